Background: an optimization exercise with open tools, aiming at small area, a short achievable clock period and few clock cycles. Do not read the settings as production practice. At most, simulation tests tie the RTL to the original design; equivalence was not proved. Runs are listed by start time; runs that overlapped did not see each other's results, and the first one shown may already differ from the original design. Some runs may be left out. An edit can pass the tests and still lose a function that they never use. No functional check of the RTL was part of runs 3 to 7, 9, 10, 12, 13, 15, 18 and 21.

--- flow/design.v ---
module Single_Reduction(sum,page_rank,out_deg,clk,reset,start,new_sum,done);
input [31:0] sum;
input [31:0] page_rank;
input [31:0] out_deg;
input clk;
input reset;
input start;
output reg [31:0] new_sum;
output reg [0:0] done;
localparam S_IDLE = 2'd0, S_ALIGN = 2'd1, S_ITER = 2'd2;
reg [1:0] state;
reg [31:0] rem;      
reg [31:0] dvs;      
reg [31:0] quo;      
reg [3:0] cnt;       
function [4:0] msb32;
	input [31:0] x;
	integer i;
	begin
		msb32 = 5'd0;
		for (i = 0; i < 32; i = i + 1)
			if (x[i]) msb32 = i;
	end
endfunction
wire [4:0] msb_r = msb32(rem);
wire [4:0] msb_d = msb32(dvs);
wire [4:0] shift = (msb_r > msb_d) ? (msb_r - msb_d) : 5'd0;
wire [31:0] dvs_aligned = dvs << {shift[4:1], 1'b0};
wire [34:0] r35 = {3'b000, rem};
wire [34:0] d1 = r35 - {3'b000, dvs};
wire [34:0] d2 = r35 - {2'b00, dvs, 1'b0};
wire [34:0] d3 = r35 - {2'b00, dvs, 1'b0} - {3'b000, dvs};
wire ge1 = ~d1[34];
wire ge2 = ~d2[34];
wire ge3 = ~d3[34];
wire [1:0] digit = ge3 ? 2'd3 : ge2 ? 2'd2 : ge1 ? 2'd1 : 2'd0;
wire [31:0] rem_next = ge3 ? d3[31:0] : ge2 ? d2[31:0] : ge1 ? d1[31:0] : rem;
wire [31:0] quo_next = {quo[29:0], digit};
always @(posedge clk, negedge reset)
begin
	if (!reset)
	begin
		state <= S_IDLE;
		done <= 1'b0;
	end
	else
	begin
		done <= 1'b0;
		case (state)
		S_IDLE: if (start) state <= S_ALIGN;
		S_ALIGN: state <= S_ITER;
		S_ITER: if (cnt == 4'd0)
		begin
			state <= S_IDLE;
			done <= 1'b1;
		end
		default: state <= S_IDLE;
		endcase
	end
end
always @(posedge clk)
begin
	case (state)
	S_IDLE:
	begin
		rem <= page_rank;
		dvs <= out_deg;
		new_sum <= sum;
	end
	S_ALIGN:
	begin
		dvs <= dvs_aligned;
		quo <= 32'd0;
		cnt <= shift[4:1];
	end
	default:
	begin
		rem <= rem_next;
		dvs <= {2'b00, dvs[31:2]};
		quo <= quo_next;
		cnt <= cnt - 4'd1;
		if (cnt == 4'd0)
			new_sum <= new_sum + quo_next;
	end
	endcase
end
endmodule
--- flow/run.sh ---
#!/bin/bash
# synth_recipe.tcl (not shown) runs the flow's synth.tcl, then flattens the netlist and writes it again
# the make line also repeats each setting of config.mk as NAME=value (left out here)
make -C /OpenROAD-flow-scripts/flow DESIGN_CONFIG=/design/flow/config.mk WORK_HOME=/design/flow/orfs CLKGATE_MAP_FILE= SYNTH_SCRIPT=/design/flow/synth_recipe.tcl finish
--- flow/config.mk ---
export PLATFORM = sky130hd
export DESIGN_NAME = Single_Reduction
export DESIGN_NICKNAME = Single_Reduction
export VERILOG_FILES = /design/flow/design.v
export SDC_FILE = /design/flow/constraint.sdc
export NUM_CORES = 4
export LEC_CHECK = 0
export CAP_MARGIN = 20
export CORE_MARGIN = 2
export CORE_UTILIZATION = 40
export SLEW_MARGIN = 20
--- flow/constraint.sdc ---
create_clock -name core_clock -period 15.0 [get_ports {clk}]
set_input_delay 3.0000 -clock core_clock [delete_from_list [all_inputs] [get_ports {clk}]]
set_output_delay 3.0000 -clock core_clock [all_outputs]
set_load 0.01 [all_outputs]
==> results of run 1 <==
-- cell usage in the layout (no fill, tap or decap), drive strengths merged, types with 28 or more instances in the layout --
master / count
a21o: 48
a21oi: 184
a31oi: 28
and2: 40
clkdlybuf4s50: 131
dfxtp: 32
edfxtp: 98
ha: 133
inv: 73
nand2: 159
nor2: 144
nor3: 36
o211ai: 31
o21a: 29
o21ai: 115
xnor2: 61
xor2: 51
-- through the flow --
stage | instance area, um2 | std cells
finish | 16200 | 2261
CTS | 16200 | 2261
global route | 16200 | 2261
detailed placement | 15600 | 2229
floorplan | 13900 | 1694
global placement | 15600 | 2229
-- flip-flops by register name, indices dropped and copies added, names as in the netlist --
| name | count |
|---|---|
| done | 1 |
| cnt | 4 |
| dvs | 32 |
| rem | 32 |
| quo | 30 |
| state | 2 |
| new_sum | 32 |
-- cell type report --
cell class,instances,area (um2)
tap,455,569
clock inverter,12,103
fill,3416,18100
inverter,68,258
timing repair buffer,150,1450
clock buffer,20,489
multi-input combinational,1423,9700
sequential,133,3660
-- metal layers --
metal	GRT usage	part of all wire
met2	0.383	0.42
met5	0	0
met4	0.0894	0.024
met1	0.390	0.49
met3	0.0363	0.065
-- worst paths after layout --
| path | from | endpoint | depth (start not counted) |
|---|---|---|---|
| max in group asynchronous | reset | state[0] | 1 |
| max reg2reg | rem[1] | new_sum[28] | 37 |
| max | rem[1] | new_sum[28] | 37 |
| min in group asynchronous | reset | done | 1 |
| min reg2reg | dvs[2] | dvs[0] | 2 |
| min | dvs[2] | dvs[0] | 2 |
-- critical path: cells and delay by family, from the launching register on --
kind,cells,cell delay (ps)
flip-flops,1,410
XOR/XNOR,2,280
adder cells (fa/ha/maj),6,1950
AO/OA/AOI/OAI,20,4340
buffers and inverters,2,170
AND/OR/NAND/NOR,7,1110
-- cells by family (layout without fill, tap and decap cells) --
family / after synthesis / in the layout / synth area share
AO/OA/AOI/OAI: 639 / 639 / 0.305
XOR/XNOR: 112 / 112 / 0.0706
adder cells (fa/ha/maj): 138 / 138 / 0.127
buffers and inverters: 138 / 250 / 0.0405
flip-flops: 133 / 133 / 0.263
multiplexers: 28 / 28 / 0.0234
AND/OR/NAND/NOR: 506 / 506 / 0.170
-- cells in the mapped netlist (29+ instances only) --
| master | number | area [um2] |
|---|---|---|
| xor2_1 | 51 | 447 |
| nor2_1 | 144 | 541 |
| o21a_1 | 29 | 218 |
| a21o_1 | 48 | 360 |
| clkbuf_1 | 51 | 191 |
| nor3_1 | 35 | 175 |
| and2_1 | 40 | 250 |
| dfxtp_1 | 32 | 641 |
| xnor2_1 | 61 | 534 |
| inv_1 | 65 | 244 |
| nand2_1 | 159 | 597 |
| a21oi_1 | 183 | 916 |
| o21ai_0 | 103 | 515 |
| ha_1 | 133 | 1660 |
| edfxtp_1 | 98 | 2940 |
==> notes.md, run 1 <==
Status = complete, no violations
Predominant post-synthesis flop cell = edfxtp_1
Synth cell types = 90
Core area = 0.0344 mm2
Initial antenna violation count = 0
Via/cell ratio = 6.10
Final #Nets = 2030
Max Cap Viol = 0
Pins Over Slew Limit = 0
Hold WS = 540 ps
Port Buffers = 131
Post-Syn Instances = 1694
Most frequent cell on the critical path = ha_1
First-pass GRT wire length = 73.6 mm
Post-CTS setup buffers = 0
Number of diodes = 0
Clock sinks = 133
Initial core utilization = 0.404
Post-synth ARST share = 0.0226
HPWL after DPL = 35.9 mm
Post-synthesis instance area = 0.0139 mm2
Layout area overhead = 16.9%
Fin. Hold Viols = 0
# rows = 68
Clock-pin slew on the worst setup and hold paths = 70 ps
HP Class = flop to flop
Die Y = 190 um
Seq cells post-synth = 133
Initial DRC count = 1461
Vias in the first global route = 13100
WL final = 47.3 mm
Final Util = 0.472
Latest clock arrival within the worst-skew pair = 460 ps
CTS Buf Count = 17
RSZ-0062 raised after global routing = false
# IOs = 132
Setup Skew = 21.3 ps
Crit start category = flop
Worst-Margin Slew = 911 ps
Slowest cell delay on critical path = 480 ps
Sequential share of the synthesized area = 0.263
Synth warnings = 1
Min Tclk post-route = 8540 ps
Cts hold-fix bufs = 0
Syn avg cell area = 8.20 um2
Gr ovfl total = 0
Max Clock Freq = 0.117 GHz
Max_slew headroom = 0.393
Share of layout cells above drive strength 1 = 0.0576
Final worst slack = 6460 ps
Gpl congestion = 0.951
Post-synth EDFFs = 98
Final period util = 0.569
Worst path arrival time = 8720 ps
Reg2Reg Setup Slack = 6460 ps
Mapped Nets = 1931
Die extent in x = 190 um
Final Setup Violations = 0
Worst slack at placement = 6600 ps
Routed wire per std cell = 20.9 um
DR vias = 13800
CP max-delay cell = a2111oi_2
Setup CP Type = flop to flop
DRC errors left = 0
CP required = 15180 ps
CTS HTree Levels = 4
TNS Setup = 0 ps
First-pass DRT Iterations = 6
Largest net degree at the start of global routing = 70
Bufs on Longest Clock Path = 2
CTS Root Cell = clkbuf_16
Gr usage total = 0.261
Worst Path Max Fanout = 7
TritonCTS clock tree = built
Setup crit end kind = flop
Post-CTS sizing = 0
DRT antenna net count = 0
Die ar. = 0.0362 mm2
Testbench counts, summed over its fixed seeds: cycles 12,771.
Power of run 1 is left out: the tool's default activity adds up to more than one toggle a clock period on the data nets, which glitch-free logic cannot reach.
==> run 2: changes to the inputs <==
--- a/flow/config.mk
+++ b/flow/config.mk
@@ -5,6 +5,7 @@
 export SDC_FILE = /design/flow/constraint.sdc
 export NUM_CORES = 4
 export LEC_CHECK = 0
+export ABC_CLOCK_PERIOD_IN_PS = 3000
 export CAP_MARGIN = 20
 export CORE_MARGIN = 2
 export CORE_UTILIZATION = 40
==> run 2 against run 1 <==
  * Via count stayed put
  * Hold slack stayed put
  * Register-to-register slack hardly changed
  * Non-clock buffer count stayed put
  * First-iteration DRC count stayed put
  * Critical endpoint unchanged
  * Routed wire length stayed put
  * Die area stayed put
  * Clock skew stayed put
  * Critical path depth stayed put
  * Sequential share of layout area stayed put
  * Worst setup slack stayed put
==> notes.md, run 2 <==
Placed Area = 0.0156 mm2 (unchanged)
Number of diodes = 0 (unchanged)
Area of the multi-input gates = 0.00970 mm2 (unchanged)
Vias in the first global route = 13100 (unchanged)
Post-synth ARST share = 0.0226 (unchanged)
DR vias = 13800 (unchanged)
Most frequent cell on the critical path = ha_1 (unchanged)
Area contributors post-synth = edfxtp_1 (21%), ha_1 (12%), a21oi_1 (6.6%) (unchanged)
Bufs on Longest Clock Path = 2 (unchanged)
Post-synth top area cell = edfxtp_1 (unchanged)
Commonest cells in the synthesized netlist = a21oi_1 (183), nand2_1 (159), nor2_1 (144) (unchanged)
Clock sinks = 133 (unchanged)
DRC errors left = 0 (unchanged)
Worst path arrival time = 8720 ps (about the same)
Post-CTS setup buffers = 0 (unchanged)
Port Buffers = 131 (unchanged)
Post-synthesis instance area = 0.0139 mm2 (unchanged)
Final Setup Violations = 0 (unchanged)
Core area = 0.0344 mm2 (unchanged)
Fin. Hold Viols = 0 (unchanged)
Gr usage total = 0.261 (unchanged)
Worst setup startpoint = rem[1] (unchanged)
HPWL after DPL = 35.9 mm (unchanged)
First-pass GRT wire length = 73.6 mm (unchanged)
Synth Area in XOR/XNOR = 0.0706 (unchanged)
Initial DRC count = 1461 (unchanged)
Share of layout cells above drive strength 1 = 0.0576 (unchanged)
DRT antenna net count = 0 (unchanged)
Routed wire per std cell = 20.9 um (unchanged)
Mux cell area share after synthesis = 0.0234 (unchanged)
Worst Path Max Fanout = 7 (unchanged)
Post-synth EDFFs = 98 (unchanged)
RSZ-0062 raised after global routing = false (unchanged)
Post-Syn Instances = 1694 (unchanged)
Most frequent cell after synthesis = a21oi_1 (unchanged)
Post-route cell area = 0.0162 mm2 (unchanged)
Min Tclk post-route = 8540 ps (unchanged)
Worst R2R Path Depth = 37 (unchanged)
WP buf/inv = 2 (unchanged)
Die extent in x = 190 um (unchanged)
Most frequent cells in the layout = a21oi_1 (182), nand2_1 (159), nor2_1 (143), ha_1 (133), clkdlybuf4s50_1 (131) (unchanged)
Status = complete, no violations (unchanged)
Final #Nets = 2030 (unchanged)
Die ar. = 0.0362 mm2 (unchanged)
Setup Skew = 21.3 ps (unchanged)
CP delay by family, top = compound AO/OA/AOI/OAI gates (unchanged)
Largest regs = dvs (32), new_sum (32), rem (32) (unchanged)
CP required = 15180 ps (about the same)
Main combinational cell family by area after synthesis = compound AO/OA/AOI/OAI gates (unchanged)
TritonCTS clock tree = built (unchanged)
Die Y = 190 um (unchanged)
Initial core utilization = 0.404 (unchanged)
Seq cells post-synth = 133 (unchanged)
Slowest cell delay on critical path = 480 ps (about the same)
Synth Area in Simple Gates = 0.170 (unchanged)
Largest net degree at the start of global routing = 70 (unchanged)
Post-CTS sizing = 0 (unchanged)
# rows = 68 (unchanged)
CP max-delay cell = a2111oi_2 (unchanged)
Setup CP Type = flop to flop (unchanged)
Reg2reg start = rem[1] (unchanged)
Layout area overhead = 16.9% (unchanged)
Critical Path Stages = 37 (unchanged)
Cts hold-fix bufs = 0 (unchanged)
Setup crit end kind = flop (unchanged)
Initial antenna violation count = 0 (unchanged)
Commonest non-fill, non-tap cell in the layout = a21oi_1 (unchanged)
Latest clock arrival within the worst-skew pair = 460 ps (about the same)
Top-area cell type share of the netlist area = 0.212 (unchanged)
First-pass DRT Iterations = 6 (unchanged)
Syn avg cell area = 8.20 um2 (unchanged)
Final period util = 0.569 (unchanged)
HP Class = flop to flop (unchanged)
Reg area = 0.00366 mm2 (unchanged)
CTS HTree Levels = 4 (unchanged)
Mapped Nets = 1931 (unchanged)
Clock-pin slew on the worst setup and hold paths = 70 ps (about the same)
Pins Over Slew Limit = 0 (unchanged)
Synth Area in Adders = 0.127 (unchanged)
CTS Root Cell = clkbuf_16 (unchanged)
Reg2Reg Setup Slack = 6460 ps (about the same)
Total of fill cells in the finished design = 3416 (unchanged)
Synth warnings = 1 (unchanged)
Synth cell types = 90 (unchanged)
Max_slew headroom = 0.393 (unchanged)
Gpl congestion = 0.951 (unchanged)
Via/cell ratio = 6.10 (unchanged)
WL final = 47.3 mm (unchanged)
CTS Buf Count = 17 (unchanged)
Max Cap Viol = 0 (unchanged)
TNS Setup = 0 ps (unchanged)
Worst-Margin Slew = 911 ps (unchanged)
# IOs = 132 (unchanged)
Gr ovfl total = 0 (unchanged)
Sequential share of the synthesized area = 0.263 (unchanged)
Max Clock Freq = 0.117 GHz (unchanged)
Worst setup path endpoint = new_sum[28] (unchanged)
Synth Area in Compound Gates = 0.305 (unchanged)
Crit start category = flop (unchanged)
Predominant post-synthesis flop cell = edfxtp_1 (unchanged)
R2R Path End = new_sum[28] (unchanged)
## run 2: cell counts in the layout (fill, tap and decap cells not counted)
Identical to the previous run, type by type.
## run 2: cells by family after synthesis
| group | Yosys count |
|---|---|
| AOI/OAI and AO/OA | 639 |
| and+or+nand+nor | 506 |
| buffers and inverters | 138 |
| adders and majority gates | 138 |
| DFF | 133 |
| xor gates and xnor gates | 112 |
| muxes | 28 |
## run 2: layout make-up
class / instances / area share
multi-input combinational: 1423 / 0.598
sequential: 133 / 0.225
timing repair buffer: 150 / 0.0896
tap: 455 / 0.0351
clock buffer: 20 / 0.0301
inverter: 68 / 0.0159
clock inverter: 12 / 0.00632
## run 2: worst min-delay path: cells and delay by family (launching register included)
| kind | cells | cell delay, ps |
|---|---|---|
| simple gates | 1 | 70 |
| flops | 1 | 350 |
| compound gates | 1 | 70 |
## run 2: through the flow
step / hold slack (ps) / worst slack, ps / utilization / cells
after global placement: 524 / 6840 / 0.455 / 2229
after floorplan: 489 / 7140 / - / 1694
after global routing: 575 / 5840 / 0.472 / 2261
after CTS: 547 / 6570 / 0.472 / 2261
after detailed placement: 535 / 6600 / 0.455 / 2229
final: 540 / 6460 / 0.472 / 2261
## run 2: per-layer routing
metal / vias to the layer above / GRT usage / share of wire
li1: 6596 / - / -
met1: 6540 / 0.390 / 0.49
met3: 78 / 0.0363 / 0.065
met5: - / 0 / 0
met2: 570 / 0.383 / 0.42
met4: 0 / 0.0894 / 0.024
## run 2: how the worst min path moves through the flow
stage | startpoint | end | cells past startpoint
final | dvs[2] | dvs[0] | 2
after global routing | quo[9] | quo[11] | 1
after CTS | dvs[2] | dvs[0] | 2
after detailed placement | dvs[2] | dvs[0] | 2
after global placement | dvs[2] | dvs[0] | 2
after floorplan | dvs[2] | dvs[0] | 2
Power of run 2 is left out for the same reason.
==> run 3: changes to the inputs <==
--- a/flow/design.v
+++ b/flow/design.v
@@ -26,16 +26,34 @@
 wire [4:0] msb_d = msb32(dvs);
 wire [4:0] shift = (msb_r > msb_d) ? (msb_r - msb_d) : 5'd0;
 wire [31:0] dvs_aligned = dvs << {shift[4:1], 1'b0};
-wire [34:0] r35 = {3'b000, rem};
-wire [34:0] d1 = r35 - {3'b000, dvs};
-wire [34:0] d2 = r35 - {2'b00, dvs, 1'b0};
-wire [34:0] d3 = r35 - {2'b00, dvs, 1'b0} - {3'b000, dvs};
+wire [33:0] b1 = {2'b00, dvs};
+wire [33:0] b2 = {1'b0, dvs, 1'b0};
+wire [34:0] d1 = {3'b000, rem} - {1'b0, b1};
+wire [34:0] d2 = {3'b000, rem} - {1'b0, b2};
+wire [34:0] ca = {3'b000, rem};
+wire [34:0] cb = ~{1'b0, b1};
+wire [34:0] cc = ~{1'b0, b2};
+wire [34:0] cs_s = ca ^ cb ^ cc;
+wire [34:0] cs_c = (ca & cb) | (ca & cc) | (cb & cc);
+wire [35:0] d3w = {cs_s, 1'b1} + {cs_c[33:0], 1'b1, 1'b1};
+wire [34:0] d3 = d3w[35:1];
 wire ge1 = ~d1[34];
 wire ge2 = ~d2[34];
 wire ge3 = ~d3[34];
 wire [1:0] digit = ge3 ? 2'd3 : ge2 ? 2'd2 : ge1 ? 2'd1 : 2'd0;
 wire [31:0] rem_next = ge3 ? d3[31:0] : ge2 ? d2[31:0] : ge1 ? d1[31:0] : rem;
 wire [31:0] quo_next = {quo[29:0], digit};
+wire [29:0] hi = new_sum[31:2] + quo[29:0];
+wire [2:0] low = {1'b0, new_sum[1:0]} + {1'b0, digit};
+reg [29:0] ones;     
+integer k;
+always @(*)
+begin
+	ones[0] = 1'b1;
+	for (k = 1; k < 30; k = k + 1)
+		ones[k] = ones[k-1] & hi[k-1];
+end
+wire [31:0] sum_last = {hi ^ (ones & {30{low[2]}}), low[1:0]};
 always @(posedge clk, negedge reset)
 begin
 	if (!reset)
@@ -80,7 +98,7 @@
 		quo <= quo_next;
 		cnt <= cnt - 4'd1;
 		if (cnt == 4'd0)
-			new_sum <= new_sum + quo_next;
+			new_sum <= sum_last;
 	end
 	endcase
 end
--- a/flow/config.mk
+++ b/flow/config.mk
@@ -5,7 +5,6 @@
 export SDC_FILE = /design/flow/constraint.sdc
 export NUM_CORES = 4
 export LEC_CHECK = 0
-export ABC_CLOCK_PERIOD_IN_PS = 3000
 export CAP_MARGIN = 20
 export CORE_MARGIN = 2
 export CORE_UTILIZATION = 40
==> run 3 against run 2 <==
  * Still clean
  * Critical path depth shrank 9
  * Clock skew fell by 7.6 ps
  * Design area increased by 7.8%
  * Sequential cell count did not move
  * First-iteration DRC count fell by 27%
  * Core utilization fell by 0.43 points
  * Worst setup slack better by 850 ps
  * Clock-buffer cell count fell by 1
  * Fmax increased by 11%
  * Final cell count grew 7.9%
  * Via count up 5.2%
  * Sequential share of layout area shrank 1.6 points
  * Critical endpoint is now new_sum[31]
  * Largest cell class unchanged
==> notes.md, run 3 <==
Post-synth top area cell = edfxtp_1 (unchanged)
Met3 Use GR = 0.0264 (was 0.0363)
Final Setup Violations = 0 (unchanged)
Commonest non-fill, non-tap cell in the layout = nand2_1 (was a21oi_1)
Worst-Margin Slew = 1010 ps (was 911 ps)
Gr usage total = 0.253 (was 0.261)
# IOs = 132 (unchanged)
Share of layout cells above drive strength 1 = 0.0483 (was 0.0576)
Gr ovfl total = 0 (unchanged)
Area contributors post-synth = edfxtp_1 (20%), ha_1 (11%), a21oi_1 (5.1%) (was edfxtp_1 (21%), ha_1 (12%), a21oi_1 (6.6%))
TritonCTS clock tree = built (unchanged)
Sequential share of the synthesized area = 0.243 (was 0.263)
CP required = 15160 ps (was 15180 ps)
Bufs on Longest Clock Path = 2 (unchanged)
Seq cells post-synth = 133 (unchanged)
Worst setup startpoint = dvs[1] (was rem[1])
Via/cell ratio = 5.94 (was 6.10)
Status = complete, no violations (unchanged)
Most frequent cell after synthesis = nand2_1 (was a21oi_1)
Min-delay src = dvs[25] (was dvs[2])
RSZ-0062 raised after global routing = false (unchanged)
Area of the multi-input gates = 0.0109 mm2 (was 0.00970 mm2)
Die extent in x = 198 um (was 190 um)
Initial antenna violation count = 1 (was 0)
Predominant post-synthesis flop cell = edfxtp_1 (unchanged)
Post-synth ARST share = 0.0226 (unchanged)
Post-CTS sizing = 0 (unchanged)
Max_slew headroom = 0.322 (was 0.393)
Worst Path Max Fanout = 29 (was 7)
CTS Root Cell = clkbuf_16 (unchanged)
Setup Skew = 13.7 ps (was 21.3 ps)
Commonest cells in the synthesized netlist = nand2_1 (167), nor2_1 (156), a21oi_1 (155) (was a21oi_1 (183), nand2_1 (159), nor2_1 (144))
Cts hold-fix bufs = 0 (unchanged)
Max Cap Viol = 0 (unchanged)
CTS HTree Levels = 4 (unchanged)
Die ar. = 0.0393 mm2 (was 0.0362 mm2)
HPWL after DPL = 37.7 mm (was 35.9 mm)
Post-synthesis instance area = 0.0151 mm2 (was 0.0139 mm2)
First-pass GRT wire length = 77.1 mm (was 73.6 mm)
Die Y = 198 um (was 190 um)
Port Buffers = 131 (unchanged)
Min Tclk post-route = 7690 ps (was 8540 ps)
Synth cell types = 91 (was 90)
CP max-delay cell = fa_1 (was a2111oi_2)
# rows = 71 (was 68)
Pins Over Slew Limit = 0 (unchanged)
WP buf/inv = 5 (was 2)
Initial core utilization = 0.403 (was 0.404)
Mapped Nets = 2084 (was 1931)
Top Usage Layer GRT = met2 (was met1)
Largest net degree at the start of global routing = 75 (was 70)
First-pass DRT Iterations = 6 (unchanged)
WL final = 49.4 mm (was 47.3 mm)
Total of fill cells in the finished design = 3692 (was 3416)
Fin. Hold Viols = 0 (unchanged)
Layout area overhead = 16.0% (was 16.9%)
Core area = 0.0374 mm2 (was 0.0344 mm2)
Final period util = 0.513 (was 0.569)
Initial DRC count = 1061 (was 1461)
Clock sinks = 133 (unchanged)
DRC errors left = 0 (unchanged)
GR Util met1 = 0.334 (was 0.390)
Setup CP Type = flop to flop (unchanged)
Post-synth EDFFs = 98 (unchanged)
Slowest cell delay on critical path = 550 ps (was 480 ps)
Clock-pin slew on the worst setup and hold paths = 70 ps (about the same)
Latest clock arrival within the worst-skew pair = 450 ps (was 460 ps)
Syn avg cell area = 8.31 um2 (was 8.20 um2)
Post-CTS setup buffers = 0 (unchanged)
Reg area = 0.00366 mm2 (about the same)
DRT antenna net count = 0 (unchanged)
TNS Setup = 0 ps (unchanged)
Setup crit end kind = flop (unchanged)
Met2 Use GR = 0.422 (was 0.383)
Gpl congestion = 0.913 (was 0.951)
HP Class = flop to flop (unchanged)
Final #Nets = 2181 (was 2030)
Post-Syn Instances = 1816 (was 1694)
Synth warnings = 1 (unchanged)
CP delay by family, top = compound AO/OA/AOI/OAI gates (unchanged)
CTS Buf Count = 17 (unchanged)
Crit start category = flop (unchanged)
Top-area cell type share of the netlist area = 0.195 (was 0.212)
Reg2reg start = dvs[1] (was rem[1])
Most frequent cells in the layout = nand2_1 (167), a21oi_1 (155), nor2_1 (154), ha_1 (132), clkdlybuf4s50_1 (131) (was a21oi_1 (182), nand2_1 (159), nor2_1 (143), ha_1 (133), clkdlybuf4s50_1 (131))
Largest regs = dvs (32), new_sum (32), rem (32) (unchanged)
Most frequent cell on the critical path = buf_4 (was ha_1)
Vias in the first global route = 14200 (was 13100)
DR vias = 14500 (was 13800)
Routed wire per std cell = 20.3 um (was 20.9 um)
Max Clock Freq = 0.130 GHz (was 0.117 GHz)
Worst path arrival time = 7860 ps (was 8720 ps)
-- run 3: metrics by stage --
step / area, um2 / worst slack, ps / std cells / hold slack [ps] / util
after floorplan: 15100 / 8940 / 1816 / 448 / -
after global placement: 16900 / 7470 / 2405 / 474 / 0.453
after detailed placement: 16900 / 7300 / 2405 / 489 / 0.453
after CTS: 17500 / 7290 / 2437 / 493 / 0.468
after global routing: 17500 / 6680 / 2437 / 516 / 0.468
final: 17500 / 7310 / 2439 / 496 / 0.468
-- run 3: cells by family after synthesis --
kind of cell,Yosys count,synth area share
AOI/OAI and AO/OA,602,0.265
and+or+nand+nor,583,0.189
adders and majority gates,169,0.159
buffers and inverters,155,0.0389
DFF,133,0.243
xor gates and xnor gates,119,0.0691
muxes,55,0.0372
-- run 3: worst paths after layout --
kind / endpoint / slack (ps) / cells after the start
worst max-delay path: new_sum[31] / 7310 / 28
worst min-delay path: dvs[23] / 500 / 2
worst max register to register: new_sum[31] / 7310 / 28
worst min register to register: dvs[23] / 500 / 2
max in group asynchronous: state[1] / 12060 / 1
min in group asynchronous: done / 2750 / 1
-- run 3: layout make-up --
| type | instances | area share |
|---|---|---|
| clock buffers | 19 | 0.0247 |
| inverters | 85 | 0.0184 |
| multi-input cells | 1528 | 0.622 |
| clock inverters | 13 | 0.00715 |
| diodes | 2 | 0.000286 |
| flip-flops and latches | 133 | 0.209 |
| repair buffers | 148 | 0.0822 |
| well taps | 511 | 0.0365 |
-- run 3: layer usage --
metal | routed length [um] | vias to the layer above | share of wire
met4 | 1790 | 0 | 0.036
met1 | 21800 | 6888 | 0.44
met3 | 2880 | 96 | 0.058
met2 | 22900 | 532 | 0.46
met5 | 0 | - | 0
li1 | - | 6978 | -
-- run 3: worst reg2reg max path: cells and delay by family (launching register included) --
kind	cells	cell delay [ps]
AO/OA/AOI/OAI	9	2420
XOR/XNOR	1	160
adder cells (fa/ha/maj)	3	1040
buffers and inverters	5	1240
flip-flops	1	480
AND/OR/NAND/NOR	10	2030
Power of run 3 is left out for the same reason.
==> run 4: changes to the inputs <==
--- a/flow/config.mk
+++ b/flow/config.mk
@@ -5,6 +5,7 @@
 export SDC_FILE = /design/flow/constraint.sdc
 export NUM_CORES = 4
 export LEC_CHECK = 0
+export ABC_AREA = 1
 export CAP_MARGIN = 20
 export CORE_MARGIN = 2
 export CORE_UTILIZATION = 40
==> run 4 against run 3 <==
  * Synthesized cell count up 14%
  * Final cell count is 8.9% higher
  * Design area decreased by 1.8%
  * Global-route usage is 0.41 points lower
  * Fmax grew 10%
  * Sequential cell count is the same
  * Synthesized area decreased by 2.3%
  * Worst setup slack gained 720 ps
  * Via count rose by 0.57%
  * Hold slack improved by 57 ps
  * Non-clock buffer count shrank 4
  * Die area shrank 2.3%
  * Highest routed layer unchanged
==> notes.md, run 4 <==
Setup crit end kind = flop (unchanged)
Synth warnings = 1 (unchanged)
Total of fill cells in the finished design = 3684 (was 3692)
Die ar. = 0.0384 mm2 (was 0.0393 mm2)
DRC errors left = 0 (unchanged)
Commonest non-fill, non-tap cell in the layout = nand2_1 (unchanged)
CTS Buf Count = 17 (unchanged)
Layout area overhead = 16.6% (was 16.0%)
Placed Area = 0.0165 mm2 (was 0.0169 mm2)
Largest regs = dvs (32), new_sum (32), rem (32) (unchanged)
Post-synth ARST share = 0.0226 (unchanged)
Initial DRC count = 981 (was 1061)
Die extent in x = 196 um (was 198 um)
Pins Over Slew Limit = 0 (unchanged)
Core area = 0.0364 mm2 (was 0.0374 mm2)
Max Cap Viol = 0 (unchanged)
Final worst slack = 8030 ps (was 7310 ps)
Max_slew headroom = 0.327 (was 0.322)
Crit start category = flop (unchanged)
# IOs = 132 (unchanged)
Worst path arrival time = 7160 ps (was 7860 ps)
# rows = 70 (was 71)
Mapped Nets = 2336 (was 2084)
Post-synthesis instance area = 0.0147 mm2 (was 0.0151 mm2)
Hold WS = 553 ps (was 496 ps)
Gpl congestion = 0.939 (was 0.913)
Largest net degree at the start of global routing = 86 (was 75)
First-pass DRT Iterations = 6 (unchanged)
Min Tclk post-route = 6970 ps (was 7690 ps)
First-pass GRT wire length = 75.2 mm (was 77.1 mm)
Max Clock Freq = 0.143 GHz (was 0.130 GHz)
DR vias = 14600 (was 14500)
Routed wire per std cell = 17.8 um (was 20.3 um)
CP required = 15190 ps (was 15160 ps)
Number of diodes = 0 (was 2)
Via/cell ratio = 5.49 (was 5.94)
Syn avg cell area = 7.12 um2 (was 8.31 um2)
R2R Path End = new_sum[31] (unchanged)
Clock sinks = 133 (unchanged)
WL final = 47.2 mm (was 49.4 mm)
Setup CP Type = flop to flop (unchanged)
CTS HTree Levels = 4 (unchanged)
Clock-pin slew on the worst setup and hold paths = 70 ps (about the same)
Synth cell types = 64 (was 91)
Final Setup Violations = 0 (unchanged)
Fin. Hold Viols = 0 (unchanged)
Sequential share of the synthesized area = 0.248 (was 0.243)
Commonest cells in the synthesized netlist = nand2_1 (475), inv_1 (261), a21oi_1 (189) (was nand2_1 (167), nor2_1 (156), a21oi_1 (155))
TNS Setup = 0 ps (unchanged)
Worst Path Max Fanout = 32 (was 29)
Latest clock arrival within the worst-skew pair = 440 ps (was 450 ps)
Most frequent cells in the layout = nand2_1 (475), inv_1 (260), a21oi_1 (189), nor2_1 (168), o21ai_0 (147) (was nand2_1 (167), a21oi_1 (155), nor2_1 (154), ha_1 (132), clkdlybuf4s50_1 (131))
Top-area cell type share of the netlist area = 0.200 (was 0.195)
Predominant post-synthesis flop cell = edfxtp_1 (unchanged)
TritonCTS clock tree = built (unchanged)
Post-CTS sizing = 0 (unchanged)
Vias in the first global route = 14300 (was 14200)
Worst setup startpoint = dvs[27] (was dvs[1])
Final period util = 0.465 (was 0.513)
Worst-Margin Slew = 1010 ps (about the same)
Reg2reg start = dvs[27] (was dvs[1])
Seq cells post-synth = 133 (unchanged)
DRT antenna net count = 0 (unchanged)
Die Y = 196 um (was 198 um)
Most frequent cell after synthesis = nand2_1 (unchanged)
Final #Nets = 2442 (was 2181)
Reg2Reg Setup Slack = 8030 ps (was 7310 ps)
CTS Root Cell = clkbuf_16 (unchanged)
CP max-delay cell = nor4b_1 (was fa_1)
Hold endpoint = dvs[28] (was dvs[23])
Min-delay src = dvs[30] (was dvs[25])
Gr usage total = 0.249 (was 0.253)
Worst slack at placement = 8020 ps (was 7300 ps)
Post-CTS setup buffers = 0 (unchanged)
Initial antenna violation count = 0 (was 1)
Setup Skew = 17.2 ps (was 13.7 ps)
HPWL after DPL = 37.6 mm (was 37.7 mm)
Area contributors post-synth = edfxtp_1 (20%), nand2_1 (12%), ha_1 (11%) (was edfxtp_1 (20%), ha_1 (11%), a21oi_1 (5.1%))
Post-synth EDFFs = 98 (unchanged)
Post-Syn Instances = 2068 (was 1816)
Post-route cell area = 0.0172 mm2 (was 0.0175 mm2)
Gr ovfl total = 0 (unchanged)
Cts hold-fix bufs = 0 (unchanged)
Bufs on Longest Clock Path = 2 (unchanged)
Min-Delay Path Depth = 2 (unchanged)
RSZ-0062 raised after global routing = false (unchanged)
Initial core utilization = 0.404 (was 0.403)
Status = complete, no violations (unchanged)
Share of layout cells above drive strength 1 = 0.0352 (was 0.0483)
Port Buffers = 131 (unchanged)
Worst R2R Path Depth = 30 (was 28)
Slowest cell delay on critical path = 720 ps (was 550 ps)
HP Class = flop to flop (unchanged)
Post-synth top area cell = edfxtp_1 (unchanged)
[run 4: cell count changes after synthesis, moves of 34 or more]
cell and delta:
nand3_1 +62, a21o_1 -52, inv_1 +177, mux2i_1 -45, and2_1 -42, a21oi_1 +34
nand2_1 +308
[run 4: cell families after synthesis]
kind of cell | after synthesis | share of synthesized area
AOI/OAI and AO/OA | 520 | 0.204
DFF | 133 | 0.248
muxes | 1 | 0.000679
buffers and inverters | 320 | 0.0820
xor gates and xnor gates | 105 | 0.0624
adders and majority gates | 169 | 0.162
and+or+nand+nor | 820 | 0.240
[run 4: how the worst max path moves through the flow]
stage	end	depth (start not counted)
after CTS	new_sum[31]	30
after global routing	new_sum[31]	30
final	new_sum[31]	30
after floorplan	new_sum[31]	36
after global placement	new_sum[31]	30
after detailed placement	new_sum[31]	30
[run 4: worst max-delay path: cells and delay by family (launching register included)]
kind,cells,cell delay (ps)
DFF,1,430
buffers and inverters,3,730
adders and majority gates,4,1250
and+or+nand+nor,23,4260
[run 4: layout make-up]
type                    instances  area, um2  area share
multi-input cells            1615       9910       0.577
flip-flops and latches        133       3660       0.213
repair buffers                144       1430      0.0832
inverters                     263        988      0.0575
well taps                     468        586      0.0341
clock buffers                  21        460      0.0268
clock inverters                11        151     0.00881
[run 4: through the flow]
stage,instances,util
finish,2655,0.471
global route,2655,0.471
CTS,2654,0.471
detailed placement,2622,0.454
global placement,2622,0.454
floorplan,2068,-
[run 4: metal layers]
layer | vias to the layer above | share of wire | global-route usage
met5 | - | 0 | 0
met4 | 0 | 0.029 | 0.0853
met3 | 70 | 0.048 | 0.0280
met2 | 406 | 0.47 | 0.427
met1 | 6825 | 0.45 | 0.327
li1 | 7275 | - | -
Power of run 4 is left out for the same reason.
==> run 5: changes to the inputs <==
==> flow/design.v (replaced) <==
module msb_pos(x, pos);
input [31:0] x;
output reg [4:0] pos;
integer i;
always @(*)
begin
	pos = 5'd0;
	for (i = 0; i < 32; i = i + 1)
		if (x[i]) pos = i;
end
endmodule
module div_align(rem, dvs, dvs_aligned, digits);
input [31:0] rem, dvs;
output [31:0] dvs_aligned;
output [3:0] digits;         
wire [4:0] msb_r, msb_d;
msb_pos pr(rem, msb_r);
msb_pos pd(dvs, msb_d);
wire [4:0] shift = (msb_r > msb_d) ? (msb_r - msb_d) : 5'd0;
assign dvs_aligned = dvs << {shift[4:1], 1'b0};
assign digits = shift[4:1];
endmodule
module div_step(rem, dvs, digit, rem_next);
input [31:0] rem, dvs;
output [1:0] digit;
output [31:0] rem_next;
wire [33:0] b1 = {2'b00, dvs};
wire [33:0] b2 = {1'b0, dvs, 1'b0};
wire [34:0] d1 = {3'b000, rem} - {1'b0, b1};
wire [34:0] d2 = {3'b000, rem} - {1'b0, b2};
wire [34:0] ca = {3'b000, rem};
wire [34:0] cb = ~{1'b0, b1};
wire [34:0] cc = ~{1'b0, b2};
wire [34:0] cs_s = ca ^ cb ^ cc;
wire [34:0] cs_c = (ca & cb) | (ca & cc) | (cb & cc);
wire [35:0] d3w = {cs_s, 1'b1} + {cs_c[33:0], 1'b1, 1'b1};
wire [34:0] d3 = d3w[35:1];
wire ge1 = ~d1[34];
wire ge2 = ~d2[34];
wire ge3 = ~d3[34];
assign digit = ge3 ? 2'd3 : ge2 ? 2'd2 : ge1 ? 2'd1 : 2'd0;
assign rem_next = ge3 ? d3[31:0] : ge2 ? d2[31:0] : ge1 ? d1[31:0] : rem;
endmodule
module acc_digit(acc, pos, digit, acc_next);
input [31:0] acc;
input [3:0] pos;
input [1:0] digit;
output [31:0] acc_next;
wire [15:0] at = 16'd1 << pos;      
reg [15:0] above;                   
reg [15:0] run;                     
integer k;
always @(*)
begin
	above[0] = 1'b0;
	for (k = 1; k < 16; k = k + 1)
		above[k] = above[k-1] | at[k-1];
	run[0] = 1'b1;
	for (k = 1; k < 16; k = k + 1)
		run[k] = run[k-1] & (~above[k-1] | (acc[2*k-1] & acc[2*k-2]));
end
wire [1:0] pair = acc[2*pos +: 2];
wire [2:0] pair_sum = {1'b0, pair} + {1'b0, digit};
genvar g;
generate
	for (g = 0; g < 16; g = g + 1)
	begin : grp
		wire c = pair_sum[2] & run[g];
		assign acc_next[2*g+1:2*g] = at[g] ? pair_sum[1:0]
			: above[g] ? {acc[2*g+1] ^ (c & acc[2*g]), acc[2*g] ^ c}
			: acc[2*g+1:2*g];
	end
endgenerate
endmodule
module Single_Reduction(sum,page_rank,out_deg,clk,reset,start,new_sum,done);
input [31:0] sum;
input [31:0] page_rank;
input [31:0] out_deg;
input clk;
input reset;
input start;
output reg [31:0] new_sum;
output reg [0:0] done;
localparam S_IDLE = 2'd0, S_ALIGN = 2'd1, S_ITER = 2'd2;
reg [1:0] state;
reg [31:0] rem;      
reg [31:0] dvs;      
reg [3:0] cnt;       
wire [31:0] dvs_aligned;
wire [3:0] digits;
wire [1:0] digit;
wire [31:0] rem_next;
wire [31:0] acc_next;
div_align al(rem, dvs, dvs_aligned, digits);
div_step st(rem, dvs, digit, rem_next);
acc_digit ac(new_sum, cnt, digit, acc_next);
always @(posedge clk, negedge reset)
begin
	if (!reset)
	begin
		state <= S_IDLE;
		done <= 1'b0;
	end
	else
	begin
		done <= 1'b0;
		case (state)
		S_IDLE: if (start) state <= S_ALIGN;
		S_ALIGN: state <= S_ITER;
		S_ITER: if (cnt == 4'd0)
		begin
			state <= S_IDLE;
			done <= 1'b1;
		end
		default: state <= S_IDLE;
		endcase
	end
end
always @(posedge clk)
begin
	case (state)
	S_IDLE:
	begin
		rem <= page_rank;
		dvs <= out_deg;
		new_sum <= sum;
	end
	S_ALIGN:
	begin
		dvs <= dvs_aligned;
		cnt <= digits;
	end
	default:
	begin
		rem <= rem_next;
		dvs <= {2'b00, dvs[31:2]};
		new_sum <= acc_next;
		cnt <= cnt - 4'd1;
	end
	endcase
end
endmodule
==> run 5 against run 4 <==
  * Non-clock buffer count fell by 1
  * First-iteration DRC count rose by 38%
  * Sequential cell count fell by 30
  * Design area fell by 9.7%
  * Final cell count fell by 4.0%
  * Synthesized cell count fell by 3.0%
  * Global-route usage rose by 3.4 points
  * Critical path depth fell by 8
==> notes.md, run 5 <==
Vias in the first global route = 13800 (was 14300)
Post-synth EDFFs = 68 (was 98)
CTS Root Cell = clkbuf_16 (unchanged)
CP delay by family, top = simple AND/OR/NAND/NOR gates (unchanged)
Initial DRC count = 1349 (was 981)
Number of diodes = 0 (unchanged)
Synth cell types = 58 (was 64)
Status = complete, no violations (unchanged)
Final Setup Violations = 0 (unchanged)
Final period util = 0.398 (was 0.465)
HP Class = flop to flop (unchanged)
Initial core utilization = 0.404 (about the same)
Crit start category = flop (unchanged)
Sequential share of the synthesized area = 0.205 (was 0.248)
Setup Skew = 16.2 ps (was 17.2 ps)
Worst-Margin Slew = 1090 ps (was 1010 ps)
Latest clock arrival within the worst-skew pair = 400 ps (was 440 ps)
Synth warnings = 3 (was 1)
Max Clock Freq = 0.168 GHz (was 0.143 GHz)
Clock-pin slew on the worst setup and hold paths = 90 ps (was 70 ps)
Port Buffers = 131 (unchanged)
Syn avg cell area = 6.72 um2 (was 7.12 um2)
Bufs on Longest Clock Path = 2 (unchanged)
Largest net degree at the start of global routing = 67 (was 86)
Clock sinks = 103 (was 133)
DRC errors left = 0 (unchanged)
Via/cell ratio = 5.62 (was 5.49)
Critical-path cell list = inv_1 -> fa_1 -> ha_1 -> inv_1 -> nor3_1 -> inv_1 -> nor2_1 -> inv_1 -> nor4_1 -> nand3_1 -> nand3_1 -> inv_1 -> buf_4 -> o21ai_1 -> ha_1 -> inv_1 -> fa_1 -> nor2_1 -> and2_1 -> ha_1 -> o21ai_0 -> o21ai_0
CTS Buf Count = 9 (was 17)
Fin. Hold Viols = 0 (unchanged)
Core area = 0.0334 mm2 (was 0.0364 mm2)
TNS Setup = 0 ps (unchanged)
DRT antenna net count = 0 (unchanged)
Routed wire per std cell = 19.6 um (was 17.8 um)
R2R Path End = new_sum[14] (was new_sum[31])
Post-synth top area cell = edfxtp_1 (unchanged)
# IOs = 132 (unchanged)
RSZ-0062 raised after global routing = false (unchanged)
# rows = 67 (was 70)
Final #Nets = 2351 (was 2442)
Top-area cell type share of the netlist area = 0.152 (was 0.200)
WP buf/inv = 7 (was 3)
Die Y = 188 um (was 196 um)
Post-Syn Instances = 2006 (was 2068)
Worst path arrival time = 6080 ps (was 7160 ps)
Die extent in x = 188 um (was 196 um)
Cts hold-fix bufs = 0 (unchanged)
Commonest non-fill, non-tap cell in the layout = nand2_1 (unchanged)
Gr usage total = 0.283 (was 0.249)
Reg2reg start = dvs[31] (was dvs[27])
TritonCTS clock tree = built (unchanged)
DR vias = 14300 (was 14600)
WL final = 50.0 mm (was 47.2 mm)
Share of layout cells above drive strength 1 = 0.0352 (about the same)
Min-delay src = state[0] (was dvs[30])
Gr ovfl total = 0 (unchanged)
CTS HTree Levels = 3 (was 4)
HPWL after DPL = 39.7 mm (was 37.6 mm)
Most frequent cell on the critical path = inv_1
Min Tclk post-route = 5970 ps (was 6970 ps)
Commonest cells in the synthesized netlist = nand2_1 (486), inv_1 (218), o21ai_0 (211) (was nand2_1 (475), inv_1 (261), a21oi_1 (189))
Post-synth ARST share = 0.0291 (was 0.0226)
Largest regs = dvs (32), new_sum (32), rem (32) (unchanged)
Setup crit end kind = flop (unchanged)
Seq cells post-synth = 103 (was 133)
Setup CP Type = flop to flop (unchanged)
Reg2Reg Setup Slack = 9030 ps (was 8030 ps)
Worst Path Max Fanout = 42 (was 32)
Post-synthesis instance area = 0.0135 mm2 (was 0.0147 mm2)
Initial antenna violation count = 0 (unchanged)
Max_slew headroom = 0.266 (was 0.327)
Max Cap Viol = 0 (unchanged)
Predominant post-synthesis flop cell = edfxtp_1 (unchanged)
Gpl congestion = 0.934 (was 0.939)
First-pass GRT wire length = 78.1 mm (was 75.2 mm)
First-pass DRT Iterations = 5 (was 6)
Die ar. = 0.0352 mm2 (was 0.0384 mm2)
Mapped Nets = 2262 (was 2336)
Slowest cell delay on critical path = 830 ps (was 720 ps)
Min-Delay Path Depth = 1 (was 2)
Worst R2R Path Depth = 22 (was 30)
CP max-delay cell = nor4_1 (was nor4b_1)
Layout area overhead = 15.1% (was 16.6%)
Hold endpoint = done (was dvs[28])
Most frequent cell after synthesis = nand2_1 (unchanged)
Area contributors post-synth = edfxtp_1 (15%), nand2_1 (14%), ha_1 (11%) (was edfxtp_1 (20%), nand2_1 (12%), ha_1 (11%))
Post-CTS sizing = 0 (unchanged)
CP required = 15120 ps (was 15190 ps)
Most frequent cells in the layout = nand2_1 (486), inv_1 (218), o21ai_0 (211), nor2_1 (165), a21oi_1 (163) (was nand2_1 (475), inv_1 (260), a21oi_1 (189), nor2_1 (168), o21ai_0 (147))
Worst setup startpoint = dvs[31] (was dvs[27])
Post-CTS setup buffers = 0 (unchanged)
Pins Over Slew Limit = 0 (unchanged)
run 5: cell count changes in the layout (fill, tap and decap cells not counted), sizes merged, moves of 15 or more:
cell    previous run  this run
edfxtp            98        68
inv              262       233
a21oi            190       165
nand2            476       491
nand3             97        70
o21ai            172       226
xnor2             48        27
run 5: worst max path at each step:
stage / to / slack, ps / depth (start not counted)
after global routing: new_sum[15] / 8790 / 23
after CTS: new_sum[14] / 9240 / 22
final: new_sum[14] / 9030 / 22
after floorplan: rem[10] / 10290 / 19
after global placement: new_sum[14] / 9310 / 22
after detailed placement: new_sum[15] / 9280 / 27
run 5: per-layer routing:
layer	vias up	global-route usage	share of wire
met5	-	0	0
met4	0	0.0912	0.030
met3	79	0.0322	0.056
met2	515	0.467	0.46
met1	6696	0.386	0.45
li1	7030	-	-
run 5: metrics by stage:
stage	cells	instance area [um2]	setup WS, ps	hold WS [ps]	utilization
2_1_floorplan	2006	13500	10290	432	-
3_3_place_gp	2532	15200	9310	517	0.456
3_5_place_dp	2532	15200	9280	520	0.456
4_1_cts	2548	15500	9240	535	0.465
5_1_grt	2548	15500	8790	571	0.465
6_report	2548	15500	9030	531	0.465
run 5: area by class of cell:
type | instances | area [um2]
fill | 3474 | 17900
multi-input combinational | 1606 | 9610
sequential | 103 | 2760
timing repair buffer | 143 | 1400
inverter | 232 | 872
tap | 448 | 561
clock buffer | 9 | 225
clock inverter | 7 | 81.3
run 5: cell families (layout without fill, tap and decap cells):
kind of cell             count (synthesis)  after routing  synth area share
AO/OA/AOI/OAI                          551            551             0.237
flip-flops                             103            103             0.205
AND/OR/NAND/NOR                        813            813             0.253
multiplexers                             2              2           0.00149
buffers and inverters                  297            391            0.0840
adder cells (fa/ha/maj)                157            157             0.166
XOR/XNOR                                83             83            0.0540
Power of run 5 is left out for the same reason.
==> run 6: changes to the inputs <==
--- a/flow/config.mk
+++ b/flow/config.mk
@@ -10,3 +10,4 @@
 export CORE_MARGIN = 2
 export CORE_UTILIZATION = 40
 export SLEW_MARGIN = 20
+export SYNTH_HIERARCHICAL = 1
==> run 6 against run 5 <==
  * Still clean on timing, DRC and antenna
  * Highest routed layer unchanged
  * Clock skew grew 2.8 ps
  * First-iteration DRC count grew 21%
  * Largest cell class unchanged
  * Hold slack gained 16 ps
  * Sequential cell count is the same
==> notes.md, run 6 <==
Initial DRC count = 1632 (was 1349)
Commonest non-fill, non-tap cell in the layout = nand2_1 (unchanged)
Die ar. = 0.0441 mm2 (was 0.0352 mm2)
Post-Syn Instances = 2938 (was 2006)
Vias in the first global route = 18700 (was 13800)
Gr usage total = 0.315 (was 0.283)
Reg2reg start = dvs[5] (was dvs[31])
DR vias = 19300 (was 14300)
Fin. Hold Viols = 0 (unchanged)
Max Cap Viol = 0 (unchanged)
Commonest cells in the synthesized netlist = nand2_1 (1157), inv_1 (413), nand3_1 (321) (was nand2_1 (486), inv_1 (218), o21ai_0 (211))
First-pass GRT wire length = 107 mm (was 78.1 mm)
Pins Over Slew Limit = 0 (unchanged)
Mapped Nets = 3189 (was 2262)
Largest net degree at the start of global routing = 98 (was 67)
Post-CTS setup buffers = 0 (unchanged)
Clock sinks = 103 (unchanged)
Worst setup path endpoint = new_sum[20] (was new_sum[14])
Max_slew headroom = 0.291 (was 0.266)
Setup CP Type = flop to flop (unchanged)
R2R Path End = new_sum[20] (was new_sum[14])
Setup crit end kind = flop (unchanged)
TNS Setup = 0 ps (unchanged)
Top-area cell type share of the netlist area = 0.256 (was 0.152)
Synth cell types = 62 (was 58)
Slowest cell delay on critical path = 560 ps (was 830 ps)
Worst-Margin Slew = 1060 ps (was 1090 ps)
Worst setup startpoint = dvs[5] (was dvs[31])
Gpl congestion = 0.987 (was 0.934)
Number of diodes = 0 (unchanged)
Setup Skew = 18.9 ps (was 16.2 ps)
Crit start category = flop (unchanged)
Final #Nets = 3260 (was 2351)
Max Clock Freq = 0.170 GHz (was 0.168 GHz)
Layout area overhead = 10.7% (was 15.1%)
Initial core utilization = 0.405 (was 0.404)
Clock-pin slew on the worst setup and hold paths = 90 ps (about the same)
CP required = 15160 ps (was 15120 ps)
Sequential share of the synthesized area = 0.162 (was 0.205)
Share of layout cells above drive strength 1 = 0.0362 (was 0.0352)
Min Tclk post-route = 5870 ps (was 5970 ps)
Worst R2R Path Depth = 25 (was 22)
HPWL after DPL = 57.0 mm (was 39.7 mm)
Final Setup Violations = 0 (unchanged)
Routed wire per std cell = 19.5 um (was 19.6 um)
Post-synth top area cell = nand2_1 (was edfxtp_1)
Die Y = 210 um (was 188 um)
Most frequent cell on the critical path = nand2_1 (was inv_1)
WL final = 69.2 mm (was 50.0 mm)
Syn avg cell area = 5.78 um2 (was 6.72 um2)
Gr ovfl total = 0 (unchanged)
# rows = 75 (was 67)
Most frequent cell after synthesis = nand2_1 (unchanged)
CTS Root Cell = clkbuf_16 (unchanged)
Status = complete, no violations (unchanged)
CTS Buf Count = 9 (unchanged)
Post-synthesis instance area = 0.0170 mm2 (was 0.0135 mm2)
Worst path arrival time = 6030 ps (was 6080 ps)
Port Buffers = 131 (unchanged)
CTS HTree Levels = 3 (unchanged)
Reg2Reg Setup Slack = 9130 ps (was 9030 ps)
DRT antenna net count = 0 (unchanged)
HP Class = flop to flop (unchanged)
Bufs on Longest Clock Path = 2 (unchanged)
Initial antenna violation count = 0 (unchanged)
Post-synth ARST share = 0.0291 (unchanged)
Predominant post-synthesis flop cell = edfxtp_1 (unchanged)
Via/cell ratio = 5.43 (was 5.62)
DRC errors left = 0 (unchanged)
Area contributors post-synth = nand2_1 (26%), edfxtp_1 (12%), nand3_1 (9.5%) (was edfxtp_1 (15%), nand2_1 (14%), ha_1 (11%))
Worst Path Max Fanout = 39 (was 42)
Synth warnings = 9 (was 3)
Post-synth EDFFs = 68 (unchanged)
First-pass DRT Iterations = 5 (unchanged)
TritonCTS clock tree = built (unchanged)
Final period util = 0.391 (was 0.398)
Latest clock arrival within the worst-skew pair = 400 ps (about the same)
CP max-delay cell = fa_1 (was nor4_1)
Most frequent cells in the layout = nand2_1 (1156), inv_1 (412), nand3_1 (321), nor2_1 (212), clkdlybuf4s50_1 (131) (was nand2_1 (486), inv_1 (218), o21ai_0 (211), nor2_1 (165), a21oi_1 (163))
Cts hold-fix bufs = 0 (unchanged)
Largest regs = dvs (32), new_sum (32), rem (32) (unchanged)
# IOs = 132 (unchanged)
Seq cells post-synth = 103 (unchanged)
Die extent in x = 210 um (was 188 um)
Core area = 0.0419 mm2 (was 0.0334 mm2)
Post-CTS sizing = 0 (unchanged)
RSZ-0062 raised after global routing = false (unchanged)
run 6: cell types whose count changed after synthesis, moves of 41 or more:
cell / delta
nand2_1: +671
nand3_1: +251
inv_1: +195
o21ai_0: -146
a21oi_1: -56
nor2_1: +47
clkbuf_1: -43
nand4_1: +41
run 6: layer usage:
metal  vias to the layer above  wire [um]  global-route usage
li1                       9487          -                   -
met1                      9114      30700               0.416
met2                       599      33100               0.543
met3                        81       3240              0.0204
met4                         0       2200               0.116
met5                         -          0                   0
run 6: worst max-delay path, delay by kind of cell (launching register included):
family / cells / cell delay, ps
adders and majority gates: 5 / 1760
DFF: 1 / 520
and+or+nand+nor: 12 / 1560
AOI/OAI and AO/OA: 3 / 350
buffers and inverters: 5 / 1340
run 6: logic make-up after synthesis:
family                   after synthesis  share of synthesized area
AO/OA/AOI/OAI                        260                     0.0876
buffers and inverters                521                      0.131
XOR/XNOR                              65                     0.0335
adder cells (fa/ha/maj)              152                      0.128
AND/OR/NAND/NOR                     1837                      0.458
flip-flops                           103                      0.162
run 6: worst min path at each step:
stage,from,to,slack [ps],cells past startpoint
after global routing,dvs[31],dvs[29],580,2
final,dvs[31],dvs[29],550,2
after floorplan,dvs[6],dvs[4],480,2
after detailed placement,dvs[31],dvs[29],530,2
after global placement,dvs[31],dvs[29],530,2
after CTS,dvs[31],dvs[29],540,2
run 6: final cells by class:
type / count / area [um2]
clock buffers: 9 / 225
clock inverters: 7 / 60.1
fillers: 4651 / 23100
inverters: 440 / 1690
multi-input cells: 2314 / 12000
flip-flops and latches: 103 / 2760
well taps: 539 / 674
repair buffers: 141 / 1390
run 6: modules after synthesis, one instance, submodules excluded:
module	copies in the design	cells inside	cell area (um2)
div_align	1	367	1770
div_step	1	1596	8400
msb_pos	2	100	408
acc_digit	1	302	1670
Single_Reduction	1	473	4310
run 6: metrics by stage:
step | utilization | cell area [um2] | setup slack (ps) | std cells | hold WS (ps)
after floorplan | - | 17000 | 10930 | 2938 | 477
after global placement | 0.441 | 18500 | 9310 | 3537 | 530
after detailed placement | 0.441 | 18500 | 9240 | 3537 | 530
final | 0.448 | 18800 | 9130 | 3553 | 547
after global routing | 0.448 | 18800 | 8780 | 3553 | 575
after CTS | 0.448 | 18800 | 9180 | 3553 | 543
Power of run 6 is left out for the same reason.
==> run 7: changes to the inputs <==
==> flow/flow/run.sh (new file) <==
#!/bin/bash
# Layout flow: the standard flow (standard.sh), with the standard synthesis unchanged, and two
# changes to the layout steps:
#  - the port buffers are sky130_fd_sc_hd__buf_2 (the default pick is a slow delay buffer);
#  - repair_timing works to a setup slack margin, so that it sizes and buffers the critical
#    paths although the 15 ns clock leaves them slack. The SDC and clock period are unchanged.
# Each step's full output goes to a log of its own here; ORFS keeps per-stage logs under orfs/logs.
set -uo pipefail
MARGIN=10
bash standard.sh synth > synth.log 2>&1 || exit 1
bash standard.sh BUFFER_PORTS_ARGS="-buffer_cell sky130_fd_sc_hd__buf_2" SETUP_SLACK_MARGIN=$MARGIN finish > layout.log 2>&1 || exit 1
==> flow/standard.sh (new file) <==
#!/bin/bash
# synth_recipe.tcl (not shown) runs the flow's synth.tcl, then flattens the netlist and writes it again
# the make line also repeats each setting of config.mk as NAME=value (left out here)
make -C /OpenROAD-flow-scripts/flow DESIGN_CONFIG=/design/flow/config.mk WORK_HOME=/design/flow/orfs CLKGATE_MAP_FILE= SYNTH_SCRIPT=/design/flow/synth_recipe.tcl "${@:-finish}"
--- a/flow/config.mk
+++ b/flow/config.mk
@@ -10,4 +10,3 @@
 export CORE_MARGIN = 2
 export CORE_UTILIZATION = 40
 export SLEW_MARGIN = 20
-export SYNTH_HIERARCHICAL = 1
removed: flow/run.sh
==> run 7 against run 6 <==
  * Non-clock buffer count rose by 70
  * Register-to-register slack improved by 1100 ps
  * Clock-buffer cell count rose by 1
  * Global-route usage fell by 3.4 points
  * Largest cell class unchanged
  * Fmax rose by 22%
==> notes.md, run 7 <==
Final cell count without fillers = 2622 (was 3553)
HPWL after DPL = 39.2 mm (was 57.0 mm)
Bufs on Longest Clock Path = 2 (unchanged)
Status = complete, no violations (unchanged)
Reg2Reg Setup Slack = 10210 ps (was 9130 ps)
Number of diodes = 0 (unchanged)
Top-area cell type share of the netlist area = 0.152 (was 0.256)
Worst Path Max Fanout = 22 (was 39)
DRT antenna net count = 0 (unchanged)
Min Tclk post-route = 4790 ps (was 5870 ps)
Gpl congestion = 0.993 (was 0.987)
Max_slew headroom = 0.465 (was 0.291)
# rows = 67 (was 75)
Clock-pin slew on the worst setup and hold paths = 80 ps (was 90 ps)
Min-Delay Path Depth = 1 (was 2)
R2R Path End = new_sum[31] (was new_sum[20])
CTS Buf Count = 9 (unchanged)
TritonCTS clock tree = built (unchanged)
Largest net degree at the start of global routing = 78 (was 98)
Port Buffers = 131 (unchanged)
CTS HTree Levels = 3 (unchanged)
GR Util met1 = 0.378 (was 0.416)
Final #Nets = 2425 (was 3260)
Die Y = 188 um (was 210 um)
Layout area overhead = 19.0% (was 10.7%)
Largest regs = dvs (32), new_sum (32), rem (32) (unchanged)
Post-synth top area cell = edfxtp_1 (was nand2_1)
Final Setup Violations = 0 (unchanged)
Min-delay src = state[0] (was dvs[31])
Via/cell ratio = 5.68 (was 5.43)
# IOs = 132 (unchanged)
Hold endpoint = done (was dvs[29])
Gr ovfl total = 0 (unchanged)
Setup CP Type = flop to flop (unchanged)
Worst-Margin Slew = 802 ps (was 1060 ps)
Max Clock Freq = 0.209 GHz (was 0.170 GHz)
Seq cells post-synth = 103 (unchanged)
CP required = 15110 ps (was 15160 ps)
Setup crit end kind = flop (unchanged)
Crit start category = flop (unchanged)
Syn avg cell area = 6.72 um2 (was 5.78 um2)
DRC errors left = 0 (unchanged)
Die extent in x = 188 um (was 210 um)
Routed wire per std cell = 19.9 um (was 19.5 um)
Sequential share of the synthesized area = 0.205 (was 0.162)
Post-synth ARST share = 0.0291 (unchanged)
Latest clock arrival within the worst-skew pair = 390 ps (was 400 ps)
Commonest non-fill, non-tap cell in the layout = nand2_1 (unchanged)
First-pass GRT wire length = 77.4 mm (was 107 mm)
Met2 Use GR = 0.459 (was 0.543)
Inst Count DP = 2533 (was 3537)
Predominant post-synthesis flop cell = edfxtp_1 (unchanged)
Commonest cells in the synthesized netlist = nand2_1 (486), inv_1 (218), o21ai_0 (211) (was nand2_1 (1157), inv_1 (413), nand3_1 (321))
Synth warnings = 3 (was 9)
Initial antenna violation count = 0 (unchanged)
Most frequent cells in the layout = nand2_1 (480), inv_1 (183), o21ai_0 (168), a21oi_1 (161), nor2_1 (158) (was nand2_1 (1156), inv_1 (412), nand3_1 (321), nor2_1 (212), clkdlybuf4s50_1 (131))
Share of layout cells above drive strength 1 = 0.183 (was 0.0362)
Gr usage total = 0.281 (was 0.315)
Fin. Hold Viols = 0 (unchanged)
Final period util = 0.320 (was 0.391)
CTS Root Cell = clkbuf_16 (unchanged)
Worst R2R Path Depth = 22 (was 25)
Most frequent cell after synthesis = nand2_1 (unchanged)
Area contributors post-synth = edfxtp_1 (15%), nand2_1 (14%), ha_1 (11%) (was nand2_1 (26%), edfxtp_1 (12%), nand3_1 (9.5%))
DR vias = 14900 (was 19300)
Post-synthesis instance area = 0.0135 mm2 (was 0.0170 mm2)
Die ar. = 0.0352 mm2 (was 0.0441 mm2)
Vias in the first global route = 13700 (was 18700)
TNS Setup = 0 ps (unchanged)
First-pass DRT Iterations = 6 (was 5)
RSZ-0062 raised after global routing = true (was false)
Setup Skew = 15.8 ps (was 18.9 ps)
HP Class = flop to flop (unchanged)
WL final = 52.2 mm (was 69.2 mm)
Post-synth EDFFs = 68 (unchanged)
Reg2reg start = dvs[13] (was dvs[5])
Post-Syn Instances = 2006 (was 2938)
Clock sinks = 103 (unchanged)
Met3 Use GR = 0.0369 (was 0.0204)
Initial core utilization = 0.404 (was 0.405)
Top Usage Layer GRT = met2 (unchanged)
Synth cell types = 58 (was 62)
Core area = 0.0334 mm2 (was 0.0419 mm2)
Max Cap Viol = 0 (unchanged)
Pins Over Slew Limit = 0 (unchanged)
Mapped Nets = 2262 (was 3189)
Worst path arrival time = 4900 ps (was 6030 ps)
Initial DRC count = 1392 (was 1632)
## run 7: cell types whose count changed after synthesis, sizes merged, moves of 21 or more
cell    previous run  this run
nand2           1174       491
nand3            327        70
inv              438       229
o21ai             87       226
buf               70        11
a21oi            113       165
nor2             222       178
clkbuf            11        54
nand4             60        17
o211ai             4        36
a31oi              6        27
## run 7: final cells by class
type                    instances  area [um2]
fillers                      3509       17300
repair buffers                211        1410
inverters                     232         933
flip-flops and latches        103        2790
repair inverters                6        42.5
well taps                     448         561
multi-input cells            1606       10000
clock buffers                  10         229
clock inverters                 6        70.1
## run 7: metrics by stage
step	hold WS (ps)	instance area, um2	util	setup slack, ps
after floorplan	432	13500	-	10290
after global placement	535	14600	0.436	9440
after detailed placement	522	14600	0.436	9490
after CTS	535	15000	0.450	9990
after global routing	558	16000	0.480	9920
final	533	16000	0.480	10210
## run 7: worst max-delay path: stages (launching register included)
cell,delay [ps]
dfxtp_2,400
clkinvlp_4,230
buf_4,240
ha_1,330
a21oi_1,210
nor2_1,60
nor2_1,130
o21ai_0,140
a221oi_1,500
nand2_2,180
a21oi_4,240
inv_6,120
o21ai_1,190
ha_1,170
inv_1,50
fa_2,390
buf_4,210
a211oi_2,200
ha_1,180
xnor2_1,120
nand2_1,60
o21ai_0,60
o21ai_0,90
## run 7: routing by layer
layer  part of all wire  up-vias
li1                   -     7198
met1               0.44     6951
met2               0.46      616
met3              0.069      123
met4              0.038        0
met5                  0        -
## run 7: worst max path at each step
stage                       start           to  slack, ps  depth (start not counted)
after floorplan            rem[1]      rem[10]      10290                         19
after global placement     dvs[1]      dvs[29]       9440                         46
after detailed placement  dvs[13]  new_sum[15]       9490                         22
after CTS                  rem[2]      dvs[31]       9990                         32
after global routing       rem[2]      dvs[22]       9920                         42
final                     dvs[13]  new_sum[31]      10210                         22
## run 7: kinds of logic (layout without fill, tap and decap cells)
family,Yosys count,count (layout),synth area share
buf+inv,297,465,0.0840
mux,2,2,0.00149
compound gates,551,551,0.237
flops,103,103,0.205
fa+ha+maj,157,157,0.166
xor+xnor,83,83,0.0540
simple gates,813,813,0.253
## run 7: what timing repair did
item	CTS	global route
hold buffers	0	0
setup buffers	9	53
gates resized for setup	43	156
endpoints found under the setup margin	56	66
cloned	3	8
pin swaps	1	16
Power of run 7 is left out for the same reason.
==> run 8: changes to the inputs <==
--- a/flow/design.v
+++ b/flow/design.v
@@ -20,9 +20,10 @@
 assign dvs_aligned = dvs << {shift[4:1], 1'b0};
 assign digits = shift[4:1];
 endmodule
-module div_step(rem, dvs, digit, rem_next);
+module div_step(rem, dvs, ge, rem_next);
 input [31:0] rem, dvs;
-output [1:0] digit;
+output [2:0] ge;                     
+wire [1:0] digit;
 output [31:0] rem_next;
 wire [33:0] b1 = {2'b00, dvs};
 wire [33:0] b2 = {1'b0, dvs, 1'b0};
@@ -39,12 +40,13 @@
 wire ge2 = ~d2[34];
 wire ge3 = ~d3[34];
 assign digit = ge3 ? 2'd3 : ge2 ? 2'd2 : ge1 ? 2'd1 : 2'd0;
+assign ge = {ge3, ge2, ge1};
 assign rem_next = ge3 ? d3[31:0] : ge2 ? d2[31:0] : ge1 ? d1[31:0] : rem;
 endmodule
-module acc_digit(acc, pos, digit, acc_next);
+module acc_digit(acc, pos, ge1, ge2, ge3, acc_next);
 input [31:0] acc;
 input [3:0] pos;
-input [1:0] digit;
+input ge1, ge2, ge3;
 output [31:0] acc_next;
 wire [15:0] at = 16'd1 << pos;      
 reg [15:0] above;                   
@@ -60,15 +62,18 @@
 		run[k] = run[k-1] & (~above[k-1] | (acc[2*k-1] & acc[2*k-2]));
 end
 wire [1:0] pair = acc[2*pos +: 2];
-wire [2:0] pair_sum = {1'b0, pair} + {1'b0, digit};
+wire cout = (ge1 & pair[1] & pair[0]) | (ge2 & pair[1]) | (ge3 & (pair[1] | pair[0]));
+wire odd = ge1 & ~ge2 | ge3;
+wire lo = pair[0] ? ~odd : odd;
+wire hi_flip = ge2 ? ~(odd & pair[0]) : (odd & pair[0]);
+wire hi = pair[1] ? ~hi_flip : hi_flip;
 genvar g;
 generate
 	for (g = 0; g < 16; g = g + 1)
 	begin : grp
-		wire c = pair_sum[2] & run[g];
-		assign acc_next[2*g+1:2*g] = at[g] ? pair_sum[1:0]
-			: above[g] ? {acc[2*g+1] ^ (c & acc[2*g]), acc[2*g] ^ c}
-			: acc[2*g+1:2*g];
+		wire c = cout & run[g] & above[g];
+		assign acc_next[2*g]   = at[g] ? lo : (c ? ~acc[2*g] : acc[2*g]);
+		assign acc_next[2*g+1] = at[g] ? hi : ((c & acc[2*g]) ? ~acc[2*g+1] : acc[2*g+1]);
 	end
 endgenerate
 endmodule
@@ -88,12 +93,12 @@
 reg [3:0] cnt;       
 wire [31:0] dvs_aligned;
 wire [3:0] digits;
-wire [1:0] digit;
+wire [2:0] ge;
 wire [31:0] rem_next;
 wire [31:0] acc_next;
 div_align al(rem, dvs, dvs_aligned, digits);
-div_step st(rem, dvs, digit, rem_next);
-acc_digit ac(new_sum, cnt, digit, acc_next);
+div_step st(rem, dvs, ge, rem_next);
+acc_digit ac(new_sum, cnt, ge[0], ge[1], ge[2], acc_next);
 always @(posedge clk, negedge reset)
 begin
 	if (!reset)
--- a/flow/flow/run.sh
+++ b/flow/flow/run.sh
@@ -6,6 +6,6 @@
 #    paths although the 15 ns clock leaves them slack. The SDC and clock period are unchanged.
 # Each step's full output goes to a log of its own here; ORFS keeps per-stage logs under orfs/logs.
 set -uo pipefail
-MARGIN=10
+MARGIN=11
 bash standard.sh synth > synth.log 2>&1 || exit 1
 bash standard.sh BUFFER_PORTS_ARGS="-buffer_cell sky130_fd_sc_hd__buf_2" SETUP_SLACK_MARGIN=$MARGIN finish > layout.log 2>&1 || exit 1
==> run 8 against run 7 <==
  * Clock skew rose by 1.6 ps
  * Still clean on timing, DRC and antenna
  * Non-clock buffer count up 96
  * Worst setup slack better by 420 ps
  * Design area grew 7.5%
  * Highest routed layer unchanged
  * Critical endpoint is now dvs[19]
  * Largest cell class unchanged
  * Core utilization grew 5.1 points
==> notes.md, run 8 <==
Initial core utilization = 0.404 (about the same)
Met3 Use GR = 0.0600 (was 0.0369)
Final Setup Violations = 0 (unchanged)
DR vias = 15500 (was 14900)
Gpl congestion = 0.947 (was 0.993)
Post-synth ARST share = 0.0291 (unchanged)
CTS HTree Levels = 3 (unchanged)
Top Usage Layer GRT = met2 (unchanged)
HPWL after DPL = 37.0 mm (was 39.2 mm)
Worst slack at placement = 9500 ps (was 9490 ps)
Most frequent cell on the critical path = nand3_1
Placed Area = 0.0142 mm2 (was 0.0146 mm2)
CP required = 15320 ps (was 15110 ps)
Die ar. = 0.0343 mm2 (was 0.0352 mm2)
Commonest non-fill, non-tap cell in the layout = nand2_1 (unchanged)
Commonest cells in the synthesized netlist = nand2_1 (498), inv_1 (233), a21oi_1 (197) (was nand2_1 (486), inv_1 (218), o21ai_0 (211))
Worst Path Max Fanout = 6 (was 22)
CTS Buf Count = 9 (unchanged)
Min-Delay Path Depth = 1 (unchanged)
Synth warnings = 3 (unchanged)
RSZ-0062 raised after global routing = true (unchanged)
Max Cap Viol = 0 (unchanged)
Max Clock Freq = 0.229 GHz (was 0.209 GHz)
Synth cell types = 57 (was 58)
Latest clock arrival within the worst-skew pair = 400 ps (was 390 ps)
Met2 Use GR = 0.489 (was 0.459)
Gr usage total = 0.305 (was 0.281)
GR Util met1 = 0.399 (was 0.378)
Pins Over Slew Limit = 0 (unchanged)
Share of layout cells above drive strength 1 = 0.263 (was 0.183)
DRC errors left = 0 (unchanged)
Routed wire per std cell = 20.0 um (was 19.9 um)
Most frequent cell after synthesis = nand2_1 (unchanged)
Top-area cell type share of the netlist area = 0.156 (was 0.152)
R2R Path End = dvs[19] (was new_sum[31])
Bufs on Longest Clock Path = 2 (unchanged)
Largest net degree at the start of global routing = 66 (was 78)
Post-Syn Instances = 1991 (was 2006)
TritonCTS clock tree = built (unchanged)
Clock-pin slew on the worst setup and hold paths = 80 ps (about the same)
Initial antenna violation count = 0 (unchanged)
Port Buffers = 131 (unchanged)
Setup Skew = 17.4 ps (was 15.8 ps)
First-pass GRT wire length = 80.5 mm (was 77.4 mm)
Clock sinks = 103 (unchanged)
Status = complete, no violations (unchanged)
Die Y = 185 um (was 188 um)
Seq cells post-synth = 103 (unchanged)
Post-synth top area cell = edfxtp_1 (unchanged)
Inst Count DP = 2514 (was 2533)
Worst path arrival time = 4700 ps (was 4900 ps)
Post-route cell area = 0.0172 mm2 (was 0.0160 mm2)
Worst R2R Path Depth = 31 (was 22)
Max_slew headroom = 0.260 (was 0.465)
Final worst slack = 10620 ps (was 10210 ps)
Initial DRC count = 1505 (was 1392)
# IOs = 132 (unchanged)
Number of diodes = 0 (unchanged)
Core area = 0.0325 mm2 (was 0.0334 mm2)
Hold endpoint = done (unchanged)
Most frequent cells in the layout = nand2_1 (468), inv_1 (192), a21oi_1 (176), nor2_1 (149), buf_4 (140) (was nand2_1 (480), inv_1 (183), o21ai_0 (168), a21oi_1 (161), nor2_1 (158))
Final period util = 0.292 (was 0.320)
Via/cell ratio = 5.72 (was 5.68)
CTS Root Cell = clkbuf_16 (unchanged)
Setup crit end kind = flop (unchanged)
Min Tclk post-route = 4380 ps (was 4790 ps)
WL final = 54.1 mm (was 52.2 mm)
Fin. Hold Viols = 0 (unchanged)
Syn avg cell area = 6.59 um2 (was 6.72 um2)
Final cell count without fillers = 2704 (was 2622)
Gr ovfl total = 0 (unchanged)
Post-synthesis instance area = 0.0131 mm2 (was 0.0135 mm2)
Predominant post-synthesis flop cell = edfxtp_1 (unchanged)
TNS Setup = 0 ps (unchanged)
Die extent in x = 185 um (was 188 um)
Post-synth EDFFs = 68 (unchanged)
First-pass DRT Iterations = 6 (unchanged)
CP max-delay cell = o311ai_1 (was a221oi_1)
Reg2Reg Setup Slack = 10620 ps (was 10210 ps)
Setup CP Type = flop to flop (unchanged)
Area contributors post-synth = edfxtp_1 (16%), nand2_1 (14%), ha_1 (10%) (was edfxtp_1 (15%), nand2_1 (14%), ha_1 (11%))
Final #Nets = 2497 (was 2425)
Mapped Nets = 2231 (was 2262)
Crit start category = flop (unchanged)
Min-delay src = state[0] (unchanged)
DRT antenna net count = 0 (unchanged)
Worst-Margin Slew = 1110 ps (was 802 ps)
Vias in the first global route = 14400 (was 13700)
Slowest cell delay on critical path = 400 ps (was 500 ps)
Sequential share of the synthesized area = 0.210 (was 0.205)
# rows = 66 (was 67)
Reg2reg start = dvs[4] (was dvs[13])
Layout area overhead = 31.4% (was 19.0%)
Largest regs = dvs (32), new_sum (32), rem (32) (unchanged)
HP Class = flop to flop (unchanged)
-- run 8: layer usage --
layer  share of wire  wire length (um)
met3           0.086              4640
met2            0.44             23900
met5               0                 0
met1            0.42             22800
met4           0.050              2700
-- run 8: cell families after synthesis --
| group | Yosys count | share of synthesized area |
|---|---|---|
| xor gates and xnor gates | 60 | 0.0401 |
| AOI/OAI and AO/OA | 564 | 0.248 |
| muxes | 2 | 0.00153 |
| buffers and inverters | 302 | 0.0878 |
| and+or+nand+nor | 819 | 0.258 |
| DFF | 103 | 0.210 |
| adders and majority gates | 141 | 0.155 |
-- run 8: worst max-delay path: cells and delay by family (launching register included) --
family | cells | cell delay [ps]
compound gates | 9 | 1500
flops | 1 | 370
buf+inv | 7 | 850
simple gates | 14 | 1330
fa+ha+maj | 1 | 260
-- run 8: cell type report --
| class | instances | area (um2) |
|---|---|---|
| Fill cell | 3132 | 15200 |
| Multi-Input combinational cell | 1588 | 10200 |
| Sequential cell | 103 | 2810 |
| Timing Repair Buffer | 307 | 2380 |
| Inverter | 242 | 1000 |
| Tap cell | 442 | 553 |
| Clock buffer | 10 | 229 |
| Clock inverter | 6 | 52.6 |
| Timing Repair inverter | 6 | 42.5 |
-- run 8: stage by stage --
| step | hold WS, ps | util |
|---|---|---|
| 2_1_floorplan | 432 | - |
| 3_3_place_gp | 524 | 0.437 |
| 3_5_place_dp | 526 | 0.437 |
| 4_1_cts | 537 | 0.491 |
| 5_1_grt | 567 | 0.531 |
| 6_report | 540 | 0.531 |
-- run 8: how the worst max path moves through the flow --
stage                     slack (ps)      end  depth (start not counted)  startpoint
after floorplan                10990   cnt[3]                         43      dvs[1]
after global placement          9580  dvs[24]                         42      dvs[3]
after detailed placement        9500  dvs[24]                         42      dvs[3]
after CTS                      10830  dvs[30]                         27      rem[7]
after global routing           10270  dvs[19]                         48      dvs[1]
final                          10620  dvs[19]                         31      dvs[4]
-- run 8: repair_timing --
| item | in CTS | in global routing |
|---|---|---|
| endpoints found under the setup margin | 173 | 150 |
| setup buffers | 86 | 72 |
| resized for setup | 219 | 189 |
| pin swaps | 36 | 82 |
| hold buffers | 0 | 0 |
| gates cloned | 14 | 2 |
Testbench counts for the RTL of run 8, summed over its fixed seeds: cycles 12,771.
Power of run 8 is left out for the same reason.
==> run 9: changes to the inputs <==
==> flow/design.v (replaced) <==
module msb_pos(x, pos);
input [31:0] x;
output reg [4:0] pos;
integer i;
always @(*)
begin
	pos = 5'd0;
	for (i = 0; i < 32; i = i + 1)
		if (x[i]) pos = i;
end
endmodule
module div_align(rem, dvs, dvs_aligned, digits);
input [31:0] rem, dvs;
output [31:0] dvs_aligned;
output [3:0] digits;         
wire [4:0] msb_r, msb_d;
msb_pos pr(rem, msb_r);
msb_pos pd(dvs, msb_d);
wire [4:0] shift = (msb_r > msb_d) ? (msb_r - msb_d) : 5'd0;
assign dvs_aligned = dvs << {shift[4:1], 1'b0};
assign digits = shift[4:1];
endmodule
module div_step(rem, dx, qhi, qlo, rem_next, dx_next);
input [32:0] rem;
input [31:0] dx;
output qhi, qlo;
output [32:0] rem_next;
output [31:0] dx_next;
wire sub1 = ~rem[32];
wire [35:0] r1w = {{2{rem[32]}}, rem, 1'b1} + {{2{sub1}}, dx, sub1, sub1};
wire [34:0] r1 = r1w[35:1];
assign qhi = ~r1[34];
wire sub2 = ~r1[34];
wire [31:0] b2x = dx ^ {32{sub1 ^ sub2}};
wire [35:0] r2w = {r1, 1'b1} + {{3{sub2}}, b2x, sub2};
wire [34:0] r2 = r2w[35:1];
assign qlo = ~r2[34];
assign rem_next = r2[32:0];
wire [31:0] dvs = dx ^ {32{sub1}};
assign dx_next = {2'b00, dvs[31:2]} ^ {32{qlo}};
endmodule
module acc_digit(acc, pos, qhi, qlo, acc_next);
input [31:0] acc;
input [3:0] pos;
input qhi, qlo;
output [31:0] acc_next;
wire [15:0] at = 16'd1 << pos;      
reg [15:0] above;                   
reg [15:0] run;                     
integer k;
always @(*)
begin
	above[0] = 1'b0;
	for (k = 1; k < 16; k = k + 1)
		above[k] = above[k-1] | at[k-1];
	run[0] = 1'b1;
	for (k = 1; k < 16; k = k + 1)
		run[k] = run[k-1] & (~above[k-1] | (acc[2*k-1] & acc[2*k-2]));
end
wire [1:0] pair = acc[2*pos +: 2];
wire c_hi = qhi & pair[1];                        
wire c_lo = pair[1] & pair[0] | qhi & (pair[1] | pair[0]);    
wire cout = qlo ? c_lo : c_hi;
wire lo = qlo ? ~pair[0] : pair[0];
wire h0 = pair[1] ^ qhi;                          
wire h1 = pair[1] ^ qhi ^ pair[0];                
wire hi = qlo ? h1 : h0;
genvar g;
generate
	for (g = 0; g < 16; g = g + 1)
	begin : grp
		wire c = cout & run[g] & above[g];
		assign acc_next[2*g]   = at[g] ? lo : (c ? ~acc[2*g] : acc[2*g]);
		assign acc_next[2*g+1] = at[g] ? hi : ((c & acc[2*g]) ? ~acc[2*g+1] : acc[2*g+1]);
	end
endgenerate
endmodule
module Single_Reduction(sum,page_rank,out_deg,clk,reset,start,new_sum,done);
input [31:0] sum;
input [31:0] page_rank;
input [31:0] out_deg;
input clk;
input reset;
input start;
output reg [31:0] new_sum;
output reg [0:0] done;
localparam S_IDLE = 2'd0, S_ALIGN = 2'd1, S_ITER = 2'd2;
reg [1:0] state;
reg [32:0] rem;      
reg [31:0] dx;       
reg [3:0] cnt;       
wire [31:0] dvs_aligned;
wire [3:0] digits;
wire qhi, qlo;
wire [32:0] rem_next;
wire [31:0] acc_next;
wire [31:0] dx_next;
div_align al(rem[31:0], dx, dvs_aligned, digits);
div_step st(rem, dx, qhi, qlo, rem_next, dx_next);
acc_digit ac(new_sum, cnt, qhi, qlo, acc_next);
always @(posedge clk, negedge reset)
begin
	if (!reset)
	begin
		state <= S_IDLE;
		done <= 1'b0;
	end
	else
	begin
		done <= 1'b0;
		case (state)
		S_IDLE: if (start) state <= S_ALIGN;
		S_ALIGN: state <= S_ITER;
		S_ITER: if (cnt == 4'd0)
		begin
			state <= S_IDLE;
			done <= 1'b1;
		end
		default: state <= S_IDLE;
		endcase
	end
end
always @(posedge clk)
begin
	case (state)
	S_IDLE:
	begin
		rem <= {1'b0, page_rank};
		dx <= out_deg;
		new_sum <= sum;
	end
	S_ALIGN:
	begin
		dx <= ~dvs_aligned;
		cnt <= digits;
	end
	default:
	begin
		rem <= rem_next;
		dx <= dx_next;
		new_sum <= acc_next;
		cnt <= cnt - 4'd1;
	end
	endcase
end
endmodule
--- a/flow/flow/run.sh
+++ b/flow/flow/run.sh
@@ -6,6 +6,6 @@
 #    paths although the 15 ns clock leaves them slack. The SDC and clock period are unchanged.
 # Each step's full output goes to a log of its own here; ORFS keeps per-stage logs under orfs/logs.
 set -uo pipefail
-MARGIN=11
+MARGIN=10
 bash standard.sh synth > synth.log 2>&1 || exit 1
 bash standard.sh BUFFER_PORTS_ARGS="-buffer_cell sky130_fd_sc_hd__buf_2" SETUP_SLACK_MARGIN=$MARGIN finish > layout.log 2>&1 || exit 1
==> run 9 against run 8 <==
  * Final cell count shrank 9.4%
  * Hold slack gained 57 ps
  * Critical path type unchanged
  * First-iteration DRC count shrank 16%
  * Sequential share of layout area grew 1.6 points
  * Largest cell class unchanged
  * Via count shrank 13%
  * Synthesized area shrank 8.3%
  * Core utilization shrank 0.42 points
  * Still clean on timing, DRC and antenna
==> notes.md, run 9 <==
Largest net degree at the start of global routing = 63 (was 66)
Area contributors post-synth = edfxtp_1 (17%), nand2_1 (15%), ha_1 (8.3%) (was edfxtp_1 (16%), nand2_1 (14%), ha_1 (10%))
Reg2reg start = rem[32] (was dvs[4])
TNS Setup = 0 ps (unchanged)
Worst R2R Path Depth = 29 (was 31)
DRT antenna net count = 0 (unchanged)
Min Tclk post-route = 5050 ps (was 4380 ps)
Initial DRC count = 1269 (was 1505)
# IOs = 132 (unchanged)
RSZ-0062 raised after global routing = true (unchanged)
Initial antenna violation count = 1 (was 0)
Post-synthesis instance area = 0.0120 mm2 (was 0.0131 mm2)
Setup CP Type = flop to flop (unchanged)
R2R Path End = new_sum[3] (was dvs[19])
CTS Root Cell = clkbuf_16 (unchanged)
Core area = 0.0296 mm2 (was 0.0325 mm2)
Fin. Hold Viols = 0 (unchanged)
Top-area cell type share of the netlist area = 0.172 (was 0.156)
Most frequent cell on the critical path = o21ai_4 (was nand3_1)
Status = complete, no violations (unchanged)
Clock-pin slew on the worst setup and hold paths = 90 ps (was 80 ps)
Final Util = 0.527 (was 0.531)
Largest register by flop count = rem
Worst Path Max Fanout = 7 (was 6)
Initial core utilization = 0.406 (was 0.404)
Bufs on Longest Clock Path = 2 (unchanged)
Worst-Margin Slew = 778 ps (was 1110 ps)
# rows = 63 (was 66)
Final period util = 0.337 (was 0.292)
HP Class = flop to flop (unchanged)
Latest clock arrival within the worst-skew pair = 380 ps (was 400 ps)
Seq cells post-synth = 104 (was 103)
Max Clock Freq = 0.198 GHz (was 0.229 GHz)
First-pass GRT wire length = 68.4 mm (was 80.5 mm)
DRC errors left = 0 (unchanged)
Post-synth top area cell = edfxtp_1 (unchanged)
WL final = 45.9 mm (was 54.1 mm)
Max reg flops = 33
Synth warnings = 3 (unchanged)
Post-synth EDFFs = 69 (was 68)
Setup crit end kind = flop (unchanged)
Final #Nets = 2235 (was 2497)
Gr ovfl total = 0 (unchanged)
Commonest non-fill, non-tap cell in the layout = nand2_1 (unchanged)
Reg area = 0.00280 mm2 (was 0.00281 mm2)
Die ar. = 0.0315 mm2 (was 0.0343 mm2)
Layout area overhead = 29.9% (was 31.4%)
Post-synth ARST share = 0.0288 (was 0.0291)
Share of layout cells above drive strength 1 = 0.270 (was 0.263)
Crit start category = flop (unchanged)
CP required = 15140 ps (was 15320 ps)
Most frequent cell after synthesis = nand2_1 (unchanged)
Setup Skew = 11.3 ps (was 17.4 ps)
Sequential share of the synthesized area = 0.232 (was 0.210)
CTS HTree Levels = 3 (unchanged)
WP buf/inv = 6 (was 7)
Max_slew headroom = 0.477 (was 0.260)
Predominant post-synthesis flop cell = edfxtp_1 (unchanged)
CTS Buf Count = 9 (unchanged)
Gr usage total = 0.282 (was 0.305)
First-pass DRT Iterations = 5 (was 6)
Slowest cell delay on critical path = 440 ps (was 400 ps)
Clock sinks = 104 (was 103)
Min-delay src = state[0] (unchanged)
Min-Delay Path Depth = 1 (unchanged)
Die Y = 177 um (was 185 um)
Max Cap Viol = 0 (unchanged)
Worst path arrival time = 5190 ps (was 4700 ps)
Via/cell ratio = 5.50 (was 5.72)
Routed wire per std cell = 18.7 um (was 20.0 um)
Syn avg cell area = 6.56 um2 (was 6.59 um2)
Area of the multi-input gates = 0.00916 mm2 (was 0.0102 mm2)
Post-Syn Instances = 1833 (was 1991)
Final Setup Violations = 0 (unchanged)
Pins Over Slew Limit = 0 (unchanged)
Hold endpoint = done (unchanged)
CP delay by family, top = compound AO/OA/AOI/OAI gates (unchanged)
Reg2Reg Setup Slack = 9950 ps (was 10620 ps)
Total of fill cells in the finished design = 2930 (was 3132)
Mapped Nets = 2015 (was 2231)
TritonCTS clock tree = built (unchanged)
Largest regs = rem (33), dx (32), new_sum (32) (was dvs (32), new_sum (32), rem (32))
Cts hold-fix bufs = 0 (unchanged)
CP max-delay cell = edfxtp_1 (was o311ai_1)
Gpl congestion = 0.941 (was 0.947)
Vias in the first global route = 12700 (was 14400)
Synth cell types = 64 (was 57)
DR vias = 13500 (was 15500)
Port Buffers = 131 (unchanged)
HPWL after DPL = 32.4 mm (was 37.0 mm)
Die extent in x = 177 um (was 185 um)
Most frequent cells in the layout = nand2_1 (454), inv_1 (235), buf_2 (131), buf_4 (115), nor2_1 (112) (was nand2_1 (468), inv_1 (192), a21oi_1 (176), nor2_1 (149), buf_4 (140))
Commonest cells in the synthesized netlist = nand2_1 (483), inv_1 (245), o21ai_0 (152) (was nand2_1 (498), inv_1 (233), a21oi_1 (197))
run 9: per-stage QoR:
stage                     instances  worst slack (ps)  hold WS (ps)  area, um2
after floorplan                1833             10330           432      12000
after detailed placement       2300              8310           566      13000
after global routing           2448              9840           607      15600
after CTS                      2385              9970           590      14300
after global placement         2300              8400           555      13000
final                          2449              9950           597      15600
run 9: how the worst max path moves through the flow:
stage                     startpoint          end  cells after the start
after floorplan              rem[32]      rem[25]                     35
after global routing         rem[32]  new_sum[29]                     30
after global placement       rem[32]  new_sum[10]                     24
after CTS                     rem[1]  new_sum[27]                     28
final                        rem[32]   new_sum[3]                     29
after detailed placement     rem[32]  new_sum[12]                     24
run 9: cells by family (layout without fill, tap and decap cells):
kind of cell	count (synthesis)	after routing	share of synthesized area
compound gates	429	429	0.217
xor+xnor	122	122	0.0889
fa+ha+maj	83	83	0.0883
buf+inv	323	541	0.105
flops	104	104	0.232
mux	2	2	0.00167
other cells	0	1	0
simple gates	770	777	0.267
run 9: area by class of cell:
cell class | count | area share
clock buffers | 9 | 0.0144
well taps | 390 | 0.0313
clock inverters | 7 | 0.00505
inverters | 260 | 0.0653
diodes | 1 | 0.000160
repair inverters | 4 | 0.00152
flip-flops and latches | 104 | 0.179
repair buffers | 261 | 0.116
multi-input cells | 1413 | 0.587
run 9: routing by layer:
metal | GRT usage | wire [um] | vias to the layer above
li1 | - | - | 6562
met1 | 0.367 | 19400 | 6286
met2 | 0.466 | 21300 | 522
met3 | 0.0328 | 3060 | 109
met4 | 0.129 | 2080 | 0
met5 | 0 | 0 | -
run 9: timing repair:
action / CTS / global route
pin swaps: 41 / 86
gates resized for setup: 105 / 212
buffers inserted: 59 / 60
gates cloned: 10 / 3
hold endpoints to repair: 0 / 0
setup endpoints to repair: 122 / 107
Power of run 9 is left out for the same reason.
==> run 10: changes to the inputs <==
--- a/flow/flow/run.sh
+++ b/flow/flow/run.sh
@@ -6,6 +6,6 @@
 #    paths although the 15 ns clock leaves them slack. The SDC and clock period are unchanged.
 # Each step's full output goes to a log of its own here; ORFS keeps per-stage logs under orfs/logs.
 set -uo pipefail
-MARGIN=10
+MARGIN=9.5
 bash standard.sh synth > synth.log 2>&1 || exit 1
 bash standard.sh BUFFER_PORTS_ARGS="-buffer_cell sky130_fd_sc_hd__buf_2" SETUP_SLACK_MARGIN=$MARGIN finish > layout.log 2>&1 || exit 1
==> run 10 against run 9 <==
  * Die area is the same
  * Sequential cell count is the same
  * Routed wire length down 5.8%
  * Via count fell by 4.3%
  * Critical path type unchanged
  * Global-route usage fell by 1.2 points
  * Sequential share of layout area increased by 1.9 points
==> notes.md, run 10 <==
RSZ-0062 raised after global routing = false (was true)
Post-synthesis instance area = 0.0120 mm2 (unchanged)
Post-synth EDFFs = 69 (unchanged)
Synth cell types = 64 (unchanged)
Worst-Margin Slew = 846 ps (was 778 ps)
CTS Buf Count = 9 (unchanged)
GR Util met1 = 0.359 (was 0.367)
Final period util = 0.361 (was 0.337)
Post-synth ARST share = 0.0288 (unchanged)
Largest regs = rem (33), dx (32), new_sum (32) (unchanged)
Predominant post-synthesis flop cell = edfxtp_1 (unchanged)
Reg2reg start = rem[32] (unchanged)
Seq cells post-synth = 104 (unchanged)
Worst Path Max Fanout = 9 (was 7)
Clock sinks = 104 (unchanged)
Final worst slack = 9580 ps (was 9950 ps)
CP max-delay cell = edfxtp_1 (unchanged)
Cts hold-fix bufs = 0 (unchanged)
Port Buffers = 131 (unchanged)
Met3 Use GR = 0.0306 (was 0.0328)
Pins Over Slew Limit = 0 (unchanged)
Top Usage Layer GRT = met2 (unchanged)
Core area = 0.0296 mm2 (unchanged)
HPWL after DPL = 32.4 mm (unchanged)
Latest clock arrival within the worst-skew pair = 380 ps (about the same)
HP Class = flop to flop (unchanged)
DR vias = 12900 (was 13500)
# IOs = 132 (unchanged)
Most frequent cells in the layout = nand2_1 (479), inv_1 (241), o21ai_0 (143), buf_2 (131), nor2_1 (124) (was nand2_1 (454), inv_1 (235), buf_2 (131), buf_4 (115), nor2_1 (112))
Die Y = 177 um (unchanged)
Initial core utilization = 0.406 (unchanged)
Mapped Nets = 2015 (unchanged)
R2R Path End = new_sum[17] (was new_sum[3])
Gr usage total = 0.270 (was 0.282)
WL final = 43.2 mm (was 45.9 mm)
Setup Skew = 14.3 ps (was 11.3 ps)
Crit start category = flop (unchanged)
Setup crit end kind = flop (unchanged)
Clock-pin slew on the worst setup and hold paths = 90 ps (about the same)
Max_slew headroom = 0.436 (was 0.477)
Post-route cell area = 0.0141 mm2 (was 0.0156 mm2)
# rows = 63 (unchanged)
Area contributors post-synth = edfxtp_1 (17%), nand2_1 (15%), ha_1 (8.3%) (unchanged)
Min-Delay Path Depth = 1 (unchanged)
Hold endpoint = done (unchanged)
Min Tclk post-route = 5420 ps (was 5050 ps)
Initial antenna violation count = 1 (unchanged)
Vias in the first global route = 12100 (was 12700)
Initial DRC count = 1183 (was 1269)
CTS Root Cell = clkbuf_16 (unchanged)
Worst R2R Path Depth = 30 (was 29)
TNS Setup = 0 ps (unchanged)
TritonCTS clock tree = built (unchanged)
Via/cell ratio = 5.44 (was 5.50)
Worst slack at placement = 8310 ps (unchanged)
Max Cap Viol = 0 (unchanged)
Setup CP Type = flop to flop (unchanged)
CTS HTree Levels = 3 (unchanged)
Synth warnings = 3 (unchanged)
Reg2Reg Setup Slack = 9580 ps (was 9950 ps)
First-pass DRT Iterations = 7 (was 5)
Reg area = 0.00279 mm2 (was 0.00280 mm2)
Fin. Hold Viols = 0 (unchanged)
Worst path arrival time = 5560 ps (was 5190 ps)
Total of fill cells in the finished design = 3119 (was 2930)
Sequential share of the synthesized area = 0.232 (unchanged)
Commonest cells in the synthesized netlist = nand2_1 (483), inv_1 (245), o21ai_0 (152) (unchanged)
Slowest cell delay on critical path = 450 ps (was 440 ps)
Gpl congestion = 0.941 (unchanged)
First-pass GRT wire length = 65.6 mm (was 68.4 mm)
Largest net degree at the start of global routing = 63 (unchanged)
Layout area overhead = 17.2% (was 29.9%)
CP required = 15140 ps (about the same)
Most frequent cell after synthesis = nand2_1 (unchanged)
Die extent in x = 177 um (unchanged)
Final #Nets = 2158 (was 2235)
DRT antenna net count = 0 (unchanged)
Max Clock Freq = 0.185 GHz (was 0.198 GHz)
Syn avg cell area = 6.56 um2 (unchanged)
Commonest non-fill, non-tap cell in the layout = nand2_1 (unchanged)
Post-Syn Instances = 1833 (unchanged)
DRC errors left = 0 (unchanged)
Top-area cell type share of the netlist area = 0.172 (unchanged)
Die ar. = 0.0315 mm2 (unchanged)
Share of layout cells above drive strength 1 = 0.165 (was 0.270)
Area of the multi-input gates = 0.00836 mm2 (was 0.00916 mm2)
Bufs on Longest Clock Path = 2 (unchanged)
Max reg flops = 33 (unchanged)
Hold WS = 598 ps (was 597 ps)
Status = complete, no violations (unchanged)
Gr ovfl total = 0 (unchanged)
Routed wire per std cell = 18.2 um (was 18.7 um)
Placed Area = 0.0130 mm2 (unchanged)
Largest register by flop count = rem (unchanged)
Met2 Use GR = 0.446 (was 0.466)
Final Setup Violations = 0 (unchanged)
Min-delay src = state[0] (unchanged)
Post-synth top area cell = edfxtp_1 (unchanged)
## run 10: logic make-up (layout without fill, tap and decap cells)
kind of cell	Yosys count	after routing	synth area share
compound gates	429	429	0.217
xor+xnor	122	122	0.0889
fa+ha+maj	83	83	0.0883
buf+inv	323	464	0.105
flops	104	104	0.232
mux	2	2	0.00167
other cells	0	1	0
simple gates	770	777	0.267
## run 10: timing repair
item                                    4_1_cts  5_1_grt
setup buffers                                18       27
endpoints found under the setup margin      106      103
gates resized for setup                      26       63
pin swaps                                     5       15
cloned                                        5        5
## run 10: worst max-delay path by stage
stage / from / endpoint / slack (ps) / cells after the start
floorplan: rem[32] / rem[25] / 10330 / 35
global placement: rem[32] / new_sum[10] / 8400 / 24
detailed placement: rem[32] / new_sum[12] / 8310 / 24
CTS: rem[32] / new_sum[7] / 9420 / 30
global route: rem[32] / rem[25] / 9430 / 36
finish: rem[32] / new_sum[17] / 9580 / 30
## run 10: worst max-delay path, delay by kind of cell, from the launching register on
kind	cells	cell delay, ps
adders and majority gates	2	600
DFF	1	450
buffers and inverters	7	1030
AOI/OAI and AO/OA	10	1720
xor gates and xnor gates	1	170
and+or+nand+nor	10	1200
## run 10: final cells by class
class                      instances  area share
antenna                            1    0.000178
tap                              390      0.0346
clock buffer                       9      0.0160
timing repair inverter             2    0.000888
inverter                         260      0.0713
clock inverter                     7     0.00559
multi-input combinational       1413       0.593
timing repair buffer             186      0.0802
sequential                       104       0.198
## run 10: per-stage QoR
stage | util | std cells
after global routing | 0.475 | 2371
after global placement | 0.437 | 2300
final | 0.475 | 2372
after detailed placement | 0.437 | 2300
after floorplan | - | 1833
after CTS | 0.459 | 2339
## run 10: layer usage
layer	wire [um]	share of wire
met5	0	0
met4	1670	0.039
met2	19900	0.46
met1	19000	0.44
met3	2570	0.059
Power of run 10 is left out for the same reason.
==> run 11: changes to the inputs <==
==> flow/design.v: back to that of run 8 <==
--- a/flow/flow/run.sh
+++ b/flow/flow/run.sh
@@ -6,6 +6,6 @@
 #    paths although the 15 ns clock leaves them slack. The SDC and clock period are unchanged.
 # Each step's full output goes to a log of its own here; ORFS keeps per-stage logs under orfs/logs.
 set -uo pipefail
-MARGIN=9.5
+MARGIN=10
 bash standard.sh synth > synth.log 2>&1 || exit 1
 bash standard.sh BUFFER_PORTS_ARGS="-buffer_cell sky130_fd_sc_hd__buf_2" SETUP_SLACK_MARGIN=$MARGIN finish > layout.log 2>&1 || exit 1
==> run 11 against run 10 <==
  * Still clean
  * Final cell count increased by 8.2%
  * Routed wire length increased by 12%
  * Sequential cell count decreased by 1
  * Design area increased by 6.2%
  * Die area increased by 8.9%
  * Non-clock buffer count decreased by 14
  * Critical path depth decreased by 10
  * Fmax increased by 15%
  * Worst setup slack improved by 720 ps
  * Clock-buffer cell count increased by 1
  * Global-route usage increased by 0.55 points
  * Core utilization decreased by 1.4 points
==> notes.md, run 11 <==
Status = complete, no violations (unchanged)
Gr usage total = 0.275 (was 0.270)
Worst Path Max Fanout = 26 (was 9)
Initial antenna violation count = 0 (was 1)
WL final = 48.2 mm (was 43.2 mm)
Final #Nets = 2360 (was 2158)
Commonest non-fill, non-tap cell in the layout = nand2_1 (unchanged)
Syn avg cell area = 6.59 um2 (was 6.56 um2)
Die Y = 185 um (was 177 um)
Largest net degree at the start of global routing = 73 (was 63)
# IOs = 132 (unchanged)
Post-synthesis instance area = 0.0131 mm2 (was 0.0120 mm2)
Crit start category = flop (unchanged)
Final Setup Violations = 0 (unchanged)
Min-delay src = state[0] (unchanged)
Number of diodes = 0 (was 1)
Clock sinks = 103 (was 104)
TNS Setup = 0 ps (unchanged)
Commonest cells in the synthesized netlist = nand2_1 (498), inv_1 (233), a21oi_1 (197) (was nand2_1 (483), inv_1 (245), o21ai_0 (152))
Top-area cell type share of the netlist area = 0.156 (was 0.172)
Die ar. = 0.0343 mm2 (was 0.0315 mm2)
Gr ovfl total = 0 (unchanged)
Port Buffers = 131 (unchanged)
Pins Over Slew Limit = 0 (unchanged)
Most frequent cell on the critical path = nand2_1
CP max-delay cell = o21ai_1 (was edfxtp_1)
CTS Buf Count = 9 (unchanged)
Max Cap Viol = 0 (unchanged)
CP required = 15110 ps (was 15140 ps)
RSZ-0062 raised after global routing = true (was false)
Reg2Reg Setup Slack = 10300 ps (was 9580 ps)
Critical-path cell list = inv_1 -> fa_1 -> ha_1 -> nand3_1 -> nand2_1 -> nand2_1 -> nand2_1 -> nand2_1 -> nand2_1 -> a21oi_2 -> o21ai_1 -> a21oi_2 -> buf_4 -> inv_1 -> buf_4 -> a21oi_4 -> inv_1 -> nand3b_1 -> a21oi_1 -> o21a_1
Hold endpoint = done (unchanged)
R2R Path End = new_sum[7] (was new_sum[17])
Latest clock arrival within the worst-skew pair = 390 ps (was 380 ps)
Final period util = 0.313 (was 0.361)
Post-synth top area cell = edfxtp_1 (unchanged)
Clock-pin slew on the worst setup and hold paths = 80 ps (was 90 ps)
Min-Delay Path Depth = 1 (unchanged)
Mapped Nets = 2231 (was 2015)
Initial core utilization = 0.404 (was 0.406)
Share of layout cells above drive strength 1 = 0.130 (was 0.165)
First-pass DRT Iterations = 6 (was 7)
Setup Skew = 10.1 ps (was 14.3 ps)
DRT antenna net count = 0 (unchanged)
Layout area overhead = 14.1% (was 17.2%)
Die extent in x = 185 um (was 177 um)
Routed wire per std cell = 18.8 um (was 18.2 um)
Predominant post-synthesis flop cell = edfxtp_1 (unchanged)
Largest regs = dvs (32), new_sum (32), rem (32) (was rem (33), dx (32), new_sum (32))
Post-synth EDFFs = 68 (was 69)
CTS Root Cell = clkbuf_16 (unchanged)
Worst path arrival time = 4810 ps (was 5560 ps)
Area contributors post-synth = edfxtp_1 (16%), nand2_1 (14%), ha_1 (10%) (was edfxtp_1 (17%), nand2_1 (15%), ha_1 (8.3%))
Max_slew headroom = 0.465 (was 0.436)
Synth cell types = 57 (was 64)
DRC errors left = 0 (unchanged)
Initial DRC count = 1323 (was 1183)
Seq cells post-synth = 103 (was 104)
HP Class = flop to flop (unchanged)
Critical Path Stages = 20 (was 30)
Via/cell ratio = 5.64 (was 5.44)
Post-synth ARST share = 0.0291 (was 0.0288)
Most frequent cells in the layout = nand2_1 (495), inv_1 (221), a21oi_1 (195), o21ai_0 (167), nor2_1 (158) (was nand2_1 (479), inv_1 (241), o21ai_0 (143), buf_2 (131), nor2_1 (124))
Setup crit end kind = flop (unchanged)
Core area = 0.0325 mm2 (was 0.0296 mm2)
Bufs on Longest Clock Path = 2 (unchanged)
Vias in the first global route = 13500 (was 12100)
Gpl congestion = 0.953 (was 0.941)
Reg2reg start = dvs[2] (was rem[32])
HPWL after DPL = 36.9 mm (was 32.4 mm)
Worst R2R Path Depth = 20 (was 30)
DR vias = 14500 (was 12900)
Worst slack at placement = 9880 ps (was 8310 ps)
Setup CP Type = flop to flop (unchanged)
Max Clock Freq = 0.213 GHz (was 0.185 GHz)
Cts hold-fix bufs = 0 (unchanged)
Synth warnings = 3 (unchanged)
Fin. Hold Viols = 0 (unchanged)
WP buf/inv = 5 (was 7)
CP delay by family, top = compound AO/OA/AOI/OAI gates (unchanged)
First-pass GRT wire length = 73.6 mm (was 65.6 mm)
CTS HTree Levels = 3 (unchanged)
Sequential share of the synthesized area = 0.210 (was 0.232)
# rows = 66 (was 63)
Min Tclk post-route = 4700 ps (was 5420 ps)
Worst setup startpoint = dvs[2] (was rem[32])
Slowest cell delay on critical path = 560 ps (was 450 ps)
Post-Syn Instances = 1991 (was 1833)
Worst-Margin Slew = 803 ps (was 846 ps)
TritonCTS clock tree = built (unchanged)
Most frequent cell after synthesis = nand2_1 (unchanged)
Final worst slack = 10300 ps (was 9580 ps)
run 11: cell types whose count changed in the layout (fill, tap and decap cells not counted), sizes merged, moves of 7 or more:
cell     before  now
xor2         88   34
o2111ai      18    0
ha           80  106
a22oi         9   26
a21oi       120  201
buf         185  169
nand2       496  505
o21ai       178  208
nor2        148  176
fa            3   35
inv         258  238
and2          6   13
xnor2        34   26
run 11: per-layer routing:
layer | track usage | share of wire | up-vias
li1 | - | - | 7039
met1 | 0.380 | 0.44 | 6713
met2 | 0.448 | 0.45 | 650
met3 | 0.0324 | 0.079 | 84
met4 | 0.0889 | 0.028 | 0
met5 | 0 | 0 | -
run 11: what timing repair did:
item,in CTS,in global routing
setup endpoints to repair,16,104
gates resized for setup,6,67
pin swaps,0,7
cloned,2,7
setup buffers,2,24
run 11: layout make-up:
type	count	area [um2]
fillers	3407	17500
multi-input cells	1586	9330
flip-flops and latches	103	2770
repair buffers	172	1060
inverters	242	941
well taps	442	553
clock buffers	10	229
repair inverters	6	45.0
clock inverters	6	42.5
run 11: metrics by stage:
stage | hold slack (ps) | utilization | cells | area (um2)
floorplan | 432 | - | 1991 | 13100
global placement | 517 | 0.438 | 2516 | 14200
detailed placement | 519 | 0.438 | 2516 | 14200
CTS | 534 | 0.447 | 2536 | 14500
global route | 577 | 0.461 | 2567 | 15000
finish | 530 | 0.461 | 2567 | 15000
run 11: worst max path at each step:
stage | endpoint | slack, ps
4_1_cts | new_sum[3] | 10010
2_1_floorplan | rem[10] | 10240
3_5_place_dp | dvs[25] | 9880
6_report | new_sum[7] | 10300
3_3_place_gp | dvs[25] | 9770
5_1_grt | dvs[23] | 9950
run 11: cell families (layout without fill, tap and decap cells):
logic type | Yosys count | count (layout) | share of synthesized area
and+or+nand+nor | 819 | 819 | 0.258
muxes | 2 | 2 | 0.00153
AOI/OAI and AO/OA | 564 | 564 | 0.248
xor gates and xnor gates | 60 | 60 | 0.0401
buffers and inverters | 302 | 436 | 0.0878
DFF | 103 | 103 | 0.210
adders and majority gates | 141 | 141 | 0.155
Testbench counts for the RTL of run 11, summed over its fixed seeds: cycles 12,771.
Power of run 11 is left out for the same reason.
==> run 12: changes to the inputs <==
==> flow/design.v (replaced) <==
module msb_pos(x, pos);
input [31:0] x;
output reg [4:0] pos;
integer i;
always @(*)
begin
	pos = 5'd0;
	for (i = 0; i < 32; i = i + 1)
		if (x[i]) pos = i;
end
endmodule
module div_align(rem, dvs, dvs_aligned, bits);
input [31:0] rem, dvs;
output [31:0] dvs_aligned;
output [4:0] bits;           
wire [4:0] msb_r, msb_d;
msb_pos pr(rem, msb_r);
msb_pos pd(dvs, msb_d);
wire [4:0] shift = (msb_r > msb_d) ? (msb_r - msb_d) : 5'd0;
assign dvs_aligned = dvs << shift;
assign bits = shift;
endmodule
module div_step(rem, dvs, q, rem_next);
input [31:0] rem, dvs;
output q;
output [31:0] rem_next;
wire [32:0] d = {1'b0, rem} - {1'b0, dvs};
assign q = ~d[32];
assign rem_next = q ? d[31:0] : rem;
endmodule
module acc_bit(acc, pos, q, acc_next);
input [31:0] acc;
input [4:0] pos;
input q;
output [31:0] acc_next;
wire [31:0] at = 32'd1 << pos;
reg [31:0] run;              
reg [31:0] from;             
integer k;
always @(*)
begin
	from[0] = at[0];
	for (k = 1; k < 32; k = k + 1)
		from[k] = from[k-1] | at[k];
	run[0] = 1'b1;
	for (k = 1; k < 32; k = k + 1)
		run[k] = run[k-1] & (~from[k-1] | acc[k-1]);
end
assign acc_next = acc ^ ({32{q}} & from & run);
endmodule
module Single_Reduction(sum,page_rank,out_deg,clk,reset,start,new_sum,done);
input [31:0] sum;
input [31:0] page_rank;
input [31:0] out_deg;
input clk;
input reset;
input start;
output reg [31:0] new_sum;
output reg [0:0] done;
localparam S_IDLE = 2'd0, S_ALIGN = 2'd1, S_ITER = 2'd2;
reg [1:0] state;
reg [31:0] rem;      
reg [31:0] dvs;      
reg [4:0] cnt;       
wire [31:0] dvs_aligned;
wire [4:0] bits;
wire q;
wire [31:0] rem_next;
wire [31:0] acc_next;
div_align al(rem, dvs, dvs_aligned, bits);
div_step st(rem, dvs, q, rem_next);
acc_bit ac(new_sum, cnt, q, acc_next);
always @(posedge clk, negedge reset)
begin
	if (!reset)
	begin
		state <= S_IDLE;
		done <= 1'b0;
	end
	else
	begin
		done <= 1'b0;
		case (state)
		S_IDLE: if (start) state <= S_ALIGN;
		S_ALIGN: state <= S_ITER;
		S_ITER: if (cnt == 5'd0)
		begin
			state <= S_IDLE;
			done <= 1'b1;
		end
		default: state <= S_IDLE;
		endcase
	end
end
always @(posedge clk)
begin
	case (state)
	S_IDLE:
	begin
		rem <= page_rank;
		dvs <= out_deg;
		new_sum <= sum;
	end
	S_ALIGN:
	begin
		dvs <= dvs_aligned;
		cnt <= bits;
	end
	default:
	begin
		rem <= rem_next;
		dvs <= {1'b0, dvs[31:1]};
		new_sum <= acc_next;
		cnt <= cnt - 5'd1;
	end
	endcase
end
endmodule
--- a/flow/flow/run.sh
+++ b/flow/flow/run.sh
@@ -6,6 +6,6 @@
 #    paths although the 15 ns clock leaves them slack. The SDC and clock period are unchanged.
 # Each step's full output goes to a log of its own here; ORFS keeps per-stage logs under orfs/logs.
 set -uo pipefail
-MARGIN=10
+MARGIN=10.8
 bash standard.sh synth > synth.log 2>&1 || exit 1
 bash standard.sh BUFFER_PORTS_ARGS="-buffer_cell sky130_fd_sc_hd__buf_2" SETUP_SLACK_MARGIN=$MARGIN finish > layout.log 2>&1 || exit 1
==> run 12 against run 11 <==
  * Clock-buffer cell count unchanged
  * Design area decreased by 19%
  * Still clean on timing, DRC and antenna
  * Die area decreased by 30%
  * Largest cell class unchanged
==> notes.md, run 12 <==
Predominant post-synthesis flop cell = edfxtp_1 (unchanged)
Worst path arrival time = 5010 ps (was 4810 ps)
Die ar. = 0.0240 mm2 (was 0.0343 mm2)
Core area = 0.0225 mm2 (was 0.0325 mm2)
WP buf/inv = 5 (unchanged)
Bufs on Longest Clock Path = 2 (unchanged)
Clock sinks = 104 (was 103)
Setup crit end kind = flop (unchanged)
Min Tclk post-route = 4700 ps (about the same)
HP Class = flop to flop (unchanged)
Layout area overhead = 33.0% (was 14.1%)
Share of layout cells above drive strength 1 = 0.303 (was 0.130)
Number of diodes = 0 (unchanged)
Largest net degree at the start of global routing = 93 (was 73)
Worst-Margin Slew = 1000 ps (was 803 ps)
Met3 Use GR = 0.0412 (was 0.0324)
First-pass GRT wire length = 49.3 mm (was 73.6 mm)
CP delay by family, top = compound AO/OA/AOI/OAI gates (unchanged)
Syn avg cell area = 6.88 um2 (was 6.59 um2)
CTS Buf Count = 9 (unchanged)
Post-synth ARST share = 0.0288 (was 0.0291)
CTS HTree Levels = 3 (unchanged)
Via/cell ratio = 5.56 (was 5.64)
First-pass DRT Iterations = 7 (was 6)
Port Buffers = 131 (unchanged)
CP max-delay cell = edfxtp_1 (was o21ai_1)
Initial antenna violation count = 0 (unchanged)
Setup Skew = 9.31 ps (was 10.1 ps)
Synth cell types = 53 (was 57)
Most frequent cell after synthesis = nand2_1 (unchanged)
Status = complete, no violations (unchanged)
GR Util met1 = 0.338 (was 0.380)
Latest clock arrival within the worst-skew pair = 370 ps (was 390 ps)
CP required = 15300 ps (was 15110 ps)
Most frequent cells in the layout = nand2_1 (287), inv_1 (142), buf_2 (131), o21ai_0 (96), edfxtp_1 (69) (was nand2_1 (495), inv_1 (221), a21oi_1 (195), o21ai_0 (167), nor2_1 (158))
Pins Over Slew Limit = 0 (unchanged)
Gpl congestion = 0.971 (was 0.953)
Final Util = 0.539 (was 0.461)
Top-area cell type share of the netlist area = 0.227 (was 0.156)
Top Usage Layer GRT = met2 (unchanged)
RSZ-0062 raised after global routing = true (unchanged)
Max_slew headroom = 0.332 (was 0.465)
Mapped Nets = 1470 (was 2231)
Cts hold-fix bufs = 0 (unchanged)
Synth warnings = 3 (unchanged)
Gr ovfl total = 0 (unchanged)
DR vias = 10100 (was 14500)
Largest regs = dvs (32), new_sum (32), rem (32) (unchanged)
Initial DRC count = 992 (was 1323)
WL final = 32.3 mm (was 48.2 mm)
Max Cap Viol = 0 (unchanged)
TritonCTS clock tree = built (unchanged)
Die extent in x = 155 um (was 185 um)
Setup CP Type = flop to flop (unchanged)
Area contributors post-synth = edfxtp_1 (23%), nand2_1 (13%), o21ai_0 (10%) (was edfxtp_1 (16%), nand2_1 (14%), ha_1 (10%))
Final Setup Violations = 0 (unchanged)
Seq cells post-synth = 104 (was 103)
Slowest cell delay on critical path = 410 ps (was 560 ps)
TNS Setup = 0 ps (unchanged)
Post-synth EDFFs = 69 (was 68)
Post-route cell area = 0.0121 mm2 (was 0.0150 mm2)
Crit start category = flop (unchanged)
Max Clock Freq = 0.213 GHz (about the same)
Die Y = 155 um (was 185 um)
HPWL after DPL = 22.1 mm (was 36.9 mm)
Sequential share of the synthesized area = 0.305 (was 0.210)
Fin. Hold Viols = 0 (unchanged)
Final #Nets = 1661 (was 2360)
Routed wire per std cell = 17.9 um (was 18.8 um)
Hold WS = 521 ps (was 530 ps)
Placed Area = 0.0100 mm2 (was 0.0142 mm2)
Initial core utilization = 0.406 (was 0.404)
DRT antenna net count = 0 (unchanged)
Post-Syn Instances = 1327 (was 1991)
DRC errors left = 0 (unchanged)
Worst Path Max Fanout = 8 (was 26)
Commonest non-fill, non-tap cell in the layout = nand2_1 (unchanged)
# IOs = 132 (unchanged)
Post-synth top area cell = edfxtp_1 (unchanged)
Commonest cells in the synthesized netlist = nand2_1 (317), o21ai_0 (188), inv_1 (163) (was nand2_1 (498), inv_1 (233), a21oi_1 (197))
Final period util = 0.314 (was 0.313)
Vias in the first global route = 9311 (was 13500)
Clock-pin slew on the worst setup and hold paths = 80 ps (about the same)
Post-synthesis instance area = 0.00913 mm2 (was 0.0131 mm2)
Gr usage total = 0.257 (was 0.275)
CTS Root Cell = clkbuf_16 (unchanged)
Met2 Use GR = 0.421 (was 0.448)
# rows = 55 (was 66)
==> run 12: changes by cell type in the layout (fill, tap and decap cells not counted), moves of 14 or more <==
cell      before  now
ha_1         106   40
inv_1        221  142
o21a_1        16    1
o21ai_2        7   54
o21ai_0      167   96
o21ai_1       34   53
nor2_1       158   68
nand2_2        7   30
a21oi_1      195   58
fa_1          35    1
nand3_1       71   44
o211ai_1      22    8
nand2_1      495  287
buf_4         34   66
==> run 12: path summary, 6_finish.rpt <==
check / start / end / slack [ps] / cells after the start
hold / removal: dvs[3] / dvs[2] / 520 / 2
setup reg to reg: rem[2] / dvs[18] / 10300 / 33
hold reg to reg: dvs[3] / dvs[2] / 520 / 2
max in group asynchronous: reset / state[0] / 12450 / 1
setup / recovery: rem[2] / dvs[18] / 10300 / 33
min in group asynchronous: reset / state[1] / 2420 / 1
==> run 12: worst register-to-register path: cells and delay by family, from the launching register on <==
| family | cells | cell delay (ps) |
|---|---|---|
| adders and majority gates | 1 | 190 |
| AOI/OAI and AO/OA | 19 | 2450 |
| and+or+nand+nor | 8 | 920 |
| DFF | 1 | 410 |
| buffers and inverters | 5 | 690 |
==> run 12: metal layers <==
layer	up-vias	routed length [um]
li1	4896	-
met1	4584	13700
met2	463	14800
met3	114	2450
met4	0	1330
met5	-	0
==> run 12: kinds of logic (layout without fill, tap and decap cells) <==
kind of cell | after synthesis | after routing | synth area share
AOI/OAI and AO/OA | 355 | 355 | 0.218
and+or+nand+nor | 534 | 535 | 0.258
adders and majority gates | 44 | 44 | 0.0620
xor gates and xnor gates | 59 | 59 | 0.0566
DFF | 104 | 104 | 0.305
muxes | 4 | 4 | 0.00439
buffers and inverters | 227 | 422 | 0.0957
==> run 12: what timing repair did <==
action                     CTS  global route
cloned                      16             2
setup endpoints to repair   78            85
pin swaps                   40            59
buffers inserted            50            26
gates resized for setup    220           114
==> run 12: per-stage QoR <==
stage | worst slack [ps] | instances
after floorplan | 10880 | 1327
after global routing | 9900 | 1808
after detailed placement | 9450 | 1698
final | 10300 | 1808
after global placement | 9490 | 1698
after CTS | 10530 | 1780
==> run 12: cell type report <==
type / instances / area, um2
fill: 2120 / 10400
multi-input combinational: 997 / 6120
sequential: 104 / 2800
timing repair buffer: 226 / 1720
inverter: 172 / 727
tap: 285 / 357
clock buffer: 10 / 250
timing repair inverter: 8 / 86.3
clock inverter: 6 / 72.6
Power of run 12 is left out for the same reason.
==> run 13: changes to the inputs <==
==> flow/design.v (replaced) <==
module msb_pos(x, pos);
input [31:0] x;
output [4:0] pos;
reg [31:0] t;                
integer i, s;
always @(*)
begin
	t = x;
	for (s = 1; s < 32; s = s * 2)
		for (i = 0; i < 32; i = i + 1)
			if (i + s < 32) t[i] = t[i] | x[i+s] | t[i+s];
end
wire [31:0] first = t & ~{1'b0, t[31:1]};    
genvar b;
generate
	for (b = 0; b < 5; b = b + 1)
	begin : enc
		wire [31:0] m;
		genvar k;
		for (k = 0; k < 32; k = k + 1)
		begin : sel
			assign m[k] = ((k >> b) & 1) ? first[k] : 1'b0;
		end
		assign pos[b] = |m;
	end
endgenerate
endmodule
module div_align(rem, dvs, dvs_aligned, digits);
input [31:0] rem, dvs;
output [31:0] dvs_aligned;
output [3:0] digits;         
wire [4:0] msb_r, msb_d;
msb_pos pr(rem, msb_r);
msb_pos pd(dvs, msb_d);
wire [4:0] shift = (msb_r > msb_d) ? (msb_r - msb_d) : 5'd0;
wire [31:0] sh2 = shift[1] ? {dvs[29:0], 2'b00} : dvs;
wire [31:0] sh4 = shift[2] ? {sh2[27:0], 4'h0} : sh2;
wire [31:0] sh8 = shift[3] ? {sh4[23:0], 8'h00} : sh4;
assign dvs_aligned = shift[4] ? {sh8[15:0], 16'h0000} : sh8;
assign digits = shift[4:1];
endmodule
module div_step(rem, dvs, ge, rem_next);
input [31:0] rem, dvs;
output [2:0] ge;                     
wire [1:0] digit;
output [31:0] rem_next;
wire [33:0] b1 = {2'b00, dvs};
wire [33:0] b2 = {1'b0, dvs, 1'b0};
wire [34:0] d1 = {3'b000, rem} - {1'b0, b1};
wire [34:0] d2 = {3'b000, rem} - {1'b0, b2};
wire [34:0] ca = {3'b000, rem};
wire [34:0] cb = ~{1'b0, b1};
wire [34:0] cc = ~{1'b0, b2};
wire [34:0] cs_s = ca ^ cb ^ cc;
wire [34:0] cs_c = (ca & cb) | (ca & cc) | (cb & cc);
wire [35:0] d3w = {cs_s, 1'b1} + {cs_c[33:0], 1'b1, 1'b1};
wire [34:0] d3 = d3w[35:1];
wire ge1 = ~d1[34];
wire ge2 = ~d2[34];
wire ge3 = ~d3[34];
assign digit = ge3 ? 2'd3 : ge2 ? 2'd2 : ge1 ? 2'd1 : 2'd0;
assign ge = {ge3, ge2, ge1};
assign rem_next = ge3 ? d3[31:0] : ge2 ? d2[31:0] : ge1 ? d1[31:0] : rem;
endmodule
module acc_digit(acc, pos, ge1, ge2, ge3, acc_next);
input [31:0] acc;
input [3:0] pos;
input ge1, ge2, ge3;
output [31:0] acc_next;
wire [15:0] at = 16'd1 << pos;      
reg [15:0] above;                   
reg [15:0] run;                     
integer k;
always @(*)
begin
	above[0] = 1'b0;
	for (k = 1; k < 16; k = k + 1)
		above[k] = above[k-1] | at[k-1];
	run[0] = 1'b1;
	for (k = 1; k < 16; k = k + 1)
		run[k] = run[k-1] & (~above[k-1] | (acc[2*k-1] & acc[2*k-2]));
end
wire [1:0] pair = acc[2*pos +: 2];
wire cout = (ge1 & pair[1] & pair[0]) | (ge2 & pair[1]) | (ge3 & (pair[1] | pair[0]));
wire odd = ge1 & ~ge2 | ge3;
wire lo = pair[0] ? ~odd : odd;
wire hi_flip = ge2 ? ~(odd & pair[0]) : (odd & pair[0]);
wire hi = pair[1] ? ~hi_flip : hi_flip;
genvar g;
generate
	for (g = 0; g < 16; g = g + 1)
	begin : grp
		wire c = cout & run[g] & above[g];
		assign acc_next[2*g]   = at[g] ? lo : (c ? ~acc[2*g] : acc[2*g]);
		assign acc_next[2*g+1] = at[g] ? hi : ((c & acc[2*g]) ? ~acc[2*g+1] : acc[2*g+1]);
	end
endgenerate
endmodule
module Single_Reduction(sum,page_rank,out_deg,clk,reset,start,new_sum,done);
input [31:0] sum;
input [31:0] page_rank;
input [31:0] out_deg;
input clk;
input reset;
input start;
output reg [31:0] new_sum;
output reg [0:0] done;
localparam S_IDLE = 2'd0, S_ALIGN = 2'd1, S_ITER = 2'd2;
reg [1:0] state;
reg [31:0] rem;      
reg [31:0] dvs;      
reg [3:0] cnt;       
wire [31:0] dvs_aligned;
wire [3:0] digits;
wire [2:0] ge;
wire [31:0] rem_next;
wire [31:0] acc_next;
div_align al(rem, dvs, dvs_aligned, digits);
div_step st(rem, dvs, ge, rem_next);
acc_digit ac(new_sum, cnt, ge[0], ge[1], ge[2], acc_next);
always @(posedge clk, negedge reset)
begin
	if (!reset)
	begin
		state <= S_IDLE;
		done <= 1'b0;
	end
	else
	begin
		done <= 1'b0;
		case (state)
		S_IDLE: if (start) state <= S_ALIGN;
		S_ALIGN: state <= S_ITER;
		S_ITER: if (cnt == 4'd0)
		begin
			state <= S_IDLE;
			done <= 1'b1;
		end
		default: state <= S_IDLE;
		endcase
	end
end
always @(posedge clk)
begin
	case (state)
	S_IDLE:
	begin
		rem <= page_rank;
		dvs <= out_deg;
		new_sum <= sum;
	end
	S_ALIGN:
	begin
		dvs <= dvs_aligned;
		cnt <= digits;
	end
	default:
	begin
		rem <= rem_next;
		dvs <= {2'b00, dvs[31:2]};
		new_sum <= acc_next;
		cnt <= cnt - 4'd1;
	end
	endcase
end
endmodule
--- a/flow/flow/run.sh
+++ b/flow/flow/run.sh
@@ -6,6 +6,6 @@
 #    paths although the 15 ns clock leaves them slack. The SDC and clock period are unchanged.
 # Each step's full output goes to a log of its own here; ORFS keeps per-stage logs under orfs/logs.
 set -uo pipefail
-MARGIN=10.8
+MARGIN=10
 bash standard.sh synth > synth.log 2>&1 || exit 1
 bash standard.sh BUFFER_PORTS_ARGS="-buffer_cell sky130_fd_sc_hd__buf_2" SETUP_SLACK_MARGIN=$MARGIN finish > layout.log 2>&1 || exit 1
==> run 13 against run 12 <==
  * Still clean on timing, DRC and antenna
  * Global-route usage up 4.8 points
  * First-iteration DRC count up 70%
  * Design area up 37%
  * Clock skew up 8.2 ps
  * Core utilization down 8.3 points
  * Register-to-register slack worse by 70 ps
  * Non-clock buffer count down 46
  * Critical path depth down 4
  * Critical endpoint is now dvs[16]
  * Highest routed layer unchanged
==> notes.md, run 13 <==
Status = complete, no violations (unchanged)
Fin. Hold Viols = 0 (unchanged)
Gr ovfl total = 0 (unchanged)
Synth cell types = 60 (was 53)
Die Y = 196 um (was 155 um)
Pins Over Slew Limit = 0 (unchanged)
WL met2 = 26.1 mm (was 14.8 mm)
First-pass DRT Iterations = 6 (was 7)
CP required = 15340 ps (was 15300 ps)
HPWL after DPL = 46.3 mm (was 22.1 mm)
Final Setup Violations = 0 (unchanged)
Routed wire per std cell = 20.0 um (was 17.9 um)
Die ar. = 0.0382 mm2 (was 0.0240 mm2)
Crit start category = flop (unchanged)
R2R Path End = dvs[16] (was dvs[18])
Worst Path Max Fanout = 18 (was 8)
Final Util = 0.456 (was 0.539)
Commonest cells in the synthesized netlist = nand2_1 (620), nor2_1 (260), inv_1 (254) (was nand2_1 (317), o21ai_0 (188), inv_1 (163))
Number of diodes = 0 (unchanged)
Predominant post-synthesis flop cell = edfxtp_1 (unchanged)
Met3 routed WL = 4.53 mm (was 2.45 mm)
Sequential share of the synthesized area = 0.191 (was 0.305)
Clock-pin slew on the worst setup and hold paths = 90 ps (was 80 ps)
Min-Delay Path Depth = 1 (was 2)
WL met1 = 26.0 mm (was 13.7 mm)
Hold endpoint = done (was dvs[2])
WL final = 58.7 mm (was 32.3 mm)
Share of layout cells above drive strength 1 = 0.121 (was 0.303)
Top-area cell type share of the netlist area = 0.159 (was 0.227)
Setup crit end kind = flop (unchanged)
Vias in the first global route = 16000 (was 9311)
Area contributors post-synth = nand2_1 (16%), edfxtp_1 (15%), ha_1 (9.0%) (was edfxtp_1 (23%), nand2_1 (13%), o21ai_0 (10%))
# rows = 70 (was 55)
Synth warnings = 3 (unchanged)
Largest regs = dvs (32), new_sum (32), rem (32) (unchanged)
CP max-delay cell = edfxtp_1 (unchanged)
RSZ-0062 raised after global routing = true (unchanged)
CTS Buf Count = 9 (unchanged)
CTS HTree Levels = 3 (unchanged)
TNS Setup = 0 ps (unchanged)
Max Clock Freq = 0.209 GHz (was 0.213 GHz)
Reg2Reg Setup Slack = 10230 ps (was 10300 ps)
Post-synth ARST share = 0.0291 (was 0.0288)
Post-synthesis instance area = 0.0147 mm2 (was 0.00913 mm2)
Post-route cell area = 0.0166 mm2 (was 0.0121 mm2)
Most frequent cell on the critical path = inv_1
Placed Area = 0.0158 mm2 (was 0.0100 mm2)
Most frequent cell after synthesis = nand2_1 (unchanged)
Gpl congestion = 1.01 (was 0.971)
Initial DRC count = 1686 (was 992)
Max Cap Viol = 0 (unchanged)
Post-synth top area cell = nand2_1 (was edfxtp_1)
Latest clock arrival within the worst-skew pair = 400 ps (was 370 ps)
TritonCTS clock tree = built (unchanged)
Initial antenna violation count = 0 (unchanged)
DR vias = 16800 (was 10100)
Worst path arrival time = 5110 ps (was 5010 ps)
Worst-Margin Slew = 875 ps (was 1000 ps)
Slowest cell delay on critical path = 490 ps (was 410 ps)
Max_slew headroom = 0.412 (was 0.332)
Setup Skew = 17.5 ps (was 9.31 ps)
Syn avg cell area = 6.30 um2 (was 6.88 um2)
Mapped Nets = 2569 (was 1470)
HP Class = flop to flop (unchanged)
CTS Root Cell = clkbuf_16 (unchanged)
Min-delay src = state[0] (was dvs[3])
Min Tclk post-route = 4770 ps (was 4700 ps)
Commonest non-fill, non-tap cell in the layout = nand2_1 (unchanged)
Via/cell ratio = 5.72 (was 5.56)
Die extent in x = 196 um (was 155 um)
Final #Nets = 2710 (was 1661)
DRC errors left = 0 (unchanged)
Final period util = 0.318 (was 0.314)
Gr usage total = 0.305 (was 0.257)
Reg2reg start = rem[30] (was rem[2])
Cts hold-fix bufs = 0 (unchanged)
Post-synth EDFFs = 72 (was 69)
Layout area overhead = 12.9% (was 33.0%)
Worst R2R Path Depth = 29 (was 33)
Clock sinks = 103 (was 104)
Seq cells post-synth = 103 (was 104)
First-pass GRT wire length = 90.0 mm (was 49.3 mm)
Uppermost layer routed = met4 (unchanged)
Setup CP Type = flop to flop (unchanged)
Initial core utilization = 0.404 (was 0.406)
Most frequent cells in the layout = nand2_1 (618), nor2_1 (253), inv_1 (247), a21oi_1 (200), o21ai_0 (163) (was nand2_1 (287), inv_1 (142), buf_2 (131), o21ai_0 (96), edfxtp_1 (69))
Bufs on Longest Clock Path = 2 (unchanged)
# IOs = 132 (unchanged)
Post-Syn Instances = 2329 (was 1327)
Core area = 0.0363 mm2 (was 0.0225 mm2)
DRT antenna net count = 0 (unchanged)
Largest net degree at the start of global routing = 53 (was 93)
Port Buffers = 131 (unchanged)
## run 13: cell types whose count changed in the layout (fill, tap and decap cells not counted), sizes merged, moves of 10 or more
cell / previous run / this run
nand2: 324 / 636
nor2: 103 / 281
a21oi: 61 / 204
nand3: 49 / 167
inv: 168 / 262
ha: 42 / 106
buf: 220 / 180
o21ai: 213 / 176
fa: 2 / 35
nor3: 17 / 40
o211ai: 8 / 19
a22oi: 29 / 19
nand4: 24 / 34
## run 13: how the worst max path moves through the flow
stage | startpoint | end | slack [ps] | depth (start not counted)
floorplan | dvs[17] | rem[10] | 10600 | 14
global placement | rem[31] | dvs[29] | 9490 | 27
detailed placement | rem[30] | dvs[29] | 9360 | 27
CTS | rem[30] | dvs[16] | 10020 | 29
global route | dvs[31] | dvs[30] | 9970 | 35
finish | rem[30] | dvs[16] | 10230 | 29
## run 13: final cells by class
type	count	area, um2
Inverter	269	1040
Clock buffer	9	225
Tap cell	468	586
Timing Repair inverter	2	15.0
Sequential cell	103	2800
Fill cell	3948	19800
Multi-Input combinational cell	1905	10800
Clock inverter	7	86.3
Timing Repair Buffer	180	1050
## run 13: cell families (layout without fill, tap and decap cells)
family,Yosys count,in the layout,synth area share
compound gates,502,502,0.196
simple gates,1192,1197,0.350
buf+inv,326,467,0.0869
fa+ha+maj,141,141,0.138
xor+xnor,65,65,0.0388
flops,103,103,0.191
## run 13: timing repair
item	4_1_cts	5_1_grt
gates cloned	6	1
setup endpoints to repair	69	70
pin swaps	4	9
gates resized for setup	15	37
buffers inserted	8	27
## run 13: metal layers
metal / global-route usage / vias up
met5: 0 / -
met4: 0.128 / 0
met3: 0.0389 / 122
met2: 0.485 / 717
met1: 0.417 / 7844
li1: - / 8137
## run 13: critical path, delay by kind of cell (launching register included)
family                   cells  cell delay (ps)
AND/OR/NAND/NOR             16             1930
AO/OA/AOI/OAI                4              700
flip-flops                   1              490
adder cells (fa/ha/maj)      2              540
XOR/XNOR                     1              280
buffers and inverters        6              760
## run 13: metrics by stage
step / worst slack (ps) / std cells / hold WS [ps]
final: 10230 / 2943 / 534
after global routing: 9970 / 2943 / 554
after CTS: 10020 / 2915 / 532
after detailed placement: 9360 / 2885 / 517
after global placement: 9490 / 2885 / 519
after floorplan: 10600 / 2329 / 432
Power of run 13 is left out for the same reason.
==> run 14: changes to the inputs <==
--- a/flow/design.v
+++ b/flow/design.v
@@ -1,29 +1,13 @@
 module msb_pos(x, pos);
 input [31:0] x;
-output [4:0] pos;
-reg [31:0] t;                
-integer i, s;
+output reg [4:0] pos;
+integer i;
 always @(*)
 begin
-	t = x;
-	for (s = 1; s < 32; s = s * 2)
-		for (i = 0; i < 32; i = i + 1)
-			if (i + s < 32) t[i] = t[i] | x[i+s] | t[i+s];
+	pos = 5'd0;
+	for (i = 0; i < 32; i = i + 1)
+		if (x[i]) pos = i;
 end
-wire [31:0] first = t & ~{1'b0, t[31:1]};    
-genvar b;
-generate
-	for (b = 0; b < 5; b = b + 1)
-	begin : enc
-		wire [31:0] m;
-		genvar k;
-		for (k = 0; k < 32; k = k + 1)
-		begin : sel
-			assign m[k] = ((k >> b) & 1) ? first[k] : 1'b0;
-		end
-		assign pos[b] = |m;
-	end
-endgenerate
 endmodule
 module div_align(rem, dvs, dvs_aligned, digits);
 input [31:0] rem, dvs;
@@ -33,10 +17,7 @@
 msb_pos pr(rem, msb_r);
 msb_pos pd(dvs, msb_d);
 wire [4:0] shift = (msb_r > msb_d) ? (msb_r - msb_d) : 5'd0;
-wire [31:0] sh2 = shift[1] ? {dvs[29:0], 2'b00} : dvs;
-wire [31:0] sh4 = shift[2] ? {sh2[27:0], 4'h0} : sh2;
-wire [31:0] sh8 = shift[3] ? {sh4[23:0], 8'h00} : sh4;
-assign dvs_aligned = shift[4] ? {sh8[15:0], 16'h0000} : sh8;
+assign dvs_aligned = dvs << {shift[4:1], 1'b0};
 assign digits = shift[4:1];
 endmodule
 module div_step(rem, dvs, ge, rem_next);
--- a/flow/config.mk
+++ b/flow/config.mk
@@ -8,5 +8,5 @@
 export ABC_AREA = 1
 export CAP_MARGIN = 20
 export CORE_MARGIN = 2
-export CORE_UTILIZATION = 40
+export CORE_UTILIZATION = 65
 export SLEW_MARGIN = 20
==> run 14 against run 13 <==
  * Clock skew down 2.4 ps
  * Final cell count shrank 19%
  * Synthesized cell count decreased by 15%
  * Critical endpoint is now rem[19]
  * Largest cell class unchanged
==> notes.md, run 14 <==
Min-Delay Path Depth = 1 (unchanged)
Fin. Hold Viols = 0 (unchanged)
Clock-pin slew on the worst setup and hold paths = 80 ps (was 90 ps)
Final Setup Violations = 0 (unchanged)
Gr usage total = 0.406 (was 0.305)
Predominant post-synthesis flop cell = edfxtp_1 (unchanged)
Synth cell types = 57 (was 60)
Largest regs = dvs (32), new_sum (32), rem (32) (unchanged)
First-pass GRT wire length = 70.1 mm (was 90.0 mm)
Setup Skew = 15.1 ps (was 17.5 ps)
CTS HTree Levels = 3 (unchanged)
Synth Area in Compound Gates = 0.248 (was 0.196)
Gr ovfl total = 0 (unchanged)
Final worst slack = 10240 ps (was 10230 ps)
CTS Buf Count = 9 (unchanged)
Critical-path cell list = inv_2 -> buf_4 -> fa_1 -> ha_1 -> a21oi_1 -> nand2_1 -> nand2_1 -> nand2_1 -> nand2_1 -> nand2_1 -> a21oi_2 -> o21ai_2 -> a21oi_4 -> buf_4 -> inv_1 -> buf_4 -> nor2_1 -> inv_1 -> o21ai_0 -> a21oi_1
WL final = 45.2 mm (was 58.7 mm)
Post-synth EDFFs = 68 (was 72)
Most frequent cells in the layout = nand2_1 (495), inv_1 (222), a21oi_1 (195), o21ai_0 (161), nor2_1 (158) (was nand2_1 (618), nor2_1 (253), inv_1 (247), a21oi_1 (200), o21ai_0 (163))
Layout area overhead = 12.0% (was 12.9%)
CP max-delay cell = fa_1 (was edfxtp_1)
Commonest cells in the synthesized netlist = nand2_1 (498), inv_1 (233), a21oi_1 (197) (was nand2_1 (620), nor2_1 (260), inv_1 (254))
Die ar. = 0.0213 mm2 (was 0.0382 mm2)
Min-delay src = state[0] (unchanged)
Initial antenna violation count = 0 (unchanged)
Mux cell area share after synthesis = 0.00153 (was 0)
Status = complete, no violations (unchanged)
Worst-Margin Slew = 1040 ps (was 875 ps)
RSZ-0062 raised after global routing = true (unchanged)
Pins Over Slew Limit = 0 (unchanged)
Max Cap Viol = 0 (unchanged)
Gpl congestion = 1.00 (was 1.01)
Routed wire per std cell = 19.0 um (was 20.0 um)
Port Buffers = 131 (unchanged)
Latest clock arrival within the worst-skew pair = 370 ps (was 400 ps)
Post-synthesis instance area = 0.0131 mm2 (was 0.0147 mm2)
Final Util = 0.747 (was 0.456)
Synth Area in Adders = 0.155 (was 0.138)
Initial core utilization = 0.667 (was 0.404)
Max_slew headroom = 0.308 (was 0.412)
Setup crit end kind = flop (unchanged)
DRC errors left = 0 (unchanged)
Hold WS = 514 ps (was 534 ps)
Max Clock Freq = 0.210 GHz (was 0.209 GHz)
Worst slack at placement = 9820 ps (was 9360 ps)
Core area = 0.0197 mm2 (was 0.0363 mm2)
Die Y = 146 um (was 196 um)
Sequential share of the synthesized area = 0.210 (was 0.191)
DR vias = 15000 (was 16800)
Final #Nets = 2351 (was 2710)
TNS Setup = 0 ps (unchanged)
Bufs on Longest Clock Path = 2 (unchanged)
Main combinational cell family by area after synthesis = simple AND/OR/NAND/NOR gates (unchanged)
Worst path arrival time = 4880 ps (was 5110 ps)
Post-synth ARST share = 0.0291 (unchanged)
Worst Path Max Fanout = 29 (was 18)
Crit start category = flop (unchanged)
Setup CP Type = flop to flop (unchanged)
Mapped Nets = 2231 (was 2569)
# rows = 51 (was 70)
Commonest non-fill, non-tap cell in the layout = nand2_1 (unchanged)
Area contributors post-synth = edfxtp_1 (16%), nand2_1 (14%), ha_1 (10%) (was nand2_1 (16%), edfxtp_1 (15%), ha_1 (9.0%))
Post-synth top area cell = edfxtp_1 (was nand2_1)
First-pass DRT Iterations = 6 (unchanged)
Total of fill cells in the finished design = 1638 (was 3948)
Number of diodes = 0 (unchanged)
CTS Root Cell = clkbuf_16 (unchanged)
Vias in the first global route = 13700 (was 16000)
Reg2reg start = dvs[3] (was rem[30])
R2R Path End = rem[19] (was dvs[16])
Worst R2R Path Depth = 20 (was 29)
Reg2Reg Setup Slack = 10240 ps (was 10230 ps)
Most frequent cell after synthesis = nand2_1 (unchanged)
Syn avg cell area = 6.59 um2 (was 6.30 um2)
# IOs = 132 (unchanged)
Most frequent cell on the critical path = nand2_1 (was inv_1)
Slowest cell delay on critical path = 440 ps (was 490 ps)
Share of layout cells above drive strength 1 = 0.125 (was 0.121)
Top-area cell type share of the netlist area = 0.156 (was 0.159)
Via/cell ratio = 6.31 (was 5.72)
CP required = 15120 ps (was 15340 ps)
Post-Syn Instances = 1991 (was 2329)
Synth Area in XOR/XNOR = 0.0401 (was 0.0388)
Hold endpoint = done (unchanged)
Seq cells post-synth = 103 (unchanged)
Min Tclk post-route = 4760 ps (was 4770 ps)
Initial DRC count = 1754 (was 1686)
TritonCTS clock tree = built (unchanged)
Largest net degree at the start of global routing = 62 (was 53)
Synth warnings = 3 (unchanged)
Die extent in x = 146 um (was 196 um)
DRT antenna net count = 0 (unchanged)
Worst setup startpoint = dvs[3] (was rem[30])
HP Class = flop to flop (unchanged)
Final period util = 0.317 (was 0.318)
HPWL after DPL = 34.1 mm (was 46.3 mm)
Synth Area in Simple Gates = 0.258 (was 0.350)
Clock sinks = 103 (unchanged)
==> run 14: cell types whose count changed in the layout (fill, tap and decap cells not counted), sizes merged, moves of 23 or more <==
cell   before  now
o21ai     176  208
nand4      34   10
nor2      281  176
nand3     167   71
inv       262  239
nand2     636  505
==> run 14: cell families (layout without fill, tap and decap cells) <==
group,after synthesis,after routing
xor gates and xnor gates,60,60
and+or+nand+nor,819,819
muxes,2,2
AOI/OAI and AO/OA,564,564
DFF,103,103
adders and majority gates,141,141
buffers and inverters,302,427
==> run 14: through the flow <==
step                std cells  instance area [um2]
detailed placement       2337                14000
CTS                      2354                14300
global route             2381                14700
floorplan                1991                13100
global placement         2337                14000
finish                   2381                14700
==> run 14: critical path: cells and delay by family, from the launching register on <==
family / cells / cell delay (ps)
fa+ha+maj: 2 / 790
simple gates: 6 / 740
flops: 1 / 410
buf+inv: 6 / 1190
compound gates: 6 / 1350
==> run 14: area by class of cell <==
type | instances | area (um2) | share of cell area
repair inverters | 6 | 45.0 | 0.00307
clock buffers | 11 | 264 | 0.0180
repair buffers | 163 | 968 | 0.0659
clock inverters | 5 | 50.0 | 0.00341
inverters | 242 | 935 | 0.0636
well taps | 265 | 332 | 0.0226
flip-flops and latches | 103 | 2760 | 0.188
multi-input cells | 1586 | 9330 | 0.635
==> run 14: timing repair <==
action / CTS / global route
hold buffers: 0 / 0
cloned: 1 / 7
pin swaps: 0 / 8
gates resized for setup: 6 / 71
buffers inserted: 0 / 20
setup endpoints to repair: 79 / 111
==> run 14: worst max path at each step <==
stage                 end  slack [ps]  cells past startpoint
2_1_floorplan     rem[10]       10240                     16
3_3_place_gp      dvs[28]        9950                     43
3_5_place_dp   new_sum[3]        9820                     20
4_1_cts           dvs[21]       10010                     48
5_1_grt           dvs[28]        9940                     43
6_report          rem[19]       10240                     20
==> run 14: per-layer routing <==
| layer | GRT usage | up-vias | routed length (um) | part of all wire |
|---|---|---|---|---|
| met1 | 0.539 | 6714 | 17800 | 0.39 |
| met4 | 0.163 | 0 | 2210 | 0.049 |
| met2 | 0.641 | 1058 | 19400 | 0.43 |
| li1 | - | 7023 | - | - |
| met5 | 0 | - | 0 | 0 |
| met3 | 0.0978 | 218 | 5770 | 0.13 |
Testbench counts for the RTL of run 14, summed over its fixed seeds: cycles 12,771.
Power of run 14 is left out for the same reason.
==> run 15: changes to the inputs <==
--- a/flow/design.v
+++ b/flow/design.v
@@ -1,21 +1,40 @@
 module msb_pos(x, pos);
 input [31:0] x;
-output reg [4:0] pos;
-integer i;
-always @(*)
-begin
-	pos = 5'd0;
-	for (i = 0; i < 32; i = i + 1)
-		if (x[i]) pos = i;
-end
+output [4:0] pos;
+wire [15:0] v1; wire [15:0] p1;
+wire [7:0] v2;  wire [15:0] p2;
+wire [3:0] v3;  wire [11:0] p3;
+wire [1:0] v4;  wire [7:0] p4;
+genvar i;
+generate
+	for (i = 0; i < 16; i = i + 1)
+	begin : l1
+		assign v1[i] = x[2*i+1] | x[2*i];
+		assign p1[i] = x[2*i+1];
+	end
+	for (i = 0; i < 8; i = i + 1)
+	begin : l2
+		assign v2[i] = v1[2*i+1] | v1[2*i];
+		assign p2[2*i+1:2*i] = v1[2*i+1] ? {1'b1, p1[2*i+1]} : {1'b0, p1[2*i]};
+	end
+	for (i = 0; i < 4; i = i + 1)
+	begin : l3
+		assign v3[i] = v2[2*i+1] | v2[2*i];
+		assign p3[3*i+2:3*i] = v2[2*i+1] ? {1'b1, p2[4*i+3:4*i+2]} : {1'b0, p2[4*i+1:4*i]};
+	end
+	for (i = 0; i < 2; i = i + 1)
+	begin : l4
+		assign v4[i] = v3[2*i+1] | v3[2*i];
+		assign p4[4*i+3:4*i] = v3[2*i+1] ? {1'b1, p3[6*i+5:6*i+3]} : {1'b0, p3[6*i+2:6*i]};
+	end
+endgenerate
+assign pos = v4[1] ? {1'b1, p4[7:4]} : {1'b0, p4[3:0]};
 endmodule
-module div_align(rem, dvs, dvs_aligned, digits);
-input [31:0] rem, dvs;
+module div_align(msb_r, msb_d, dvs, dvs_aligned, digits);
+input [4:0] msb_r, msb_d;
+input [31:0] dvs;
 output [31:0] dvs_aligned;
 output [3:0] digits;         
-wire [4:0] msb_r, msb_d;
-msb_pos pr(rem, msb_r);
-msb_pos pd(dvs, msb_d);
 wire [4:0] shift = (msb_r > msb_d) ? (msb_r - msb_d) : 5'd0;
 assign dvs_aligned = dvs << {shift[4:1], 1'b0};
 assign digits = shift[4:1];
@@ -91,12 +110,16 @@
 reg [31:0] rem;      
 reg [31:0] dvs;      
 reg [3:0] cnt;       
+reg [4:0] msb_r, msb_d;    
 wire [31:0] dvs_aligned;
 wire [3:0] digits;
 wire [2:0] ge;
 wire [31:0] rem_next;
 wire [31:0] acc_next;
-div_align al(rem, dvs, dvs_aligned, digits);
+wire [4:0] msb_pr, msb_od;
+msb_pos mp(page_rank, msb_pr);
+msb_pos md(out_deg, msb_od);
+div_align al(msb_r, msb_d, dvs, dvs_aligned, digits);
 div_step st(rem, dvs, ge, rem_next);
 acc_digit ac(new_sum, cnt, ge[0], ge[1], ge[2], acc_next);
 always @(posedge clk, negedge reset)
@@ -129,6 +152,8 @@
 		rem <= page_rank;
 		dvs <= out_deg;
 		new_sum <= sum;
+		msb_r <= msb_pr;
+		msb_d <= msb_od;
 	end
 	S_ALIGN:
 	begin
--- a/flow/config.mk
+++ b/flow/config.mk
@@ -8,5 +8,5 @@
 export ABC_AREA = 1
 export CAP_MARGIN = 20
 export CORE_MARGIN = 2
-export CORE_UTILIZATION = 65
+export CORE_UTILIZATION = 40
 export SLEW_MARGIN = 20
==> run 15 against run 14 <==
  * Via count up 2.5%
  * Global-route usage down 12 points
  * Synthesized area up 7.5%
  * Fmax up 4.6%
  * Core utilization down 29 points
  * Die area up 72%
  * Sequential share of layout area up 0.52 points
  * Routed wire length up 15%
  * Critical path depth down 4
  * Clock-buffer cell count up 10
  * Synthesized cell count up 9.2%
  * Sequential cell count up 10
  * Critical path type unchanged
  * Largest cell class unchanged
==> notes.md, run 15 <==
Max Cap Viol = 0 (unchanged)
DRT antenna net count = 0 (unchanged)
Status = complete, no violations (unchanged)
Setup CP Type = flop to flop (unchanged)
Most frequent cell after synthesis = nand2_1 (unchanged)
First-pass DRT Iterations = 6 (unchanged)
Reg2Reg Setup Slack = 10450 ps (was 10240 ps)
Clock sinks = 113 (was 103)
Latest clock arrival within the worst-skew pair = 440 ps (was 370 ps)
Bufs on Longest Clock Path = 2 (unchanged)
Initial antenna violation count = 1 (was 0)
Core area = 0.0346 mm2 (was 0.0197 mm2)
Post-CTS sizing = 0 (was 6)
Synth warnings = 2 (was 3)
Syn avg cell area = 6.49 um2 (was 6.59 um2)
Min-delay src = dvs[19] (was state[0])
DR vias = 15400 (was 15000)
WL final = 52.0 mm (was 45.2 mm)
CTS Buf Count = 17 (was 9)
Post-synthesis instance area = 0.0141 mm2 (was 0.0131 mm2)
Reg area = 0.00306 mm2 (was 0.00276 mm2)
DRC errors left = 0 (unchanged)
Synth cell types = 51 (was 57)
RSZ-0062 raised after global routing = false (was true)
Pins Over Slew Limit = 0 (unchanged)
CTS Root Cell = clkbuf_16 (unchanged)
Predominant post-synthesis flop cell = edfxtp_1 (unchanged)
Largest regs = dvs (32), new_sum (32), rem (32) (unchanged)
Max_slew headroom = 0.370 (was 0.308)
CTS HTree Levels = 4 (was 3)
Top-area cell type share of the netlist area = 0.166 (was 0.156)
Post-synth top area cell = edfxtp_1 (unchanged)
Gpl congestion = 0.942 (was 1.00)
Port Buffers = 131 (unchanged)
Worst setup startpoint = dvs[11] (was dvs[3])
Vias in the first global route = 14700 (was 13700)
Largest net degree at the start of global routing = 78 (was 62)
Worst-Margin Slew = 944 ps (was 1040 ps)
Sequential share of the synthesized area = 0.217 (was 0.210)
Worst R2R Path Depth = 16 (was 20)
First-pass GRT wire length = 80.3 mm (was 70.1 mm)
Die ar. = 0.0368 mm2 (was 0.0213 mm2)
Area of the multi-input gates = 0.00980 mm2 (was 0.00933 mm2)
Setup crit end kind = flop (unchanged)
Routed wire per std cell = 19.0 um (about the same)
Min-Delay Path Depth = 2 (was 1)
Most frequent cells in the layout = nand2_1 (565), inv_1 (260), a21oi_1 (226), nor2_1 (189), o21ai_0 (174) (was nand2_1 (495), inv_1 (222), a21oi_1 (195), o21ai_0 (161), nor2_1 (158))
Post-synth ARST share = 0.0265 (was 0.0291)
Worst path arrival time = 4850 ps (was 4880 ps)
Post-CTS setup buffers = 0 (unchanged)
Cts hold-fix bufs = 0 (unchanged)
HP Class = flop to flop (unchanged)
Fin. Hold Viols = 0 (unchanged)
# rows = 68 (was 51)
Die extent in x = 192 um (was 146 um)
Final period util = 0.303 (was 0.317)
Final Setup Violations = 0 (unchanged)
Post-synth EDFFs = 78 (was 68)
Post-route cell area = 0.0158 mm2 (was 0.0147 mm2)
Initial core utilization = 0.407 (was 0.667)
Commonest non-fill, non-tap cell in the layout = nand2_1 (unchanged)
HPWL after DPL = 41.6 mm (was 34.1 mm)
Gr ovfl total = 0 (unchanged)
Seq cells post-synth = 113 (was 103)
Worst Path Max Fanout = 21 (was 29)
TritonCTS clock tree = built (unchanged)
Total of fill cells in the finished design = 3674 (was 1638)
R2R Path End = new_sum[7] (was rem[19])
Die Y = 192 um (was 146 um)
Gr usage total = 0.283 (was 0.406)
Mapped Nets = 2413 (was 2231)
TNS Setup = 0 ps (unchanged)
Commonest cells in the synthesized netlist = nand2_1 (565), inv_1 (261), a21oi_1 (227) (was nand2_1 (498), inv_1 (233), a21oi_1 (197))
Share of layout cells above drive strength 1 = 0.0897 (was 0.125)
Layout area overhead = 12.2% (was 12.0%)
Setup Skew = 14.7 ps (was 15.1 ps)
Via/cell ratio = 5.62 (was 6.31)
CP required = 15300 ps (was 15120 ps)
# IOs = 132 (unchanged)
Final #Nets = 2511 (was 2351)
Final worst slack = 10450 ps (was 10240 ps)
Placed Area = 0.0152 mm2 (was 0.0140 mm2)
Area contributors post-synth = edfxtp_1 (17%), nand2_1 (15%), ha_1 (9.3%) (was edfxtp_1 (16%), nand2_1 (14%), ha_1 (10%))
Max Clock Freq = 0.220 GHz (was 0.210 GHz)
Worst slack at placement = 10310 ps (was 9820 ps)
Post-Syn Instances = 2174 (was 1991)
Initial DRC count = 1403 (was 1754)
Clock-pin slew on the worst setup and hold paths = 50 ps (was 80 ps)
Reg2reg start = dvs[11] (was dvs[3])
Min Tclk post-route = 4550 ps (was 4760 ps)
Hold endpoint = dvs[17] (was done)
Crit start category = flop (unchanged)
[run 15: routing by layer]
metal | share of wire | track usage | vias up | wire length (um)
li1 | - | - | 7556 | -
met1 | 0.44 | 0.376 | 7146 | 23000
met2 | 0.45 | 0.463 | 597 | 23500
met3 | 0.067 | 0.0389 | 94 | 3470
met4 | 0.038 | 0.114 | 0 | 2000
met5 | 0 | 0 | - | 0
[run 15: cell families after synthesis]
logic type,share of synthesized area
flops,0.217
compound gates,0.219
buf+inv,0.0900
simple gates,0.292
fa+ha+maj,0.143
xor+xnor,0.0385
mux,0.000710
[run 15: worst max-delay path by stage]
stage | to | slack [ps]
detailed placement | msb_r[0] | 10310
finish | new_sum[7] | 10450
global placement | msb_r[1] | 10390
CTS | new_sum[31] | 10510
global route | new_sum[7] | 10110
floorplan | rem[10] | 10910
[run 15: final cells by class]
type                       count  area share
clock inverter                11      0.0117
clock buffer                  21      0.0285
timing repair buffer         142      0.0479
tap                          455      0.0360
sequential                   113       0.193
antenna                        1    0.000158
inverter                     267      0.0633
multi-input combinational   1731       0.619
[run 15: metrics by stage]
stage,util,hold WS (ps),instances
6_report,0.457,507,2741
3_5_place_dp,0.439,496,2708
2_1_floorplan,-,442,2174
5_1_grt,0.457,526,2740
3_3_place_gp,0.438,494,2707
4_1_cts,0.457,508,2740
[run 15: worst max-delay path, cell delays in order (launching register included)]
cell and delay (ps):
dfxtp_1 310, inv_1 260, fa_1 480, ha_1 380, a21oi_1 220, o21ai_0 130
a21oi_1 170, nand3_2 170, nand2_1 100, nand2_1 60, inv_1 680, nand2_1 120
ha_1 250, xor2_1 170, nor2_2 640, o21ai_0 170, nand2_1 90
Power of run 15 is left out for the same reason.
==> run 16: changes to the inputs <==
--- a/flow/design.v
+++ b/flow/design.v
@@ -1,40 +1,21 @@
 module msb_pos(x, pos);
 input [31:0] x;
-output [4:0] pos;
-wire [15:0] v1; wire [15:0] p1;
-wire [7:0] v2;  wire [15:0] p2;
-wire [3:0] v3;  wire [11:0] p3;
-wire [1:0] v4;  wire [7:0] p4;
-genvar i;
-generate
-	for (i = 0; i < 16; i = i + 1)
-	begin : l1
-		assign v1[i] = x[2*i+1] | x[2*i];
-		assign p1[i] = x[2*i+1];
-	end
-	for (i = 0; i < 8; i = i + 1)
-	begin : l2
-		assign v2[i] = v1[2*i+1] | v1[2*i];
-		assign p2[2*i+1:2*i] = v1[2*i+1] ? {1'b1, p1[2*i+1]} : {1'b0, p1[2*i]};
-	end
-	for (i = 0; i < 4; i = i + 1)
-	begin : l3
-		assign v3[i] = v2[2*i+1] | v2[2*i];
-		assign p3[3*i+2:3*i] = v2[2*i+1] ? {1'b1, p2[4*i+3:4*i+2]} : {1'b0, p2[4*i+1:4*i]};
-	end
-	for (i = 0; i < 2; i = i + 1)
-	begin : l4
-		assign v4[i] = v3[2*i+1] | v3[2*i];
-		assign p4[4*i+3:4*i] = v3[2*i+1] ? {1'b1, p3[6*i+5:6*i+3]} : {1'b0, p3[6*i+2:6*i]};
-	end
-endgenerate
-assign pos = v4[1] ? {1'b1, p4[7:4]} : {1'b0, p4[3:0]};
+output reg [4:0] pos;
+integer i;
+always @(*)
+begin
+	pos = 5'd0;
+	for (i = 0; i < 32; i = i + 1)
+		if (x[i]) pos = i;
+end
 endmodule
-module div_align(msb_r, msb_d, dvs, dvs_aligned, digits);
-input [4:0] msb_r, msb_d;
-input [31:0] dvs;
+module div_align(rem, dvs, dvs_aligned, digits);
+input [31:0] rem, dvs;
 output [31:0] dvs_aligned;
 output [3:0] digits;         
+wire [4:0] msb_r, msb_d;
+msb_pos pr(rem, msb_r);
+msb_pos pd(dvs, msb_d);
 wire [4:0] shift = (msb_r > msb_d) ? (msb_r - msb_d) : 5'd0;
 assign dvs_aligned = dvs << {shift[4:1], 1'b0};
 assign digits = shift[4:1];
@@ -110,16 +91,12 @@
 reg [31:0] rem;      
 reg [31:0] dvs;      
 reg [3:0] cnt;       
-reg [4:0] msb_r, msb_d;    
 wire [31:0] dvs_aligned;
 wire [3:0] digits;
 wire [2:0] ge;
 wire [31:0] rem_next;
 wire [31:0] acc_next;
-wire [4:0] msb_pr, msb_od;
-msb_pos mp(page_rank, msb_pr);
-msb_pos md(out_deg, msb_od);
-div_align al(msb_r, msb_d, dvs, dvs_aligned, digits);
+div_align al(rem, dvs, dvs_aligned, digits);
 div_step st(rem, dvs, ge, rem_next);
 acc_digit ac(new_sum, cnt, ge[0], ge[1], ge[2], acc_next);
 always @(posedge clk, negedge reset)
@@ -152,8 +129,6 @@
 		rem <= page_rank;
 		dvs <= out_deg;
 		new_sum <= sum;
-		msb_r <= msb_pr;
-		msb_d <= msb_od;
 	end
 	S_ALIGN:
 	begin
--- a/flow/flow/run.sh
+++ b/flow/flow/run.sh
@@ -6,6 +6,6 @@
 #    paths although the 15 ns clock leaves them slack. The SDC and clock period are unchanged.
 # Each step's full output goes to a log of its own here; ORFS keeps per-stage logs under orfs/logs.
 set -uo pipefail
-MARGIN=10
+MARGIN=10.4
 bash standard.sh synth > synth.log 2>&1 || exit 1
 bash standard.sh BUFFER_PORTS_ARGS="-buffer_cell sky130_fd_sc_hd__buf_2" SETUP_SLACK_MARGIN=$MARGIN finish > layout.log 2>&1 || exit 1
==> run 16 against run 15 <==
  * Clock skew fell by 1.2 ps
  * Worst setup slack gained 56 ps
  * First-iteration DRC count rose by 6.1%
  * Largest cell class unchanged
  * Die area is 6.8% lower
  * Synthesized cell count fell by 8.4%
  * Design area fell by 2.4%
  * Highest routed layer unchanged
==> notes.md, run 16 <==
Post-synthesis instance area = 0.0131 mm2 (was 0.0141 mm2)
Commonest non-fill, non-tap cell in the layout = nand2_1 (unchanged)
Sequential share of the synthesized area = 0.210 (was 0.217)
Post-Syn Instances = 1991 (was 2174)
HP Class = flop to flop (unchanged)
Bufs on Longest Clock Path = 2 (unchanged)
Number of diodes = 0 (was 1)
Worst R2R Path Depth = 29 (was 16)
CP required = 15320 ps (was 15300 ps)
TritonCTS clock tree = built (unchanged)
Slowest cell delay on critical path = 480 ps (was 680 ps)
Worst-Margin Slew = 764 ps (was 944 ps)
Cts hold-fix bufs = 0 (unchanged)
Mapped Nets = 2231 (was 2413)
Final period util = 0.300 (was 0.303)
Min-delay src = state[0] (was dvs[19])
Initial antenna violation count = 0 (was 1)
Vias in the first global route = 13400 (was 14700)
Initial core utilization = 0.404 (was 0.407)
WL final = 49.1 mm (was 52.0 mm)
Max Cap Viol = 0 (unchanged)
Largest regs = dvs (32), new_sum (32), rem (32) (unchanged)
Total of fill cells in the finished design = 3361 (was 3674)
Top-area cell type share of the netlist area = 0.156 (was 0.166)
Pins Over Slew Limit = 0 (unchanged)
Port Buffers = 131 (unchanged)
Die Y = 185 um (was 192 um)
Min-Delay Path Depth = 1 (was 2)
Area contributors post-synth = edfxtp_1 (16%), nand2_1 (14%), ha_1 (10%) (was edfxtp_1 (17%), nand2_1 (15%), ha_1 (9.3%))
Core area = 0.0325 mm2 (was 0.0346 mm2)
DRT antenna net count = 0 (unchanged)
# rows = 66 (was 68)
Layout area overhead = 17.8% (was 12.2%)
R2R Path End = dvs[30] (was new_sum[7])
CTS HTree Levels = 3 (was 4)
Hold WS = 525 ps (was 507 ps)
Gr ovfl total = 0 (unchanged)
Post-synth EDFFs = 68 (was 78)
CTS Buf Count = 9 (was 17)
CTS Root Cell = clkbuf_16 (unchanged)
Gr usage total = 0.278 (was 0.283)
First-pass DRT Iterations = 6 (unchanged)
DRC errors left = 0 (unchanged)
Fin. Hold Viols = 0 (unchanged)
Predominant post-synthesis flop cell = edfxtp_1 (unchanged)
Crit start category = flop (unchanged)
TNS Setup = 0 ps (unchanged)
Final Setup Violations = 0 (unchanged)
Largest net degree at the start of global routing = 71 (was 78)
Post-synth ARST share = 0.0291 (was 0.0265)
Worst path arrival time = 4810 ps (was 4850 ps)
Most frequent cell after synthesis = nand2_1 (unchanged)
Reg2reg start = rem[2] (was dvs[11])
Share of layout cells above drive strength 1 = 0.164 (was 0.0897)
Routed wire per std cell = 19.0 um (about the same)
Final #Nets = 2383 (was 2511)
Clock sinks = 103 (was 113)
Status = complete, no violations (unchanged)
Setup Skew = 13.6 ps (was 14.7 ps)
Hold endpoint = done (was dvs[17])
Latest clock arrival within the worst-skew pair = 380 ps (was 440 ps)
Synth warnings = 3 (was 2)
Synth cell types = 57 (was 51)
Gpl congestion = 0.939 (was 0.942)
CP max-delay cell = edfxtp_1 (was inv_1)
Post-synth top area cell = edfxtp_1 (unchanged)
Reg2Reg Setup Slack = 10510 ps (was 10450 ps)
Setup CP Type = flop to flop (unchanged)
Most frequent cells in the layout = nand2_1 (490), inv_1 (211), a21oi_1 (194), nor2_1 (155), o21ai_0 (138) (was nand2_1 (565), inv_1 (260), a21oi_1 (226), nor2_1 (189), o21ai_0 (174))
Max Clock Freq = 0.223 GHz (was 0.220 GHz)
Most frequent cell on the critical path = nand3_1 (was nand2_1)
HPWL after DPL = 36.8 mm (was 41.6 mm)
DR vias = 14700 (was 15400)
First-pass GRT wire length = 74.4 mm (was 80.3 mm)
Die ar. = 0.0343 mm2 (was 0.0368 mm2)
RSZ-0062 raised after global routing = true (was false)
Worst Path Max Fanout = 4 (was 21)
Clock-pin slew on the worst setup and hold paths = 90 ps (was 50 ps)
Syn avg cell area = 6.59 um2 (was 6.49 um2)
Max_slew headroom = 0.491 (was 0.370)
Commonest cells in the synthesized netlist = nand2_1 (498), inv_1 (233), a21oi_1 (197) (was nand2_1 (565), inv_1 (261), a21oi_1 (227))
Setup crit end kind = flop (unchanged)
Seq cells post-synth = 103 (was 113)
Die extent in x = 185 um (was 192 um)
Initial DRC count = 1488 (was 1403)
Via/cell ratio = 5.68 (was 5.62)
Min Tclk post-route = 4490 ps (was 4550 ps)
# IOs = 132 (unchanged)
-- run 16: worst max-delay path by stage --
| stage | cells past startpoint | start | slack (ps) | to |
|---|---|---|---|---|
| after global placement | 42 | dvs[1] | 9800 | dvs[25] |
| after global routing | 47 | rem[2] | 10150 | dvs[20] |
| final | 29 | rem[2] | 10510 | dvs[30] |
| after detailed placement | 46 | dvs[3] | 9870 | dvs[28] |
| after floorplan | 16 | dvs[1] | 10860 | rem[10] |
| after CTS | 45 | dvs[4] | 10380 | dvs[28] |
-- run 16: cell families after synthesis --
kind of cell	after synthesis	share of synthesized area
and+or+nand+nor	819	0.258
AOI/OAI and AO/OA	564	0.248
buffers and inverters	302	0.0878
adders and majority gates	141	0.155
DFF	103	0.210
xor gates and xnor gates	60	0.0401
muxes	2	0.00153
-- run 16: final cells by class --
type	instances	area, um2	area share
multi-input combinational	1587	9510	0.615
sequential	103	2780	0.180
timing repair buffer	195	1300	0.0841
inverter	242	973	0.0630
tap	442	553	0.0358
clock buffer	10	229	0.0148
clock inverter	6	75.1	0.00486
timing repair inverter	5	37.5	0.00243
-- run 16: per-stage QoR --
step,setup WS (ps),util,cells,area [um2]
6_report,10510,0.476,2590,15400
3_5_place_dp,9870,0.438,2516,14200
5_1_grt,10150,0.476,2590,15400
4_1_cts,10380,0.452,2542,14700
3_3_place_gp,9800,0.438,2516,14200
2_1_floorplan,10860,-,1991,13100
-- run 16: per-layer routing --
metal / GRT usage / vias to the layer above / wire length, um
met5: 0 / - / 0
met4: 0.0756 / 0 / 1100
met3: 0.0385 / 87 / 3770
met2: 0.449 / 667 / 22400
met1: 0.388 / 6862 / 21800
li1: - / 7094 / -
-- run 16: what timing repair did --
item / in CTS / in global routing
buffers inserted: 6 / 41
gates resized for setup: 38 / 136
cloned: 4 / 7
endpoints found under the setup margin: 84 / 93
pin swaps: 1 / 26
-- run 16: critical path, delay by kind of cell, from the launching register on --
| family | cells | cell delay [ps] |
|---|---|---|
| compound gates | 7 | 1240 |
| fa+ha+maj | 1 | 330 |
| buf+inv | 5 | 610 |
| flops | 1 | 480 |
| simple gates | 16 | 1740 |
Testbench counts for the RTL of run 16, summed over its fixed seeds: cycles 12,771.
Power of run 16 is left out for the same reason.
==> run 17: changes to the inputs <==
--- a/flow/flow/run.sh
+++ b/flow/flow/run.sh
@@ -6,6 +6,6 @@
 #    paths although the 15 ns clock leaves them slack. The SDC and clock period are unchanged.
 # Each step's full output goes to a log of its own here; ORFS keeps per-stage logs under orfs/logs.
 set -uo pipefail
-MARGIN=10.4
+MARGIN=10
 bash standard.sh synth > synth.log 2>&1 || exit 1
 bash standard.sh BUFFER_PORTS_ARGS="-buffer_cell sky130_fd_sc_hd__buf_2" SETUP_SLACK_MARGIN=$MARGIN finish > layout.log 2>&1 || exit 1
--- a/flow/config.mk
+++ b/flow/config.mk
@@ -5,7 +5,6 @@
 export SDC_FILE = /design/flow/constraint.sdc
 export NUM_CORES = 4
 export LEC_CHECK = 0
-export ABC_AREA = 1
 export CAP_MARGIN = 20
 export CORE_MARGIN = 2
 export CORE_UTILIZATION = 40
==> run 17 against run 16 <==
  * Fmax fell by 5.5%
  * Via count fell by 2.7%
  * Sequential cell count did not move
  * Non-clock buffer count fell by 27
  * Critical path type unchanged
  * Highest routed layer unchanged
==> notes.md, run 17 <==
Status = complete, no violations (unchanged)
Clock sinks = 103 (unchanged)
Port Buffers = 131 (unchanged)
CP delay by family, top = compound AO/OA/AOI/OAI gates (was simple AND/OR/NAND/NOR gates)
First-pass GRT wire length = 76.4 mm (was 74.4 mm)
Gr usage total = 0.274 (was 0.278)
Post-synthesis instance area = 0.0134 mm2 (was 0.0131 mm2)
Commonest cells in the synthesized netlist = a21oi_1 (197), nand2_1 (174), nor2_1 (154) (was nand2_1 (498), inv_1 (233), a21oi_1 (197))
Syn avg cell area = 7.71 um2 (was 6.59 um2)
Largest regs = dvs (32), new_sum (32), rem (32) (unchanged)
TNS Setup = 0 ps (unchanged)
Core area = 0.0328 mm2 (was 0.0325 mm2)
Final cell count without fillers = 2278 (was 2590)
Worst path arrival time = 5000 ps (was 4810 ps)
WL final = 49.7 mm (was 49.1 mm)
Final period util = 0.317 (was 0.300)
Gpl congestion = 0.957 (was 0.939)
Clock-pin slew on the worst setup and hold paths = 90 ps (about the same)
Mapped Nets = 1976 (was 2231)
Slowest cell delay on critical path = 520 ps (was 480 ps)
Setup crit end kind = flop (unchanged)
Bufs on Longest Clock Path = 2 (unchanged)
Die ar. = 0.0349 mm2 (was 0.0343 mm2)
Crit start category = flop (unchanged)
Max Cap Viol = 0 (unchanged)
HPWL after DPL = 36.8 mm (about the same)
Routed wire per std cell = 21.8 um (was 19.0 um)
Final Setup Violations = 0 (unchanged)
Area contributors post-synth = edfxtp_1 (15%), ha_1 (9.9%), a21oi_1 (7.4%) (was edfxtp_1 (16%), nand2_1 (14%), ha_1 (10%))
TritonCTS clock tree = built (unchanged)
Initial antenna violation count = 0 (unchanged)
Worst-Margin Slew = 955 ps (was 764 ps)
Setup Skew = 13.9 ps (was 13.6 ps)
Worst Path Max Fanout = 12 (was 4)
Layout area overhead = 13.8% (was 17.8%)
Post-Syn Instances = 1736 (was 1991)
Post-synth top area cell = edfxtp_1 (unchanged)
Sequential share of the synthesized area = 0.206 (was 0.210)
DRC errors left = 0 (unchanged)
Synth warnings = 3 (unchanged)
Synth cell types = 81 (was 57)
Max Clock Freq = 0.210 GHz (was 0.223 GHz)
Share of layout cells above drive strength 1 = 0.151 (was 0.164)
WP buf/inv = 3 (was 5)
CTS Buf Count = 9 (unchanged)
CTS Root Cell = clkbuf_16 (unchanged)
DRT antenna net count = 0 (unchanged)
Initial core utilization = 0.408 (was 0.404)
HP Class = flop to flop (unchanged)
Die extent in x = 187 um (was 185 um)
CP required = 15250 ps (was 15320 ps)
Final #Nets = 2070 (was 2383)
Vias in the first global route = 13400 (about the same)
Critical-path cell list = inv_2 -> a21oi_1 -> o21ai_0 -> a21o_1 -> a21oi_1 -> o21ai_0 -> a21oi_1 -> o21ai_0 -> a21oi_1 -> a221oi_1 -> ha_1 -> inv_1 -> fa_1 -> xnor2_1 -> buf_4 -> and2_2 -> a22oi_1 -> o22ai_1 -> mux2_4 -> a211oi_2 -> o21ai_0
CTS HTree Levels = 3 (unchanged)
Setup CP Type = flop to flop (unchanged)
Most frequent cells in the layout = a21oi_1 (191), nand2_1 (173), nor2_1 (148), buf_2 (132), o21ai_0 (110) (was nand2_1 (490), inv_1 (211), a21oi_1 (194), nor2_1 (155), o21ai_0 (138))
Post-synth EDFFs = 68 (unchanged)
DR vias = 14300 (was 14700)
Post-route cell area = 0.0152 mm2 (was 0.0154 mm2)
RSZ-0062 raised after global routing = true (unchanged)
Largest net degree at the start of global routing = 73 (was 71)
Gr ovfl total = 0 (unchanged)
Most frequent cell after synthesis = a21oi_1 (was nand2_1)
# IOs = 132 (unchanged)
Initial DRC count = 1678 (was 1488)
Placed Area = 0.0144 mm2 (was 0.0142 mm2)
# rows = 66 (unchanged)
Inst Count DP = 2236 (was 2516)
Latest clock arrival within the worst-skew pair = 390 ps (was 380 ps)
CP max-delay cell = fa_1 (was edfxtp_1)
Predominant post-synthesis flop cell = edfxtp_1 (unchanged)
Via/cell ratio = 6.28 (was 5.68)
Pins Over Slew Limit = 0 (unchanged)
First-pass DRT Iterations = 7 (was 6)
Seq cells post-synth = 103 (unchanged)
Top-area cell type share of the netlist area = 0.153 (was 0.156)
Max_slew headroom = 0.363 (was 0.491)
Commonest non-fill, non-tap cell in the layout = a21oi_1 (was nand2_1)
Min Tclk post-route = 4760 ps (was 4490 ps)
Die Y = 187 um (was 185 um)
Fin. Hold Viols = 0 (unchanged)
Post-synth ARST share = 0.0291 (unchanged)
## run 17: what timing repair did
item                       in CTS  in global routing
pin swaps                       4                  7
cloned                          2                  2
gates resized for setup        25                 57
setup endpoints to repair      65                121
setup buffers                   8                 13
hold buffers                    0                  0
## run 17: per-layer routing
layer / routed length (um) / GRT usage / up-vias
li1: - / - / 6739
met1: 21700 / 0.380 / 6758
met2: 22700 / 0.441 / 702
met3: 3650 / 0.0321 / 118
met4: 1710 / 0.0968 / 0
met5: 0 / 0 / -
## run 17: area by class of cell
class	count	area [um2]
Multi-Input combinational cell	1471	10300
Fill cell	3271	17600
Inverter	77	300
Timing Repair Buffer	168	993
Antenna cell	1	2.50
Tap cell	442	553
Clock inverter	7	86.3
Clock buffer	9	225
Sequential cell	103	2770
## run 17: stage by stage
step                      setup slack [ps]  utilization  hold slack [ps]
after floorplan                      10500            -              479
after global placement                9270        0.439              525
after detailed placement              9150        0.439              537
after CTS                            10020        0.453              567
after global routing                  9950        0.465              587
final                                10240        0.465              552
## run 17: worst reg2reg max path: stages, from the launching register on
cell      delay (ps)
dfxtp_1          380
inv_2            160
a21oi_1           80
o21ai_0          150
a21o_1           160
a21oi_1           70
o21ai_0          210
a21oi_1          110
o21ai_0          290
a21oi_1          130
a221oi_1         290
ha_1             240
inv_1             70
fa_1             520
xnor2_1          170
buf_4            200
and2_2           310
a22oi_1          210
o22ai_1          190
mux2_4           350
a211oi_2         250
o21ai_0          100
## run 17: worst paths after layout
kind / from / to / slack (ps) / depth (start not counted)
worst max-delay path: dvs[2] / dvs[28] / 10240 / 21
worst min-delay path: dvs[5] / dvs[3] / 550 / 2
worst min register to register: dvs[5] / dvs[3] / 550 / 2
max in group asynchronous: reset / state[1] / 12510 / 1
worst max register to register: dvs[2] / dvs[28] / 10240 / 21
min in group asynchronous: reset / state[0] / 2380 / 1
## run 17: logic make-up (layout without fill, tap and decap cells)
logic type	Yosys count	after routing	synth area share
AO/OA/AOI/OAI	666	667	0.319
flip-flops	103	103	0.206
buffers and inverters	164	261	0.0486
AND/OR/NAND/NOR	545	546	0.186
multiplexers	40	40	0.0394
XOR/XNOR	77	77	0.0504
other	0	1	0
adder cells (fa/ha/maj)	141	141	0.151
Power of run 17 is left out for the same reason.
==> run 18: changes to the inputs <==
--- a/flow/design.v
+++ b/flow/design.v
@@ -1,13 +1,20 @@
 module msb_pos(x, pos);
 input [31:0] x;
-output reg [4:0] pos;
-integer i;
+output [4:0] pos;
+reg [2:0] in_byte [0:3];
+integer g, i;
 always @(*)
 begin
-	pos = 5'd0;
-	for (i = 0; i < 32; i = i + 1)
-		if (x[i]) pos = i;
+	for (g = 0; g < 4; g = g + 1)
+	begin
+		in_byte[g] = 3'd0;
+		for (i = 0; i < 8; i = i + 1)
+			if (x[8*g+i]) in_byte[g] = i;
+	end
 end
+wire [3:0] nz = {|x[31:24], |x[23:16], |x[15:8], |x[7:0]};
+wire [1:0] top = nz[3] ? 2'd3 : nz[2] ? 2'd2 : nz[1] ? 2'd1 : 2'd0;
+assign pos = {top, in_byte[top]};
 endmodule
 module div_align(rem, dvs, dvs_aligned, digits);
 input [31:0] rem, dvs;
==> flow/flow/run.sh (replaced) <==
#!/bin/bash
# Layout flow: the standard flow (standard.sh), with the standard synthesis unchanged, and two
# changes to the layout steps:
#  - the port buffers are sky130_fd_sc_hd__buf_1 (the default pick is a slow delay buffer);
#  - repair_timing works to a setup slack margin, so that it sizes and buffers the critical
#    paths although the 15 ns clock leaves them slack. The SDC and clock period are unchanged.
# Each step's full output goes to a log of its own here; ORFS keeps per-stage logs under orfs/logs.
set -uo pipefail
MARGIN=10.4
bash standard.sh synth > synth.log 2>&1 || exit 1
bash standard.sh BUFFER_PORTS_ARGS="-buffer_cell sky130_fd_sc_hd__buf_1" SETUP_SLACK_MARGIN=$MARGIN finish > layout.log 2>&1 || exit 1
--- a/flow/config.mk
+++ b/flow/config.mk
@@ -5,6 +5,7 @@
 export SDC_FILE = /design/flow/constraint.sdc
 export NUM_CORES = 4
 export LEC_CHECK = 0
+export ABC_AREA = 1
 export CAP_MARGIN = 20
 export CORE_MARGIN = 2
 export CORE_UTILIZATION = 40
==> run 18 against run 17 <==
  * Hold slack worse by 5.1 ps
  * Global-route usage up 1.5 points
  * Via count up 9.6%
  * Register-to-register slack better by 410 ps
  * Non-clock buffer count up 2
  * Core utilization down 1.3 points
  * Routed wire length up 7.4%
  * Fmax up 9.5%
  * Final cell count up 21%
  * Critical path depth down 1
  * First-iteration DRC count down 4.7%
  * Critical endpoint is now new_sum[29]
==> notes.md, run 18 <==
TNS Setup = 0 ps (unchanged)
Seq cells post-synth = 103 (unchanged)
Clock sinks = 103 (unchanged)
Via/cell ratio = 5.68 (was 6.28)
Initial core utilization = 0.405 (was 0.408)
Share of layout cells above drive strength 1 = 0.0577 (was 0.151)
Worst Path Max Fanout = 41 (was 12)
Post-route cell area = 0.0156 mm2 (was 0.0152 mm2)
Initial antenna violation count = 0 (unchanged)
Post-synth EDFFs = 68 (unchanged)
CTS Root Cell = clkbuf_16 (unchanged)
Setup Skew = 17.9 ps (was 13.9 ps)
HPWL after DPL = 41.6 mm (was 36.8 mm)
Hold endpoint = dvs[6] (was dvs[3])
HP Class = flop to flop (unchanged)
# IOs = 132 (unchanged)
Largest regs = dvs (32), new_sum (32), rem (32) (unchanged)
Crit start category = flop (unchanged)
Vias in the first global route = 14700 (was 13400)
Most frequent cell after synthesis = nand2_1 (was a21oi_1)
Min-delay src = dvs[8] (was dvs[5])
Fin. Hold Viols = 0 (unchanged)
Post-synthesis instance area = 0.0139 mm2 (was 0.0134 mm2)
Post-synth top area cell = nand2_1 (was edfxtp_1)
Max Clock Freq = 0.230 GHz (was 0.210 GHz)
Min Tclk post-route = 4350 ps (was 4760 ps)
Min-Delay Path Depth = 2 (unchanged)
Worst-Margin Slew = 992 ps (was 955 ps)
Die Y = 191 um (was 187 um)
Mapped Nets = 2419 (was 1976)
WL final = 53.4 mm (was 49.7 mm)
Final Setup Violations = 0 (unchanged)
Port Buffers = 131 (unchanged)
Max Cap Viol = 0 (unchanged)
Routed wire per std cell = 19.3 um (was 21.8 um)
Hold WS = 547 ps (was 552 ps)
Post-synth ARST share = 0.0291 (unchanged)
Reg2reg start = dvs[9] (was dvs[2])
Synth warnings = 4 (was 3)
Number of diodes = 0 (was 1)
Sequential share of the synthesized area = 0.198 (was 0.206)
Clock-pin slew on the worst setup and hold paths = 90 ps (about the same)
Final period util = 0.290 (was 0.317)
Max_slew headroom = 0.337 (was 0.363)
DRT antenna net count = 0 (unchanged)
Predominant post-synthesis flop cell = edfxtp_1 (unchanged)
Commonest non-fill, non-tap cell in the layout = nand2_1 (was a21oi_1)
Setup crit end kind = flop (unchanged)
Initial DRC count = 1599 (was 1678)
Worst path arrival time = 4460 ps (was 5000 ps)
Pins Over Slew Limit = 0 (unchanged)
CTS HTree Levels = 3 (unchanged)
DRC errors left = 0 (unchanged)
First-pass DRT Iterations = 6 (was 7)
Placed Area = 0.0148 mm2 (was 0.0144 mm2)
CP required = 15120 ps (was 15250 ps)
Largest net degree at the start of global routing = 60 (was 73)
RSZ-0062 raised after global routing = true (unchanged)
CTS Buf Count = 9 (unchanged)
Final #Nets = 2539 (was 2070)
Area of the multi-input gates = 0.0101 mm2 (was 0.0103 mm2)
TritonCTS clock tree = built (unchanged)
Setup CP Type = flop to flop (unchanged)
Gr ovfl total = 0 (unchanged)
Top-area cell type share of the netlist area = 0.161 (was 0.153)
Total of fill cells in the finished design = 3789 (was 3271)
Most frequent cells in the layout = nand2_1 (597), inv_1 (219), a21oi_1 (204), nor2_1 (188), nand3_1 (170) (was a21oi_1 (191), nand2_1 (173), nor2_1 (148), buf_2 (132), o21ai_0 (110))
Layout area overhead = 11.6% (was 13.8%)
# rows = 68 (was 66)
Area contributors post-synth = nand2_1 (16%), edfxtp_1 (15%), ha_1 (9.4%) (was edfxtp_1 (15%), ha_1 (9.9%), a21oi_1 (7.4%))
Post-Syn Instances = 2180 (was 1736)
Cts hold-fix bufs = 0 (unchanged)
Gr usage total = 0.289 (was 0.274)
Commonest cells in the synthesized netlist = nand2_1 (598), inv_1 (230), a21oi_1 (206) (was a21oi_1 (197), nand2_1 (174), nor2_1 (154))
Reg2Reg Setup Slack = 10650 ps (was 10240 ps)
Bufs on Longest Clock Path = 2 (unchanged)
Die extent in x = 191 um (was 187 um)
Worst R2R Path Depth = 20 (was 21)
Reg area = 0.00276 mm2 (was 0.00277 mm2)
Synth cell types = 55 (was 81)
Latest clock arrival within the worst-skew pair = 400 ps (was 390 ps)
Status = complete, no violations (unchanged)
R2R Path End = new_sum[29] (was dvs[28])
Core area = 0.0345 mm2 (was 0.0328 mm2)
Die ar. = 0.0364 mm2 (was 0.0349 mm2)
Syn avg cell area = 6.39 um2 (was 7.71 um2)
First-pass GRT wire length = 81.2 mm (was 76.4 mm)
DR vias = 15700 (was 14300)
Gpl congestion = 0.988 (was 0.957)
run 18: layout make-up:
| cell class | count | area share |
|---|---|---|
| Tap cell | 455 | 0.0366 |
| Inverter | 238 | 0.0596 |
| Multi-Input combinational cell | 1775 | 0.649 |
| Timing Repair Buffer | 170 | 0.0567 |
| Timing Repair inverter | 3 | 0.00129 |
| Clock buffer | 9 | 0.0145 |
| Clock inverter | 7 | 0.00466 |
| Sequential cell | 103 | 0.177 |
run 18: worst max path at each step:
stage	startpoint	to	slack (ps)	depth (start not counted)
global route	dvs[9]	new_sum[15]	10280	18
detailed placement	rem[26]	dvs[28]	9970	21
global placement	rem[26]	dvs[28]	10020	21
CTS	dvs[23]	dvs[13]	10410	24
finish	dvs[9]	new_sum[29]	10650	20
floorplan	dvs[7]	rem[10]	10690	14
run 18: logic make-up after synthesis:
group,count (synthesis),share of synthesized area
xor gates and xnor gates,66,0.0415
buffers and inverters,302,0.0861
DFF,103,0.198
AOI/OAI and AO/OA,502,0.209
adders and majority gates,140,0.145
and+or+nand+nor,1067,0.322
run 18: what timing repair did:
action,CTS,global route
buffers inserted,3,21
endpoints found under the setup margin,37,70
gates resized for setup,11,33
hold endpoints to repair,0,0
gates cloned,2,4
pin swaps,0,2
run 18: per-stage QoR:
stage,worst slack (ps),instances,utilization
floorplan,10690,2180,-
detailed placement,9970,2714,0.430
global placement,10020,2714,0.430
CTS,10410,2735,0.441
finish,10650,2760,0.452
global route,10280,2760,0.452
run 18: worst max-delay path, stage by stage, from the launching register on:
cell and delay, ps:
dfxtp_1 350, inv_1 320, fa_1 500, ha_1 390
nand2_1 90, nor2_1 150, nand4_1 150, nor2_1 120
nand2_1 70, nand3_1 200, nand2_1 80, nand2_1 120
buf_4 500, nand2_1 120, nand2_2 250, nand3_1 130
nor2_2 150, nand3_1 100, nand2_1 80, nand2_1 70
nor2_1 120
run 18: layer usage:
layer / vias up / track usage / share of wire
li1: 7611 / - / -
met1: 7202 / 0.384 / 0.43
met2: 768 / 0.474 / 0.46
met3: 106 / 0.0442 / 0.081
met4: 0 / 0.103 / 0.033
met5: - / 0 / 0
Power of run 18 is left out for the same reason.
==> run 19: changes to the inputs <==
--- a/flow/design.v
+++ b/flow/design.v
@@ -1,20 +1,13 @@
 module msb_pos(x, pos);
 input [31:0] x;
-output [4:0] pos;
-reg [2:0] in_byte [0:3];
-integer g, i;
+output reg [4:0] pos;
+integer i;
 always @(*)
 begin
-	for (g = 0; g < 4; g = g + 1)
-	begin
-		in_byte[g] = 3'd0;
-		for (i = 0; i < 8; i = i + 1)
-			if (x[8*g+i]) in_byte[g] = i;
-	end
+	pos = 5'd0;
+	for (i = 0; i < 32; i = i + 1)
+		if (x[i]) pos = i;
 end
-wire [3:0] nz = {|x[31:24], |x[23:16], |x[15:8], |x[7:0]};
-wire [1:0] top = nz[3] ? 2'd3 : nz[2] ? 2'd2 : nz[1] ? 2'd1 : 2'd0;
-assign pos = {top, in_byte[top]};
 endmodule
 module div_align(rem, dvs, dvs_aligned, digits);
 input [31:0] rem, dvs;
==> run 19 against run 18 <==
  * Worst setup slack worse by 140 ps
  * Non-clock buffer count grew 11
  * Still clean
  * Sequential share of layout area grew 0.64 points
==> notes.md, run 19 <==
Predominant post-synthesis flop cell = edfxtp_1 (unchanged)
Port Buffers = 131 (unchanged)
Synth cell types = 57 (was 55)
Syn avg cell area = 6.59 um2 (was 6.39 um2)
Share of layout cells above drive strength 1 = 0.0895 (was 0.0577)
Gr ovfl total = 0 (unchanged)
Largest regs = dvs (32), new_sum (32), rem (32) (unchanged)
Hold endpoint = done (was dvs[6])
Setup CP Type = flop to flop (unchanged)
Commonest non-fill, non-tap cell in the layout = nand2_1 (unchanged)
Setup Skew = 14.0 ps (was 17.9 ps)
Die Y = 185 um (was 191 um)
First-pass GRT wire length = 73.8 mm (was 81.2 mm)
Pins Over Slew Limit = 0 (unchanged)
Min-delay src = state[0] (was dvs[8])
Post-synth ARST share = 0.0291 (unchanged)
# IOs = 132 (unchanged)
R2R Path End = dvs[19] (was new_sum[29])
Worst Path Max Fanout = 8 (was 41)
Worst R2R Path Depth = 30 (was 20)
Min-Delay Path Depth = 1 (was 2)
WL final = 48.6 mm (was 53.4 mm)
Total of fill cells in the finished design = 3381 (was 3789)
Final period util = 0.299 (was 0.290)
CTS Root Cell = clkbuf_16 (unchanged)
Vias in the first global route = 13500 (was 14700)
Fin. Hold Viols = 0 (unchanged)
TritonCTS clock tree = built (unchanged)
HP Class = flop to flop (unchanged)
DR vias = 14500 (was 15700)
Latest clock arrival within the worst-skew pair = 390 ps (was 400 ps)
Gpl congestion = 0.976 (was 0.988)
Post-synthesis instance area = 0.0131 mm2 (was 0.0139 mm2)
Clock sinks = 103 (unchanged)
Via/cell ratio = 5.64 (was 5.68)
Slowest cell delay on critical path = 480 ps (was 500 ps)
# rows = 66 (was 68)
Most frequent cell after synthesis = nand2_1 (unchanged)
Max Clock Freq = 0.223 GHz (was 0.230 GHz)
Largest net degree at the start of global routing = 68 (was 60)
RSZ-0062 raised after global routing = true (unchanged)
Clock-pin slew on the worst setup and hold paths = 90 ps (about the same)
HPWL after DPL = 36.6 mm (was 41.6 mm)
CTS HTree Levels = 3 (unchanged)
Initial DRC count = 1401 (was 1599)
Status = complete, no violations (unchanged)
CTS Buf Count = 9 (unchanged)
Gr usage total = 0.277 (was 0.289)
Max Cap Viol = 0 (unchanged)
Top-area cell type share of the netlist area = 0.156 (was 0.161)
Post-synth EDFFs = 68 (unchanged)
DRC errors left = 0 (unchanged)
Die ar. = 0.0343 mm2 (was 0.0364 mm2)
TNS Setup = 0 ps (unchanged)
Most frequent cells in the layout = nand2_1 (490), inv_1 (216), a21oi_1 (193), nor2_1 (156), o21ai_0 (142) (was nand2_1 (597), inv_1 (219), a21oi_1 (204), nor2_1 (188), nand3_1 (170))
DRT antenna net count = 0 (unchanged)
Worst-Margin Slew = 842 ps (was 992 ps)
Setup crit end kind = flop (unchanged)
Reg2Reg Setup Slack = 10520 ps (was 10650 ps)
Min Tclk post-route = 4480 ps (was 4350 ps)
Synth warnings = 3 (was 4)
Initial core utilization = 0.404 (was 0.405)
Cts hold-fix bufs = 0 (unchanged)
First-pass DRT Iterations = 6 (unchanged)
CP max-delay cell = edfxtp_1 (was fa_1)
Routed wire per std cell = 18.9 um (was 19.3 um)
Mapped Nets = 2231 (was 2419)
Crit start category = flop (unchanged)
Commonest cells in the synthesized netlist = nand2_1 (498), inv_1 (233), a21oi_1 (197) (was nand2_1 (598), inv_1 (230), a21oi_1 (206))
Reg2reg start = rem[2] (was dvs[9])
Die extent in x = 185 um (was 191 um)
Final Setup Violations = 0 (unchanged)
Post-synth top area cell = edfxtp_1 (was nand2_1)
Core area = 0.0325 mm2 (was 0.0345 mm2)
Final #Nets = 2369 (was 2539)
Number of diodes = 0 (unchanged)
Area contributors post-synth = edfxtp_1 (16%), nand2_1 (14%), ha_1 (10%) (was nand2_1 (16%), edfxtp_1 (15%), ha_1 (9.4%))
Sequential share of the synthesized area = 0.210 (was 0.198)
Initial antenna violation count = 0 (unchanged)
Worst path arrival time = 4790 ps (was 4460 ps)
Seq cells post-synth = 103 (unchanged)
Post-Syn Instances = 1991 (was 2180)
CP required = 15300 ps (was 15120 ps)
Max_slew headroom = 0.439 (was 0.337)
Bufs on Longest Clock Path = 2 (unchanged)
Most frequent cell on the critical path = nand3_1 (was nand2_1)
Layout area overhead = 14.9% (was 11.6%)
-- run 19: cell count changes in the layout (fill, tap and decap cells not counted), moves of 13 or more --
cell     previous run  this run
nand2_1           597       490
nand3_1           170        71
nor2_1            188       156
o21ai_2             1        27
o21ai_1            16        39
a21o_1             14         1
-- run 19: how the worst max path moves through the flow --
stage	from	to	cells after the start
global placement	dvs[1]	dvs[24]	42
global route	rem[2]	dvs[23]	48
CTS	dvs[4]	dvs[10]	43
floorplan	dvs[1]	rem[10]	16
finish	rem[2]	dvs[19]	30
detailed placement	dvs[1]	dvs[24]	42
-- run 19: timing repair --
item | CTS | global route
setup buffers | 2 | 31
resized for setup | 32 | 123
cloned | 7 | 4
endpoints found under the setup margin | 100 | 90
pin swaps | 2 | 22
-- run 19: cell families (layout without fill, tap and decap cells) --
group / count (synthesis) / in the layout / synth area share
compound gates: 564 / 564 / 0.248
xor+xnor: 60 / 60 / 0.0401
fa+ha+maj: 141 / 141 / 0.155
buf+inv: 302 / 445 / 0.0878
flops: 103 / 103 / 0.210
mux: 2 / 2 / 0.00153
simple gates: 819 / 819 / 0.258
-- run 19: final cells by class --
type / count / area [um2] / share of cell area
clock inverters: 6 / 42.5 / 0.00282
clock buffers: 10 / 229 / 0.0152
repair inverters: 6 / 45.0 / 0.00299
well taps: 442 / 553 / 0.0367
multi-input cells: 1586 / 9480 / 0.629
repair buffers: 181 / 1010 / 0.0671
flip-flops and latches: 103 / 2770 / 0.184
inverters: 242 / 945 / 0.0627
-- run 19: worst max-delay path, delay by kind of cell (launching register included) --
kind,cells,cell delay (ps)
AOI/OAI and AO/OA,8,1240
adders and majority gates,1,320
buffers and inverters,6,860
DFF,1,480
and+or+nand+nor,15,1490
-- run 19: routing by layer --
metal,part of all wire,up-vias,global-route usage
met5,0,-,0
met4,0.033,0,0.0940
met3,0.078,122,0.0419
met2,0.45,665,0.445
met1,0.44,6670,0.380
li1,-,7069,-
-- run 19: stage by stage --
step                       util  instance area [um2]  worst slack, ps  hold WS, ps  cells
final                     0.464                15100            10520          529   2576
after global routing      0.464                15100            10180          544   2576
after CTS                 0.446                14500            10380          535   2540
after detailed placement  0.433                14000             9900          525   2515
after global placement    0.433                14000             9830          520   2515
after floorplan               -                13100            10860          432   1991
Testbench counts for the RTL of run 19, summed over its fixed seeds: cycles 12,771.
Power of run 19 is left out for the same reason.
==> run 20: changes to the inputs <==
--- a/flow/flow/run.sh
+++ b/flow/flow/run.sh
@@ -6,6 +6,6 @@
 #    paths although the 15 ns clock leaves them slack. The SDC and clock period are unchanged.
 # Each step's full output goes to a log of its own here; ORFS keeps per-stage logs under orfs/logs.
 set -uo pipefail
-MARGIN=10.4
+MARGIN=10.6
 bash standard.sh synth > synth.log 2>&1 || exit 1
 bash standard.sh BUFFER_PORTS_ARGS="-buffer_cell sky130_fd_sc_hd__buf_1" SETUP_SLACK_MARGIN=$MARGIN finish > layout.log 2>&1 || exit 1
==> run 20 against run 19 <==
  * Largest cell class unchanged
  * Worst setup slack worse by 27 ps
  * Sequential cell count unchanged
  * Still clean
  * Final cell count up 1.2%
  * Via count up 1.9%
  * Core utilization up 1.3 points
  * Synthesized area unchanged
  * Highest routed layer unchanged
==> notes.md, run 20 <==
Status = complete, no violations (unchanged)
Initial core utilization = 0.404 (unchanged)
HP Class = flop to flop (unchanged)
Fin. Hold Viols = 0 (unchanged)
Most frequent cell after synthesis = nand2_1 (unchanged)
Post-route cell area = 0.0155 mm2 (was 0.0151 mm2)
Clock sinks = 103 (unchanged)
Die Y = 185 um (unchanged)
Synth Area in Adders = 0.155 (unchanged)
Gr usage total = 0.280 (was 0.277)
Synth warnings = 3 (unchanged)
CP max-delay cell = dfxtp_2 (was edfxtp_1)
Inst Count DP = 2515 (unchanged)
Seq cells post-synth = 103 (unchanged)
DRT antenna net count = 0 (unchanged)
Gpl congestion = 0.976 (unchanged)
Slowest cell delay on critical path = 360 ps (was 480 ps)
Largest regs = dvs (32), new_sum (32), rem (32) (unchanged)
Clock-pin slew on the worst setup and hold paths = 90 ps (about the same)
Final cell count without fillers = 2606 (was 2576)
Mux cell area share after synthesis = 0.00153 (unchanged)
Worst Path Max Fanout = 6 (was 8)
First-pass GRT wire length = 74.5 mm (was 73.8 mm)
Post-Syn Instances = 1991 (unchanged)
Synth Area in XOR/XNOR = 0.0401 (unchanged)
Latest clock arrival within the worst-skew pair = 390 ps (about the same)
Top-area cell type share of the netlist area = 0.156 (unchanged)
Setup CP Type = flop to flop (unchanged)
# rows = 66 (unchanged)
Placed Area = 0.0140 mm2 (unchanged)
First-pass DRT Iterations = 6 (unchanged)
Post-synth EDFFs = 68 (unchanged)
Final Setup Violations = 0 (unchanged)
Core area = 0.0325 mm2 (unchanged)
Synth Area in Simple Gates = 0.258 (unchanged)
Layout area overhead = 18.2% (was 14.9%)
DR vias = 14800 (was 14500)
CTS HTree Levels = 3 (unchanged)
Commonest non-fill, non-tap cell in the layout = nand2_1 (unchanged)
RSZ-0062 raised after global routing = true (unchanged)
Synth Area in Compound Gates = 0.248 (unchanged)
Port Buffers = 131 (unchanged)
Post-synth top area cell = edfxtp_1 (unchanged)
Area contributors post-synth = edfxtp_1 (16%), nand2_1 (14%), ha_1 (10%) (unchanged)
Most frequent cells in the layout = nand2_1 (487), inv_1 (209), a21oi_1 (191), nor2_1 (155), o21ai_0 (139) (was nand2_1 (490), inv_1 (216), a21oi_1 (193), nor2_1 (156), o21ai_0 (142))
Final #Nets = 2399 (was 2369)
Max Cap Viol = 0 (unchanged)
Worst path arrival time = 4810 ps (was 4790 ps)
Routed wire per std cell = 19.2 um (was 18.9 um)
Min-Delay Path Depth = 1 (unchanged)
Synth cell types = 57 (unchanged)
Setup crit end kind = flop (unchanged)
Initial DRC count = 1567 (was 1401)
Pins Over Slew Limit = 0 (unchanged)
Share of layout cells above drive strength 1 = 0.113 (was 0.0895)
Crit start category = flop (unchanged)
Most frequent cell on the critical path = nand3_1 (unchanged)
Mapped Nets = 2231 (unchanged)
CP required = 15310 ps (was 15300 ps)
Bufs on Longest Clock Path = 2 (unchanged)
Setup Skew = 10.2 ps (was 14.0 ps)
Main combinational cell family by area after synthesis = simple AND/OR/NAND/NOR gates (unchanged)
TritonCTS clock tree = built (unchanged)
Min Tclk post-route = 4510 ps (was 4480 ps)
WL final = 50.0 mm (was 48.6 mm)
Predominant post-synthesis flop cell = edfxtp_1 (unchanged)
HPWL after DPL = 36.6 mm (unchanged)
Worst-Margin Slew = 868 ps (was 842 ps)
Syn avg cell area = 6.59 um2 (unchanged)
TNS Setup = 0 ps (unchanged)
Post-synth ARST share = 0.0291 (unchanged)
Largest net degree at the start of global routing = 68 (unchanged)
Post-synthesis instance area = 0.0131 mm2 (unchanged)
DRC errors left = 0 (unchanged)
Total of fill cells in the finished design = 3334 (was 3381)
Number of diodes = 0 (unchanged)
Reg2Reg Setup Slack = 10490 ps (was 10520 ps)
Initial antenna violation count = 0 (unchanged)
Gr ovfl total = 0 (unchanged)
CTS Buf Count = 9 (unchanged)
Via/cell ratio = 5.68 (was 5.64)
Commonest cells in the synthesized netlist = nand2_1 (498), inv_1 (233), a21oi_1 (197) (unchanged)
CTS Root Cell = clkbuf_16 (unchanged)
Max_slew headroom = 0.416 (was 0.439)
Die extent in x = 185 um (unchanged)
# IOs = 132 (unchanged)
Max Clock Freq = 0.222 GHz (was 0.223 GHz)
Sequential share of the synthesized area = 0.210 (unchanged)
Die ar. = 0.0343 mm2 (unchanged)
Worst R2R Path Depth = 30 (unchanged)
Final period util = 0.301 (was 0.299)
Vias in the first global route = 13600 (was 13500)
run 20: timing repair:
item,4_1_cts,5_1_grt
hold buffers,0,0
resized for setup,76,127
cloned,9,6
pin swaps,6,22
buffers inserted,11,49
hold endpoints to repair,0,0
endpoints found under the setup margin,135,129
run 20: worst paths after layout:
kind / startpoint / endpoint
worst min-delay path: state[0] / done
min in group asynchronous: reset / done
worst max register to register: dvs[2] / dvs[21]
worst max-delay path: dvs[2] / dvs[21]
max in group asynchronous: reset / state[1]
worst min register to register: state[0] / done
run 20: kinds of logic after synthesis:
kind of cell	count (synthesis)
mux	2
flops	103
xor+xnor	60
fa+ha+maj	141
simple gates	819
compound gates	564
buf+inv	302
run 20: worst max-delay path: cells and delay by family (launching register included):
family	cells	cell delay (ps)
adder cells (fa/ha/maj)	1	290
buffers and inverters	6	830
AND/OR/NAND/NOR	13	1240
flip-flops	1	360
AO/OA/AOI/OAI	10	1700
run 20: per-stage QoR:
| step | utilization | hold WS (ps) | worst slack [ps] |
|---|---|---|---|
| floorplan | - | 432 | 10860 |
| global placement | 0.433 | 520 | 9830 |
| CTS | 0.452 | 535 | 10560 |
| global route | 0.478 | 548 | 10150 |
| detailed placement | 0.433 | 525 | 9900 |
| finish | 0.478 | 534 | 10490 |
run 20: metal layers:
layer  wire (um)  vias to the layer above  track usage  share of wire
met5           0                        -            0              0
met2       22400                      722        0.453           0.45
met1       22000                     6804        0.378           0.44
met4        1510                        0       0.0917          0.030
met3        3990                      136       0.0490          0.080
li1            -                     7136            -              -
run 20: final cells by class:
| cell class | instances | area, um2 | share of cell area |
|---|---|---|---|
| Clock buffer | 10 | 229 | 0.0148 |
| Timing Repair Buffer | 208 | 1290 | 0.0832 |
| Multi-Input combinational cell | 1588 | 9560 | 0.617 |
| Tap cell | 442 | 553 | 0.0357 |
| Clock inverter | 6 | 42.5 | 0.00275 |
| Inverter | 242 | 987 | 0.0637 |
| Timing Repair inverter | 7 | 56.3 | 0.00363 |
| Sequential cell | 103 | 2780 | 0.179 |
Power of run 20 is left out for the same reason.
==> run 21: changes to the inputs <==
--- a/flow/design.v
+++ b/flow/design.v
@@ -1,13 +1,20 @@
 module msb_pos(x, pos);
 input [31:0] x;
-output reg [4:0] pos;
-integer i;
+output [4:0] pos;
+reg [2:0] in_byte [0:3];
+integer g, i;
 always @(*)
 begin
-	pos = 5'd0;
-	for (i = 0; i < 32; i = i + 1)
-		if (x[i]) pos = i;
+	for (g = 0; g < 4; g = g + 1)
+	begin
+		in_byte[g] = 3'd0;
+		for (i = 0; i < 8; i = i + 1)
+			if (x[8*g+i]) in_byte[g] = i;
+	end
 end
+wire [3:0] nz = {|x[31:24], |x[23:16], |x[15:8], |x[7:0]};
+wire [1:0] top = nz[3] ? 2'd3 : nz[2] ? 2'd2 : nz[1] ? 2'd1 : 2'd0;
+assign pos = {top, in_byte[top]};
 endmodule
 module div_align(rem, dvs, dvs_aligned, digits);
 input [31:0] rem, dvs;
==> run 21 against run 20 <==
  * Global-route usage grew 1.0 points
  * Design area grew 2.3%
  * Final cell count grew 6.8%
  * Die area grew 6.1%
  * First-iteration DRC count grew 16%
  * Worst setup slack gained 180 ps
  * Synthesized area grew 6.3%
==> notes.md, run 21 <==
Status = complete, no violations (unchanged)
DRT antenna net count = 0 (unchanged)
Pins Over Slew Limit = 0 (unchanged)
WL met1 = 23.3 mm (was 22.0 mm)
Uppermost layer routed = met4 (unchanged)
Worst path arrival time = 4660 ps (was 4810 ps)
Die Y = 191 um (was 185 um)
Synth cell types = 55 (was 57)
Initial DRC count = 1814 (was 1567)
CTS Buf Count = 9 (unchanged)
Syn avg cell area = 6.39 um2 (was 6.59 um2)
Top-area cell type share of the netlist area = 0.161 (was 0.156)
WL final = 54.1 mm (was 50.0 mm)
Total of fill cells in the finished design = 3759 (was 3334)
Via/cell ratio = 5.67 (was 5.68)
Predominant post-synthesis flop cell = edfxtp_1 (unchanged)
Core area = 0.0345 mm2 (was 0.0325 mm2)
Post-synth ARST share = 0.0291 (unchanged)
Most frequent cells in the layout = nand2_1 (594), inv_1 (216), a21oi_1 (203), nor2_1 (187), nand3_1 (168) (was nand2_1 (487), inv_1 (209), a21oi_1 (191), nor2_1 (155), o21ai_0 (139))
Sequential share of the synthesized area = 0.198 (was 0.210)
Routed wire per std cell = 19.4 um (was 19.2 um)
DRC errors left = 0 (unchanged)
Latest clock arrival within the worst-skew pair = 400 ps (was 390 ps)
Gr ovfl total = 0 (unchanged)
Post-Syn Instances = 2180 (was 1991)
Post-synth EDFFs = 68 (unchanged)
HP Class = flop to flop (unchanged)
Worst Path Max Fanout = 15 (was 6)
Max Clock Freq = 0.231 GHz (was 0.222 GHz)
Initial core utilization = 0.405 (was 0.404)
Synth warnings = 4 (was 3)
Max_slew headroom = 0.328 (was 0.416)
Initial antenna violation count = 0 (unchanged)
# rows = 68 (was 66)
Mapped Nets = 2419 (was 2231)
Largest net degree at the start of global routing = 56 (was 68)
Die ar. = 0.0364 mm2 (was 0.0343 mm2)
HPWL after DPL = 41.6 mm (was 36.6 mm)
Port Buffers = 131 (unchanged)
Gr usage total = 0.290 (was 0.280)
WL met2 = 24.6 mm (was 22.4 mm)
Commonest cells in the synthesized netlist = nand2_1 (598), inv_1 (230), a21oi_1 (206) (was nand2_1 (498), inv_1 (233), a21oi_1 (197))
Gpl congestion = 0.988 (was 0.976)
CP required = 15330 ps (was 15310 ps)
First-pass DRT Iterations = 6 (unchanged)
First-pass GRT wire length = 81.6 mm (was 74.5 mm)
Cts hold-fix bufs = 0 (unchanged)
Area contributors post-synth = nand2_1 (16%), edfxtp_1 (15%), ha_1 (9.4%) (was edfxtp_1 (16%), nand2_1 (14%), ha_1 (10%))
Setup Skew = 21.7 ps (was 10.2 ps)
Max Cap Viol = 0 (unchanged)
Share of layout cells above drive strength 1 = 0.0726 (was 0.113)
DR vias = 15800 (was 14800)
Final period util = 0.289 (was 0.301)
CTS HTree Levels = 3 (unchanged)
Setup CP Type = flop to flop (unchanged)
Seq cells post-synth = 103 (unchanged)
Min Tclk post-route = 4330 ps (was 4510 ps)
TritonCTS clock tree = built (unchanged)
Most frequent cell after synthesis = nand2_1 (unchanged)
Fin. Hold Viols = 0 (unchanged)
Die extent in x = 191 um (was 185 um)
Final Setup Violations = 0 (unchanged)
Layout area overhead = 13.8% (was 18.2%)
Clock sinks = 103 (unchanged)
RSZ-0062 raised after global routing = true (unchanged)
# IOs = 132 (unchanged)
CTS Root Cell = clkbuf_16 (unchanged)
Final #Nets = 2562 (was 2399)
Worst-Margin Slew = 1010 ps (was 868 ps)
Bufs on Longest Clock Path = 2 (unchanged)
Vias in the first global route = 14800 (was 13600)
Largest regs = dvs (32), new_sum (32), rem (32) (unchanged)
Number of diodes = 0 (unchanged)
Commonest non-fill, non-tap cell in the layout = nand2_1 (unchanged)
Post-synth top area cell = nand2_1 (was edfxtp_1)
Setup crit end kind = flop (unchanged)
Post-synthesis instance area = 0.0139 mm2 (was 0.0131 mm2)
TNS Setup = 0 ps (unchanged)
Met3 routed WL = 4.30 mm (was 3.99 mm)
Crit start category = flop (unchanged)
Clock-pin slew on the worst setup and hold paths = 100 ps (was 90 ps)
## run 21: logic make-up after synthesis
group / share of synthesized area
xor+xnor: 0.0415
flops: 0.198
fa+ha+maj: 0.145
compound gates: 0.209
simple gates: 0.322
buf+inv: 0.0861
## run 21: per-layer routing
layer / GRT usage / vias to the layer above
met5: 0 / -
met1: 0.385 / 7275
met4: 0.105 / 0
met2: 0.475 / 724
li1: - / 7665
met3: 0.0475 / 109
## run 21: worst max-delay path, cell delays in order (launching register included)
cell and delay (ps):
edfxtp_1 510, nor4_1 470, nand2_1 200, inv_1 140, nor3_1 70, a2111oi_1 410
a21oi_1 160, ha_1 310, nand2_1 60, clkinv_1 80, a21oi_2 170, nor2_1 70
nor2_2 130, o21bai_4 140, nand3_4 170, buf_12 180, clkinvlp_4 160, nand2_1 120
nand2_1 60, nand2_1 60, nand2_1 70, nor2_1 190, nand2_1 100, nand2_1 100
nand2_1 60, nand2_1 80
## run 21: area by class of cell
type	instances	area, um2	area share
clock inverters	7	72.6	0.00458
clock buffers	9	225	0.0142
repair inverters	3	20.0	0.00126
repair buffers	192	1090	0.0687
multi-input cells	1776	10200	0.642
flip-flops and latches	103	2760	0.174
inverters	238	937	0.0591
well taps	455	569	0.0359
## run 21: worst paths after layout
check / start / to / slack, ps / cells past startpoint
hold / removal: dvs[8] / dvs[6] / 540 / 2
setup reg to reg: rem[11] / dvs[21] / 10670 / 25
min in group asynchronous: reset / done / 2400 / 1
max in group asynchronous: reset / state[1] / 12440 / 1
setup / recovery: rem[11] / dvs[21] / 10670 / 25
hold reg to reg: dvs[8] / dvs[6] / 540 / 2
## run 21: metrics by stage
step | hold slack, ps | worst slack, ps | area [um2] | util | instances
3_3_place_gp | 484 | 10020 | 14800 | 0.430 | 2714
3_5_place_dp | 483 | 9970 | 14800 | 0.430 | 2714
2_1_floorplan | 455 | 10690 | 13900 | - | 2180
6_report | 543 | 10670 | 15900 | 0.460 | 2783
5_1_grt | 579 | 10400 | 15900 | 0.460 | 2783
4_1_cts | 546 | 10620 | 15300 | 0.445 | 2743
## run 21: timing repair
item                                    4_1_cts  5_1_grt
cloned                                        3        6
endpoints found under the setup margin       66      115
buffers inserted                             10       34
gates resized for setup                      22       58
pin swaps                                     0        9
Power of run 21 is left out for the same reason.

port drivers added, routing unchanged:
The flow's constraints put no driver on any port. The routed layouts listed below were extracted and timed again, unchanged, in two steps.
Step 1: set_driving_cell puts a clkbuf_16 on clk and a buf_2 on each other input, an assumption about the parent block.
Step 2 adds t to the input delays and takes it off the output delays; t is the mean of the earliest and latest rising clock arrival at the registers after step 1. Input paths then give back, and output paths get back, about the clock's delay inside the block.
Slacks: no drivers / after step 1 / after step 2; pairs: no drivers / after step 1.
| run | t (ns) | slack for setup (ns) | hold slack, ns | worst setup path after step 2 | worst data-port slew with drivers (ns) |
|---|---|---|---|---|---|
| run 1 | 0.504 | 6.458 / 6.458 / 6.458 | 0.540 / 0.540 / 0.540 | register to register | 0.08 |
| run 2 | 0.504 | 6.458 / 6.458 / 6.458 | 0.540 / 0.540 / 0.540 | register to register | 0.08 |
| run 3 | 0.491 | 7.308 / 7.308 / 7.308 | 0.496 / 0.496 / 0.496 | register to register | 0.10 |
| run 4 | 0.489 | 8.029 / 8.029 / 8.029 | 0.553 / 0.553 / 0.553 | register to register | 0.08 |
| run 5 | 0.444 | 9.033 / 9.033 / 9.033 | 0.531 / 0.531 / 0.531 | register to register | 0.05 |
| run 6 | 0.448 | 9.133 / 9.133 / 9.133 | 0.547 / 0.547 / 0.547 | register to register | 0.05 |
| run 7 | 0.435 | 10.206 / 10.206 / 10.206 | 0.533 / 0.533 / 0.533 | register to register | 0.04 |
| run 8 | 0.442 | 10.624 / 10.624 / 10.624 | 0.540 / 0.540 / 0.540 | register to register | 0.05 |
| run 9 | 0.422 | 9.947 / 9.947 / 9.947 | 0.597 / 0.597 / 0.597 | register to register | 0.07 |
| run 10 | 0.421 | 9.582 / 9.582 / 9.582 | 0.598 / 0.598 / 0.598 | register to register | 0.07 |
| run 11 | 0.434 | 10.298 / 10.298 / 10.298 | 0.530 / 0.530 / 0.530 | register to register | 0.05 |
| run 12 | 0.406 | 10.296 / 10.296 / 10.296 | 0.521 / 0.521 / 0.521 | register to register | 0.06 |
| run 13 | 0.447 | 10.226 / 10.226 / 10.226 | 0.534 / 0.534 / 0.534 | register to register | 0.05 |
| run 14 | 0.416 | 10.239 / 10.239 / 10.239 | 0.514 / 0.514 / 0.514 | register to register | 0.06 |
| run 15 | 0.486 | 10.450 / 10.450 / 10.186 | 0.508 / 0.508 / 0.508 | input to register | 0.08 |
| run 16 | 0.428 | 10.506 / 10.506 / 10.506 | 0.525 / 0.525 / 0.525 | register to register | 0.04 |
| run 17 | 0.442 | 10.244 / 10.244 / 10.244 | 0.552 / 0.552 / 0.552 | register to register | 0.09 |
| run 18 | 0.447 | 10.654 / 10.654 / 10.654 | 0.547 / 0.547 / 0.547 | register to register | 0.06 |
| run 19 | 0.433 | 10.519 / 10.519 / 10.519 | 0.529 / 0.529 / 0.529 | register to register | 0.06 |
| run 20 | 0.436 | 10.491 / 10.491 / 10.491 | 0.534 / 0.534 / 0.534 | register to register | 0.06 |
| run 21 | 0.447 | 10.670 / 10.670 / 10.670 | 0.543 / 0.543 / 0.543 | register to register | 0.06 |
After both steps every run listed still meets setup and hold. For run 15, which loses most, drivers alone change the setup slack by 0.000 ns; drivers and shift together by -0.264 ns.
